Source: an optimization exercise on an open RTL-to-GDS flow (aim: small area). Production flows keep margins and buffers that such runs may drop. The RTL was checked by simulation tests, not by an equivalence proof against the original design. The runs stand in the order in which they began. Some may have run side by side, so a run need not build on the results above it, and the first need not be the original design. Not every run is shown, and edits may drop behaviour that the tests do not exercise. Power is estimated from default activity; no workload was simulated.

File: design/flow/run.sh
#!/bin/bash
# synth_recipe.tcl (not shown) runs the flow's synth.tcl, then flattens the netlist and writes it again
# the make line also repeats each setting of config.mk as NAME=value (left out here)
make -C /OpenROAD-flow-scripts/flow DESIGN_CONFIG=/design/flow/config.mk WORK_HOME=/design/flow/orfs CLKGATE_MAP_FILE= SYNTH_SCRIPT=/design/flow/synth_recipe.tcl finish
File: design/flow/config.mk
export PLATFORM = sky130hd
export DESIGN_NAME = ITVM
export DESIGN_NICKNAME = ITVM
export VERILOG_FILES = /design/flow/design.v
export SDC_FILE = /design/flow/constraint.sdc
export NUM_CORES = 4
export LEC_CHECK = 0
export CAP_MARGIN = 20
export CORE_MARGIN = 2
export CORE_UTILIZATION = 40
export SLEW_MARGIN = 20
File: design/flow/constraint.sdc
create_clock -name core_clock -period 10.0 [get_ports {clk}]
set_input_delay 2.0000 -clock core_clock [delete_from_list [all_inputs] [get_ports {clk}]]
set_output_delay 2.0000 -clock core_clock [all_outputs]
set_load 0.01 [all_outputs]
File: design/flow/design.v
module ITVM(clk,rst,vehicleType,destination,seatType,numSeat,confirm,paymentMethod,mobileBank,tk50,tk100,tk500,tk1000,cashin,ticket,totalFare, returnMoney);
input clk, rst;
input [1:0]vehicleType;  
input destination; 
input [1:0]seatType;  
input [11:0]numSeat;
input confirm;
input paymentMethod; 
input mobileBank;  
input tk50; 
input tk100; 
input tk500; 
input tk1000;
output reg [13:0]cashin;
output reg ticket;
output reg [13:0]returnMoney;
output reg [13:0] totalFare;
reg [13:0] noteCounter;
reg [3:0]state;
parameter Bus_Ac_Sylhet = 600;
parameter Bus_NonAc_Cox = 500;
parameter Train_Ac_Sylhet = 400;
parameter Train_NonAc_Cox = 500;
parameter Ship_Ac_Sylhet = 400 ;
parameter Ship_NonAc_Cox = 300;
parameter Aero_Busi_Sylhet = 4000;
parameter Aero_Eco_Cox = 3000;
parameter Bus_NonAc_Sylhet = 400;
parameter Bus_Ac_Cox = 1000;
parameter Train_NonAc_Sylhet = 200;
parameter Train_Ac_Cox = 700;
parameter Ship_NonAc_Sylhet = 300;
parameter Ship_Ac_Cox = 500;
parameter Aero_Eco_Sylhet = 2000;
parameter Aero_Busi_Cox = 5000;
localparam 
Start= 4'd0,
chooseVehicle= 4'd1, 
chooseDestination= 4'd2, 
chooseSeatType= 4'd3,
calculation = 4'd4,
confirmation= 4'd5,
choosePayment= 4'd6,
mobilebaking= 4'd7,
cashcount=4'd8,
ticketOut=4'd9,
returnticket=4'd10;
always @(posedge clk )
begin
if(rst)
begin cashin<=0;
noteCounter<=0;end
else
begin
if(tk50) begin noteCounter<=noteCounter+50; end
else if(tk100) begin noteCounter<=noteCounter+100;end
else if(tk500) begin noteCounter<=noteCounter+500;end
else if(tk1000) begin noteCounter<=noteCounter+1000;end
else  begin noteCounter<=noteCounter;end
end
cashin<=noteCounter;
end
always @(posedge clk )
begin
if( rst==1'b1)
begin
state<= Start;
ticket<=1'b0;
returnMoney<=11'b0;
totalFare<=0;
end
else
begin
case(state)
Start: 
 begin
 state<=((vehicleType==2'b00 ||vehicleType==2'b01|| vehicleType==2'b10||vehicleType==2'b11))?chooseVehicle:Start;
 ticket<=1'b0;
 returnMoney<=11'b0;
 end
 chooseVehicle:
 begin
 state<=((destination==1'b0 ||destination==1'b1 ))?chooseDestination:Start;
 ticket<=1'b0;
  returnMoney<=11'b0;
  end
  chooseDestination:
  begin
  state<=((seatType==2'b00 ||seatType==2'b01|| seatType==2'b10||seatType==2'b11))?calculation:Start;
 ticket<=1'b0;
 returnMoney<=11'b0;
  end
  calculation:
 begin
if(vehicleType==2'b00 && destination==1'b0 && seatType==2'b00)
begin
totalFare<=Bus_Ac_Sylhet*numSeat;
ticket<=1'b0;
returnMoney<=11'b0;
state<=confirmation;
end
else if(vehicleType==2'b00 && destination==1'b0 && seatType==2'b01)
begin
totalFare<=Bus_NonAc_Sylhet*numSeat;
ticket<=1'b0;
returnMoney<=11'b0;
state<=confirmation;
end
else if(vehicleType==2'b00 && destination==1'b1 && seatType==2'b00)
begin
totalFare<=Bus_Ac_Cox*numSeat;
ticket<=1'b0;
returnMoney<=11'b0;
state<=confirmation;
end
else if(vehicleType==2'b00 && destination==1'b1 && seatType==2'b01)
begin
totalFare<=Bus_NonAc_Cox*numSeat;
ticket<=1'b0;
returnMoney<=11'b0;
state<=confirmation;
end
else if(vehicleType==2'b01 && destination==1'b0 && seatType==2'b00)
begin
totalFare<=Ship_Ac_Sylhet*numSeat;
ticket<=1'b0;
returnMoney<=11'b0;
state<=confirmation;
end
else if(vehicleType==2'b01 && destination==1'b0 && seatType==2'b01)
begin
totalFare<=Ship_NonAc_Sylhet*numSeat;
ticket<=1'b0;
returnMoney<=11'b0;
state<=confirmation;
end
else if(vehicleType==2'b01 && destination==1'b1 && seatType==2'b00)
begin
totalFare<=Ship_Ac_Cox*numSeat;
ticket<=1'b0;
returnMoney<=11'b0;
state<=confirmation;
end
else if(vehicleType==2'b01 && destination==1'b1 && seatType==2'b01)
begin
totalFare<=Ship_NonAc_Cox*numSeat;
ticket<=1'b0;
returnMoney<=11'b0;
state<=confirmation;
end
else if(vehicleType==2'b10 && destination==1'b0 && seatType==2'b00)
begin
totalFare<=Train_Ac_Sylhet*numSeat;
ticket<=1'b0;
returnMoney<=11'b0;
state<=confirmation;
end
else if(vehicleType==2'b10 && destination==1'b0 && seatType==2'b01)
begin
totalFare<=Train_NonAc_Sylhet*numSeat;
ticket<=1'b0;
returnMoney<=11'b0;
state<=confirmation;
end
else if(vehicleType==2'b10 && destination==1'b1 && seatType==2'b00)
begin
totalFare<=Train_Ac_Cox*numSeat;
ticket<=1'b0;
returnMoney<=11'b0;
state<=confirmation;
end
else if(vehicleType==2'b10 && destination==1'b1 && seatType==2'b01)
begin
totalFare<=Train_NonAc_Cox*numSeat;
ticket<=1'b0;
returnMoney<=11'b0;
state<=confirmation;
end
else if(vehicleType==2'b11 && destination==1'b0 && seatType==2'b10)
begin
totalFare<=Aero_Busi_Sylhet*numSeat;
ticket<=1'b0;
returnMoney<=11'b0;
state<=confirmation;
end
else if(vehicleType==2'b11 && destination==1'b0 && seatType==2'b11)
begin
totalFare<=Aero_Eco_Sylhet*numSeat;
ticket<=1'b0;
returnMoney<=11'b0;
state<=confirmation;
end
else if(vehicleType==2'b11 && destination==1'b1 && seatType==2'b10)
begin
totalFare<=Aero_Busi_Cox*numSeat;
ticket<=1'b0;
returnMoney<=11'b0;
state<=confirmation;
end
else if(vehicleType==2'b11 && destination==1'b1 && seatType==2'b11)
begin
totalFare<=Aero_Eco_Cox*numSeat;
ticket<=1'b0;
returnMoney<=11'b0;
state<=confirmation;
end
end
confirmation:
begin
state<=(confirm==1'b1)?choosePayment:Start;
ticket<=1'b0;
returnMoney<=11'b0;
end
choosePayment:
begin
state<=(paymentMethod==1'b1)?mobilebaking:((paymentMethod==1'b0)?cashcount:Start);
ticket<=1'b0;
returnMoney<=11'b0;
end
mobilebaking:
begin
state<=(mobileBank==1'b1 )?ticketOut:Start;
ticket<=1'b0;
returnMoney<=11'b0;
end
cashcount:
begin
if(cashin>totalFare)begin ticket<=1'b0; returnMoney<=0 ; state<=returnticket; end
else if(cashin==totalFare)begin ticket<=1'b0; returnMoney<=0; state<=ticketOut; end
else begin ticket<=1'b0; returnMoney<=0; state<=cashcount ;end
end
ticketOut:
begin
  ticket<=1'b1;
  returnMoney<=0;
  state<=Start;
end
returnticket:
begin
  ticket<=1'b1;
  returnMoney<=cashin-totalFare;
    state<=Start;
    end
endcase
end
end
endmodule
==> results.tsv, run 1 <==
metric	value	unit
max_freq	0.130	GHz
internal_power	1.02	mW
powerDensity	203	mW/mm2
rsz0062_at_grt	no	
grt_pass1_vias	8394	
drv_cap	0	
cts_hold_buf	0	
power.switching	1.10	mW
areaGrowthSynthToFinish	11.5	%
yosysSeqAreaShare	11.9	%
drv_slew	0	
drt-pass1-iter-count	7	
cts_sinks	56	
drtAntennaViolNets	0	
async_flop_share	0	%
cts_buffers	5	
fin_skew	0.00515	ns
post_drt_via_cell_ratio	5.56	
die_height	157	um
start_util	40.3	%
cp.arrival	7.88	ns
drt_wl_total	29300	um
power.share.clock	8.4	%
finalCriticalPeriod	7.72	ns
mostFrequentLayoutCell	inv_1	
root_buffer	clkbuf_16	
hold_start	noteCounter[13]	
grt_util_all_layers	24.5	%
layout_worst_path_cycle_share	77.2	%
p_leak	4.62	nW
clkSlewWorstSetupHoldPaths	0.07	ns
yosysWarnings	1	
nets	1444	
std_cell_rows	56	
worstReg2RegStart	totalFare[2]	
cts_tree	built	
grt_max_degree	50	
htreeDepth	2	
crit_path_start	numSeat[1]	
drive_gt1_share	1.81	%
synth_cells	1174	
post_dp_cell_area	0.0103	mm2
route.detailed.drc	0	
start_kind	primary input	
wl_per_cell	19.1	um
vias	8528	
core-area	0.0233	mm2
place_congestion	0.983	
pin_count	69	
design.die.area	0.0247	mm2
synth_ff_type	dfxtp_1	
cts_resized	0	
final_cell_mix	inv_1 (185), ha_1 (121), nor2_1 (106), fa_1 (83), a21oi_1 (82)	
dieWidth	157	um
drtIter0Drc	520	
grt_overflow	0	
status	no timing/DRC/antenna violations	
antenna_found_initial	0	
crit_fanout	15	
cts_setup_buffers	0	
synth-edff-count	0	
synth_area_per_cell	7.99	um2
required	10.16	ns
p_sw_share	52.0	%
ys_seq_elements	56	
peakVddDrop	147	uV
diodes	0	
grt_pass1_wl	47200	um
critPathCaptureType	flop	
ys_types	62	
power_frac_seq	13.2	%
setup_violations	0	
syn_area	0.00938	mm2
tightest_slew	0.959	ns
cts_max_path_buffers	2	
criticalPathCategory	primary input to flop	
insertion_delay	0.30	ns
min_path_type	flop to flop	
hold_viol	0	
setup_tns	0	ns
maxSlewHeadroom	35.5	%
final_area	0.0105	mm2
dp_hpwl	24100	um
numPortBuffers	64	
p_comb_share	78.3	%
flip-flops by register name (all words and copies together), names as in the netlist:
register and count:
cashin 13, noteCounter 13, returnMoney 13, state 4, ticket 1, totalFare 12
Yosys cell counts (all sizes together), types with 6 or more instances:
| cell | count | area share (%) |
|---|---|---|
| o221ai | 7 | 0.65 |
| buf | 17 | 0.97 |
| o21ai | 59 | 3.1 |
| a31oi | 8 | 0.53 |
| inv | 186 | 7.4 |
| xnor2 | 61 | 5.7 |
| o21bai | 7 | 0.56 |
| a221oi | 17 | 1.6 |
| a22oi | 15 | 1.2 |
| nor2b | 14 | 0.93 |
| nand2b | 8 | 0.53 |
| or3 | 7 | 0.47 |
| nand2 | 69 | 2.8 |
| o211ai | 10 | 0.80 |
| a21o | 23 | 1.8 |
| nor4 | 6 | 0.40 |
| a211oi | 28 | 2.2 |
| ha | 121 | 16 |
| nor3 | 26 | 1.4 |
| fa | 83 | 18 |
| dfxtp | 56 | 12 |
| xor2 | 36 | 3.4 |
| nor2 | 106 | 4.2 |
| o22ai | 10 | 0.67 |
| a2111oi | 8 | 0.75 |
| clkbuf | 25 | 1.0 |
| nand3 | 12 | 0.64 |
| a21oi | 82 | 4.4 |
layer usage:
metal	vias up	track usage, %	wire length (um)
met2	259	42.9	14000
met5	-	0	0
li1	4108	-	-
met3	48	1.27	1080
met1	4113	32.8	13300
met4	0	7.49	907
final cells by class:
class	instances	area (um2)
Inverter	186	698
Tap cell	319	399
Clock inverter	3	27.5
Fill cell	2419	12800
Sequential cell	56	1120
Clock buffer	5	125
Multi-Input combinational cell	893	7390
Timing Repair Buffer	72	696
critical path, stage by stage:
cell	delay, ns
clkdlybuf4s50_1	1.07
inv_1	0.34
fa_1	0.75
fa_1	0.48
fa_1	0.49
fa_1	0.51
inv_1	0.04
ha_1	0.32
xor2_1	0.56
a21oi_1	0.15
a2111oi_0	0.63
nor4_1	0.12
o22ai_1	0.18
a31o_2	0.18
a211oi_1	0.06
power by group through the flow:
stage	Clock (mW)	Combinational, mW	Sequential (mW)
after global placement	0	1.64	0.286
final	0.179	1.66	0.281
after global routing	0.193	1.85	0.285
after floorplan	0	1.21	0.270
after CTS	0.184	1.65	0.281
after detailed placement	0	1.64	0.287
stage by stage:
step                      hold slack (ns)  utilization (%)  setup WS, ns  cells  power, mW
after global placement              0.358             44.3          2.21   1526       1.93
after detailed placement            0.364             44.3          2.08   1526       1.93
after CTS                           0.374             45.0          2.37   1534       2.12
final                               0.371             45.0          2.28   1534       2.12
after floorplan                     0.329                -          3.79   1177       1.48
after global routing                0.383             45.0          1.86   1534       2.33
cells by family after synthesis:
group | Yosys count | share of synthesized area [%]
AND/OR/NAND/NOR | 273 | 13.3
other | 1 | 0.0400
XOR/XNOR | 98 | 9.29
adder cells (fa/ha/maj) | 204 | 33.8
buffers and inverters | 228 | 9.43
flip-flops | 56 | 11.9
multiplexers | 5 | 0.533
AO/OA/AOI/OAI | 309 | 21.6
path summary, 6_finish.rpt:
check	endpoint	slack, ns	cells after the start
min reg2reg	cashin[13]	0.37	0
max reg2reg	returnMoney[12]	7.31	12
max	totalFare[12]	2.28	15
min	cashin[13]	0.37	0
==> run 2, diff against run 1 <==
==> design/flow/design.v (replaced) <==
module ITVM(clk,rst,vehicleType,destination,seatType,numSeat,confirm,paymentMethod,mobileBank,tk50,tk100,tk500,tk1000,cashin,ticket,totalFare, returnMoney);
input clk, rst;
input [1:0]vehicleType;  
input destination; 
input [1:0]seatType;  
input [11:0]numSeat;
input confirm;
input paymentMethod; 
input mobileBank;  
input tk50;
input tk100;
input tk500;
input tk1000;
output [13:0]cashin;
output ticket;
output [13:0]returnMoney;
output [13:0] totalFare;
reg [12:0] cash;
reg [2:0] pend;
localparam P_NONE = 3'd0, P_50 = 3'd1, P_100 = 3'd2, P_500 = 3'd3, P_1000 = 3'd4, P_ZERO = 3'd5;
reg [11:0] fare;
reg [12:0] ret;
reg [3:0] state;
localparam
Start = 4'd0,
chooseVehicle = 4'd1,
chooseDestination = 4'd2,
calculation = 4'd3,
confirmation = 4'd4,
choosePayment = 4'd5,
mobilebaking = 4'd6,
cashcount = 4'd7,
ticketOut = 4'd8,
returnticket = 4'd9,
ticketStart = 4'd10;  
assign cashin = {cash, 1'b0};
assign totalFare = {fare, 2'b00};
assign returnMoney = {ret, 1'b0};
assign ticket = (state == ticketStart);
function [12:0] rca;
  input [12:0] a, b;
  input ci;
  integer i;
  reg c;
  begin
    c = ci;
    for (i = 0; i < 13; i = i + 1) begin
      rca[i] = a[i] ^ b[i] ^ c;
      c = (a[i] & b[i]) | (c & (a[i] ^ b[i]));
    end
  end
endfunction
reg [8:0] addv;
always @(*) begin
  case (pend)
    P_50: addv = 9'd25;
    P_100: addv = 9'd50;
    P_500: addv = 9'd250;
    P_1000: addv = 9'd500;
    default: addv = 9'd0;
  endcase
end
wire [12:0] ncSum = rca(cash, {4'd0, addv}, 1'b0);
wire [12:0] noteCounter = (pend == P_ZERO) ? 13'd0 : ncSum;
always @(posedge clk) begin
  cash <= noteCounter;
  if (rst) pend <= P_ZERO;
  else if (tk50) pend <= P_50;
  else if (tk100) pend <= P_100;
  else if (tk500) pend <= P_500;
  else if (tk1000) pend <= P_1000;
  else pend <= P_NONE;
end
reg valid, a2, a4, a8, b1, b2, bn;
always @(*) begin
  valid = 1'b1;
  {a2, a4, a8, b1, b2, bn} = 6'b000000;
  case ({vehicleType, destination, seatType})
    5'b00_0_00: {a4, b2} = 2'b11;           
    5'b00_0_01: a4 = 1'b1;                  
    5'b00_1_00: {a8, b2} = 2'b11;           
    5'b00_1_01: {a4, b1} = 2'b11;           
    5'b01_0_00: a4 = 1'b1;                  
    5'b01_0_01: {a2, b1} = 2'b11;           
    5'b01_1_00: {a4, b1} = 2'b11;           
    5'b01_1_01: {a2, b1} = 2'b11;           
    5'b10_0_00: a4 = 1'b1;                  
    5'b10_0_01: a2 = 1'b1;                  
    5'b10_1_00: {a8, bn} = 2'b11;           
    5'b10_1_01: {a4, b1} = 2'b11;           
    5'b11_0_10: a8 = 1'b1;                  
    5'b11_0_11: a4 = 1'b1;                  
    5'b11_1_10: {a8, b2} = 2'b11;           
    5'b11_1_11: {a4, b2} = 2'b11;           
    default: valid = 1'b0;
  endcase
  if (rst) {a2, a4, a8, b1, b2, bn} = 6'b000000;
end
wire aero = (vehicleType == 2'b11);
wire [11:0] x = numSeat;
wire [11:0] xp = {rca({3'd0, x[11:2]}, {3'd0, x[9:0] & {10{aero}}}, 1'b0), x[1:0]};
wire [11:0] opA = ({12{a2}} & {xp[10:0], 1'b0}) | ({12{a4}} & {xp[9:0], 2'b0}) | ({12{a8}} & {xp[8:0], 3'b0});
wire [11:0] opB = ({12{b1}} & xp) | ({12{b2}} & {xp[10:0], 1'b0}) | ({12{bn}} & ~xp);
wire [11:0] z = rca({1'b0, opA}, {1'b0, opB}, bn);
wire [11:0] t1 = {z[8:0], 3'b0};
wire [11:0] t2 = {z[7:0], 4'b0};
wire [11:0] cs = z ^ t1 ^ t2;
wire [11:0] cc = ((z & t1) | (z & t2) | (t1 & t2));
wire [11:0] prod = rca({1'b0, cs}, {1'b0, cc[10:0], 1'b0}, 1'b0);
wire [12:0] dsum = rca({1'b0, cash[12:1]}, {1'b0, ~fare}, 1'b1);
wire [11:0] diff = dsum[11:0];
wire nb = dsum[12];             
wire same = (diff == 12'd0);    
wire eq = same & !cash[0];
wire gt = nb & !eq;
always @(posedge clk) begin
  if (rst || (state == calculation && valid)) fare <= prod;
  if (rst) begin
    state <= Start;
    ret <= 13'd0;
  end else begin
    ret <= 13'd0;
    case (state)
      Start, ticketStart: state <= chooseVehicle;
      chooseVehicle: state <= chooseDestination;
      chooseDestination: state <= calculation;
      calculation: if (valid) state <= confirmation;
      confirmation: state <= confirm ? choosePayment : Start;
      choosePayment: state <= paymentMethod ? mobilebaking : cashcount;
      mobilebaking: state <= mobileBank ? ticketOut : Start;
      cashcount: state <= gt ? returnticket : (eq ? ticketOut : cashcount);
      ticketOut: state <= ticketStart;
      returnticket: begin
        state <= ticketStart;
        ret <= {diff, cash[0]};
      end
      default: state <= Start;
    endcase
  end
end
endmodule
==> run 2 against run 1 <==
Against the previous run:
- still clean on timing, DRC and antenna
- sequential share of layout area up 13 points
- combinational power is 81% lower
- synthesized cell count down 70%
- wire length fell by 76%
- die area down 62%
- register-to-register slack got worse by 3.8 ns
- core utilization increased by 5.1 points
- clock skew grew 0.0054 ns
- largest power group unchanged
==> results.tsv, run 2 <==
metric	value	unit
final_cell_mix	clkdlybuf4s50_1 (64), inv_1 (57), fa_1 (50), dfxtp_1 (33), nor2_1 (32)	
die_height	97.4	um
grt_max_degree	17	
critPathCaptureType	flop	
pin_count	69	
cp_top_family	adder cells	
start_kind	primary input	
grt_pass1_wl	12200	um
synth_ff_type	dfxtp_1	
final_util	50.1	%
crit_fanout	9	
antenna_found_initial	0	
rsz0062_at_grt	no	
root_buffer	clkbuf_8	
drt-pass1-iter-count	6	
status	no timing/DRC/antenna violations	
whs_path_depth	2	
yosys.area.top_type	fa_1	
slowest_stage	fa_1	
criticalPathCategory	primary input to flop	
drv_slew	0	
p_leak	1.81	nW
grt_pass1_vias	2641	
tightest_slew	0.689	ns
diodes	0	
design.die.area	0.00949	mm2
place_inst	510	
grt_overflow	0	
yosysWarnings	1	
dieWidth	97.4	um
fillCellCount	799	
synth-edff-count	12	
layout_worst_path_cycle_share	93.9	%
min_path_type	flop to flop	
max_freq	0.106	GHz
setup_violations	0	
cp.depth	26	
synth_most_common_cell	inv_1	
cts_setup_buffers	0	
insertion_delay	0.29	ns
cts_max_path_buffers	2	
crit_top_cell	fa_1	
mostFrequentLayoutCell	clkdlybuf4s50_1	
cp.arrival	9.43	ns
htreeDepth	2	
synth.area.top_cells	fa_1 (29%), dfxtp_1 (19%), edfxtp_1 (10%)	
drtIter0Drc	91	
hold_viol	0	
powerDensity	161	mW/mm2
cts_hold_buf	0	
grt_util_all_layers	15.8	%
reg2regPathDepth	18	
cts_resized	0	
place_congestion	0.837	
core-area	0.00859	mm2
finalCriticalPeriod	9.39	ns
yosysSeqAreaShare	29.2	%
top_regs	cash x13, ret x13, fare x12	
areaGrowthSynthToFinish	23.2	%
numPortBuffers	64	
seqCellArea	0.00102	mm2
dp_hpwl	5990	um
max_stage_delay	0.56	ns
synth_cells	347	
stdcell_count	518	
clkSlewWorstSetupHoldPaths	0.09	ns
maxSlewHeadroom	54.0	%
synthTopCellsByCount	inv_1 (57), fa_1 (50), dfxtp_1 (33)	
synth_top_cell_area_share	28.7	%
drv_cap	0	
drt_wl_total	7020	um
fin_ws	0.609	ns
std_cell_rows	34	
required	10.04	ns
post_drt_via_cell_ratio	4.96	
nets	496	
peakVddDrop	59.6	uV
setup_tns	0	ns
cts_buffers	5	
syn_area	0.00349	mm2
vias	2568	
worst-path-buf-inv	5	
synth_area_per_cell	10.1	um2
ys_seq_elements	45	
wl_per_cell	13.5	um
fin_skew	0.0106	ns
cts_tree	built	
drive_gt1_share	4.63	%
route.detailed.drc	0	
start_util	40.6	%
cts_sinks	45	
async_flop_share	0	%
drtAntennaViolNets	0	
multi_input_area	0.00217	mm2
ys_types	57	
place_ws	0.282	ns
[run 2: final cells by class]
type                            instances  share of cell area (%)
Multi-Input combinational cell        230                    50.4
Sequential cell                        45                    23.7
Timing Repair Buffer                   69                    15.8
Inverter                               58                    5.06
Tap cell                              108                    3.14
Clock buffer                            7                    1.77
Clock inverter                          1                   0.145
[run 2: logic make-up after synthesis]
group	count (synthesis)	share of synthesized area (%)
other	1	0.107
buffers and inverters	75	8.99
xor gates and xnor gates	8	2.40
AOI/OAI and AO/OA	59	11.9
adders and majority gates	61	32.6
DFF	45	29.2
and+or+nand+nor	98	14.8
[run 2: layer usage]
metal  vias up  part of all wire, %  GRT usage, %
met5         -                    0             0
met4         0                  1.5          3.74
met3         7                  4.7          2.45
met2        79                   53          30.5
met1      1228                   40          18.2
li1       1254                    -             -
[run 2: metrics by stage]
| step | hold slack, ns | power (mW) | area [um2] |
|---|---|---|---|
| after floorplan | 0.476 | 0.466 | 3500 |
| after global placement | 0.483 | 0.588 | 4220 |
| after detailed placement | 0.497 | 0.595 | 4220 |
| after CTS | 0.509 | 0.706 | 4300 |
| after global routing | 0.523 | 0.764 | 4300 |
| final | 0.488 | 0.694 | 4300 |
[run 2: path summary, 6_finish.rpt]
path / start / end / slack, ns
setup / recovery: seatType[1] / fare[11] / 0.61
hold / removal: cash[0] / ret[0] / 0.49
setup reg to reg: fare[0] / state[2] / 3.55
hold reg to reg: cash[0] / ret[0] / 0.49
[run 2: report_power, final]
group,leakage [nW],internal [mW],switching (mW)
Sequential,0.390,0.230,0.0325
Combinational,1.38,0.162,0.160
Clock,0.0428,0.0497,0.0588
Total,1.81,0.442,0.252
[run 2: tightest hold or removal path: stages, from the launching register on]
cell	delay, ns
dfxtp_1	0.35
inv_1	0.06
nor2_1	0.04
==> run 3, diff against run 2 <==
==> design/flow/flow/run.sh (new file) <==
#!/bin/bash
# The standard layout (standard.sh), with two changes:
#  - synthesis maps logic with an area-oriented ABC script (flow/mysynth.tcl);
#  - port buffers are buf_1 cells instead of the default choice.
set -euo pipefail
here=$(pwd)
bash standard.sh SYNTH_SCRIPT="$here/flow/mysynth.tcl" \
  BUFFER_PORTS_ARGS="-buffer_cell sky130_fd_sc_hd__buf_1" finish > standard.log 2>&1
==> design/flow/flow/abc_area.script (new file) <==
strash
dch
amap
==> design/flow/flow/mysynth.tcl (new file) <==
# The standard flow's synthesis script (synth_recipe.tcl), with ABC run on an area-oriented
# script (abc_area.script beside this file) instead of ORFS's speed script.
set my_abc_script [file join [file dirname [file normalize [info script]]] abc_area.script]
proc synth {args} { yosys synth -nofsm -noshare {*}$args }
proc abc {args} {
  set i [lsearch $args -script]
  if {$i >= 0} { lset args [expr {$i + 1}] $::my_abc_script }
  yosys abc {*}$args
}
source $::env(SCRIPTS_DIR)/synth.tcl
# left out here: clear keep_hierarchy, flatten, clean up, hide names made inside functions, write 1_2_yosys.v
==> design/flow/standard.sh (new file) <==
#!/bin/bash
# synth_recipe.tcl (not shown) runs the flow's synth.tcl, then flattens the netlist and writes it again
# the make line also repeats each setting of config.mk as NAME=value (left out here)
make -C /OpenROAD-flow-scripts/flow DESIGN_CONFIG=/design/flow/config.mk WORK_HOME=/design/flow/orfs CLKGATE_MAP_FILE= SYNTH_SCRIPT=/design/flow/synth_recipe.tcl "${@:-finish}"
removed: design/flow/run.sh
==> run 3 against run 2 <==
Against the previous run:
- register-to-register slack improved by 0.02 ns
- flip-flop and latch count is the same
- global-route usage is 0.19 points lower
- first-iteration DRC count shrank 27%
- worst setup slack gained 0.31 ns
- cell count increased by 1.7%
- maximum frequency grew 3.4%
- core utilization shrank 3.8 points
- still clean
- synthesized cell count is 0.58% higher
- highest routed layer unchanged
- critical path depth is the same
==> results.tsv, run 3 <==
metric	value	unit
synth_cells	349	
synth.area.top_cells	fa_1 (30%), dfxtp_1 (20%), edfxtp_1 (11%)	
setup_violations	0	
whs_path_depth	1	
fin_skew	0.00713	ns
wl_met3	338	um
grt_max_degree	14	
cts_sinks	45	
synthTopCellsByCount	clkinv_1 (63), nor2_1 (62), fa_1 (50)	
yosys.area.top_type	fa_1	
yosysWarnings	1	
final_cell_mix	clkinv_1 (65), buf_1 (64), nor2_1 (62), fa_1 (50), dfxtp_1 (33)	
nets	508	
fin_ws	0.916	ns
place_ws	0.597	ns
drtIter0Drc	66	
async_flop_share	0	%
wl_met2	3060	um
synth_adder_area_share	34.3	%
cp-endpoint	fare[11]	
max_freq	0.110	GHz
clkSlewWorstSetupHoldPaths	0.08	ns
root_buffer	clkbuf_8	
top_regs	cash x13, ret x13, fare x12	
numPortBuffers	64	
route.detailed.drc	0	
areaGrowthSynthToFinish	13.5	%
status	no timing/DRC/antenna violations	
synth_top_cell_area_share	30.2	%
drtAntennaViolNets	0	
start_util	40.8	%
maxSlewHeadroom	32.2	%
place_congestion	0.941	
p_leak	1.36	nW
regToRegSetupSlack	3.57	ns
dp_hpwl	5400	um
layout_worst_path_cycle_share	90.8	%
antenna_found_initial	0	
required	10.04	ns
grt_overflow	0	
drv_cap	0	
pin_count	69	
synth-xor-area-share	0.792	%
htreeDepth	2	
wl_met1	2770	um
crit_path_start	vehicleType[0]	
min_path_type	flop to flop	
grt_util_all_layers	15.6	%
worstReg2RegStart	cash[1]	
crit_fanout	11	
place_inst	519	
critPathCaptureType	flop	
die_height	95.0	um
holdWs	0.536	ns
design.die.area	0.00903	mm2
rsz0062_at_grt	no	
synth_top_family_by_area	adder cells	
yosysSeqAreaShare	30.8	%
cts_tree	built	
finalCriticalPeriod	9.08	ns
grt_pass1_wl	11100	um
peakVddDrop	59.1	uV
drt-pass1-iter-count	4	
tightest_slew	1.01	ns
powerDensity	164	mW/mm2
synth_ff_type	dfxtp_1	
ys_types	32	
diodes	0	
drt_wl_total	6250	um
cts_hold_buf	0	
synth-edff-count	12	
start_kind	primary input	
cts_buffers	5	
cts_resized	0	
stdcell_count	527	
ys_seq_elements	45	
cts_max_path_buffers	2	
muxShareOfSynthArea	0	%
vias	2555	
dieWidth	95.0	um
hold_viol	0	
wl_per_cell	11.9	um
criticalPathCategory	primary input to flop	
synth_compound_area_share	9.74	%
fillCellCount	796	
cts_setup_buffers	0	
core-area	0.00813	mm2
mostFrequentLayoutCell	clkinv_1	
syn_area	0.00332	mm2
yosys.area_share.simple	16.2	%
post_drt_via_cell_ratio	4.85	
std_cell_rows	33	
drv_slew	0	
grt_pass1_vias	2509	
insertion_delay	0.29	ns
r2r-end	state[1]	
synth_area_per_cell	9.50	um2
cp.arrival	9.13	ns
routed.top_layer	met4	
setup_tns	0	ns
reg2regPathDepth	20	
drive_gt1_share	1.90	%
synth_most_common_cell	clkinv_1	
==> run 3: changes by cell type in the layout (fill, tap and decap cells not counted), moves of 5 or more <==
cell	delta
clkdlybuf4s50_1	-64
xnor2_1	-5
nor3_1	+14
clkinv_1	+65
and3_1	-5
buf_1	+64
nand2b_1	-5
a222oi_1	-5
nor2_1	+30
inv_1	-57
and2_1	-9
==> run 3: routing by layer <==
layer / track usage, % / up-vias
li1: - / 1281
met1: 19.6 / 1206
met2: 27.6 / 61
met3: 2.69 / 7
met4: 4.83 / 0
met5: 0 / -
==> run 3: area by class of cell <==
type	count	area (um2)	area share (%)
multi-input cells	240	2040	54.2
clock inverters	3	12.5	0.332
flip-flops and latches	45	1020	27.1
clock buffers	5	68.8	1.83
well taps	105	131	3.49
repair buffers	66	255	6.78
inverters	63	236	6.28
==> run 3: cells by family (layout without fill, tap and decap cells) <==
| family | Yosys count | after routing |
|---|---|---|
| compound gates | 51 | 51 |
| xor+xnor | 3 | 3 |
| fa+ha+maj | 61 | 61 |
| buf+inv | 67 | 137 |
| flops | 45 | 45 |
| other cells | 1 | 4 |
| simple gates | 121 | 121 |
==> run 3: critical path, cell delays in order <==
cell	delay, ns
buf_1	0.30
clkinv_1	0.19
nor2_1	0.41
clkinv_1	0.29
nor3_1	0.19
o21ai_0	0.11
buf_4	0.18
nor2_1	0.09
a221oi_1	0.07
fa_1	0.44
fa_1	0.44
clkinv_1	0.08
fa_1	0.19
fa_1	0.18
clkinv_1	0.08
fa_1	0.45
fa_1	0.55
clkinv_1	0.17
fa_1	0.52
fa_1	0.44
fa_1	0.39
fa_1	0.40
fa_1	0.44
fa_1	0.38
nand2_1	0.07
o21ai_0	0.07
==> run 3: power breakdown <==
group	switching (mW)	total [mW]	leakage, nW	internal (mW)
Clock	0.0582	0.105	0.0430	0.0471
Sequential	0.0262	0.253	0.391	0.227
Combinational	0.153	0.259	0.922	0.106
Total	0.237	0.617	1.36	0.380
==> run 3: worst min path at each step <==
stage	startpoint	end
after floorplan	cash[0]	ret[0]
after global placement	cash[0]	ret[0]
after detailed placement	cash[0]	ret[0]
after CTS	cash[0]	ret[0]
after global routing	cash[0]	ret[0]
final	cash[0]	ret[0]
==> run 3: through the flow <==
step	area (um2)	total power, mW	util, %
after detailed placement	3680	0.523	45.3
after global placement	3680	0.515	45.3
final	3760	0.617	46.3
after global routing	3760	0.684	46.3
after CTS	3760	0.629	46.3
after floorplan	3330	0.448	-
==> run 4, diff against run 3 <==
--- a/design/flow/config.mk
+++ b/design/flow/config.mk
@@ -8,4 +8,4 @@
 export CAP_MARGIN = 20
 export CORE_MARGIN = 2
-export CORE_UTILIZATION = 40
+export CORE_UTILIZATION = 70
 export SLEW_MARGIN = 20
==> run 4 against run 3 <==
Against the previous run:
- register-to-register slack worse by 0.14 ns
- still clean on timing, DRC and antenna
- global-route usage is 11 points higher
- critical path type unchanged
- sequential power hardly changed
- flip-flop and latch count stayed put
- worst setup slack worse by 0.067 ns
- total power is 1.4% higher
- largest power group unchanged
==> results.tsv, run 4 <==
metric	value	unit
wl_per_cell	13.2	um
synth_cells	349	
synth_ff_type	dfxtp_1	
grt_overflow	0	
post_dp_cell_area	0.00362	mm2
power.switching	242	uW
tightest_slew	0.890	ns
powerDensity	169	mW/mm2
ys_types	32	
grt_pass1_vias	2521	
drt-pass1-iter-count	4	
start_kind	primary input	
root_buffer	clkbuf_8	
fin_ws	0.849	ns
power_frac_seq	40.6	%
synth-edff-count	12	
final_area	0.00371	mm2
syn_area	0.00332	mm2
drtIter0Drc	95	
layout_worst_path_cycle_share	91.5	%
maxSlewHeadroom	40.6	%
slowest_stage	fa_1	
ys_seq_elements	45	
cts_sinks	45	
crit_path_start	vehicleType[0]	
p_leak	1.36	nW
vias	2653	
antenna_found_initial	0	
reg2regPathDepth	20	
drv_slew	0	
synth_most_common_cell	clkinv_1	
synth_top_cell_area_share	30.2	%
fin_skew	0.00474	ns
criticalPathCategory	primary input to flop	
yosys.area.top_type	fa_1	
die_height	72.8	um
p_comb_share	42.6	%
synth.area.top_cells	fa_1 (30%), dfxtp_1 (20%), edfxtp_1 (11%)	
regToRegSetupSlack	3.43	ns
insertion_delay	0.29	ns
core-area	0.00463	mm2
internal_power	384	uW
areaGrowthSynthToFinish	11.8	%
top_regs	cash x13, ret x13, fare x12	
peakVddDrop	78.8	uV
yosysSeqAreaShare	30.8	%
route.detailed.drc	0	
nets	509	
cp-endpoint	fare[11]	
required	10.04	ns
worst-path-buf-inv	7	
final_cell_mix	buf_1 (64), clkinv_1 (63), nor2_1 (62), fa_1 (50), dfxtp_1 (33)	
numPortBuffers	64	
cp.arrival	9.19	ns
crit_top_cell	fa_1	
synthTopCellsByCount	clkinv_1 (63), nor2_1 (62), fa_1 (50)	
clkSlewWorstSetupHoldPaths	0.08	ns
design.die.area	0.00530	mm2
finalCriticalPeriod	9.15	ns
holdWs	0.532	ns
worstReg2RegStart	cash[1]	
grt_pass1_wl	11000	um
htreeDepth	2	
cts_resized	0	
yosysWarnings	1	
cts_buffers	5	
cp.depth	26	
dp_hpwl	5230	um
crit_fanout	11	
rsz0062_at_grt	no	
power.share.clock	16.9	%
std_cell_rows	25	
total_power	626	uW
async_flop_share	0	%
stdcell_count	477	
post_drt_via_cell_ratio	5.56	
max_freq	0.109	GHz
cts_setup_buffers	0	
drv_cap	0	
r2r-end	state[1]	
cts_tree	built	
final_util	80.1	%
diodes	0	
drtAntennaViolNets	0	
min_path_type	flop to flop	
status	no timing/DRC/antenna violations	
cp_top_family	adder cells	
p_sw_share	38.7	%
place_inst	468	
synth_area_per_cell	9.50	um2
pin_count	69	
cts_hold_buf	0	
setup_violations	0	
grt_max_degree	14	
hold_viol	0	
fillCellCount	325	
drt_wl_total	6300	um
cts_max_path_buffers	2	
mostFrequentLayoutCell	buf_1	
start_util	71.6	%
grt_util_all_layers	26.7	%
dieWidth	72.8	um
setup_tns	0	ns
max_stage_delay	0.57	ns
critPathCaptureType	flop	
place_ws	0.531	ns
drive_gt1_share	2.36	%
place_congestion	0.916	
==> run 4: cell counts after synthesis <==
No cell type changed its count.
==> run 4: cell type report <==
class | count | area (um2) | area share (%)
Clock buffer | 6 | 72.6 | 1.96
Sequential cell | 45 | 1020 | 27.5
Tap cell | 54 | 67.6 | 1.82
Timing Repair Buffer | 67 | 260 | 7.02
Multi-Input combinational cell | 240 | 2040 | 55.0
Inverter | 63 | 236 | 6.38
Clock inverter | 2 | 10.0 | 0.270
==> run 4: logic make-up (layout without fill, tap and decap cells) <==
kind of cell / Yosys count / count (layout) / synth area share [%]
AOI/OAI and AO/OA: 51 / 51 / 9.74
xor gates and xnor gates: 3 / 3 / 0.793
adders and majority gates: 61 / 61 / 34.3
buffers and inverters: 67 / 138 / 8.04
DFF: 45 / 45 / 30.8
other: 1 / 4 / 0.113
and+or+nand+nor: 121 / 121 / 16.2
==> run 4: how the worst min path moves through the flow <==
stage            start     end  slack [ns]  depth (start not counted)
2_1_floorplan  cash[0]  ret[0]        0.52                          1
3_3_place_gp   cash[0]  ret[0]        0.50                          1
3_5_place_dp   cash[0]  ret[0]        0.52                          1
4_1_cts        cash[0]  ret[0]        0.54                          1
5_1_grt        cash[0]  ret[0]        0.55                          1
6_report       cash[0]  ret[0]        0.53                          1
==> run 4: worst reg2reg max path, delay by kind of cell, from the launching register on <==
kind	cells	cell delay, ns
adders and majority gates	12	4.58
and+or+nand+nor	4	1.05
DFF	1	0.34
buffers and inverters	3	0.28
AOI/OAI and AO/OA	1	0.21
==> run 4: power groups by stage <==
stage	clock network (mW)	registers (mW)	logic, mW
after global placement	0	0.257	0.251
after detailed placement	0	0.258	0.268
after global routing	0.116	0.259	0.308
after floorplan	0	0.268	0.180
final	0.106	0.254	0.266
after CTS	0.107	0.254	0.269
==> run 4: routing by layer <==
metal | vias up | wire, um | track usage [%]
li1 | 1278 | - | -
met1 | 1264 | 2580 | 34.4
met2 | 96 | 3270 | 45.7
met3 | 15 | 300 | 3.73
met4 | 0 | 144 | 11.1
met5 | - | 0 | 0
==> run 5, diff against run 4 <==
--- a/design/flow/config.mk
+++ b/design/flow/config.mk
@@ -8,4 +8,5 @@
 export CAP_MARGIN = 20
 export CORE_MARGIN = 2
-export CORE_UTILIZATION = 70
+export CORE_UTILIZATION = 40
+export CTS_BUF_LIST = sky130_fd_sc_hd__clkbuf_4 sky130_fd_sc_hd__clkbuf_8
 export SLEW_MARGIN = 20
==> run 5 against run 4 <==
Against the previous run:
- via count down 3.7%
- worst setup slack better by 0.067 ns
- largest cell class unchanged
- wire length down 0.84%
- global-route usage down 11 points
- still clean on timing, DRC and antenna
- clock power about the same
==> results.tsv, run 5 <==
metric	value	unit
synth.area.top_cells	fa_1 (30%), dfxtp_1 (20%), edfxtp_1 (11%)	
synth_area_per_cell	9.50	um2
mostFrequentLayoutCell	clkinv_1	
wl_per_cell	11.9	um
crit_top_cell	fa_1	
cts_max_path_buffers	2	
grtUsageMet1	19.6	%
whs_path_depth	1	
clkSlewWorstSetupHoldPaths	0.08	ns
cts_buffers	5	
layout_worst_path_cycle_share	90.8	%
dp_hpwl	5400	um
areaGrowthSynthToFinish	13.5	%
cts_hold_buf	0	
yosys.area.top_type	fa_1	
max_stage_delay	0.55	ns
hold_viol	0	
cp.arrival	9.13	ns
drt-pass1-iter-count	4	
maxSlewHeadroom	32.2	%
grt_pass1_vias	2509	
max_freq	0.110	GHz
core-area	0.00813	mm2
diodes	0	
place_ws	0.597	ns
top_regs	cash x13, ret x13, fare x12	
rsz0062_at_grt	no	
tightest_slew	1.01	ns
grt_max_degree	14	
slowest_stage	fa_1	
setup_tns	0	ns
grtUsageMet3	2.69	%
criticalPathCategory	primary input to flop	
yosysWarnings	1	
nets	508	
htreeDepth	2	
pin_count	69	
vias	2555	
post_drt_via_cell_ratio	4.85	
powerDensity	164	mW/mm2
numPortBuffers	64	
syn_area	0.00332	mm2
synth_most_common_cell	clkinv_1	
drtAntennaViolNets	0	
ys_types	32	
cts_setup_buffers	0	
die_height	95.0	um
fin_skew	0.00713	ns
busiest_layer	met2	
critPathCaptureType	flop	
ys_seq_elements	45	
dieWidth	95.0	um
synth_top_cell_area_share	30.2	%
drt_wl_total	6250	um
synth-edff-count	12	
grt_util_all_layers	15.6	%
start_util	40.8	%
fin_ws	0.916	ns
design.die.area	0.00903	mm2
synthTopCellsByCount	clkinv_1 (63), nor2_1 (62), fa_1 (50)	
reg2regPathDepth	20	
std_cell_rows	33	
synth_cells	349	
start_kind	primary input	
p_leak	1.36	nW
fillCellCount	796	
antenna_found_initial	0	
drtIter0Drc	66	
drv_slew	0	
peakVddDrop	59.1	uV
drv_cap	0	
place_congestion	0.941	
finalCriticalPeriod	9.08	ns
insertion_delay	0.29	ns
status	no timing/DRC/antenna violations	
async_flop_share	0	%
yosysSeqAreaShare	30.8	%
setup_violations	0	
synth_ff_type	dfxtp_1	
met2_usage	27.6	%
route.detailed.drc	0	
cts_sinks	45	
grt_pass1_wl	11100	um
min_path_type	flop to flop	
cts_resized	0	
required	10.04	ns
root_buffer	clkbuf_8	
crit_fanout	11	
cts_tree	built	
grt_overflow	0	
final_cell_mix	clkinv_1 (65), buf_1 (64), nor2_1 (62), fa_1 (50), dfxtp_1 (33)	
drive_gt1_share	1.90	%
## run 5: changes by cell type in the layout (fill, tap and decap cells not counted), sizes merged
cell    delta
clkinv     +1
clkbuf     -2
## run 5: cells by family (layout without fill, tap and decap cells)
logic type / after synthesis / count (layout) / synth area share [%]
flip-flops: 45 / 45 / 30.8
adder cells (fa/ha/maj): 61 / 61 / 34.3
AND/OR/NAND/NOR: 121 / 121 / 16.2
other: 1 / 4 / 0.113
AO/OA/AOI/OAI: 51 / 51 / 9.74
XOR/XNOR: 3 / 3 / 0.793
buffers and inverters: 67 / 137 / 8.04
## run 5: path summary, 6_finish.rpt
path                       start  slack [ns]  endpoint
hold reg to reg          cash[0]        0.54    ret[0]
hold / removal           cash[0]        0.54    ret[0]
setup / recovery  vehicleType[0]        0.92  fare[11]
setup reg to reg         cash[1]        3.57  state[1]
## run 5: area by class of cell
cell class	instances	area, um2	share of cell area (%)
multi-input combinational	240	2040	54.2
sequential	45	1020	27.1
timing repair buffer	66	255	6.78
inverter	63	236	6.28
tap	105	131	3.49
clock buffer	5	68.8	1.83
clock inverter	3	12.5	0.332
## run 5: through the flow
step / util [%] / area [um2] / cells / power, mW / hold slack [ns]
after floorplan: - / 3330 / 352 / 0.448 / 0.520
after global placement: 45.3 / 3680 / 519 / 0.515 / 0.508
after detailed placement: 45.3 / 3680 / 519 / 0.523 / 0.527
after CTS: 46.3 / 3760 / 527 / 0.629 / 0.543
after global routing: 46.3 / 3760 / 527 / 0.684 / 0.564
final: 46.3 / 3760 / 527 / 0.617 / 0.536
## run 5: power breakdown
group          switching [mW]  total [mW]  internal, mW
clock                  0.0582       0.105        0.0471
sequential             0.0262       0.253         0.227
combinational           0.153       0.259         0.106
total                   0.237       0.617         0.380
## run 5: per-layer routing
layer / wire length [um] / part of all wire, %
met4: 80 / 1.3
met2: 3060 / 49
met1: 2770 / 44
met5: 0 / 0
met3: 338 / 5.4
## run 5: critical path: cells and delay by family
family | cells | cell delay (ns)
adder cells (fa/ha/maj) | 12 | 4.82
buffers and inverters | 7 | 1.29
AO/OA/AOI/OAI | 3 | 0.25
AND/OR/NAND/NOR | 4 | 0.76
==> run 6, diff against run 5 <==
--- a/design/flow/design.v
+++ b/design/flow/design.v
@@ -72,34 +72,36 @@
   else pend <= P_NONE;
 end
-reg valid, a2, a4, a8, b1, b2, bn;
+reg valid, a4, a8, b1, b2, bn;
 always @(*) begin
   valid = 1'b1;
-  {a2, a4, a8, b1, b2, bn} = 6'b000000;
+  {a8, b1, b2, bn} = 4'b0000;
+  a4 = 1'b0;
   case ({vehicleType, destination, seatType})
-    5'b00_0_00: {a4, b2} = 2'b11;           
-    5'b00_0_01: a4 = 1'b1;                  
+    5'b00_0_00: {b2} = 1'b1;                
+    5'b00_0_01: ;                           
     5'b00_1_00: {a8, b2} = 2'b11;           
-    5'b00_1_01: {a4, b1} = 2'b11;           
-    5'b01_0_00: a4 = 1'b1;                  
-    5'b01_0_01: {a2, b1} = 2'b11;           
-    5'b01_1_00: {a4, b1} = 2'b11;           
-    5'b01_1_01: {a2, b1} = 2'b11;           
-    5'b10_0_00: a4 = 1'b1;                  
-    5'b10_0_01: a2 = 1'b1;                  
-    5'b10_1_00: {a8, bn} = 2'b11;           
-    5'b10_1_01: {a4, b1} = 2'b11;           
+    5'b00_1_01: {b1} = 1'b1;                
+    5'b01_0_00: ;                           
+    5'b01_0_01: {b1, bn} = 2'b11;           
+    5'b01_1_00: {b1} = 1'b1;                
+    5'b01_1_01: {b1, bn} = 2'b11;           
+    5'b10_0_00: ;                           
+    5'b10_0_01: {b2, bn} = 2'b11;           
+    5'b10_1_00: {a8, b1, bn} = 3'b111;      
+    5'b10_1_01: {b1} = 1'b1;                
     5'b11_0_10: a8 = 1'b1;                  
-    5'b11_0_11: a4 = 1'b1;                  
+    5'b11_0_11: ;                           
     5'b11_1_10: {a8, b2} = 2'b11;           
-    5'b11_1_11: {a4, b2} = 2'b11;           
+    5'b11_1_11: {b2} = 1'b1;                
     default: valid = 1'b0;
   endcase
-  if (rst) {a2, a4, a8, b1, b2, bn} = 6'b000000;
+  a4 = !a8;
+  if (rst) {a4, a8, b1, b2, bn} = 5'b00000;
 end
 wire aero = (vehicleType == 2'b11);
 wire [11:0] x = numSeat;
 wire [11:0] xp = {rca({3'd0, x[11:2]}, {3'd0, x[9:0] & {10{aero}}}, 1'b0), x[1:0]};
-wire [11:0] opA = ({12{a2}} & {xp[10:0], 1'b0}) | ({12{a4}} & {xp[9:0], 2'b0}) | ({12{a8}} & {xp[8:0], 3'b0});
-wire [11:0] opB = ({12{b1}} & xp) | ({12{b2}} & {xp[10:0], 1'b0}) | ({12{bn}} & ~xp);
+wire [11:0] opA = ({12{a4}} & {xp[9:0], 2'b0}) | ({12{a8}} & {xp[8:0], 3'b0});
+wire [11:0] opB = (({12{b1}} & xp) | ({12{b2}} & {xp[10:0], 1'b0})) ^ {12{bn}};
 wire [11:0] z = rca({1'b0, opA}, {1'b0, opB}, bn);
 wire [11:0] t1 = {z[8:0], 3'b0};
--- a/design/flow/config.mk
+++ b/design/flow/config.mk
@@ -9,4 +9,3 @@
 export CORE_MARGIN = 2
 export CORE_UTILIZATION = 40
-export CTS_BUF_LIST = sky130_fd_sc_hd__clkbuf_4 sky130_fd_sc_hd__clkbuf_8
 export SLEW_MARGIN = 20
==> run 6 against run 5 <==
Against the previous run:
- sequential share of layout area is 0.52 points higher
- global-route usage fell by 0.49 points
- synthesized cell count shrank 4.6%
- maximum frequency increased by 6.3%
- clock-buffer cell count up 1
- still clean on timing, DRC and antenna
- largest cell class unchanged
- core utilization grew 1.3 points
- register-to-register slack is essentially flat
- cell count is 3.4% lower
- non-clock buffer count grew 1
- clock skew grew 0.0026 ns
==> results.tsv, run 6 <==
metric	value	unit
status	no timing/DRC/antenna violations	
cts_resized	0	
cts_tree	built	
synth_ff_type	dfxtp_1	
hold_viol	0	
cp.arrival	8.59	ns
drive_gt1_share	2.46	%
std_cell_rows	32	
route.detailed.drc	0	
grt_pass1_wl	10700	um
yosys.area.top_type	fa_1	
cts_hold_buf	0	
total_power	709	uW
drtIter0Drc	96	
grt_pass1_vias	2468	
required	10.04	ns
powerDensity	192	mW/mm2
diodes	0	
fin_skew	0.00970	ns
routed.top_layer	met4	
drt_wl_total	5930	um
top_regs	cash x13, ret x13, fare x12	
cts_max_path_buffers	2	
design.die.area	0.00883	mm2
cts_sinks	45	
worstReg2RegStart	cash[1]	
yosysWarnings	1	
min_path_type	flop to flop	
wl_met3	350	um
drt-pass1-iter-count	5	
post_drt_via_cell_ratio	4.80	
mostFrequentLayoutCell	buf_1	
place_congestion	0.924	
synth_cells	333	
ys_seq_elements	45	
die_height	94.0	um
holdWs	0.527	ns
rsz0062_at_grt	no	
layout_worst_path_cycle_share	85.5	%
start_util	41.7	%
setup_tns	0	ns
synth_most_common_cell	nor2_1	
hold_start	cash[0]	
synth_area_per_cell	9.73	um2
htreeDepth	2	
peakVddDrop	74.2	uV
ys_types	31	
syn_area	0.00324	mm2
async_flop_share	0	%
setup_violations	0	
wl_per_cell	11.6	um
synth_top_cell_area_share	30.3	%
yosysSeqAreaShare	31.5	%
final_cell_mix	buf_1 (64), nor2_1 (57), clkinv_1 (56), fa_1 (49), dfxtp_1 (33)	
grt_util_all_layers	15.1	%
stdcell_count	509	
tightest_slew	0.752	ns
nets	492	
numPortBuffers	64	
areaGrowthSynthToFinish	14.0	%
insertion_delay	0.29	ns
grt_overflow	0	
critPathCaptureType	flop	
maxSlewHeadroom	49.5	%
crit_fanout	9	
dp_hpwl	5080	um
drv_cap	0	
criticalPathCategory	primary input to flop	
dieWidth	94.0	um
pin_count	69	
cts_buffers	5	
drtAntennaViolNets	0	
drv_slew	0	
start_kind	primary input	
vias	2444	
core-area	0.00777	mm2
root_buffer	clkbuf_8	
place_inst	501	
synthTopCellsByCount	nor2_1 (57), clkinv_1 (56), fa_1 (49)	
clkSlewWorstSetupHoldPaths	0.08	ns
wl_met2	2870	um
synth-edff-count	12	
cts_setup_buffers	0	
antenna_found_initial	0	
max_freq	0.117	GHz
synth.area.top_cells	fa_1 (30%), dfxtp_1 (20%), edfxtp_1 (11%)	
crit_path_start	vehicleType[0]	
p_leak	1.35	nW
grt_max_degree	23	
finalCriticalPeriod	8.55	ns
wl_met1	2640	um
## run 6: cell types whose count changed in the layout (fill, tap and decap cells not counted), sizes merged, moves of 2 or more
cell and change:
or2 +2, o21ai -2, nor2 -5, o22ai +5, nand2 +2, o221ai -2
nand2b +2, clkinv -8, nor3 -11, a221oi -2, o22a +2, a21oi -2
nor2b +3
## run 6: stage by stage
stage	utilization [%]	cell area [um2]	setup slack [ns]
after floorplan	-	3250	1.12
after global placement	46.5	3610	1.12
after detailed placement	46.5	3610	1.11
after CTS	47.6	3690	1.42
after global routing	47.6	3690	0.969
final	47.6	3690	1.45
## run 6: per-layer routing
layer,vias up,track usage (%)
met5,-,0
met4,0,4.35
met3,6,2.81
met2,68,26.9
met1,1145,18.7
li1,1225,-
## run 6: path summary, 6_finish.rpt
check	to	slack, ns	cells past startpoint
hold / removal	ret[0]	0.53	1
hold reg to reg	ret[0]	0.53	1
setup / recovery	fare[11]	1.45	25
setup reg to reg	state[1]	3.57	20
## run 6: logic make-up after synthesis
group | Yosys count | share of synthesized area (%)
xor gates and xnor gates | 3 | 0.811
other | 1 | 0.116
AOI/OAI and AO/OA | 50 | 9.81
DFF | 45 | 31.5
buffers and inverters | 60 | 7.42
and+or+nand+nor | 114 | 15.8
adders and majority gates | 60 | 34.5
## run 6: critical path: stages
cell      delay, ns
buf_1          0.17
clkinv_1       0.18
nor2_1         0.45
clkinv_1       0.27
nor2_1         0.14
ha_1           0.18
fa_1           0.41
clkinv_1       0.09
o22ai_1        0.11
nand2_1        0.12
o21ai_0        0.12
fa_1           0.42
fa_1           0.37
clkinv_1       0.07
fa_1           0.41
clkinv_1       0.13
fa_1           0.45
fa_1           0.45
fa_1           0.39
fa_1           0.39
fa_1           0.39
fa_1           0.38
fa_1           0.38
nand2_1        0.07
nand2b_1       0.05
## run 6: power breakdown
| part | leakage [nW] | total [mW] | internal [mW] | switching [mW] |
|---|---|---|---|---|
| sequential | 0.389 | 0.268 | 0.239 | 0.0286 |
| clock | 0.0450 | 0.106 | 0.0485 | 0.0572 |
| combinational | 0.911 | 0.335 | 0.144 | 0.191 |
| total | 1.35 | 0.709 | 0.432 | 0.277 |
## run 6: cell type report
cell class,count,area [um2]
Sequential cell,45,1020
Fill cell,760,4070
Clock buffer,6,72.6
Multi-Input combinational cell,231,1990
Tap cell,102,128
Timing Repair Buffer,67,263
Clock inverter,2,10.0
Inverter,56,210
==> run 7, diff against run 6 <==
==> design/flow/flow/abc_area.script (replaced) <==
&get -n
&st
&deepsyn -T 40
&put
dch -f
amap
&get -n
&st
&deepsyn -T 20 -S 7
&put
dch
amap
==> design/flow/flow/mysynth.tcl (replaced) <==
# The standard flow's synthesis script (synth_recipe.tcl), with two changes for area:
#  - ABC runs an area-oriented script (abc_area.script beside this file)
#    instead of ORFS's speed script;
#  - only full adders are extracted as adder cells; half adders stay plain
#    logic for ABC to map.
set my_abc_script [file join [file dirname [file normalize [info script]]] abc_area.script]
proc synth {args} { yosys synth -nofsm -noshare {*}$args }
proc abc {args} {
  set i [lsearch $args -script]
  if {$i >= 0} { lset args [expr {$i + 1}] $::my_abc_script }
  yosys abc {*}$args
}
proc extract_fa {args} { yosys extract_fa -fa }
source $::env(SCRIPTS_DIR)/synth.tcl
# left out here: clear keep_hierarchy, flatten, clean up, hide names made inside functions, write 1_2_yosys.v
==> run 7 against run 6 <==
Against the previous run:
- still clean on timing, DRC and antenna
- global-route usage is 0.63 points higher
- sequential power shrank 2%
- first-iteration DRC count shrank 15%
- clock-buffer cell count up 1
- worst hold slack worse by 0.028 ns
- clock skew is 0.0017 ns lower
- maximum frequency fell by 7.8%
- clock power is 15% higher
- largest power group unchanged
==> results.tsv, run 7 <==
metric	value	unit
p_leak	1.24	nW
grt_util_all_layers	15.8	%
diodes	0	
hold_viol	0	
internal_power	417	uW
synth-edff-count	12	
max_freq	0.108	GHz
design.die.area	0.00857	mm2
criticalPathCategory	primary input to flop	
grt_overflow	0	
cts_hold_buf	0	
syn_area	0.00314	mm2
crit_top_cell	fa_1	
grt_pass1_wl	10700	um
whs_path_depth	2	
required	10.04	ns
finalCriticalPeriod	9.27	ns
min_path_type	flop to flop	
dieWidth	92.6	um
drv_slew	0	
std_cell_rows	32	
synth.area.top_cells	fa_1 (31%), dfxtp_1 (21%), edfxtp_1 (11%)	
crit_fanout	10	
cts_resized	0	
cts_setup_buffers	0	
synth_adder_area_share	31.2	%
p_sw_share	38.3	%
cp.depth	31	
start_kind	primary input	
maxSlewHeadroom	38.6	%
drt-pass1-iter-count	4	
max_stage_delay	0.55	ns
yosys.area.top_type	fa_1	
synth_most_common_cell	clkinv_1	
grt_pass1_vias	2410	
nets	472	
cts_sinks	45	
insertion_delay	0.29	ns
core-area	0.00765	mm2
numPortBuffers	64	
worst-path-buf-inv	7	
synth_ff_type	dfxtp_1	
slowest_stage	nor2b_1	
ys_types	30	
drt_wl_total	6080	um
final_cell_mix	buf_1 (64), clkinv_1 (63), fa_1 (49), nor2_1 (47), dfxtp_1 (33)	
synth_compound_area_share	13.6	%
cts_tree	built	
power.switching	259	uW
synth_area_per_cell	9.63	um2
p_comb_share	43.1	%
cts_max_path_buffers	2	
final_util	47.0	%
drv_cap	0	
total_power	676	uW
reg2regPathDepth	20	
root_buffer	clkbuf_8	
final_area	0.00360	mm2
place_congestion	0.814	
drtIter0Drc	82	
layout_worst_path_cycle_share	92.7	%
wl_per_cell	12.2	um
cts_buffers	5	
dp_hpwl	5320	um
power.share.clock	18.1	%
fillCellCount	768	
post_drt_via_cell_ratio	4.85	
synth_cells	326	
die_height	92.6	um
place_inst	492	
synth_top_cell_area_share	31.2	%
mostFrequentLayoutCell	buf_1	
grt_max_degree	14	
cp_top_family	adder cells	
synth_top_family_by_area	adder cells	
clkSlewWorstSetupHoldPaths	0.08	ns
pin_count	69	
antenna_found_initial	0	
peakVddDrop	71.0	uV
setup_tns	0	ns
areaGrowthSynthToFinish	14.6	%
critPathCaptureType	flop	
htreeDepth	2	
power_frac_seq	38.8	%
cp.arrival	9.31	ns
muxShareOfSynthArea	0	%
route.detailed.drc	0	
fin_skew	0.00804	ns
status	no timing/DRC/antenna violations	
setup_violations	0	
yosys.area_share.simple	13.6	%
stdcell_count	500	
synth-xor-area-share	0.558	%
drive_gt1_share	1.76	%
top_regs	cash x13, ret x13, fare x12	
drtAntennaViolNets	0	
start_util	41.1	%
vias	2424	
async_flop_share	0	%
rsz0062_at_grt	no	
tightest_slew	0.916	ns
powerDensity	188	mW/mm2
ys_seq_elements	45	
yosysWarnings	1	
yosysSeqAreaShare	32.5	%
post_dp_cell_area	0.00350	mm2
synthTopCellsByCount	clkinv_1 (62), fa_1 (49), nor2_1 (47)	
==> run 7: layer usage <==
layer	routed length (um)	share of wire [%]	track usage, %
met1	2690	44	19.0
met2	2950	49	28.5
met3	300	4.9	2.52
met4	133	2.2	5.47
met5	0	0	0
==> run 7: worst paths after layout <==
kind,start,to,slack (ns)
worst max-delay path,vehicleType[0],fare[11],0.73
worst min-delay path,cash[0],ret[0],0.50
worst min register to register,cash[0],ret[0],0.50
worst max register to register,cash[2],state[1],3.92
==> run 7: cell families (layout without fill, tap and decap cells) <==
kind of cell,Yosys count,after routing
XOR/XNOR,2,2
AND/OR/NAND/NOR,97,97
flip-flops,45,45
adder cells (fa/ha/maj),49,49
other,1,4
buffers and inverters,66,135
AO/OA/AOI/OAI,66,66
==> run 7: power by group through the flow <==
stage                     Sequential, mW  Combinational (mW)  Clock (mW)
after CTS                          0.264               0.298       0.125
after global routing               0.268               0.343       0.133
after detailed placement           0.268               0.297           0
after global placement             0.267               0.288           0
after floorplan                    0.276               0.202           0
final                              0.262               0.291       0.122
==> run 7: worst register-to-register path: stages (launching register included) <==
cell and delay, ns:
dfxtp_1 0.39, clkinv_1 0.11, fa_1 0.44, fa_1 0.39
fa_1 0.40, fa_1 0.41, fa_1 0.40, fa_1 0.41
fa_1 0.40, fa_1 0.40, fa_1 0.39, fa_1 0.37
clkinv_1 0.06, fa_1 0.46, nor3_1 0.21, nand4b_1 0.17
a21oi_1 0.23, a21oi_1 0.09, clkinv_1 0.07, o21a_1 0.11
nor3_1 0.04
==> run 7: final cells by class <==
class | count | area (um2) | area share, %
Tap cell | 102 | 128 | 3.55
Timing Repair Buffer | 65 | 248 | 6.89
Inverter | 62 | 233 | 6.47
Sequential cell | 45 | 1020 | 28.4
Multi-Input combinational cell | 218 | 1870 | 51.9
Clock inverter | 1 | 3.75 | 0.104
Clock buffer | 7 | 97.6 | 2.71
==> run 7: metrics by stage <==
stage               setup WS [ns]  hold slack (ns)
global route                0.161            0.534
floorplan                    1.13            0.486
global placement            0.676            0.487
CTS                         0.772            0.498
finish                      0.730            0.499
detailed placement          0.459            0.486
==> run 8, diff against run 7 <==
==> design/flow/flow/abc_area.script (replaced) <==
strash
dch
amap
==> design/flow/flow/mysynth.tcl (replaced) <==
# The standard flow's synthesis script (synth_recipe.tcl), with ABC run on an area-oriented
# script (abc_area.script beside this file) instead of ORFS's speed script.
set my_abc_script [file join [file dirname [file normalize [info script]]] abc_area.script]
proc synth {args} { yosys synth -nofsm -noshare {*}$args }
proc abc {args} {
  set i [lsearch $args -script]
  if {$i >= 0} { lset args [expr {$i + 1}] $::my_abc_script }
  yosys abc {*}$args
}
source $::env(SCRIPTS_DIR)/synth.tcl
# left out here: clear keep_hierarchy, flatten, clean up, hide names made inside functions, write 1_2_yosys.v
--- a/design/flow/config.mk
+++ b/design/flow/config.mk
@@ -9,3 +9,6 @@
 export CORE_MARGIN = 2
 export CORE_UTILIZATION = 40
+export CTS_BUF_LIST = sky130_fd_sc_hd__clkbuf_8
+export CTS_CLUSTER_DIAMETER = 200
+export CTS_CLUSTER_SIZE = 25
 export SLEW_MARGIN = 20
==> run 8 against run 7 <==
Against the previous run:
- die area up 3.0%
- global-route usage shrank 0.63 points
- cell area is 2.7% higher
- critical endpoint unchanged
- via count increased by 0.62%
- worst setup slack better by 0.72 ns
- combinational power grew 15%
- highest routed layer unchanged
- critical path depth shrank 6
- clock skew is 0.0010 ns higher
- clock-buffer cell count fell by 2
- flip-flop and latch count stayed put
- largest power group unchanged
- maximum frequency increased by 8.5%
==> results.tsv, run 8 <==
metric	value	unit
fillCellCount	760	
hold_viol	0	
crit_fanout	9	
post_dp_cell_area	0.00361	mm2
synth-edff-count	12	
design.die.area	0.00883	mm2
layout_worst_path_cycle_share	85.5	%
cp.arrival	8.59	ns
cts_sinks	45	
place_congestion	0.924	
ys_seq_elements	45	
fin_skew	0.00904	ns
peakVddDrop	74.2	uV
diodes	0	
synth_cells	333	
drt_wl_total	5930	um
place_ws	1.11	ns
mostFrequentLayoutCell	buf_1	
required	10.04	ns
cts_buffers	5	
grt_max_degree	23	
dieWidth	94.0	um
cts_resized	0	
slowest_stage	nor2_1	
power.share.clock	14.8	%
syn_area	0.00324	mm2
total_power	708	uW
drtIter0Drc	96	
die_height	94.0	um
status	no timing/DRC/antenna violations	
drt-pass1-iter-count	5	
synth.area.top_cells	fa_1 (30%), dfxtp_1 (20%), edfxtp_1 (11%)	
final_cell_mix	buf_1 (64), nor2_1 (57), clkinv_1 (56), fa_1 (49), dfxtp_1 (33)	
power.switching	277	uW
grt_pass1_wl	10700	um
tightest_slew	0.746	ns
drtAntennaViolNets	0	
cts_tree	built	
top_regs	cash x13, ret x13, fare x12	
power_frac_seq	37.9	%
numPortBuffers	64	
finalCriticalPeriod	8.55	ns
insertion_delay	0.29	ns
dp_hpwl	5080	um
areaGrowthSynthToFinish	14.0	%
cp_top_family	adder cells	
yosys.area.top_type	fa_1	
seqCellArea	0.00102	mm2
worst-path-buf-inv	6	
synth_most_common_cell	nor2_1	
criticalPathCategory	primary input to flop	
synth_ff_type	dfxtp_1	
std_cell_rows	32	
wl_per_cell	11.6	um
grt_pass1_vias	2468	
maxSlewHeadroom	49.9	%
pin_count	69	
cts_hold_buf	0	
start_util	41.7	%
start_kind	primary input	
min_path_type	flop to flop	
grt_util_all_layers	15.1	%
ys_types	31	
drv_cap	0	
fin_ws	1.45	ns
clkSlewWorstSetupHoldPaths	0.08	ns
route.detailed.drc	0	
vias	2439	
cts_max_path_buffers	2	
root_buffer	clkbuf_8	
max_freq	0.117	GHz
synthTopCellsByCount	nor2_1 (57), clkinv_1 (56), fa_1 (49)	
yosysWarnings	1	
synth_area_per_cell	9.73	um2
grt_overflow	0	
nets	492	
final_util	47.6	%
synth_top_cell_area_share	30.3	%
drive_gt1_share	2.46	%
drv_slew	0	
setup_tns	0	ns
htreeDepth	2	
multi_input_area	0.00199	mm2
final_area	0.00369	mm2
antenna_found_initial	0	
setup_violations	0	
powerDensity	192	mW/mm2
post_drt_via_cell_ratio	4.79	
critPathCaptureType	flop	
core-area	0.00777	mm2
p_comb_share	47.3	%
async_flop_share	0	%
crit_top_cell	fa_1	
rsz0062_at_grt	no	
internal_power	431	uW
max_stage_delay	0.45	ns
cts_setup_buffers	0	
p_sw_share	39.1	%
p_leak	1.35	nW
yosysSeqAreaShare	31.5	%
## run 8: cell types whose count changed in the layout (fill, tap and decap cells not counted), moves of 3 or more
cell,change
a211oi_1,-8
a31oi_1,-3
clkinv_1,-7
ha_1,+11
nor2_1,+10
nor2b_1,+7
nor4_1,+3
o21ai_0,-5
o221ai_1,-3
## run 8: worst paths after layout
path | depth (start not counted) | slack [ns] | from | to
worst max register to register | 20 | 3.57 | cash[1] | state[1]
worst min-delay path | 1 | 0.53 | cash[0] | ret[0]
worst max-delay path | 25 | 1.45 | vehicleType[0] | fare[11]
worst min register to register | 1 | 0.53 | cash[0] | ret[0]
## run 8: through the flow
stage / instances / hold WS [ns]
floorplan: 336 / 0.520
global placement: 501 / 0.510
detailed placement: 501 / 0.522
CTS: 509 / 0.531
global route: 509 / 0.557
finish: 509 / 0.528
## run 8: power by group through the flow
stage	logic, mW	clock network (mW)	registers, mW
final	0.335	0.105	0.268
after global routing	0.402	0.117	0.276
after CTS	0.344	0.109	0.269
after detailed placement	0.343	0	0.274
after global placement	0.335	0	0.274
after floorplan	0.240	0	0.285
## run 8: final cells by class
cell class | instances | share of cell area, %
tap | 102 | 3.46
timing repair buffer | 67 | 7.11
clock inverter | 3 | 0.373
inverter | 56 | 5.69
sequential | 45 | 27.6
multi-input combinational | 231 | 53.9
clock buffer | 5 | 1.86
## run 8: logic make-up after synthesis
kind of cell / after synthesis / share of synthesized area [%]
AO/OA/AOI/OAI: 50 / 9.81
other: 1 / 0.116
flip-flops: 45 / 31.5
adder cells (fa/ha/maj): 60 / 34.5
XOR/XNOR: 3 / 0.811
buffers and inverters: 60 / 7.42
AND/OR/NAND/NOR: 114 / 15.8
## run 8: metal layers
metal	share of wire, %	GRT usage (%)
met5	0	0
met4	1.2	4.35
met1	45	18.7
met3	5.9	2.81
met2	48	26.9
==> run 9, diff against run 8 <==
--- a/design/flow/config.mk
+++ b/design/flow/config.mk
@@ -9,6 +9,6 @@
 export CORE_MARGIN = 2
 export CORE_UTILIZATION = 40
-export CTS_BUF_LIST = sky130_fd_sc_hd__clkbuf_8
-export CTS_CLUSTER_DIAMETER = 200
-export CTS_CLUSTER_SIZE = 25
+export CTS_BUF_LIST = sky130_fd_sc_hd__clkbuf_16
+export CTS_CLUSTER_DIAMETER = 500
+export CTS_CLUSTER_SIZE = 50
 export SLEW_MARGIN = 20
==> run 9 against run 8 <==
Against the previous run:
- non-clock buffer count unchanged
- first-iteration DRC count down 4.2%
- combinational power is essentially flat
- maximum frequency decreased by 0.32%
- sequential share of layout area fell by 0.42 points
- worst hold slack worse by 0.0010 ns
- clock skew fell by 0.0042 ns
- worst setup slack got worse by 0.027 ns
- critical path depth increased by 1
- synthesized cell count unchanged
==> results.tsv, run 9 <==
metric	value	unit
status	no timing/DRC/antenna violations	
cts_tree	built	
grt_overflow	0	
synthTopCellsByCount	nor2_1 (57), clkinv_1 (56), fa_1 (49)	
setup_violations	0	
crit_top_cell	fa_1	
cts_hold_buf	0	
areaGrowthSynthToFinish	15.8	%
yosysWarnings	1	
p_leak	1.38	nW
setup_tns	0	ns
dp_hpwl	5080	um
fin_ws	1.43	ns
cts_max_path_buffers	2	
nets	492	
drt-pass1-iter-count	4	
synth_most_common_cell	nor2_1	
peakVddDrop	88.8	uV
critPathCaptureType	flop	
htreeDepth	2	
drv_slew	0	
grt_max_degree	23	
async_flop_share	0	%
drv_cap	0	
start_kind	primary input	
rsz0062_at_grt	no	
mostFrequentLayoutCell	buf_1	
max_stage_delay	0.45	ns
design.die.area	0.00883	mm2
final_util	48.3	%
grtUsageMet1	19.0	%
cts_buffers	5	
grtUsageMet3	2.81	%
grt_pass1_vias	2467	
drive_gt1_share	2.46	%
busiest_layer	met2	
fillCellCount	754	
route.detailed.drc	0	
place_congestion	0.924	
drtAntennaViolNets	0	
cts_setup_buffers	0	
synth_top_cell_area_share	30.3	%
yosysSeqAreaShare	31.5	%
layout_worst_path_cycle_share	85.7	%
max_freq	0.117	GHz
synth_area_per_cell	9.73	um2
required	10.03	ns
drt_wl_total	5980	um
syn_area	0.00324	mm2
tightest_slew	0.775	ns
insertion_delay	0.28	ns
drtIter0Drc	92	
std_cell_rows	32	
synth.area.top_cells	fa_1 (30%), dfxtp_1 (20%), edfxtp_1 (11%)	
maxSlewHeadroom	48.0	%
holdWs	0.527	ns
regToRegSetupSlack	3.58	ns
diodes	0	
cp.arrival	8.61	ns
wl_per_cell	11.7	um
finalCriticalPeriod	8.57	ns
min_path_type	flop to flop	
fin_skew	0.00480	ns
synth-edff-count	12	
yosys.area.top_type	fa_1	
synth_ff_type	dfxtp_1	
ys_seq_elements	45	
grt_util_all_layers	15.2	%
root_buffer	clkbuf_16	
powerDensity	202	mW/mm2
worst-path-buf-inv	7	
dieWidth	94.0	um
crit_fanout	9	
synth_cells	333	
final_cell_mix	buf_1 (64), nor2_1 (57), clkinv_1 (56), fa_1 (49), dfxtp_1 (33)	
pin_count	69	
place_ws	1.11	ns
criticalPathCategory	primary input to flop	
top_regs	cash x13, ret x13, fare x12	
slowest_stage	nor2_1	
vias	2443	
ys_types	31	
antenna_found_initial	0	
start_util	41.7	%
post_drt_via_cell_ratio	4.80	
cts_sinks	45	
numPortBuffers	64	
met2_usage	26.9	%
grt_pass1_wl	10800	um
clkSlewWorstSetupHoldPaths	0.06	ns
hold_viol	0	
cp_top_family	adder cells	
core-area	0.00777	mm2
cts_resized	0	
die_height	94.0	um
-- run 9: cell counts after synthesis --
Identical to the previous run, type by type.
-- run 9: per-layer routing --
metal / vias up / part of all wire (%) / wire length [um]
li1: 1228 / - / -
met1: 1136 / 45 / 2660
met2: 72 / 48 / 2870
met3: 7 / 6.0 / 359
met4: 0 / 1.3 / 80
met5: - / 0 / 0
-- run 9: area by class of cell --
type | count | area (um2) | area share [%]
tap | 102 | 128 | 3.40
sequential | 45 | 1020 | 27.2
inverter | 56 | 210 | 5.61
clock inverter | 3 | 13.8 | 0.367
timing repair buffer | 67 | 263 | 7.01
multi-input combinational | 231 | 1990 | 53.1
clock buffer | 5 | 125 | 3.34
-- run 9: report_power, final --
group          switching [mW]  leakage (nW)  total [mW]  internal, mW
clock                  0.0631        0.0748       0.154        0.0906
sequential             0.0293         0.389       0.269         0.240
combinational           0.192         0.911       0.336         0.144
total                   0.284          1.38       0.759         0.475
-- run 9: logic make-up (layout without fill, tap and decap cells) --
kind of cell	Yosys count	after routing	share of synthesized area (%)
other cells	1	4	0.116
fa+ha+maj	60	60	34.5
compound gates	50	50	9.81
flops	45	45	31.5
buf+inv	60	131	7.42
xor+xnor	3	3	0.811
simple gates	114	114	15.8
-- run 9: stage by stage --
stage	total power [mW]	instance area (um2)	instances
floorplan	0.525	3250	336
global placement	0.609	3610	501
detailed placement	0.617	3610	501
CTS	0.772	3750	509
global route	0.844	3750	509
finish	0.759	3750	509
-- run 9: path summary, 6_finish.rpt --
check	startpoint	to	cells after the start
max	vehicleType[0]	fare[11]	26
min	cash[12]	cash[12]	1
max reg2reg	cash[1]	state[1]	20
min reg2reg	cash[12]	cash[12]	1
==> run 10, diff against run 9 <==
--- a/design/flow/design.v
+++ b/design/flow/design.v
@@ -18,5 +18,5 @@
 reg [12:0] cash;
 reg [2:0] pend;
-localparam P_NONE = 3'd0, P_50 = 3'd1, P_100 = 3'd2, P_500 = 3'd3, P_1000 = 3'd4, P_ZERO = 3'd5;
+localparam P_NONE = 3'd0, P_50 = 3'd1, P_100 = 3'd2, P_500 = 3'd3, P_1000 = 3'd4;
 reg [11:0] fare;
 reg [12:0] ret;
@@ -33,5 +33,6 @@
 ticketOut = 4'd8,
 returnticket = 4'd9,
-ticketStart = 4'd10;  
+ticketStart = 4'd10,  
+resetStart = 4'd11;  
 assign cashin = {cash, 1'b0};
 assign totalFare = {fare, 2'b00};
@@ -62,9 +63,8 @@
 end
 wire [12:0] ncSum = rca(cash, {4'd0, addv}, 1'b0);
-wire [12:0] noteCounter = (pend == P_ZERO) ? 13'd0 : ncSum;
+wire [12:0] noteCounter = (state == resetStart) ? 13'd0 : ncSum;
 always @(posedge clk) begin
   cash <= noteCounter;
-  if (rst) pend <= P_ZERO;
-  else if (tk50) pend <= P_50;
+  if (tk50) pend <= P_50;
   else if (tk100) pend <= P_100;
   else if (tk500) pend <= P_500;
@@ -119,10 +119,10 @@
   if (rst || (state == calculation && valid)) fare <= prod;
   if (rst) begin
-    state <= Start;
+    state <= resetStart;
     ret <= 13'd0;
   end else begin
     ret <= 13'd0;
     case (state)
-      Start, ticketStart: state <= chooseVehicle;
+      Start, ticketStart, resetStart: state <= chooseVehicle;
       chooseVehicle: state <= chooseDestination;
       chooseDestination: state <= calculation;
==> design/flow/flow/abc_area.script (replaced) <==
&get -n
&st
&deepsyn -T 40
&put
dch -f
amap
&get -n
&st
&deepsyn -T 20 -S 7
&put
dch
amap
==> design/flow/flow/mysynth.tcl (replaced) <==
# The standard flow's synthesis script (synth_recipe.tcl), with two changes for area:
#  - ABC runs an area-oriented script (abc_area.script beside this file)
#    instead of ORFS's speed script;
#  - only full adders are extracted as adder cells; half adders stay plain
#    logic for ABC to map.
set my_abc_script [file join [file dirname [file normalize [info script]]] abc_area.script]
proc synth {args} { yosys synth -nofsm -noshare {*}$args }
proc abc {args} {
  set i [lsearch $args -script]
  if {$i >= 0} { lset args [expr {$i + 1}] $::my_abc_script }
  yosys abc {*}$args
}
proc extract_fa {args} { yosys extract_fa -fa }
source $::env(SCRIPTS_DIR)/synth.tcl
# left out here: clear keep_hierarchy, flatten, clean up, hide names made inside functions, write 1_2_yosys.v
--- a/design/flow/config.mk
+++ b/design/flow/config.mk
@@ -9,6 +9,3 @@
 export CORE_MARGIN = 2
 export CORE_UTILIZATION = 40
-export CTS_BUF_LIST = sky130_fd_sc_hd__clkbuf_16
-export CTS_CLUSTER_DIAMETER = 500
-export CTS_CLUSTER_SIZE = 50
 export SLEW_MARGIN = 20
==> run 10 against run 9 <==
Against the previous run:
- clock-buffer cell count up 1
- total power up 1.8%
- critical endpoint unchanged
- wire length rose by 2.7%
- combinational power is 9.2% higher
- synthesized cell count rose by 1.2%
- die area decreased by 3.2%
- non-clock buffer count shrank 2
- clock power shrank 23%
- critical path type unchanged
- first-iteration DRC count down 15%
- area after synthesis decreased by 3.4%
- still clean
==> results.tsv, run 10 <==
metric	value	unit
top_regs	cash x13, ret x13, fare x12	
stdcell_count	510	
layout_worst_path_cycle_share	91.0	%
criticalPathCategory	primary input to flop	
std_cell_rows	32	
vias	2435	
post_dp_cell_area	0.00349	mm2
design.die.area	0.00855	mm2
htreeDepth	2	
peakVddDrop	73.9	uV
cts_setup_buffers	0	
start_kind	primary input	
fin_skew	0.00676	ns
maxSlewHeadroom	39.2	%
synthTopCellsByCount	nor2_1 (67), clkinv_1 (64), fa_1 (49)	
synth_cells	337	
dp_hpwl	5290	um
place_inst	503	
final_cell_mix	nor2_1 (67), clkinv_1 (64), buf_1 (64), fa_1 (49), dfxtp_1 (33)	
drv_slew	0	
crit_fanout	19	
grt_pass1_wl	10900	um
max_freq	0.110	GHz
yosysWarnings	1	
grtUsageMet3	2.52	%
drt_wl_total	6140	um
drt-pass1-iter-count	5	
yosys.area.top_type	fa_1	
cts_buffers	5	
syn_area	0.00313	mm2
grtUsageMet1	18.5	%
status	no timing/DRC/antenna violations	
diodes	0	
p_leak	1.26	nW
root_buffer	clkbuf_8	
grt_util_all_layers	15.9	%
crit_top_cell	fa_1	
nets	483	
yosysSeqAreaShare	32.6	%
antenna_found_initial	0	
areaGrowthSynthToFinish	14.5	%
synth_ff_type	dfxtp_1	
synth-edff-count	12	
slowest_stage	fa_1	
synth_most_common_cell	nor2_1	
cts_sinks	45	
ys_seq_elements	45	
wl_per_cell	12.0	um
fillCellCount	746	
grt_overflow	0	
met2_usage	30.5	%
min_path_type	flop to flop	
max_stage_delay	0.54	ns
required	10.04	ns
drive_gt1_share	1.96	%
busiest_layer	met2	
synth_area_per_cell	9.29	um2
setup_tns	0	ns
powerDensity	215	mW/mm2
core-area	0.00765	mm2
total_power	772	uW
cts_max_path_buffers	2	
synth.area.top_cells	fa_1 (31%), dfxtp_1 (21%), edfxtp_1 (12%)	
insertion_delay	0.29	ns
pin_count	69	
rsz0062_at_grt	no	
ys_types	27	
clkSlewWorstSetupHoldPaths	0.08	ns
mostFrequentLayoutCell	nor2_1	
synth_top_cell_area_share	31.3	%
post_drt_via_cell_ratio	4.77	
final_area	0.00359	mm2
die_height	92.5	um
place_congestion	0.784	
drtIter0Drc	78	
hold_viol	0	
grt_pass1_vias	2439	
finalCriticalPeriod	9.10	ns
start_util	40.9	%
cts_hold_buf	0	
numPortBuffers	64	
dieWidth	92.5	um
critPathCaptureType	flop	
cts_tree	built	
cp.arrival	9.13	ns
holdWs	0.498	ns
tightest_slew	0.909	ns
async_flop_share	0	%
drv_cap	0	
grt_max_degree	20	
route.detailed.drc	0	
setup_violations	0	
cts_resized	0	
drtAntennaViolNets	0	
## run 10: cell types whose count changed in the layout (fill, tap and decap cells not counted), sizes merged, moves of 3 or more
cell / previous run / this run
clkinv: 58 / 65
ha: 11 / 0
o22ai: 14 / 17
nor2b: 13 / 4
a21oi: 12 / 20
nor2: 57 / 67
## run 10: path summary, 6_finish.rpt
path,from,endpoint,slack (ns),cells after the start
worst max-delay path,seatType[0],fare[11],0.90,29
worst min-delay path,cash[0],ret[0],0.50,2
worst max register to register,cash[2],state[1],3.72,21
worst min register to register,cash[0],ret[0],0.50,2
## run 10: critical path: cells and delay by family
| family | cells | cell delay (ns) |
|---|---|---|
| fa+ha+maj | 11 | 4.24 |
| buf+inv | 5 | 0.94 |
| simple gates | 9 | 1.70 |
| compound gates | 4 | 0.25 |
## run 10: cell families (layout without fill, tap and decap cells)
family | after synthesis | in the layout | share of synthesized area [%]
buffers and inverters | 68 | 136 | 8.63
and+or+nand+nor | 114 | 114 | 15.6
adders and majority gates | 49 | 49 | 31.3
AOI/OAI and AO/OA | 58 | 58 | 11.2
DFF | 45 | 45 | 32.6
xor gates and xnor gates | 2 | 2 | 0.560
other | 1 | 4 | 0.120
## run 10: power breakdown
part	switching (mW)	internal, mW
combinational	0.217	0.150
sequential	0.0382	0.247
clock	0.0568	0.0626
total	0.312	0.460
## run 10: area by class of cell
class	instances	area (um2)	share of cell area [%]
clock buffer	6	93.8	2.62
timing repair buffer	65	248	6.91
tap	102	128	3.56
inverter	64	240	6.70
clock inverter	1	5.00	0.140
multi-input combinational	227	1850	51.6
sequential	45	1020	28.5
## run 10: stage by stage
stage / setup slack [ns] / utilization [%]
floorplan: 1.19 / -
global placement: 0.876 / 45.6
detailed placement: 0.546 / 45.6
CTS: 0.877 / 46.9
global route: 0.308 / 46.9
finish: 0.903 / 46.9
## run 10: per-layer routing
metal  wire length, um  vias up
met4                78        0
met5                 0        -
met1              2510     1140
li1                  -     1224
met2              3280       64
met3               270        7
==> run 11, diff against run 10 <==
==> design/flow/flow/run.sh (replaced) <==
#!/bin/bash
# The standard layout (standard.sh), with three changes:
#  - synthesis maps logic with an area-oriented ABC script (flow/mysynth.tcl);
#  - port buffers are buf_1 cells instead of the default choice;
#  - clock tree synthesis adds no dummy loads to the clock nets.
set -euo pipefail
here=$(pwd)
bash standard.sh SYNTH_SCRIPT="$here/flow/mysynth.tcl" \
  BUFFER_PORTS_ARGS="-buffer_cell sky130_fd_sc_hd__buf_1" \
  CTS_ARGS="-sink_clustering_enable -repair_clock_nets -dont_use_dummy_load" \
  finish > standard.log 2>&1
==> run 11 against run 10 <==
Against the previous run:
- sequential power about the same
- wire length down 0.16%
- synthesized cell count unchanged
- clock power down 18%
- cell area down 0.84%
- die area unchanged
- highest routed layer unchanged
- combinational power about the same
- cell count down 0.39%
- sequential share of layout area up 0.24 points
- largest cell class unchanged
- area after synthesis unchanged
- clock skew up 0.0089 ns
- first-iteration DRC count down 15%
==> results.tsv, run 11 <==
metric	value	unit
vias	2421	
cts_resized	0	
antenna_found_initial	0	
yosys.area_share.simple	15.6	%
start_util	40.9	%
whs_path_depth	2	
crit_top_cell	fa_1	
post_drt_via_cell_ratio	4.77	
worstReg2RegStart	cash[2]	
yosysWarnings	1	
drv_slew	0	
synth_top_cell_area_share	31.3	%
setup_tns	0	ns
wl_per_cell	12.1	um
p_leak	1.25	nW
yosysSeqAreaShare	32.6	%
drive_gt1_share	1.48	%
place_congestion	0.784	
synth_most_common_cell	nor2_1	
route.detailed.drc	0	
grt_overflow	0	
drt-pass1-iter-count	6	
slowest_stage	fa_1	
synth_cells	337	
cp.arrival	9.13	ns
cts_sinks	45	
yosys.area.top_type	fa_1	
synth_adder_area_share	31.3	%
grt_pass1_wl	10900	um
muxShareOfSynthArea	0	%
powerDensity	211	mW/mm2
cts_hold_buf	0	
reg2regPathDepth	21	
layout_worst_path_cycle_share	91.0	%
clkSlewWorstSetupHoldPaths	0.08	ns
crit_fanout	19	
setup_violations	0	
fin_skew	0.0156	ns
synth_ff_type	dfxtp_1	
cts_tree	built	
r2r-end	state[1]	
peakVddDrop	73.7	uV
synth_top_family_by_area	adder cells	
ys_types	27	
max_freq	0.110	GHz
top_regs	cash x13, ret x13, fare x12	
min_path_type	flop to flop	
root_buffer	clkbuf_8	
async_flop_share	0	%
final_cell_mix	nor2_1 (67), clkinv_1 (64), buf_1 (64), fa_1 (49), dfxtp_1 (33)	
dp_hpwl	5290	um
place_ws	0.546	ns
mostFrequentLayoutCell	nor2_1	
cts_max_path_buffers	2	
place_inst	503	
htreeDepth	2	
grt_pass1_vias	2432	
synth.area.top_cells	fa_1 (31%), dfxtp_1 (21%), edfxtp_1 (12%)	
fin_ws	0.898	ns
syn_area	0.00313	mm2
pin_count	69	
cts_buffers	5	
criticalPathCategory	primary input to flop	
finalCriticalPeriod	9.10	ns
grt_max_degree	20	
drtIter0Drc	66	
ys_seq_elements	45	
rsz0062_at_grt	no	
critPathCaptureType	flop	
drtAntennaViolNets	0	
status	no timing/DRC/antenna violations	
whs_endpoint	ret[0]	
numPortBuffers	64	
die_height	92.5	um
stdcell_count	508	
core-area	0.00765	mm2
start_kind	primary input	
tightest_slew	0.910	ns
synth_compound_area_share	11.2	%
required	10.03	ns
synth_area_per_cell	9.29	um2
insertion_delay	0.29	ns
design.die.area	0.00855	mm2
dieWidth	92.5	um
nets	483	
drv_cap	0	
areaGrowthSynthToFinish	13.6	%
regToRegSetupSlack	3.74	ns
grt_util_all_layers	16.0	%
hold_viol	0	
cts_setup_buffers	0	
diodes	0	
drt_wl_total	6130	um
synth-xor-area-share	0.560	%
synth-edff-count	12	
synthTopCellsByCount	nor2_1 (67), clkinv_1 (64), fa_1 (49)	
maxSlewHeadroom	39.1	%
std_cell_rows	32	
max_stage_delay	0.54	ns
hold_start	cash[0]	
==> run 11: changes by cell type in the layout (fill, tap and decap cells not counted), sizes merged <==
| cell | change |
|---|---|
| clkinv | -1 |
| clkbuf | -1 |
==> run 11: how the worst max path moves through the flow <==
stage,from,end,depth (start not counted)
floorplan,vehicleType[1],fare[11],25
detailed placement,seatType[0],fare[11],30
finish,seatType[0],fare[11],29
CTS,seatType[0],fare[11],30
global placement,destination,fare[11],30
global route,destination,fare[11],30
==> run 11: cells by family (layout without fill, tap and decap cells) <==
family / count (synthesis) / count (layout)
simple gates: 114 / 114
buf+inv: 68 / 134
compound gates: 58 / 58
fa+ha+maj: 49 / 49
flops: 45 / 45
xor+xnor: 2 / 2
other cells: 1 / 4
==> run 11: metrics by stage <==
step / hold WS, ns / util [%] / power [mW] / area, um2
floorplan: 0.482 / - / 0.554 / 3140
global placement: 0.488 / 45.6 / 0.652 / 3490
detailed placement: 0.492 / 45.6 / 0.664 / 3490
CTS: 0.505 / 46.5 / 0.764 / 3560
global route: 0.526 / 46.5 / 0.835 / 3560
finish: 0.498 / 46.5 / 0.750 / 3560
==> run 11: cell type report <==
class | count | area, um2
inverters | 64 | 240
flip-flops and latches | 45 | 1020
multi-input cells | 227 | 1850
well taps | 102 | 128
repair buffers | 65 | 248
fillers | 745 | 4090
clock buffers | 5 | 68.8
==> run 11: worst max-delay path: cells and delay by family <==
family                     cells  cell delay (ns)
buffers and inverters          5             0.94
adders and majority gates     11             4.24
AOI/OAI and AO/OA              4             0.25
and+or+nand+nor                9             1.70
==> run 11: metal layers <==
| metal | GRT usage (%) | wire length, um | share of wire, % | vias up |
|---|---|---|---|---|
| li1 | - | - | - | 1220 |
| met1 | 18.4 | 2510 | 41 | 1135 |
| met2 | 30.6 | 3270 | 53 | 59 |
| met3 | 2.52 | 258 | 4.2 | 7 |
| met4 | 4.10 | 84 | 1.4 | 0 |
| met5 | 0 | 0 | 0 | - |
==> run 11: report_power, final <==
| part | internal, mW | switching, mW |
|---|---|---|
| Clock | 0.0451 | 0.0525 |
| Combinational | 0.149 | 0.217 |
| Sequential | 0.247 | 0.0383 |
==> run 12, diff against run 11 <==
--- a/design/flow/config.mk
+++ b/design/flow/config.mk
@@ -6,6 +6,6 @@
 export NUM_CORES = 4
 export LEC_CHECK = 0
-export CAP_MARGIN = 20
+export CAP_MARGIN = 0
 export CORE_MARGIN = 2
 export CORE_UTILIZATION = 40
-export SLEW_MARGIN = 20
+export SLEW_MARGIN = 0
==> run 12 against run 11 <==
Against the previous run:
- cell area unchanged
- clock power is essentially flat
- core utilization is the same
- synthesized cell count stayed put
- worst setup slack stayed put
- die area is the same
- wire length unchanged
- area after synthesis is the same
- flip-flop and latch count did not move
- non-clock buffer count unchanged
- critical endpoint unchanged
- largest cell class unchanged
- highest routed layer unchanged
==> results.tsv, run 12 <==
metric	value	unit
status	no timing/DRC/antenna violations	
cts_buffers	5	
p_sw_share	41.1	%
yosys.area.top_type	fa_1	
cp.arrival	9.13	ns
powerDensity	211	mW/mm2
synth_top_family_by_area	adder cells	
cts_hold_buf	0	
met2_usage	30.6	%
synth.area.top_cells	fa_1 (31%), dfxtp_1 (21%), edfxtp_1 (12%)	
grt_pass1_wl	10900	um
insertion_delay	0.29	ns
setup_tns	0	ns
criticalPathCategory	primary input to flop	
final_cell_mix	nor2_1 (67), clkinv_1 (64), buf_1 (64), fa_1 (49), dfxtp_1 (33)	
diodes	0	
syn_area	0.00313	mm2
max_freq	0.110	GHz
synth_cells	337	
grtUsageMet1	18.4	%
async_flop_share	0	%
synth-edff-count	12	
ys_types	27	
grtUsageMet3	2.52	%
cp_top_family	adder cells	
tightest_slew	0.910	ns
drtAntennaViolNets	0	
antenna_found_initial	0	
muxShareOfSynthArea	0	%
crit_fanout	19	
start_util	40.9	%
p_comb_share	48.9	%
drive_gt1_share	1.48	%
cts_resized	0	
yosysSeqAreaShare	32.6	%
drt_wl_total	6130	um
root_buffer	clkbuf_8	
layout_worst_path_cycle_share	91.0	%
grt_overflow	0	
maxSlewHeadroom	39.1	%
synth_compound_area_share	11.2	%
synth_area_per_cell	9.29	um2
critPathCaptureType	flop	
worst-path-buf-inv	5	
cts_max_path_buffers	2	
required	10.03	ns
areaGrowthSynthToFinish	13.6	%
cts_sinks	45	
vias	2421	
post_drt_via_cell_ratio	4.77	
power_frac_seq	38.1	%
top_regs	cash x13, ret x13, fare x12	
crit_top_cell	fa_1	
cts_setup_buffers	0	
synthTopCellsByCount	nor2_1 (67), clkinv_1 (64), fa_1 (49)	
clkSlewWorstSetupHoldPaths	0.08	ns
nets	483	
synth_adder_area_share	31.3	%
die_height	92.5	um
mostFrequentLayoutCell	nor2_1	
drtIter0Drc	66	
post_dp_cell_area	0.00349	mm2
setup_violations	0	
wl_per_cell	12.1	um
power.switching	308	uW
numPortBuffers	64	
power.share.clock	13.0	%
rsz0062_at_grt	no	
place_congestion	0.784	
hold_viol	0	
route.detailed.drc	0	
cts_tree	built	
drv_slew	0	
design.die.area	0.00855	mm2
fin_skew	0.0156	ns
core-area	0.00765	mm2
htreeDepth	2	
dieWidth	92.5	um
p_leak	1.25	nW
slowest_stage	fa_1	
synth_top_cell_area_share	31.3	%
drt-pass1-iter-count	6	
grt_util_all_layers	16.0	%
yosys.area_share.simple	15.6	%
grt_pass1_vias	2432	
max_stage_delay	0.54	ns
synth-xor-area-share	0.560	%
final_util	46.5	%
std_cell_rows	32	
final_area	0.00356	mm2
ys_seq_elements	45	
dp_hpwl	5290	um
min_path_type	flop to flop	
synth_ff_type	dfxtp_1	
grt_max_degree	20	
finalCriticalPeriod	9.10	ns
pin_count	69	
start_kind	primary input	
drv_cap	0	
yosysWarnings	1	
internal_power	442	uW
busiest_layer	met2	
synth_most_common_cell	nor2_1	
peakVddDrop	73.7	uV
## run 12: kinds of logic (layout without fill, tap and decap cells)
| logic type | count (synthesis) | count (layout) |
|---|---|---|
| simple gates | 114 | 114 |
| compound gates | 58 | 58 |
| buf+inv | 68 | 134 |
| flops | 45 | 45 |
| xor+xnor | 2 | 2 |
| other cells | 1 | 4 |
| fa+ha+maj | 49 | 49 |
## run 12: worst paths after layout
check,slack [ns],from,cells past startpoint,end
setup reg to reg,3.74,cash[2],21,state[1]
hold / removal,0.50,cash[0],2,ret[0]
setup / recovery,0.90,seatType[0],29,fare[11]
hold reg to reg,0.50,cash[0],2,ret[0]
## run 12: routing by layer
layer | wire [um] | up-vias
met5 | 0 | -
met1 | 2510 | 1135
met4 | 84 | 0
li1 | - | 1220
met2 | 3270 | 59
met3 | 258 | 7
## run 12: power groups by stage
| stage | Clock (mW) | Combinational, mW | Sequential (mW) |
|---|---|---|---|
| 3_3_place_gp | 0 | 0.362 | 0.290 |
| 2_1_floorplan | 0 | 0.249 | 0.304 |
| 5_1_grt | 0.108 | 0.434 | 0.293 |
| 3_5_place_dp | 0 | 0.374 | 0.291 |
| 4_1_cts | 0.103 | 0.375 | 0.287 |
| 6_report | 0.0976 | 0.366 | 0.286 |
## run 12: final cells by class
class	instances	area, um2
clock buffers	5	68.8
fillers	745	4090
inverters	64	240
multi-input cells	227	1850
flip-flops and latches	45	1020
well taps	102	128
repair buffers	65	248
## run 12: through the flow
stage	total power [mW]	hold slack (ns)	instances	worst slack, ns
floorplan	0.554	0.482	340	1.19
global placement	0.652	0.488	503	0.876
detailed placement	0.664	0.492	503	0.546
CTS	0.764	0.505	508	0.868
global route	0.835	0.526	508	0.296
finish	0.750	0.498	508	0.898
## run 12: worst min-delay path, cell delays in order, from the launching register on
cell	delay [ns]
dfxtp_1	0.32
clkinv_1	0.09
nor2_1	0.05
==> run 13, diff against run 12 <==
--- a/design/flow/flow/run.sh
+++ b/design/flow/flow/run.sh
@@ -8,4 +8,4 @@
 bash standard.sh SYNTH_SCRIPT="$here/flow/mysynth.tcl" \
   BUFFER_PORTS_ARGS="-buffer_cell sky130_fd_sc_hd__buf_1" \
-  CTS_ARGS="-sink_clustering_enable -repair_clock_nets -dont_use_dummy_load" \
+  CTS_ARGS="-sink_clustering_enable -repair_clock_nets -dont_use_dummy_load -root_buf sky130_fd_sc_hd__clkbuf_4 -buf_list {sky130_fd_sc_hd__clkbuf_4}" \
   finish > standard.log 2>&1
--- a/design/flow/config.mk
+++ b/design/flow/config.mk
@@ -6,6 +6,7 @@
 export NUM_CORES = 4
 export LEC_CHECK = 0
-export CAP_MARGIN = 0
+export CAP_MARGIN = 20
 export CORE_MARGIN = 2
-export CORE_UTILIZATION = 40
-export SLEW_MARGIN = 0
+export CORE_UTILIZATION = 85
+export PLACE_DENSITY = 0.9
+export SLEW_MARGIN = 20
==> run 13 against run 12 <==
Against the previous run:
- the flow now stops in 3_5_place_dp
- synthesized cell count is the same
- area after synthesis is the same
==> results.tsv, run 13 <==
metric	value	unit
yosys.area.top_type	fa_1	
start_util	86.8	%
die_height	64.7	um
numPortBuffers	64	
std_cell_rows	22	
dieWidth	64.7	um
yosysSeqAreaShare	32.6	%
synth_area_per_cell	9.29	um2
synth_top_cell_area_share	31.3	%
async_flop_share	0	%
synthTopCellsByCount	nor2_1 (67), clkinv_1 (64), fa_1 (49)	
status	aborted with a tool error	
ys_seq_elements	45	
pin_count	69	
place_congestion	0.882	
ys_types	27	
synth_most_common_cell	nor2_1	
synth-edff-count	12	
synth_cells	337	
lastStage	3_5_place_dp	
yosysWarnings	1	
synth_ff_type	dfxtp_1	
error	[ERROR DPL-0033] detailed placement checks failed during check placement.	
synth.area.top_cells	fa_1 (31%), dfxtp_1 (21%), edfxtp_1 (12%)	
dp_hpwl	6510	um
syn_area	0.00313	mm2
run 13: worst max path at each step:
stage              startpoint       end  depth (start not counted)
2_1_floorplan  vehicleType[1]  fare[11]                         25
3_3_place_gp      destination  fare[11]                         30
run 13: cells by family after synthesis:
logic type	share of synthesized area [%]
other	0.120
xor gates and xnor gates	0.560
buffers and inverters	8.63
and+or+nand+nor	15.6
adders and majority gates	31.3
AOI/OAI and AO/OA	11.2
DFF	32.6
run 13: power groups by stage:
| stage | clock network [mW] | registers, mW | logic [mW] |
|---|---|---|---|
| floorplan | 0 | 0.304 | 0.249 |
| global placement | 0 | 0.286 | 0.348 |
==> run 14, diff against run 13 <==
--- a/design/flow/design.v
+++ b/design/flow/design.v
@@ -75,26 +75,24 @@
 always @(*) begin
   valid = 1'b1;
-  {a8, b1, b2, bn} = 4'b0000;
-  a4 = 1'b0;
+  {a4, a8, b1, b2, bn} = 5'b00000;
   case ({vehicleType, destination, seatType})
-    5'b00_0_00: {b2} = 1'b1;                
-    5'b00_0_01: ;                           
+    5'b00_0_00: {a4, b2} = 2'b11;           
+    5'b00_0_01: a4 = 1'b1;                  
     5'b00_1_00: {a8, b2} = 2'b11;           
-    5'b00_1_01: {b1} = 1'b1;                
-    5'b01_0_00: ;                           
-    5'b01_0_01: {b1, bn} = 2'b11;           
-    5'b01_1_00: {b1} = 1'b1;                
-    5'b01_1_01: {b1, bn} = 2'b11;           
-    5'b10_0_00: ;                           
-    5'b10_0_01: {b2, bn} = 2'b11;           
-    5'b10_1_00: {a8, b1, bn} = 3'b111;      
-    5'b10_1_01: {b1} = 1'b1;                
+    5'b00_1_01: {a4, b1} = 2'b11;           
+    5'b01_0_00: a4 = 1'b1;                  
+    5'b01_0_01: {a4, bn} = 2'b11;           
+    5'b01_1_00: {a4, b1} = 2'b11;           
+    5'b01_1_01: {a4, bn} = 2'b11;           
+    5'b10_0_00: a4 = 1'b1;                  
+    5'b10_0_01: b2 = 1'b1;                  
+    5'b10_1_00: {a8, bn} = 2'b11;           
+    5'b10_1_01: {a4, b1} = 2'b11;           
     5'b11_0_10: a8 = 1'b1;                  
-    5'b11_0_11: ;                           
+    5'b11_0_11: a4 = 1'b1;                  
     5'b11_1_10: {a8, b2} = 2'b11;           
-    5'b11_1_11: {b2} = 1'b1;                
+    5'b11_1_11: {a4, b2} = 2'b11;           
     default: valid = 1'b0;
   endcase
-  a4 = !a8;
   if (rst) {a4, a8, b1, b2, bn} = 5'b00000;
 end
@@ -103,5 +101,5 @@
 wire [11:0] xp = {rca({3'd0, x[11:2]}, {3'd0, x[9:0] & {10{aero}}}, 1'b0), x[1:0]};
 wire [11:0] opA = ({12{a4}} & {xp[9:0], 2'b0}) | ({12{a8}} & {xp[8:0], 3'b0});
-wire [11:0] opB = (({12{b1}} & xp) | ({12{b2}} & {xp[10:0], 1'b0})) ^ {12{bn}};
+wire [11:0] opB = ({12{b1}} & xp) | ({12{b2}} & {xp[10:0], 1'b0}) | ({12{bn}} & ~xp);
 wire [11:0] z = rca({1'b0, opA}, {1'b0, opB}, bn);
 wire [11:0] t1 = {z[8:0], 3'b0};
--- a/design/flow/flow/run.sh
+++ b/design/flow/flow/run.sh
@@ -8,4 +8,4 @@
 bash standard.sh SYNTH_SCRIPT="$here/flow/mysynth.tcl" \
   BUFFER_PORTS_ARGS="-buffer_cell sky130_fd_sc_hd__buf_1" \
-  CTS_ARGS="-sink_clustering_enable -repair_clock_nets -dont_use_dummy_load -root_buf sky130_fd_sc_hd__clkbuf_4 -buf_list {sky130_fd_sc_hd__clkbuf_4}" \
+  CTS_ARGS="-sink_clustering_enable -repair_clock_nets -dont_use_dummy_load" \
   finish > standard.log 2>&1
--- a/design/flow/config.mk
+++ b/design/flow/config.mk
@@ -8,5 +8,4 @@
 export CAP_MARGIN = 20
 export CORE_MARGIN = 2
-export CORE_UTILIZATION = 85
-export PLACE_DENSITY = 0.9
+export CORE_UTILIZATION = 40
 export SLEW_MARGIN = 20
==> run 14 against run 13 <==
Against the previous run:
- the run now finishes clean
- area after synthesis shrank 0.60%
- synthesized cell count shrank 3.0%
==> results.tsv, run 14 <==
metric	value	unit
status	no timing/DRC/antenna violations	
finalCriticalPeriod	9.23	ns
yosys.area.top_type	fa_1	
wl_met1	2530	um
root_buffer	clkbuf_8	
crit_path_start	vehicleType[1]	
ys_seq_elements	45	
cp.depth	32	
peakVddDrop	81.8	uV
cts_tree	built	
slowest_stage	fa_1	
worst-path-buf-inv	6	
maxSlewHeadroom	38.3	%
cp.arrival	9.25	ns
drt-pass1-iter-count	4	
drv_cap	0	
fin_skew	0.0168	ns
clkSlewWorstSetupHoldPaths	0.07	ns
max_stage_delay	0.54	ns
drtAntennaViolNets	0	
synth-edff-count	12	
total_power	767	uW
regToRegSetupSlack	4.03	ns
layout_worst_path_cycle_share	92.3	%
crit_fanout	11	
yosysSeqAreaShare	32.8	%
wl_met2	2940	um
powerDensity	215	mW/mm2
die_height	92.2	um
min_path_type	flop to flop	
drt_wl_total	5960	um
rsz0062_at_grt	no	
dp_hpwl	5260	um
htreeDepth	2	
vias	2382	
hold_viol	0	
numPortBuffers	64	
syn_area	0.00311	mm2
synth_cells	327	
top_regs	cash x13, ret x13, fare x12	
synth_ff_type	dfxtp_1	
design.die.area	0.00850	mm2
std_cell_rows	32	
r2r-end	state[2]	
insertion_delay	0.30	ns
max_freq	0.108	GHz
crit_top_cell	fa_1	
drv_slew	0	
yosysWarnings	1	
final_area	0.00357	mm2
areaGrowthSynthToFinish	14.6	%
p_leak	1.25	nW
grt_pass1_vias	2294	
wl_met3	382	um
cp_top_family	adder cells	
setup_violations	0	
worstReg2RegStart	cash[2]	
synth_area_per_cell	9.52	um2
criticalPathCategory	primary input to flop	
grt_overflow	0	
routed.top_layer	met4	
synth.area.top_cells	fa_1 (32%), dfxtp_1 (21%), edfxtp_1 (12%)	
diodes	0	
drive_gt1_share	2.76	%
grt_max_degree	14	
core-area	0.00765	mm2
synth_top_cell_area_share	31.5	%
cp-endpoint	fare[11]	
antenna_found_initial	0	
wl_per_cell	11.9	um
dieWidth	92.2	um
cts_buffers	5	
grt_pass1_wl	10200	um
grt_util_all_layers	15.3	%
async_flop_share	0	%
post_dp_cell_area	0.00349	mm2
ys_types	29	
tightest_slew	0.922	ns
place_congestion	0.886	
start_kind	primary input	
mostFrequentLayoutCell	clkinv_1	
drtIter0Drc	82	
pin_count	69	
setup_tns	0	ns
required	10.02	ns
start_util	40.7	%
synth_most_common_cell	clkinv_1	
cts_max_path_buffers	2	
nets	476	
post_drt_via_cell_ratio	4.75	
final_cell_mix	clkinv_1 (68), buf_1 (64), nor2_1 (58), fa_1 (49), dfxtp_1 (33)	
critPathCaptureType	flop	
cts_sinks	45	
synthTopCellsByCount	clkinv_1 (68), nor2_1 (58), fa_1 (49)	
cts_hold_buf	0	
route.detailed.drc	0	
reg2regPathDepth	20	
[run 14: changes by cell type after synthesis, moves of 4 or more]
| cell | change |
|---|---|
| o221a_1 | +6 |
| clkinv_1 | +4 |
| a21oi_1 | -4 |
| nor2_1 | -9 |
| nand2_1 | +4 |
| o22ai_1 | -10 |
[run 14: through the flow]
stage	std cells	setup slack, ns	util, %	hold WS, ns
final	501	0.772	46.6	0.491
after global routing	501	0.0686	46.6	0.512
after CTS	501	0.474	46.5	0.487
after detailed placement	496	0.176	45.6	0.476
after global placement	496	0.529	45.6	0.475
after floorplan	330	0.439	-	0.489
[run 14: kinds of logic after synthesis]
kind of cell / Yosys count / synth area share, %
AOI/OAI and AO/OA: 56 / 12.3
xor gates and xnor gates: 1 / 0.282
adders and majority gates: 49 / 31.5
buffers and inverters: 72 / 9.17
DFF: 45 / 32.8
other: 1 / 0.121
and+or+nand+nor: 103 / 13.8
[run 14: worst register-to-register path: cells and delay by family, from the launching register on]
family	cells	cell delay, ns
AO/OA/AOI/OAI	3	0.57
adder cells (fa/ha/maj)	11	4.33
buffers and inverters	3	0.27
flip-flops	1	0.39
AND/OR/NAND/NOR	3	0.28
[run 14: layer usage]
metal  GRT usage, %  vias to the layer above
li1               -                     1185
met1           19.2                     1124
met2           25.2                       63
met3           4.44                       10
met4           5.60                        0
met5              0                        -
[run 14: worst min-delay path by stage]
stage / from / end / slack (ns) / depth (start not counted)
after detailed placement: cash[0] / ret[0] / 0.48 / 2
after floorplan: cash[0] / ret[0] / 0.49 / 2
after CTS: cash[0] / ret[0] / 0.49 / 2
after global placement: cash[0] / ret[0] / 0.48 / 2
final: cash[0] / ret[0] / 0.49 / 2
after global routing: cash[0] / ret[0] / 0.51 / 2
[run 14: report_power, final]
part / internal (mW) / switching, mW
clock network: 0.0451 / 0.0539
registers: 0.249 / 0.0412
logic: 0.155 / 0.224
total: 0.449 / 0.319
[run 14: cell type report]
class	count	area (um2)
timing repair buffer	68	270
sequential	45	1020
fill	747	4080
inverter	68	255
multi-input combinational	213	1820
clock buffer	5	68.8
tap	102	128
[run 14: what timing repair did]
item / CTS / global route
setup endpoints to repair: 0 / 1
gates resized for setup: 0 / 3
buffers inserted: 0 / 0
==> run 15, diff against run 14 <==
--- a/design/flow/flow/run.sh
+++ b/design/flow/flow/run.sh
@@ -1,7 +1,9 @@
 #!/bin/bash
 # The standard layout (standard.sh), with three changes:
-#  - synthesis maps logic with an area-oriented ABC script (flow/mysynth.tcl);
+#  - synthesis is flow/mysynth.tcl: area-oriented ABC, and a choice of
+#    full-adder polarity that saves inverters (flow/rtlil_pol.py);
 #  - port buffers are buf_1 cells instead of the default choice;
 #  - clock tree synthesis adds no dummy loads to the clock nets.
+# Each tool's output is in the ORFS logs under orfs/logs; standard.log has the rest.
 set -euo pipefail
 here=$(pwd)
==> design/flow/flow/abc_area.script (replaced) <==
&get -n
&st
&deepsyn -T 20
&put
dch -f
amap
==> design/flow/flow/mysynth.tcl (replaced) <==
# The standard flow's synthesis script (synth_recipe.tcl), with three changes for area:
#  - only full adders are extracted as adder cells; half adders stay plain
#    logic for ABC to map;
#  - just before ABC maps the logic, rtlil_pol.py picks for each full adder
#    whether to use it with all pins inverted (a full adder is self-dual),
#    so that fewer inverters end up between adders, flip-flops and ports;
#  - ABC runs an area-oriented script (abc_area.script beside this file)
#    instead of ORFS's speed script.
set my_dir [file dirname [file normalize [info script]]]
proc synth {args} { yosys synth -nofsm -noshare {*}$args }
proc extract_fa {args} { yosys extract_fa -fa }
proc abc {args} {
  set pre $::env(RESULTS_DIR)/1_2_pre_abc.il
  set post $::env(RESULTS_DIR)/1_2_pre_abc_pol.il
  yosys write_rtlil $pre
  set py python3
  if {[info exists ::env(PYTHON_EXE)] && $::env(PYTHON_EXE) ne ""} { set py $::env(PYTHON_EXE) }
  exec $py $::my_dir/rtlil_pol.py $pre $post $::env(DESIGN_NAME) >@ stdout 2>@ stdout
  yosys design -reset
  yosys read_rtlil $post
  yosys hierarchy -top $::env(DESIGN_NAME)
  set i [lsearch $args -script]
  if {$i >= 0} { lset args [expr {$i + 1}] $::my_dir/abc_area.script }
  yosys abc {*}$args
}
source $::env(SCRIPTS_DIR)/synth.tcl
# left out here: clear keep_hierarchy, flatten, clean up, hide names made inside functions, write 1_2_yosys.v
==> design/flow/flow/rtlil_pol.py (new file) <==
#!/usr/bin/env python3
"""Full-adder polarity choice before ABC (own synthesis step).

A full adder is self-dual: inverting its three inputs inverts both outputs.
Reads the RTLIL dump taken just before ABC maps the logic, and for each
full-adder cell (sky130_fd_sc_hd__fa_1) chooses whether to use it with all
its pins inverted, so that fewer inverters are left where ABC cannot fold
them into other gates: between two full adders, or between a full adder and
a flip-flop, a port or a primary input. Inverted pins get $_NOT_ cells, which
ABC merges with the logic around them. The function is unchanged.
Usage: rtlil_pol.py in.il out.il top
"""
import re, sys, random

src, dst, top = sys.argv[1], sys.argv[2], sys.argv[3]
text = open(src).read()
mstart = text.index('\nmodule \\%s\n' % top) + 1
mend = text.index('\nend\n', mstart) + 1
mod = text[mstart:mend]
lines = mod.split('\n')

FA = '\\sky130_fd_sc_hd__fa_1'
FA_OUT = {'COUT', 'SUM'}
LOGIC = {'$_AND_', '$_OR_', '$_XOR_', '$_XNOR_', '$_NAND_', '$_NOR_', '$_ANDNOT_',
         '$_ORNOT_', '$_MUX_', '$_NMUX_', '$_AOI3_', '$_OAI3_', '$_AOI4_', '$_OAI4_'}
OUTPINS = {'Y', 'Q', 'X', 'COUT', 'SUM', 'HI', 'LO', 'Q_N'}

wires = {}
ports_in, ports_out = set(), set()
for l in lines:
    m = re.match(r'\s*wire\s+(.*)$', l)
    if m:
        toks = m.group(1).split()
        name = toks[-1]
        width = 1; off = 0
        i = 0
        while i < len(toks) - 1:
            if toks[i] == 'width': width = int(toks[i + 1]); i += 2
            elif toks[i] == 'offset': off = int(toks[i + 1]); i += 2
            elif toks[i] in ('input', 'output', 'inout'):
                (ports_in if toks[i] == 'input' else ports_out).add(name); i += 2
            elif toks[i] == 'upto': i += 1
            else: i += 1
        wires[name] = (width, off)

tok_re = re.compile(r"\{|\}|\d+'[01xzm-]+|[\\$]\S+(?:\s+\[\d+(?::\d+)?\])?")
def bits(spec):
    out = []
    for t in tok_re.findall(spec):
        if t in '{}': continue
        if t[0].isdigit():
            n, v = t.split("'")
            out.extend(('const', c) for c in reversed(v))
            continue
        m = re.match(r'(\S+)(?:\s+\[(\d+)(?::(\d+))?\])?$', t)
        name, a, b = m.group(1), m.group(2), m.group(3)
        w, off = wires[name]
        if a is None:
            out.extend((name, off + k) for k in range(w))
        elif b is None:
            out.append((name, int(a)))
        else:
            out.extend((name, k) for k in range(int(b), int(a) + 1))
    # tok list is MSB first inside concatenations; RTLIL sigspecs list MSB first
    return out
def bits_lsb(spec):
    # RTLIL writes concatenations MSB first and ranges as [hi:lo]; return LSB first
    parts = []
    s = spec.strip()
    if s.startswith('{'):
        inner = s[1:-1]
        for t in tok_re.findall(inner):
            parts.append(t)
        res = []
        for t in reversed(parts):
            res.extend(bits(t))
        return res
    return bits(s)

parent = {}
def find(x):
    while parent.get(x, x) != x:
        parent[x] = parent.get(parent[x], parent[x]); x = parent[x]
    return x
def union(a, b):
    ra, rb = find(a), find(b)
    if ra == rb: return
    if ra[0] == 'const': ra, rb = rb, ra
    parent[ra] = rb

cells = []  # (type, name, {pin: spec}, line index of 'cell', line index of 'end')
i = 0
while i < len(lines):
    l = lines[i]
    m = re.match(r'  cell (\S+) (\S+)$', l)
    if m:
        conns = {}
        j = i + 1
        while not lines[j].startswith('  end'):
            mm = re.match(r'    connect \\(\S+) (.*)$', lines[j])
            if mm: conns[mm.group(1)] = mm.group(2)
            j += 1
        cells.append((m.group(1), m.group(2), conns, i, j))
        i = j + 1
        continue
    m = re.match(r'  connect (.*)$', l)
    if m:
        # split the two sigspecs
        s = m.group(1)
        toks = []
        depth = 0; cur = ''
        for t in re.findall(r"\{|\}|\d+'[01xzm-]+|[\\$]\S+(?:\s+\[\d+(?::\d+)?\])?", s):
            cur += t + ' '
            if t == '{': depth += 1
            elif t == '}': depth -= 1
            if depth == 0:
                toks.append(cur.strip()); cur = ''
        a, b = bits_lsb(toks[0]), bits_lsb(toks[1])
        for x, y in zip(a, b): union(x, y)
    i += 1

def pinbit(spec):
    b = bits_lsb(spec)
    assert len(b) == 1, spec
    return b[0]

# drivers and consumers per net root
drv = {}
cons = {}
for ci, (t, n, conns, _, _) in enumerate(cells):
    for p, s in conns.items():
        b = find(pinbit(s))
        if p in OUTPINS:
            drv[b] = (ci, p)
        else:
            cons.setdefault(b, []).append((ci, p))
for w in ports_in:
    for k in range(wires[w][0]):
        drv.setdefault(find((w, wires[w][1] + k)), ('PI', None))
outbits = set()
for w in ports_out:
    for k in range(wires[w][0]):
        outbits.add(find((w, wires[w][1] + k)))

# families through $_NOT_ chains
fam = {}
def family(b):
    if b in fam: return fam[b]
    d = drv.get(b)
    if d and d[0] != 'PI' and cells[d[0]][0] == '$_NOT_':
        base, pol = family(find(pinbit(cells[d[0]][2]['A'])))
        r = (base, pol ^ 1)
    else:
        r = (b, 0)
    fam[b] = r
    return r

fas = [ci for ci, c in enumerate(cells) if c[0] == FA]
kind = {}
bneeds = {}   # base -> list of (consumer fa or None, pol)
for b in set(list(drv.keys()) + list(cons.keys()) + list(outbits)):
    base, pol = family(b)
    for ci, p in cons.get(b, []):
        t = cells[ci][0]
        if t == '$_NOT_': continue
        if t in LOGIC:
            bneeds.setdefault(base, []).append((-1, pol))
            continue
        bneeds.setdefault(base, []).append((ci if t == FA else None, pol))
    if b in outbits:
        bneeds.setdefault(base, []).append((None, pol))
def drvkind(base):
    if base[0] == 'const': return ('const', None)
    d = drv.get(base)
    if d is None or d[0] == 'PI': return ('fixed', None)
    t = cells[d[0]][0]
    if t == FA: return ('fa', d[0])
    if t in LOGIC: return ('logic', None)
    return ('fixed', None)
dk = {b: drvkind(b) for b in bneeds}
flip = {f: 0 for f in fas}
touch = {f: set() for f in fas}
for b, xs in bneeds.items():
    if dk[b][0] == 'fa': touch[dk[b][1]].add(b)
    for f, _ in xs:
        if f is not None and f != -1: touch[f].add(b)
LW = 0.0  # inverters next to other logic: ABC folds them into the gates
def inv_needed(b):
    k, f = dk[b]
    if k == 'const': return 0
    hard = set(pol ^ (flip[c] if c is not None else 0) for c, pol in bneeds[b] if c != -1)
    soft = set(pol for c, pol in bneeds[b] if c == -1)
    if k == 'logic':
        return 1 if len(hard) > 1 else 0
    P = flip[f] if k == 'fa' else 0
    if any(n != P for n in hard): return 1
    return LW if any(n != P for n in soft) else 0
def cost(): return sum(inv_needed(b) for b in bneeds)

start = cost(); best = start; best_flip = dict(flip)
rng = random.Random(1)
for rnd in range(200):
    if rnd:
        flip = dict(best_flip)
        for f in rng.sample(fas, max(1, len(fas) // 8)): flip[f] ^= 1
    improved = True
    while improved:
        improved = False
        for f in fas:
            before = sum(inv_needed(b) for b in touch[f])
            flip[f] ^= 1
            after = sum(inv_needed(b) for b in touch[f])
            if after < before: improved = True
            elif after > before or rng.random() < 0.5: flip[f] ^= 1
    c = cost()
    if c < best: best, best_flip = c, dict(flip)
flip = best_flip

# rewrite. Flipped full adders drive new wires, and a $_NOT_ restores each
# original output net. Then every full-adder input is wired to the base of its
# signal, or to one shared $_NOT_ of that base, as its polarity needs.
new_wires, new_cells = [], []
out_lines = list(lines)
def sig(bit):
    if bit[0] == 'const': return "1'" + bit[1]
    w, i = bit
    width, off = wires.get(w, (1, 0))
    return w if width == 1 and off == 0 and i == 0 else '%s [%d]' % (w, i)
def setpin(f, p, spec):
    t, n, conns, li, le = cells[f]
    for j in range(li + 1, le):
        if out_lines[j].startswith('    connect \\%s ' % p):
            out_lines[j] = '    connect \\%s %s' % (p, spec)
k = 0
overrides = {}
def newwire():
    global k
    w = '$polfix$w%d' % k; k += 1
    new_wires.append('  wire %s' % w)
    wires[w] = (1, 0)
    return w
for f in fas:
    if not flip[f]: continue
    conns = cells[f][2]
    for p in ('COUT', 'SUM'):
        if p not in conns: continue
        w = newwire()
        new_cells.append('  cell $_NOT_ $polfix$c%d\n    connect \\A %s\n    connect \\Y %s\n  end' % (k, w, conns[p]))
        setpin(f, p, w)
        b = find(pinbit(conns[p]))
        overrides[b] = ((w, 0), 1)     # the output net is now the inverse of the new wire
        overrides[(w, 0)] = ((w, 0), 0)
fam.clear()
fam.update(overrides)
inv_of = {}
for f in fas:
    conns = cells[f][2]
    for p in ('A', 'B', 'CIN'):
        if p not in conns: continue
        b = find(pinbit(conns[p]))
        base, pol = family(b)
        if base[0] == 'const':
            val = base[1] if (pol ^ flip[f]) == 0 else {'0': '1', '1': '0'}.get(base[1], base[1])
            setpin(f, p, "1'" + val)
            continue
        if (pol ^ flip[f]) == 0:
            setpin(f, p, sig(base))
        else:
            if base not in inv_of:
                w = newwire()
                new_cells.append('  cell $_NOT_ $polfix$c%d\n    connect \\A %s\n    connect \\Y %s\n  end' % (k, sig(base), w))
                inv_of[base] = w
            setpin(f, p, inv_of[base])
first_cell = next(j for j, l in enumerate(out_lines) if l.startswith('  cell ') or l.startswith('  attribute '))
out_lines[first_cell:first_cell] = new_wires
body = '\n'.join(out_lines)
if not body.endswith('\n'): body += '\n'
body += '\n'.join(new_cells) + '\n'
open(dst, 'w').write(text[:mstart] + body + text[mend:])
sys.stderr.write('rtlil_pol: %d full adders, %d flipped; boundary inverter cost %g -> %g\n'
                 % (len(fas), sum(flip.values()), start, best))
==> run 15 against run 14 <==
Against the previous run:
- global-route usage down 0.15 points
- first-iteration DRC count up 52%
- maximum frequency about the same
- critical path type unchanged
==> results.tsv, run 15 <==
metric	value	unit
status	no timing/DRC/antenna violations	
cts_buffers	5	
die_height	90.9	um
cp.arrival	9.26	ns
place_congestion	0.861	
synth.area.top_cells	fa_1 (32%), dfxtp_1 (22%), edfxtp_1 (12%)	
maxSlewHeadroom	34.2	%
whs_path_depth	1	
dp_hpwl	5090	um
total_power	926	uW
top_regs	cash x13, ret x13, fare x12	
crit_path_start	rst	
dieWidth	90.9	um
syn_area	0.00302	mm2
synth_top_cell_area_share	32.5	%
synth_area_per_cell	10.0	um2
mostFrequentLayoutCell	buf_1	
critPathCaptureType	flop	
yosysSeqAreaShare	33.8	%
yosys.area.top_type	fa_1	
place_ws	0.294	ns
vias	2300	
cts_hold_buf	0	
slowest_stage	fa_2	
grt_pass1_vias	2196	
grt_max_degree	15	
design.die.area	0.00826	mm2
max_freq	0.108	GHz
setup_violations	0	
ys_types	29	
min_path_type	flop to flop	
drive_gt1_share	3.50	%
grt_overflow	0	
synth_ff_type	dfxtp_1	
drv_slew	0	
rsz0062_at_grt	no	
r2r-end	state[1]	
max_stage_delay	0.65	ns
grt_util_all_layers	15.2	%
power_frac_seq	34.7	%
powerDensity	267	mW/mm2
required	10.03	ns
yosysWarnings	1	
std_cell_rows	31	
drt-pass1-iter-count	4	
cts_max_path_buffers	2	
route.detailed.drc	0	
hold_start	cash[12]	
async_flop_share	0	%
p_sw_share	43.4	%
areaGrowthSynthToFinish	15.0	%
crit_fanout	10	
drv_cap	0	
root_buffer	clkbuf_8	
synth_most_common_cell	fa_1	
cts_sinks	45	
drtIter0Drc	125	
layout_worst_path_cycle_share	92.3	%
start_kind	primary input	
worstReg2RegStart	cash[2]	
power.switching	402	uW
drtAntennaViolNets	0	
core-area	0.00729	mm2
start_util	41.4	%
place_inst	465	
ys_seq_elements	45	
fin_ws	0.772	ns
p_comb_share	54.5	%
fin_skew	0.0187	ns
final_cell_mix	buf_1 (64), fa_1 (47), clkinv_1 (45), nor2_1 (40), dfxtp_1 (33)	
setup_tns	0	ns
stdcell_count	470	
synth_cells	302	
insertion_delay	0.30	ns
crit_top_cell	fa_1	
internal_power	524	uW
peakVddDrop	105	uV
numPortBuffers	64	
clkSlewWorstSetupHoldPaths	0.09	ns
tightest_slew	0.983	ns
synth-edff-count	12	
finalCriticalPeriod	9.23	ns
post_drt_via_cell_ratio	4.89	
regToRegSetupSlack	3.83	ns
nets	448	
cts_tree	built	
diodes	0	
antenna_found_initial	0	
wl_per_cell	12.7	um
hold_viol	0	
p_leak	1.29	nW
grt_pass1_wl	10000	um
power.share.clock	10.8	%
htreeDepth	2	
reg2regPathDepth	18	
criticalPathCategory	primary input to flop	
drt_wl_total	5980	um
pin_count	69	
synthTopCellsByCount	fa_1 (49), clkinv_1 (45), nor2_1 (40)	
whs_endpoint	cash[12]	
-- run 15: cell count changes after synthesis, moves of 3 or more --
cell      before  now
buf_1          0    3
o21ai_0       10   22
a211oi_1       4    1
o221a_1        6    0
nor2_1        58   40
clkinv_1      68   45
or3_1          1    4
nand2_1       23   14
o22a_1         4    0
nor2b_1        5   16
o22ai_1        7   20
a21oi_1       16   10
-- run 15: logic make-up after synthesis --
family / share of synthesized area, %
AND/OR/NAND/NOR: 14.2
flip-flops: 33.8
other: 0.124
buffers and inverters: 6.96
AO/OA/AOI/OAI: 12.4
adder cells (fa/ha/maj): 32.5
-- run 15: worst max-delay path: cells and delay by family --
family                   cells  cell delay (ns)
buffers and inverters        3             0.52
AO/OA/AOI/OAI                9             1.18
AND/OR/NAND/NOR              5             0.72
adder cells (fa/ha/maj)     11             4.85
-- run 15: timing repair --
action	CTS	global route
gates resized for setup	0	3
setup buffers	0	0
endpoints found under the setup margin	0	1
-- run 15: layout make-up --
cell class,instances,area (um2)
clock buffers,5,68.8
fillers,742,3820
inverters,45,169
multi-input cells,208,1820
flip-flops and latches,45,1020
well taps,99,124
repair buffers,68,270
-- run 15: layer usage --
| layer | share of wire [%] | track usage [%] |
|---|---|---|
| met1 | 44 | 20.2 |
| met5 | 0 | 0 |
| met3 | 5.5 | 3.59 |
| met2 | 49 | 24.6 |
| met4 | 1.4 | 4.67 |
-- run 15: worst max-delay path by stage --
stage | to | depth (start not counted)
after floorplan | fare[11] | 28
after global placement | fare[11] | 28
after detailed placement | fare[11] | 28
after CTS | fare[11] | 28
after global routing | fare[11] | 28
final | fare[11] | 28
-- run 15: power by group through the flow --
stage / logic [mW] / registers, mW / clock network [mW]
floorplan: 0.329 / 0.338 / 0
global placement: 0.500 / 0.327 / 0
detailed placement: 0.506 / 0.327 / 0
CTS: 0.511 / 0.323 / 0.104
global route: 0.581 / 0.332 / 0.113
finish: 0.505 / 0.321 / 0.0999
-- run 15: through the flow --
| stage | area, um2 | utilization [%] | hold WS (ns) |
|---|---|---|---|
| after global routing | 3470 | 47.6 | 0.545 |
| after CTS | 3460 | 47.4 | 0.515 |
| final | 3470 | 47.6 | 0.517 |
| after floorplan | 3030 | - | 0.488 |
| after global placement | 3390 | 46.5 | 0.481 |
| after detailed placement | 3390 | 46.5 | 0.500 |
==> run 16, diff against run 15 <==
--- a/design/flow/flow/run.sh
+++ b/design/flow/flow/run.sh
@@ -10,4 +10,4 @@
 bash standard.sh SYNTH_SCRIPT="$here/flow/mysynth.tcl" \
   BUFFER_PORTS_ARGS="-buffer_cell sky130_fd_sc_hd__buf_1" \
-  CTS_ARGS="-sink_clustering_enable -repair_clock_nets -dont_use_dummy_load" \
+  CTS_ARGS="-sink_clustering_enable -repair_clock_nets -dont_use_dummy_load -sink_clustering_size 16 -sink_clustering_max_diameter 200 -buf_list {sky130_fd_sc_hd__clkbuf_8}" \
   finish > standard.log 2>&1
==> run 16 against run 15 <==
Against the previous run:
- via count did not move
- critical path depth unchanged
- global-route usage stayed put
- wire length unchanged
- synthesized cell count did not move
- combinational power is essentially flat
- cell area unchanged
- sequential power is essentially flat
- critical path type unchanged
- area after synthesis unchanged
- clock power about the same
- register-to-register slack about the same
- critical endpoint unchanged
==> results.tsv, run 16 <==
metric	value	unit
maxSlewHeadroom	34.2	%
cts_max_path_buffers	2	
p_leak	1.29	nW
drtIter0Drc	125	
max_freq	0.108	GHz
drv_cap	0	
std_cell_rows	31	
synth-edff-count	12	
start_kind	primary input	
drtAntennaViolNets	0	
wl_per_cell	12.7	um
synth_top_cell_area_share	32.5	%
cts_sinks	45	
reg2regPathDepth	18	
start_util	41.4	%
synth.area.top_cells	fa_1 (32%), dfxtp_1 (22%), edfxtp_1 (12%)	
root_buffer	clkbuf_8	
min_path_type	flop to flop	
post_dp_cell_area	0.00339	mm2
crit_path_start	rst	
cts_tree	built	
ys_types	29	
antenna_found_initial	0	
htreeDepth	2	
drt-pass1-iter-count	4	
design.die.area	0.00826	mm2
vias	2300	
cts_hold_buf	0	
cts_setup_buffers	0	
grt_max_degree	15	
die_height	90.9	um
grt_pass1_wl	10000	um
setup_violations	0	
drt_wl_total	5980	um
dp_hpwl	5090	um
synthTopCellsByCount	fa_1 (49), clkinv_1 (45), nor2_1 (40)	
worstReg2RegStart	cash[2]	
final_cell_mix	buf_1 (64), fa_1 (47), clkinv_1 (45), nor2_1 (40), dfxtp_1 (33)	
rsz0062_at_grt	no	
critPathCaptureType	flop	
hold_start	cash[12]	
yosys.area.top_type	fa_1	
nets	448	
whs_path_depth	1	
diodes	0	
powerDensity	267	mW/mm2
synth_area_per_cell	10.0	um2
required	10.03	ns
final_area	0.00347	mm2
fin_skew	0.0187	ns
route.detailed.drc	0	
status	no timing/DRC/antenna violations	
core-area	0.00729	mm2
insertion_delay	0.30	ns
setup_tns	0	ns
grt_overflow	0	
areaGrowthSynthToFinish	15.0	%
crit_fanout	10	
yosysSeqAreaShare	33.8	%
cts_buffers	5	
cts_resized	0	
criticalPathCategory	primary input to flop	
synth_cells	302	
finalCriticalPeriod	9.23	ns
peakVddDrop	105	uV
ys_seq_elements	45	
grt_util_all_layers	15.2	%
async_flop_share	0	%
drive_gt1_share	3.50	%
yosysWarnings	1	
pin_count	69	
post_drt_via_cell_ratio	4.89	
grt_pass1_vias	2196	
numPortBuffers	64	
dieWidth	90.9	um
layout_worst_path_cycle_share	92.3	%
clkSlewWorstSetupHoldPaths	0.09	ns
hold_viol	0	
top_regs	cash x13, ret x13, fare x12	
cp.arrival	9.26	ns
mostFrequentLayoutCell	buf_1	
synth_ff_type	dfxtp_1	
synth_most_common_cell	fa_1	
tightest_slew	0.983	ns
syn_area	0.00302	mm2
place_congestion	0.861	
drv_slew	0	
## run 16: layout make-up
type                       count  area (um2)
tap                           99         124
fill                         742        3820
multi-input combinational    208        1820
sequential                    45        1020
clock buffer                   5        68.8
timing repair buffer          68         270
inverter                      45         169
## run 16: kinds of logic (layout without fill, tap and decap cells)
logic type                 count (synthesis)  after routing  synth area share (%)
AOI/OAI and AO/OA                         63             63                  12.4
other                                      1              4                 0.124
DFF                                       45             45                  33.8
and+or+nand+nor                           92             92                  14.2
adders and majority gates                 49             49                  32.5
buffers and inverters                     52            118                  6.96
## run 16: worst max-delay path, cell delays in order
cell and delay (ns):
buf_1 0.18, clkinv_1 0.19, nand3_1 0.16, o21ai_0 0.14, nand2b_2 0.20, o21ai_0 0.16
a21oi_1 0.17, nor2b_1 0.20, o32ai_1 0.12, clkinv_1 0.15, o21ai_0 0.13, fa_1 0.44
fa_1 0.45, fa_1 0.44, fa_2 0.65, fa_1 0.46, fa_1 0.44, fa_1 0.39
fa_1 0.39, fa_1 0.41, fa_1 0.39, fa_1 0.39, a21oi_1 0.17, nor2_1 0.06
a21oi_1 0.14, o21ai_0 0.11, nor2_1 0.10, a21oi_1 0.04
## run 16: metrics by stage
stage	worst slack (ns)	hold slack (ns)	power, mW	std cells	utilization (%)
6_report	0.772	0.517	0.926	470	47.6
3_3_place_gp	0.499	0.481	0.827	465	46.5
4_1_cts	0.583	0.515	0.938	470	47.4
3_5_place_dp	0.294	0.500	0.834	465	46.5
2_1_floorplan	0.0917	0.488	0.667	305	-
5_1_grt	0.0440	0.545	1.03	470	47.6
## run 16: path summary, 6_finish.rpt
path	end	slack, ns
setup / recovery	fare[11]	0.77
setup reg to reg	state[1]	3.83
hold reg to reg	cash[12]	0.52
hold / removal	cash[12]	0.52
## run 16: per-layer routing
layer | global-route usage (%) | vias to the layer above | wire length, um
met1 | 20.2 | 1091 | 2620
met5 | 0 | - | 0
li1 | - | 1141 | -
met3 | 3.59 | 8 | 327
met2 | 24.6 | 60 | 2950
met4 | 4.67 | 0 | 82
## run 16: report_power, final
group	internal, mW	total [mW]	leakage, nW	switching, mW
combinational	0.213	0.505	0.858	0.292
sequential	0.266	0.321	0.392	0.0553
clock	0.0451	0.0999	0.0359	0.0548
total	0.524	0.926	1.29	0.402
==> run 17, diff against run 16 <==
--- a/design/flow/flow/run.sh
+++ b/design/flow/flow/run.sh
@@ -10,4 +10,4 @@
 bash standard.sh SYNTH_SCRIPT="$here/flow/mysynth.tcl" \
   BUFFER_PORTS_ARGS="-buffer_cell sky130_fd_sc_hd__buf_1" \
-  CTS_ARGS="-sink_clustering_enable -repair_clock_nets -dont_use_dummy_load -sink_clustering_size 16 -sink_clustering_max_diameter 200 -buf_list {sky130_fd_sc_hd__clkbuf_8}" \
+  CTS_ARGS="-sink_clustering_enable -repair_clock_nets -dont_use_dummy_load" \
   finish > standard.log 2>&1
--- a/design/flow/config.mk
+++ b/design/flow/config.mk
@@ -8,4 +8,4 @@
 export CAP_MARGIN = 20
 export CORE_MARGIN = 2
-export CORE_UTILIZATION = 40
+export CORE_UTILIZATION = 65
 export SLEW_MARGIN = 20
==> run 17 against run 16 <==
Against the previous run:
- still clean
- sequential power hardly changed
- synthesized cell count stayed put
- critical path depth is 1 higher
- sequential share of layout area is 0.67 points higher
- critical path type unchanged
- critical endpoint unchanged
- highest routed layer unchanged
==> results.tsv, run 17 <==
metric	value	unit
status	no timing/DRC/antenna violations	
clkSlewWorstSetupHoldPaths	0.08	ns
vias	2332	
holdWs	0.496	ns
drtIter0Drc	80	
htreeDepth	2	
yosys.area.top_type	fa_1	
areaGrowthSynthToFinish	12.5	%
nets	448	
syn_area	0.00302	mm2
synth_top_cell_area_share	32.5	%
crit_top_cell	fa_1	
fillCellCount	326	
hold_viol	0	
std_cell_rows	24	
final_cell_mix	buf_1 (64), fa_1 (49), clkinv_1 (45), nor2_1 (40), dfxtp_1 (33)	
synth_area_per_cell	10.0	um2
insertion_delay	0.30	ns
drv_cap	0	
drv_slew	0	
fin_skew	0.0265	ns
p_leak	1.29	nW
yosysWarnings	1	
criticalPathCategory	primary input to flop	
place_congestion	0.901	
synthTopCellsByCount	fa_1 (49), clkinv_1 (45), nor2_1 (40)	
synth-edff-count	12	
drtAntennaViolNets	0	
maxSlewHeadroom	39.0	%
grt_util_all_layers	26.1	%
synth_ff_type	dfxtp_1	
tightest_slew	0.911	ns
synth_cells	302	
pin_count	69	
drt-pass1-iter-count	4	
seqCellArea	0.00102	mm2
synth_most_common_cell	fa_1	
ys_seq_elements	45	
design.die.area	0.00521	mm2
wl_per_cell	14.9	um
cts_max_path_buffers	2	
start_util	68.4	%
crit_fanout	10	
multi_input_area	0.00180	mm2
slowest_stage	fa_1	
ys_types	29	
route.detailed.drc	0	
min_path_type	flop to flop	
required	10.05	ns
grt_max_degree	15	
diodes	0	
setup_tns	0	ns
max_freq	0.106	GHz
mostFrequentLayoutCell	buf_1	
grt_pass1_vias	2210	
cts_tree	built	
finalCriticalPeriod	9.42	ns
top_regs	cash x13, ret x13, fare x12	
peakVddDrop	215	uV
cts_sinks	45	
drive_gt1_share	2.70	%
die_height	72.2	um
start_kind	primary input	
grt_pass1_wl	10200	um
powerDensity	279	mW/mm2
synth.area.top_cells	fa_1 (32%), dfxtp_1 (22%), edfxtp_1 (12%)	
rsz0062_at_grt	no	
setup_violations	0	
dieWidth	72.2	um
drt_wl_total	6310	um
grt_overflow	0	
cts_buffers	5	
core-area	0.00441	mm2
max_stage_delay	0.63	ns
final_util	76.9	%
dp_hpwl	5310	um
yosysSeqAreaShare	33.8	%
cts_setup_buffers	0	
layout_worst_path_cycle_share	94.2	%
post_drt_via_cell_ratio	5.51	
critPathCaptureType	flop	
root_buffer	clkbuf_8	
antenna_found_initial	0	
async_flop_share	0	%
numPortBuffers	64	
cp.arrival	9.47	ns
[run 17: cell counts after synthesis]
No cell type changed its count.
[run 17: worst paths after layout]
kind	start	end	slack, ns	cells past startpoint
max	vehicleType[0]	fare[11]	0.58	29
min	cash[12]	cash[12]	0.50	1
max reg2reg	cash[2]	state[1]	3.48	18
min reg2reg	cash[12]	cash[12]	0.50	1
[run 17: routing by layer]
layer	global-route usage (%)	share of wire, %	vias up
met3	4.72	6.6	8
met5	0	0	-
li1	-	-	1142
met1	34.8	41	1071
met2	44.0	51	111
met4	8.18	1.5	0
[run 17: per-stage QoR]
stage                     instances  worst slack, ns  total power, mW  instance area [um2]
after global placement          418            0.398            0.808                 3320
after global routing            423           0.0518             1.03                 3400
after CTS                       423            0.500            0.948                 3390
after detailed placement        418            0.182            0.850                 3320
final                           423            0.581            0.947                 3400
after floorplan                 305           0.0917            0.667                 3030
[run 17: cell type report]
type	instances	area share, %
Clock buffer	5	2.03
Inverter	45	4.97
Multi-Input combinational cell	208	53.1
Sequential cell	45	30.1
Tap cell	52	1.92
Timing Repair Buffer	68	7.96
[run 17: critical path, delay by kind of cell]
kind / cells / cell delay [ns]
buf+inv: 3 / 0.39
simple gates: 6 / 0.96
compound gates: 9 / 1.17
fa+ha+maj: 11 / 4.92
[run 17: what timing repair did]
item | 4_1_cts | 5_1_grt
hold buffers | 0 | 0
setup endpoints to repair | 0 | 1
resized for setup | 0 | 1
[run 17: logic make-up (layout without fill, tap and decap cells)]
group | after synthesis | in the layout | share of synthesized area [%]
adder cells (fa/ha/maj) | 49 | 49 | 32.5
buffers and inverters | 52 | 118 | 6.96
AND/OR/NAND/NOR | 92 | 92 | 14.2
AO/OA/AOI/OAI | 63 | 63 | 12.4
other | 1 | 4 | 0.124
flip-flops | 45 | 45 | 33.8
[run 17: power by group]
part           internal, mW  switching (mW)
sequential            0.266          0.0581
combinational         0.221           0.304
clock                0.0450          0.0528
total                 0.532           0.415
==> run 18, diff against run 17 <==
--- a/design/flow/config.mk
+++ b/design/flow/config.mk
@@ -8,4 +8,4 @@
 export CAP_MARGIN = 20
 export CORE_MARGIN = 2
-export CORE_UTILIZATION = 65
+export CORE_UTILIZATION = 75
 export SLEW_MARGIN = 20
==> run 18 against run 17 <==
Against the previous run:
- clock skew shrank 0.0073 ns
- core utilization up 9.2 points
- worst setup slack lost 0.063 ns
- area after synthesis stayed put
- critical path depth decreased by 2
- still clean
- largest cell class unchanged
- non-clock buffer count is the same
- critical endpoint unchanged
- die area down 13%
- sequential share of layout area stayed put
- clock power barely moved
==> results.tsv, run 18 <==
metric	value	unit
p_leak	1.29	nW
power_frac_seq	34.2	%
core-area	0.00394	mm2
design.die.area	0.00455	mm2
insertion_delay	0.29	ns
dp_hpwl	5300	um
criticalPathCategory	primary input to flop	
grt_overflow	0	
synth_ff_type	dfxtp_1	
maxSlewHeadroom	37.5	%
drv_slew	0	
synth_top_cell_area_share	32.5	%
synth_cells	302	
crit_path_start	rst	
layout_worst_path_cycle_share	94.8	%
diodes	0	
status	no timing/DRC/antenna violations	
post_drt_via_cell_ratio	5.76	
tightest_slew	0.934	ns
holdWs	0.508	ns
final_area	0.00340	mm2
required	10.05	ns
nets	448	
dieWidth	67.4	um
cp-endpoint	fare[11]	
pin_count	69	
finalCriticalPeriod	9.48	ns
p_sw_share	43.7	%
yosys.area.top_type	fa_1	
grt_pass1_wl	10300	um
post_dp_cell_area	0.00332	mm2
areaGrowthSynthToFinish	12.5	%
cts_tree	built	
reg2regPathDepth	18	
peakVddDrop	233	uV
p_comb_share	55.1	%
wl_per_cell	14.9	um
clkSlewWorstSetupHoldPaths	0.09	ns
worstReg2RegStart	cash[2]	
fin_ws	0.518	ns
powerDensity	277	mW/mm2
syn_area	0.00302	mm2
yosysSeqAreaShare	33.8	%
critPathCaptureType	flop	
regToRegSetupSlack	3.80	ns
route.detailed.drc	0	
internal_power	529	uW
setup_tns	0	ns
max_freq	0.105	GHz
drtAntennaViolNets	0	
ys_seq_elements	45	
synth.area.top_cells	fa_1 (32%), dfxtp_1 (22%), edfxtp_1 (12%)	
drt-pass1-iter-count	4	
synth-edff-count	12	
place_congestion	0.837	
htreeDepth	2	
cts_setup_buffers	0	
drive_gt1_share	2.96	%
drtIter0Drc	127	
power.switching	410	uW
numPortBuffers	64	
cp.arrival	9.53	ns
setup_violations	0	
std_cell_rows	23	
synth_area_per_cell	10.0	um2
ys_types	29	
power.share.clock	10.7	%
cts_buffers	5	
start_kind	primary input	
drt_wl_total	6270	um
start_util	76.6	%
drv_cap	0	
cts_hold_buf	0	
grt_max_degree	14	
crit_fanout	12	
fin_skew	0.0192	ns
synth_most_common_cell	fa_1	
cts_resized	0	
die_height	67.4	um
grt_pass1_vias	2311	
root_buffer	clkbuf_8	
yosysWarnings	1	
antenna_found_initial	0	
hold_viol	0	
top_regs	cash x13, ret x13, fare x12	
rsz0062_at_grt	no	
r2r-end	state[1]	
cts_max_path_buffers	2	
async_flop_share	0	%
cts_sinks	45	
synthTopCellsByCount	fa_1 (49), clkinv_1 (45), nor2_1 (40)	
vias	2424	
min_path_type	flop to flop	
final_cell_mix	buf_1 (64), fa_1 (49), clkinv_1 (45), nor2_1 (40), dfxtp_1 (33)	
grt_util_all_layers	31.1	%
fillCellCount	219	
place_ws	0.0170	ns
mostFrequentLayoutCell	buf_1	
run 18: cell count changes in the layout (fill, tap and decap cells not counted):
cell     delta
nand2_1     -1
nand2_2     +1
run 18: cell type report:
| type | count | area (um2) | area share (%) |
|---|---|---|---|
| clock buffer | 5 | 68.8 | 2.03 |
| inverter | 45 | 169 | 4.97 |
| sequential | 45 | 1020 | 30.1 |
| tap | 50 | 62.6 | 1.84 |
| multi-input combinational | 208 | 1800 | 53.1 |
| timing repair buffer | 68 | 270 | 7.96 |
run 18: kinds of logic (layout without fill, tap and decap cells):
group	count (synthesis)	in the layout	synth area share (%)
fa+ha+maj	49	49	32.5
compound gates	63	63	12.4
other cells	1	4	0.124
flops	45	45	33.8
buf+inv	52	118	6.96
simple gates	92	92	14.2
run 18: worst min-delay path by stage:
stage,startpoint,endpoint,depth (start not counted)
final,cash[12],cash[12],1
after global routing,cash[12],cash[12],1
after floorplan,cash[0],ret[0],2
after CTS,cash[12],cash[12],1
after detailed placement,cash[12],cash[12],1
after global placement,cash[0],ret[0],2
run 18: critical path, cell delays in order:
cell,delay [ns]
buf_1,0.12
or3_1,0.40
o21ai_0,0.29
nand2b_2,0.21
o21ai_0,0.17
a21oi_1,0.10
nor2b_1,0.16
buf_4,0.18
o22ai_1,0.11
o21ai_0,0.14
fa_1,0.46
fa_1,0.46
fa_1,0.44
fa_1,0.45
fa_1,0.64
fa_1,0.50
fa_1,0.46
fa_1,0.40
fa_1,0.42
fa_1,0.40
fa_1,0.39
a21oi_1,0.17
nor2_1,0.06
a21oi_1,0.14
o21ai_0,0.11
nor2_1,0.10
a21oi_1,0.04
run 18: per-layer routing:
metal | GRT usage, % | part of all wire (%)
met1 | 38.8 | 39
met2 | 55.3 | 52
met3 | 6.00 | 7.5
met4 | 9.18 | 1.5
met5 | 0 | 0
run 18: power groups by stage:
| stage | logic [mW] | clock network (mW) | registers, mW |
|---|---|---|---|
| floorplan | 0.329 | 0 | 0.338 |
| global placement | 0.481 | 0 | 0.323 |
| detailed placement | 0.516 | 0 | 0.326 |
| CTS | 0.518 | 0.101 | 0.322 |
| global route | 0.589 | 0.107 | 0.330 |
| finish | 0.518 | 0.100 | 0.321 |
run 18: through the flow:
step	power [mW]	utilization, %	cells
finish	0.939	86.1	421
global route	1.03	86.1	421
CTS	0.941	86.0	421
detailed placement	0.842	84.3	416
global placement	0.804	84.3	416
floorplan	0.667	-	305
==> run 19, diff against run 18 <==
--- a/design/flow/flow/run.sh
+++ b/design/flow/flow/run.sh
@@ -10,4 +10,4 @@
 bash standard.sh SYNTH_SCRIPT="$here/flow/mysynth.tcl" \
   BUFFER_PORTS_ARGS="-buffer_cell sky130_fd_sc_hd__buf_1" \
-  CTS_ARGS="-sink_clustering_enable -repair_clock_nets -dont_use_dummy_load" \
+  CTS_ARGS="-sink_clustering_enable -repair_clock_nets -dont_use_dummy_load -root_buf sky130_fd_sc_hd__clkbuf_8 -buf_list {sky130_fd_sc_hd__clkbuf_4}" \
   finish > standard.log 2>&1
==> run 19 against run 18 <==
Against the previous run:
- largest cell class unchanged
- wire length unchanged
- critical path depth unchanged
- combinational power about the same
- sequential power about the same
- maximum frequency stayed put
- cell count did not move
- register-to-register slack is essentially flat
- core utilization stayed put
- area after synthesis stayed put
==> results.tsv, run 19 <==
metric	value	unit
diodes	0	
drive_gt1_share	2.96	%
place_ws	0.0170	ns
layout_worst_path_cycle_share	94.8	%
crit_top_cell	fa_1	
ys_seq_elements	45	
clkSlewWorstSetupHoldPaths	0.09	ns
antenna_found_initial	0	
numPortBuffers	64	
dp_hpwl	5300	um
cts_max_path_buffers	2	
mostFrequentLayoutCell	buf_1	
hold_start	cash[12]	
max_freq	0.105	GHz
drv_cap	0	
vias	2424	
fillCellCount	219	
p_leak	1.29	nW
worst-path-buf-inv	2	
post_drt_via_cell_ratio	5.76	
p_sw_share	43.7	%
final_area	0.00340	mm2
p_comb_share	55.1	%
synth_area_per_cell	10.0	um2
cp_top_family	adder cells	
insertion_delay	0.29	ns
yosysWarnings	1	
synth_top_cell_area_share	32.5	%
power.switching	410	uW
tightest_slew	0.934	ns
synth_cells	302	
hold_viol	0	
yosys.area.top_type	fa_1	
grt_overflow	0	
drtIter0Drc	127	
place_congestion	0.837	
setup_violations	0	
r2r-end	state[1]	
synth.area.top_cells	fa_1 (32%), dfxtp_1 (22%), edfxtp_1 (12%)	
whs_path_depth	1	
powerDensity	277	mW/mm2
grt_max_degree	14	
required	10.05	ns
start_util	76.6	%
power.share.clock	10.7	%
regToRegSetupSlack	3.80	ns
wl_per_cell	14.9	um
pin_count	69	
final_cell_mix	buf_1 (64), fa_1 (49), clkinv_1 (45), nor2_1 (40), dfxtp_1 (33)	
syn_area	0.00302	mm2
cts_sinks	45	
synth_most_common_cell	fa_1	
drv_slew	0	
stdcell_count	421	
worstReg2RegStart	cash[2]	
async_flop_share	0	%
cts_hold_buf	0	
final_util	86.1	%
maxSlewHeadroom	37.5	%
fin_ws	0.518	ns
setup_tns	0	ns
ys_types	29	
grt_pass1_vias	2311	
yosysSeqAreaShare	33.8	%
synth_ff_type	dfxtp_1	
critPathCaptureType	flop	
fin_skew	0.0192	ns
drt_wl_total	6270	um
core-area	0.00394	mm2
reg2regPathDepth	18	
min_path_type	flop to flop	
status	no timing/DRC/antenna violations	
design.die.area	0.00455	mm2
cts_tree	built	
cts_buffers	5	
max_stage_delay	0.64	ns
drt-pass1-iter-count	4	
slowest_stage	fa_1	
root_buffer	clkbuf_8	
std_cell_rows	23	
synth-edff-count	12	
die_height	67.4	um
drtAntennaViolNets	0	
dieWidth	67.4	um
top_regs	cash x13, ret x13, fare x12	
nets	448	
htreeDepth	2	
grt_util_all_layers	31.1	%
cp.arrival	9.53	ns
whs_endpoint	cash[12]	
internal_power	529	uW
peakVddDrop	233	uV
grt_pass1_wl	10300	um
synthTopCellsByCount	fa_1 (49), clkinv_1 (45), nor2_1 (40)	
place_inst	416	
rsz0062_at_grt	no	
crit_fanout	12	
post_dp_cell_area	0.00332	mm2
power_frac_seq	34.2	%
areaGrowthSynthToFinish	12.5	%
criticalPathCategory	primary input to flop	
start_kind	primary input	
finalCriticalPeriod	9.48	ns
route.detailed.drc	0	
run 19: cell counts in the layout (fill, tap and decap cells not counted):
No cell type changed its count.
run 19: worst max path at each step:
stage | startpoint | to | slack [ns] | cells after the start
finish | rst | fare[11] | 0.52 | 27
global route | vehicleType[1] | fare[11] | 0.04 | 31
CTS | vehicleType[1] | fare[11] | 0.33 | 29
detailed placement | vehicleType[1] | fare[11] | 0.02 | 29
global placement | vehicleType[0] | fare[11] | 0.45 | 29
floorplan | vehicleType[1] | fare[11] | 0.09 | 28
run 19: area by class of cell:
cell class                      count  area (um2)  share of cell area, %
Clock buffer                        5        68.8                   2.03
Timing Repair Buffer               68         270                   7.96
Tap cell                           50        62.6                   1.84
Inverter                           45         169                   4.97
Sequential cell                    45        1020                   30.1
Multi-Input combinational cell    208        1800                   53.1
run 19: layer usage:
metal	GRT usage (%)	vias to the layer above	wire, um
met4	9.18	0	97
met2	55.3	112	3290
met5	0	-	0
met1	38.8	1152	2410
li1	-	1146	-
met3	6.00	14	470
run 19: stage by stage:
step	power [mW]	hold WS, ns
floorplan	0.667	0.488
global route	1.03	0.517
global placement	0.804	0.492
finish	0.939	0.508
CTS	0.941	0.511
detailed placement	0.842	0.500
run 19: worst register-to-register path: cells and delay by family (launching register included):
kind / cells / cell delay (ns)
flops: 1 / 0.41
fa+ha+maj: 11 / 4.53
buf+inv: 2 / 0.25
compound gates: 1 / 0.12
simple gates: 4 / 0.75
run 19: logic make-up after synthesis:
family / after synthesis / synth area share [%]
other cells: 1 / 0.124
compound gates: 63 / 12.4
buf+inv: 52 / 6.96
fa+ha+maj: 49 / 32.5
flops: 45 / 33.8
simple gates: 92 / 14.2
run 19: power groups by stage:
stage | clock network, mW | registers, mW | logic (mW)
after global routing | 0.107 | 0.330 | 0.589
after CTS | 0.101 | 0.322 | 0.518
after floorplan | 0 | 0.338 | 0.329
after global placement | 0 | 0.323 | 0.481
final | 0.100 | 0.321 | 0.518
after detailed placement | 0 | 0.326 | 0.516
run 19: timing repair:
| action | 4_1_cts | 5_1_grt |
|---|---|---|
| resized for setup | 0 | 2 |
| setup buffers | 0 | 0 |
| setup endpoints to repair | 0 | 1 |

[afterwards: timing with drivers on the ports]
In the flow no input, the clock included, has a driving cell. The finished layouts below were timed again as built, in two steps. Step 1: set_driving_cell puts a clkbuf_16 on clk and a buf_2 on each other input, an assumption about the parent block. Step 2 also shifts input and output timing later by t, the mid clock arrival at the registers, as if the neighbouring blocks saw the same clock. Three values: ideal, step 1, step 2; two values: the first two.
run	t, ns	slack for setup (ns)	slew at the worst register clock pin (ns)
run 1	0.335	2.283 / 2.301 / 1.967	0.07 / 0.07
run 2	0.317	0.609 / 0.616 / 0.299	0.09 / 0.09
run 3	0.320	0.916 / 0.919 / 0.600	0.08 / 0.08
run 4	0.317	0.849 / 0.855 / 0.538	0.08 / 0.08
run 5	0.320	0.916 / 0.919 / 0.600	0.08 / 0.08
run 6	0.316	1.454 / 1.462 / 1.147	0.09 / 0.09
run 7	0.320	0.730 / 0.741 / 0.421	0.08 / 0.08
run 8	0.316	1.455 / 1.463 / 1.147	0.08 / 0.08
run 9	0.310	1.427 / 1.439 / 1.129	0.06 / 0.06
run 10	0.314	0.903 / 0.906 / 0.592	0.08 / 0.08
run 11	0.307	0.898 / 0.898 / 0.591	0.08 / 0.08
run 12	0.307	0.898 / 0.898 / 0.591	0.08 / 0.08
run 14	0.316	0.772 / 0.778 / 0.462	0.09 / 0.09
run 15	0.315	0.772 / 0.777 / 0.462	0.09 / 0.09
run 16	0.315	0.772 / 0.777 / 0.462	0.09 / 0.09
run 17	0.314	0.581 / 0.592 / 0.278	0.09 / 0.09
run 18	0.308	0.518 / 0.523 / 0.215	0.09 / 0.09
run 19	0.308	0.518 / 0.523 / 0.215	0.09 / 0.09
After both steps every run listed still meets setup and hold.
